Background: an optimization exercise with open tools, aiming at small area, a short achievable clock period and few clock cycles per item. Do not read the settings as production practice. RTL that was checked went through simulation tests only; none was proved equivalent to the original. Order is by start time. A run may have started before the one above it ended, and the first run may already hold edits. The series may have gaps, and a smaller design here may also do less where the tests do not look. Only the layout flow was run in run 2; the RTL was not checked for function there.

[run.sh]
#!/bin/bash
# synth_recipe.tcl (not shown) runs the flow's synth.tcl, then flattens the netlist and writes it again
# the make line also repeats each setting of config.mk as NAME=value (left out here)
make -C /OpenROAD-flow-scripts/flow DESIGN_CONFIG=/design/flow/config.mk WORK_HOME=/design/flow/orfs CLKGATE_MAP_FILE= SYNTH_SCRIPT=/design/flow/synth_recipe.tcl finish
[constraint.sdc]
create_clock -name core_clock -period 12.0 [get_ports {clk}]
set_input_delay 2.4000 -clock core_clock [delete_from_list [all_inputs] [get_ports {clk}]]
set_output_delay 2.4000 -clock core_clock [all_outputs]
set_load 0.01 [all_outputs]
[config.mk]
export PLATFORM = sky130hd
export DESIGN_NAME = dsha_miner
export DESIGN_NICKNAME = dsha_miner
export VERILOG_FILES = /design/flow/design.v
export SDC_FILE = /design/flow/constraint.sdc
export NUM_CORES = 8
export LEC_CHECK = 0
export CAP_MARGIN = 30
export CORE_MARGIN = 2
export CORE_UTILIZATION = 40
export SLEW_MARGIN = 30
[design.v]
`timescale 1ns / 1ps
module karray(
		input wire [5:0] idx, output reg [31:0] k
	);
	always @(*) begin
		case (idx)
			6'b000000: k = 32'h428a2f98;
			6'b000001: k = 32'h71374491;
			6'b000010: k = 32'hb5c0fbcf;
			6'b000011: k = 32'he9b5dba5;
			6'b000100: k = 32'h3956c25b;
			6'b000101: k = 32'h59f111f1;
			6'b000110: k = 32'h923f82a4;
			6'b000111: k = 32'hab1c5ed5;
			6'b001000: k = 32'hd807aa98;
			6'b001001: k = 32'h12835b01;
			6'b001010: k = 32'h243185be;
			6'b001011: k = 32'h550c7dc3;
			6'b001100: k = 32'h72be5d74;
			6'b001101: k = 32'h80deb1fe;
			6'b001110: k = 32'h9bdc06a7;
			6'b001111: k = 32'hc19bf174;
			6'b010000: k = 32'he49b69c1;
			6'b010001: k = 32'hefbe4786;
			6'b010010: k = 32'h0fc19dc6;
			6'b010011: k = 32'h240ca1cc;
			6'b010100: k = 32'h2de92c6f;
			6'b010101: k = 32'h4a7484aa;
			6'b010110: k = 32'h5cb0a9dc;
			6'b010111: k = 32'h76f988da;
			6'b011000: k = 32'h983e5152;
			6'b011001: k = 32'ha831c66d;
			6'b011010: k = 32'hb00327c8;
			6'b011011: k = 32'hbf597fc7;
			6'b011100: k = 32'hc6e00bf3;
			6'b011101: k = 32'hd5a79147;
			6'b011110: k = 32'h06ca6351;
			6'b011111: k = 32'h14292967;
			6'b100000: k = 32'h27b70a85;
			6'b100001: k = 32'h2e1b2138;
			6'b100010: k = 32'h4d2c6dfc;
			6'b100011: k = 32'h53380d13;
			6'b100100: k = 32'h650a7354;
			6'b100101: k = 32'h766a0abb;
			6'b100110: k = 32'h81c2c92e;
			6'b100111: k = 32'h92722c85;
			6'b101000: k = 32'ha2bfe8a1;
			6'b101001: k = 32'ha81a664b;
			6'b101010: k = 32'hc24b8b70;
			6'b101011: k = 32'hc76c51a3;
			6'b101100: k = 32'hd192e819;
			6'b101101: k = 32'hd6990624;
			6'b101110: k = 32'hf40e3585;
			6'b101111: k = 32'h106aa070;
			6'b110000: k = 32'h19a4c116;
			6'b110001: k = 32'h1e376c08;
			6'b110010: k = 32'h2748774c;
			6'b110011: k = 32'h34b0bcb5;
			6'b110100: k = 32'h391c0cb3;
			6'b110101: k = 32'h4ed8aa4a;
			6'b110110: k = 32'h5b9cca4f;
			6'b110111: k = 32'h682e6ff3;
			6'b111000: k = 32'h748f82ee;
			6'b111001: k = 32'h78a5636f;
			6'b111010: k = 32'h84c87814;
			6'b111011: k = 32'h8cc70208;
			6'b111100: k = 32'h90befffa;
			6'b111101: k = 32'ha4506ceb;
			6'b111110: k = 32'hbef9a3f7;
			6'b111111: k = 32'hc67178f2;
		endcase
	end
endmodule
module dsha_finisher #(parameter START_ROUND=0) (input wire clk, input wire rst, input wire [255:0] X, input wire [95:0] Y, input wire [31:0] in_nonce, output reg [255:0] hash, output reg [31:0] out_nonce, output wire accepted);
	wire [511:0] data1;
	assign data1[95:0] = Y;
	assign data1[127:96] = in_nonce;
	assign data1[135:128] = 8'h80;
	assign data1[495:136] = 0;
	assign data1[511:496] = 16'h8002;
	sha256_chunk #(.START_ROUND(START_ROUND)) chunk1(.clk(clk), .rst(rst), .data(data1), .V_in(X), .hash(hash1), .valid(valid1));
	wire valid1;
	wire [255:0] hash1;
	wire [511:0] data2;
	assign data2[255:0] = hash1;
	assign data2[263:256] = 8'h80;
	assign data2[495:264] = 0;
	assign data2[511:496] = 16'h0001;
	sha256_chunk #(.START_ROUND(START_ROUND)) chunk2(.clk(clk), .rst(rst), .data(data2), .V_in(256'h5be0cd191f83d9ab9b05688c510e527fa54ff53a3c6ef372bb67ae856a09e667), .hash(hash2), .valid(valid2));
	wire [255:0] hash2;
	wire valid2;
	assign accepted = valid2;
	reg [31:0] nonce1, nonce2;
	always @(posedge clk) begin
		if (valid2) begin
			hash <= hash2;
			nonce1 <= in_nonce;
			nonce2 <= nonce1;
			out_nonce <= nonce2;
		end
	end
endmodule
module sha256_chunk #(parameter START_ROUND=0) (
		input wire clk, input wire rst, input wire [511:0] data, input wire [255:0] V_in, output wire [255:0] hash, output wire accepted, output wire valid
	);
	function [31:0] rotate (input [31:0] data, input [4:0] shift);
		reg [63:0] tmp;
		begin
		  tmp = {data, data} >> shift;
		  rotate = tmp[31:0];
		end
	endfunction
	function [31:0] flipbytes (input [31:0] data);
		flipbytes = {data[7:0], data[15:8], data[23:16], data[31:24]};
	endfunction
	reg [5:0] roundnum;
	reg [255:0] V;
	reg [31:0] R[7:0];  
	reg [31:0] w[15:0];
	reg [31:0] nw, nR[7:0], s0, s1, S1, ch, temp1, S0, maj, temp2;
	wire [31:0] k;
	karray karray(.idx(roundnum), .k(k));
	assign hash[31:0] = flipbytes(V[31:0] + nR[0]);
	assign hash[63:32] = flipbytes(V[63:32] + nR[1]);
	assign hash[95:64] = flipbytes(V[95:64] + nR[2]);
	assign hash[127:96] = flipbytes(V[127:96] + nR[3]);
	assign hash[159:128] = flipbytes(V[159:128] + nR[4]);
	assign hash[191:160] = flipbytes(V[191:160] + nR[5]);
	assign hash[223:192] = flipbytes(V[223:192] + nR[6]);
	assign hash[255:224] = flipbytes(V[255:224] + nR[7]);
	assign accepted = (roundnum == 6'b111111);
	assign valid = (roundnum == 6'b111111);
	always @(*) begin
		s0 = rotate(w[1], 7) ^ rotate(w[1], 18) ^ (w[1] >> 3);
		s1 = rotate(w[14], 17) ^ rotate(w[14], 19) ^ (w[14] >> 10);
		nw = w[0] + s0 + w[9] + s1;
		S1 = rotate(R[4], 6) ^ rotate(R[4], 11) ^ rotate(R[4], 25);
		ch = (R[4] & R[5]) ^ ((~R[4]) & R[6]);
		temp1 = R[7] + S1 + ch + k + w[0];
		S0 = rotate(R[0], 2) ^ rotate(R[0], 13) ^ rotate(R[0], 22);
		maj = (R[0] & R[1]) ^ (R[0] & R[2]) ^ (R[1] & R[2]);
		temp2 = S0 + maj;
		nR[7] = R[6];
		nR[6] = R[5];
		nR[5] = R[4];
		nR[4] = R[3] + temp1;
		nR[3] = R[2];
		nR[2] = R[1];
		nR[1] = R[0];
		nR[0] = temp1 + temp2;
	end
	always @(posedge clk) begin
		if (roundnum == 6'b111111) begin
			V <= V_in;
			R[0] <= V_in[31:0];
			R[1] <= V_in[63:32];
			R[2] <= V_in[95:64];
			R[3] <= V_in[127:96];
			R[4] <= V_in[159:128];
			R[5] <= V_in[191:160];
			R[6] <= V_in[223:192];
			R[7] <= V_in[255:224];
			w[0] <= flipbytes(data[31:0]);
			w[1] <= flipbytes(data[63:32]);
			w[2] <= flipbytes(data[95:64]);
			w[3] <= flipbytes(data[127:96]);
			w[4] <= flipbytes(data[159:128]);
			w[5] <= flipbytes(data[191:160]);
			w[6] <= flipbytes(data[223:192]);
			w[7] <= flipbytes(data[255:224]);
			w[8] <= flipbytes(data[287:256]);
			w[9] <= flipbytes(data[319:288]);
			w[10] <= flipbytes(data[351:320]);
			w[11] <= flipbytes(data[383:352]);
			w[12] <= flipbytes(data[415:384]);
			w[13] <= flipbytes(data[447:416]);
			w[14] <= flipbytes(data[479:448]);
			w[15] <= flipbytes(data[511:480]);
		end else begin
			R[0] <= nR[0];
			R[1] <= nR[1];
			R[2] <= nR[2];
			R[3] <= nR[3];
			R[4] <= nR[4];
			R[5] <= nR[5];
			R[6] <= nR[6];
			R[7] <= nR[7];
			w[0] <= w[1];
			w[1] <= w[2];
			w[2] <= w[3];
			w[3] <= w[4];
			w[4] <= w[5];
			w[5] <= w[6];
			w[6] <= w[7];
			w[7] <= w[8];
			w[8] <= w[9];
			w[9] <= w[10];
			w[10] <= w[11];
			w[11] <= w[12];
			w[12] <= w[13];
			w[13] <= w[14];
			w[14] <= w[15];
			w[15] <= nw;
		end
		if (rst)
			roundnum <= START_ROUND;
		else
			roundnum <= roundnum + 1'b1;
	end
endmodule
`timescale 1ns / 1ps
`default_nettype none
module dsha_miner(
		input wire clk,
		input wire rst,
		input wire [255:0] midstate,
		input wire [95:0] tail,
		input wire [31:0] start_nonce,
		output reg out_valid,
		output reg [31:0] out_nonce,
		output reg [255:0] out_hash
	);
	localparam NUM_COPIES = 4;
	reg [31:0] in_nonce;
	wire accepted;
	wire [255:0] _out_hash[NUM_COPIES-1:0];
	wire [31:0] _out_nonce[NUM_COPIES-1:0];
	wire [NUM_COPIES-1:0] _dsha_accepted;
	genvar idx;
	generate
		for (idx = 0; idx < NUM_COPIES; idx = idx + 1) begin: block_dsha
			dsha_finisher #(.START_ROUND(idx)) dsha(.clk(clk), .rst(rst), .X(midstate), .Y(tail), .in_nonce(in_nonce), .hash(_out_hash[idx]), .out_nonce(_out_nonce[idx]), .accepted(_dsha_accepted[idx]));
		end
	endgenerate
	assign accepted = (_dsha_accepted != 0);
	reg [3:0] warm;
	reg [NUM_COPIES-1:0] sel;
	always @(posedge clk) begin
		if (rst) begin
			in_nonce <= start_nonce;
			warm <= 4'd0;
			out_valid <= 1'b0;
			sel <= 0;
		end else begin
			if (accepted) in_nonce <= in_nonce + 1;
			if (accepted && warm != 4'd8) warm <= warm + 1'b1;
			out_valid <= accepted && (warm == 4'd8);
			sel <= _dsha_accepted;
		end
	end
	integer i;
	always @(*) begin
		out_nonce = _out_nonce[0];
		out_hash = _out_hash[0];
		for (i = 1; i < NUM_COPIES; i = i + 1) begin
			if (sel[i]) begin
				out_nonce = _out_nonce[i];
				out_hash = _out_hash[i];
			end
		end
	end
endmodule
==> reports/metrics.cfg, run 1 <==
[status]
status = timing/DRC/antenna clean

[clock_tree]
hold_buffers = 0
ctsResizeCount = 0
post_cts_buffers = 0
clk_pin_slew_worst_paths_ps = 60
clkSinkCount = 8920
cts_root_buf = clkbuf_16
cts.path.max_buffers = 6
cts_buffers = 1107
htreeDepth = 7
cts_tree = built
clk_latency_ps = 1320

[synth]
synth_xor_area_frac = 0.08910
synth_area_leader_cell = dfxtp_1
synth-simple-area-share = 0.1628
syn_area_um2 = 456400
synth-main-ff-cell = dfxtp_1
synthCells = 47210
synthAdderAreaFrac = 0.1281
synth_area_leaders = dfxtp_1 28%, edfxtp_1 16%, fa_1 6.7%
ys_warn_count = 22
synth-seq-cells = 8920
syn-num-nets = 51300
async_flop_share = 0
netlist.area_leader.share = 0.2832
synth_top_family_by_area = simple AND/OR/NAND/NOR gates
syn_area_per_cell_um2 = 9.667
synth_compound_area_frac = 0.1249
synth-edff-count = 2464
synth_cell_types = 127
seq_area_frac_synth = 0.4453
synthMuxAreaShare = 0.01517

[setup_path]
cp.depth = 42
cp.arrival_ps = 11650
cp_top_family = compound AO/OA/AOI/OAI gates
slowest_stage = o31ai_1
critPathRequiredTime_ps = 13130
setup.worst_path.start_class = register
worstRegToRegCells = 42
crit_buf_inv = 6
cpMostUsedCell = a21oi_1
endpoint_kind = register
max_stage_delay_ps = 660
path_class = register to register
cp_max_fo = 6

[global_route]
antenna_found_initial = 353
grt_overflow = 0
grt_usage = 0.3979
grt_pass1_vias = 350100
grt_pass1_wl_um = 3123000
grt_max_degree = 240

[timing]
max_slew_margin = 0.1673
timing.final.crit_share = 0.8761
setup_viol = 0
clock_skew_ps = 104.2
rsz0062_at_grt = no
finalCriticalPeriod_ps = 10510
slew_violations = 0
fin_tns_setup_ps = 0
worst_slew_pin_slew_ps = 1236
max_freq_ghz = 0.09511
hold_violations = 0
fin_ws_ps = 1486

[placement]
gp_congestion = 1.099
numPortBuffers = 674
hpwl_um = 1892000
post-place-ws_ps = 1618
placed_area_um2 = 481700

[floorplan]
die_y_um = 1072
num_io_pins = 675
core-area_um2 = 1138000
initial_core_util = 0.4009
design.die.area_um2 = 1150000
rows = 392
die_width_um = 1072

[final_layout]
final_area_um2 = 519200
finalNetCount = 51770
area_growth_syn_to_layout_pct = 13.77
drive_gt1_frac = 0.07540
final_cell_mix = 7517 x nand2_1, 6445 x dfxtp_1, 3104 x xnor2_1
fill_cells = 108200
mostFrequentLayoutCell = nand2_1

[drt]
first_iter_violations = 40510
via_per_inst = 5.697
postRouteAntennaNets = 0
num_vias = 366300
firstDrtPassIters = 7
drc = 0
wire_per_inst_um = 36.74
drt_wl_total_um = 2362000

[job]
maxCapViolCount = 0

[min_path]
hold_depth = 1
hold_path.class = register to register

[cell type report]
class,instances,area (µm²),area share
well taps,15170,18980,0.03655
diodes,660,1652,0.003181
inverters,1912,7237,0.01394
clock buffers,1526,31560,0.06079
repair buffers,1644,13560,0.02611
multi-input cells,34090,239000,0.4604
flip-flops and latches,8920,203300,0.3915
clock inverters,386,3936,0.007581
[final timing paths]
kind                                 startpoint                                  to  slack, ps
max          block_dsha[3].dsha.chunk1.R[4][27]  block_dsha[3].dsha.chunk2.w[0][31]       1490
min          block_dsha[1].dsha.chunk1.w[15][8]  block_dsha[1].dsha.chunk1.w[14][8]        370
max reg2reg  block_dsha[3].dsha.chunk1.R[4][27]  block_dsha[3].dsha.chunk2.w[0][31]       1490
min reg2reg  block_dsha[1].dsha.chunk1.w[15][8]  block_dsha[1].dsha.chunk1.w[14][8]        370
[logic make-up (layout without fill, tap and decap cells)]
family                     Yosys count  after routing
and+or+nand+nor                  15980          15980
AOI/OAI and AO/OA                 9063           9063
DFF                               8920           8920
xor gates and xnor gates          4628           4628
buffers and inverters             4203           5468
adders and majority gates         3767           3767
muxes                              652            652
other                                0            660
[layer usage]
layer / GRT usage / vias up / wire length (µm)
met5: 0 / - / 665
met4: 0.3633 / 100 / 254900
met3: 0.06949 / 5289 / 156400
met2: 0.6329 / 18000 / 1078000
met1: 0.4588 / 181700 / 872800
li1: - / 161300 / -
[Yosys cell counts, types with 236 or more instances]
cell and number:
nand2_1 7525, dfxtp_1 6456, xnor2_1 3168, and2_1 2823, o21ai_0 2770, edfxtp_1 2464
nor2_1 2328, a21oi_1 2266, ha_1 2179, clkbuf_1 2062, inv_1 1892, fa_1 1528
xor2_1 1450, a21o_1 963, nand2b_1 782, nand3_1 653, nor3_1 594, mux2i_1 372
o21a_1 341, a211oi_1 325, a31oi_1 309, mux2_2 276, o211ai_1 272, nor2b_1 250
o21bai_1 236
[metrics by stage]
stage                     hold slack [ps]  std cells    util
after floorplan                     386.3      47210       -
after global placement              391.9      61710  0.4226
after detailed placement            393.6      61720  0.4232
after CTS                           367.6      63640  0.4544
after global routing                393.5      63940  0.4553
final                               366.8      64310  0.4561
[state kept, by name, summed over array words and instances, names as in the netlist, 3 cells and up]
signal                           count
block_dsha.dsha.chunk2.R          1024
warm                                 4
sel                                  3
block_dsha.dsha.chunk1.k           128
block_dsha.dsha.nonce1             128
block_dsha.dsha.chunk1.R          1024
block_dsha.dsha.out_nonce          128
in_nonce                            32
block_dsha.dsha.nonce2             128
block_dsha.dsha.chunk1.V          1024
block_dsha.dsha.chunk2.w          2048
block_dsha.dsha.hash              1024
block_dsha.dsha.chunk1.w          2048
block_dsha.dsha.chunk2.k           128
block_dsha.dsha.chunk2.roundnum     24
block_dsha.dsha.chunk1.roundnum     24
Testbench counts, summed over its fixed seeds: cycles 133,136, items 8,192.
Power of run 1 is not shown: default switching activity piles up to over one toggle a cycle in this logic, so the estimate is an artifact.
==> run 2: too many edits to list; what changed since run 1 <==
design.v: 262 -> 2413 lines; modules unchanged: 0
  dsha_miner: edited, 50 -> 2411 lines, shown in part
  removed: karray, dsha_finisher, sha256_chunk
  code outside the modules changed too, not shown
==> module dsha_miner, changes in run 2, first 48 of 2438 lines <==
@@ -8,43 +8,2404 @@
 		output reg [31:0] out_nonce,
 		output reg [255:0] out_hash
 	);
-	localparam NUM_COPIES = 4;
-	reg [31:0] in_nonce;
-	wire accepted;
-	wire [255:0] _out_hash[NUM_COPIES-1:0];
-	wire [31:0] _out_nonce[NUM_COPIES-1:0];
-	wire [NUM_COPIES-1:0] _dsha_accepted;
-	genvar idx;
-	generate
-		for (idx = 0; idx < NUM_COPIES; idx = idx + 1) begin: block_dsha
-			dsha_finisher #(.START_ROUND(idx)) dsha(.clk(clk), .rst(rst), .X(midstate), .Y(tail), .in_nonce(in_nonce), .hash(_out_hash[idx]), .out_nonce(_out_nonce[idx]), .accepted(_dsha_accepted[idx]));
-		end
-	endgenerate
-	assign accepted = (_dsha_accepted != 0);
-	reg [3:0] warm;
-	reg [NUM_COPIES-1:0] sel;
+	function [31:0] flip(input [31:0] x);
+		flip = {x[7:0], x[15:8], x[23:16], x[31:24]};
+	endfunction
+	reg [31:0] a0, b0, c0, d0, e0, f0, g0, k0;
+	reg p0;
+	reg [31:0] w0_0, w0_1, w0_2, w0_3, w0_4, w0_5, w0_6, w0_7;
+	reg [31:0] a1, b1, c1, d1, e1, f1, g1, k1;
+	reg p1;
+	reg [31:0] w1_0, w1_1, w1_2, w1_3, w1_4, w1_5, w1_6, w1_7;
+	reg [31:0] a2, b2, c2, d2, e2, f2, g2, k2;
+	reg p2;
+	reg [31:0] w2_0, w2_1, w2_2, w2_3, w2_4, w2_5, w2_6, w2_7;
+	reg [31:0] a3, b3, c3, d3, e3, f3, g3, k3;
+	reg p3;
+	reg [31:0] w3_0, w3_1, w3_2, w3_3, w3_4, w3_5, w3_6, w3_7;
+	reg [31:0] a4, b4, c4, d4, e4, f4, g4, k4;
+	reg p4;
+	reg [31:0] w4_0, w4_1, w4_2, w4_3, w4_4, w4_5, w4_6, w4_7;
+	reg [31:0] a5, b5, c5, d5, e5, f5, g5, k5;
+	reg p5;
+	reg [31:0] w5_0, w5_1, w5_2, w5_3, w5_4, w5_5, w5_6, w5_7;
+	reg [31:0] a6, b6, c6, d6, e6, f6, g6, k6;
+	reg p6;
+	reg [31:0] w6_0, w6_1, w6_2, w6_3, w6_4, w6_5, w6_6, w6_7;
+	reg [31:0] a7, b7, c7, d7, e7, f7, g7, k7;
+	reg p7;
+	reg [31:0] w7_0, w7_1, w7_2, w7_3, w7_4, w7_5, w7_6, w7_7;
+	reg [31:0] a8, b8, c8, d8, e8, f8, g8, k8;
+	reg p8;
--- a/config.mk
+++ b/config.mk
@@ -5,6 +5,7 @@
 export SDC_FILE = /design/flow/constraint.sdc
 export NUM_CORES = 8
 export LEC_CHECK = 0
+export ABC_AREA = 1
 export CAP_MARGIN = 30
 export CORE_MARGIN = 2
 export CORE_UTILIZATION = 40
==> reports/metrics.cfg, run 2 <==
[status]
status = complete, but fails checks  ; was timing/DRC/antenna clean
so_faults = antenna violations

[setup_path]
crit_buf_inv = 1  ; was 6
cp.depth = 1  ; was 42
endpoint = out_hash[51]  ; was block_dsha[3].dsha.chunk2.w[0][31]
crit_chain = clkdlybuf4s50_1
path_class = register to primary output  ; was register to register
critPathRequiredTime_ps = 9600  ; was 13130 ps
critPathLaunch = out_hash[51]  ; was block_dsha[3].dsha.chunk1.R[4][27]
reg2reg_to = g0[7]  ; was block_dsha[3].dsha.chunk2.w[0][31]
cp_max_fo = 6  ; unchanged
setup.worst_path.start_class = register  ; unchanged
worstRegToRegCells = 9  ; was 42
endpoint_kind = primary output  ; was register
cp.arrival_ps = 4050  ; was 11650 ps
cp_top_family = flip-flops  ; was compound AO/OA/AOI/OAI gates
r2r_slack_ps = 5820  ; was 1490 ps
rr_startpoint = p64  ; was block_dsha[3].dsha.chunk1.R[4][27]
max_stage_delay_ps = 1050  ; was 660 ps
slowest_stage = dfxtp_1  ; was o31ai_1

[timing]
fin_tns_setup_ps = 0  ; unchanged
rsz0062_at_grt = no  ; unchanged
clock_skew_ps = 158.2  ; was 104.2 ps
setup_viol = 0  ; unchanged
hold_violations = 0  ; unchanged
finalCriticalPeriod_ps = 6452  ; was 10510 ps
worst_slew_pin_slew_ps = 1408  ; was 1236 ps
slew_violations = 0  ; unchanged
max_slew_margin = 0.06051  ; was 0.1673
timing.final.crit_share = 0.5377  ; was 0.8761
max_freq_ghz = 0.1550  ; was 0.09511 GHz

[global_route]
grt_pass1_vias = 1277000  ; was 350.1k
antenna_found_initial = 2277  ; was 353
grt_max_degree = 88  ; was 240
grt_overflow = 0  ; unchanged
grt_usage = 0.4112  ; was 0.3979
grt_pass1_wl_um = 12200000  ; was 3123000 µm

[job]
maxCapViolCount = 0  ; unchanged

[drt]
first_iter_violations = 188100  ; was 40.51k
wire_per_inst_um = 36.85  ; was 36.74 µm
firstDrtPassIters = 9  ; was 7
num_vias = 1371000  ; was 366.3k
drt_wl_total_um = 9554000  ; was 2362000 µm
via_per_inst = 5.288  ; was 5.697
postRouteAntennaNets = 2  ; was 0
drc = 0  ; unchanged

[synth]
syn_area_um2 = 1782000  ; was 456400 µm²
synthCells = 188900  ; was 47.21k
seq_area_frac_synth = 0.4632  ; was 0.4453
synth_area_leader_cell = dfxtp_1  ; unchanged
synth_xor_area_frac = 0.09456  ; was 0.08910
synthMuxAreaShare = 0.005736  ; was 0.01517
synth-main-ff-cell = dfxtp_1  ; unchanged
synth_common_cells = 41.13k x dfxtp_1, 33.16k x inv_1, 30.72k x nand2_1  ; was 7525 x nand2_1, 6456 x dfxtp_1, 3168 x xnor2_1
synth-simple-area-share = 0.1267  ; was 0.1628
yosysMostFrequentCell = dfxtp_1  ; was nand2_1
synth_top_family_by_area = adder cells  ; was simple AND/OR/NAND/NOR gates
syn_area_per_cell_um2 = 9.431  ; was 9.667 µm²
synth-seq-cells = 41190  ; was 8920
synth_cell_types = 56  ; was 127
synth_compound_area_frac = 0.05579  ; was 0.1249
synth_area_leaders = dfxtp_1 46%, fa_1 11%, inv_1 7.0%  ; was dfxtp_1 28%, edfxtp_1 16%, fa_1 6.7%
synth-edff-count = 64  ; was 2464
ys_warn_count = 1  ; was 22
syn-num-nets = 208100  ; was 51.30k
netlist.area_leader.share = 0.4621  ; was 0.2832
synthAdderAreaFrac = 0.1818  ; was 0.1281
async_flop_share = 0  ; unchanged

[min_path]
hold_path.class = register to register  ; unchanged

[final_layout]
largestRegisters = mid: 256 flops, out_hash: 256 flops, tl: 96 flops  ; was block_dsha.dsha.chunk1.w: 2048 flops, block_dsha.dsha.chunk2.w: 2048 flops
fill_cells = 435600  ; was 108.2k
final_cell_mix = 40.79k x dfxtp_1, 33.14k x inv_1, 30.71k x nand2_1  ; was 7517 x nand2_1, 6445 x dfxtp_1, 3104 x xnor2_1
final_cells = 259300  ; was 64.31k
mostFrequentLayoutCell = dfxtp_1  ; was nand2_1
final_area_um2 = 2023000  ; was 519200 µm²
finalNetCount = 212700  ; was 51.77k
drive_gt1_frac = 0.04699  ; was 0.07540
area_growth_syn_to_layout_pct = 13.54  ; was 13.77%

[placement]
dp.cells = 248100  ; was 61.72k
numPortBuffers = 674  ; unchanged
placed_area_um2 = 1863000  ; was 481700 µm²
gp_congestion = 1.100  ; was 1.099
hpwl_um = 8378000  ; was 1892000 µm

[clock_tree]
cts.path.max_buffers = 8  ; was 6
clk_latency_ps = 1980  ; was 1320 ps
ctsResizeCount = 0  ; unchanged
cts_root_buf = clkbuf_16  ; unchanged
cts_buffers = 4416  ; was 1107
post_cts_buffers = 0  ; unchanged
cts_tree = built  ; unchanged
clkSinkCount = 41190  ; was 8920
hold_buffers = 0  ; unchanged
clk_pin_slew_worst_paths_ps = 60  ; about the same
htreeDepth = 9  ; was 7

[floorplan]
initial_core_util = 0.4006  ; was 0.4009
rows = 775  ; was 392
num_io_pins = 675  ; unchanged
core-area_um2 = 4448000  ; was 1138000 µm²
design.die.area_um2 = 4471000  ; was 1150000 µm²
die_y_um = 2115  ; was 1072 µm
die_width_um = 2115  ; was 1072 µm

## run 2: changes by cell type after synthesis, sizes merged, moves of 2947 or more
cell	change
nand3	+6870
nand2	+23190
fa	+7898
xor2	+9942
inv	+31260
nor2	+9776
dfxtp	+34670
xnor2	+4676
a21oi	+5848
o21ai	+2947
ha	+7228
## run 2: worst min-delay path by stage
stage	start	end	depth (start not counted)
3_3_place_gp	w43_42[27]	w44_42[27]	0
2_1_floorplan	p0	p1	0
3_5_place_dp	w1_3[17]	w2_3[17]	0
5_1_grt	w2_5[7]	w3_5[7]	0
6_report	w51_40[23]	w52_40[23]	0
4_1_cts	w56_52[27]	w57_52[27]	0
## run 2: metal layers
layer	up-vias	share of wire	track usage
met4	740	0.061	0.2116
met1	679400	0.42	0.5644
li1	597000	-	-
met3	15760	0.11	0.1295
met5	-	0.00056	0.0006431
met2	78280	0.40	0.5780
## run 2: through the flow
step	setup WS [ps]	utilization	hold WS [ps]
after floorplan	7548	-	309.6
after global placement	6065	0.4187	309.5
after detailed placement	6308	0.4189	312.0
after CTS	5557	0.4529	211.6
after global routing	5596	0.4540	221.9
final	5548	0.4549	213.9
## run 2: area by class of cell
cell class	instances	area, µm²	area share
well taps	59050	73890	0.03652
inverters	33160	124500	0.06153
clock inverters	1988	26940	0.01332
clock buffers	5866	124300	0.06144
repair buffers	1212	11030	0.005451
diodes	3309	8280	0.004093
flip-flops and latches	41190	825700	0.4081
multi-input cells	113500	828500	0.4095
## run 2: cells by family (layout without fill, tap and decap cells)
group / after synthesis / count (layout)
AO/OA/AOI/OAI: 17930 / 17930
XOR/XNOR: 19240 / 19240
adder cells (fa/ha/maj): 20580 / 20580
buffers and inverters: 34230 / 42230
flip-flops: 41190 / 41190
multiplexers: 946 / 946
other: 0 / 3309
AND/OR/NAND/NOR: 54810 / 54810
Power of run 2 is left out for the same reason.
==> run 3: too many edits to list; what changed since run 2 <==
design.v: 2413 -> 3591 lines; modules unchanged: 0
  dsha_miner: edited, 2411 -> 3589 lines, shown in part
==> module dsha_miner, changes in run 3, first 45 of 4863 lines <==
@@ -11,255 +11,243 @@
 	function [31:0] flip(input [31:0] x);
 		flip = {x[7:0], x[15:8], x[23:16], x[31:24]};
 	endfunction
-	reg [31:0] a0, b0, c0, d0, e0, f0, g0, k0;
-	reg p0;
-	reg [31:0] w0_0, w0_1, w0_2, w0_3, w0_4, w0_5, w0_6, w0_7;
-	reg [31:0] a1, b1, c1, d1, e1, f1, g1, k1;
+	reg [31:0] a1, b1, c1, d1, e1, f1, g1, h1;
 	reg p1;
 	reg [31:0] w1_0, w1_1, w1_2, w1_3, w1_4, w1_5, w1_6, w1_7;
-	reg [31:0] a2, b2, c2, d2, e2, f2, g2, k2;
+	reg [31:0] a2, b2, c2, d2, e2, f2, g2, h2;
 	reg p2;
 	reg [31:0] w2_0, w2_1, w2_2, w2_3, w2_4, w2_5, w2_6, w2_7;
-	reg [31:0] a3, b3, c3, d3, e3, f3, g3, k3;
+	reg [31:0] a3, b3, c3, d3, e3, f3, g3, h3;
 	reg p3;
 	reg [31:0] w3_0, w3_1, w3_2, w3_3, w3_4, w3_5, w3_6, w3_7;
-	reg [31:0] a4, b4, c4, d4, e4, f4, g4, k4;
+	reg [31:0] a4, b4, c4, d4, e4, f4, g4, h4;
 	reg p4;
 	reg [31:0] w4_0, w4_1, w4_2, w4_3, w4_4, w4_5, w4_6, w4_7;
-	reg [31:0] a5, b5, c5, d5, e5, f5, g5, k5;
+	reg [31:0] a5, b5, c5, d5, e5, f5, g5, h5;
 	reg p5;
 	reg [31:0] w5_0, w5_1, w5_2, w5_3, w5_4, w5_5, w5_6, w5_7;
-	reg [31:0] a6, b6, c6, d6, e6, f6, g6, k6;
+	reg [31:0] a6, b6, c6, d6, e6, f6, g6, h6;
 	reg p6;
 	reg [31:0] w6_0, w6_1, w6_2, w6_3, w6_4, w6_5, w6_6, w6_7;
-	reg [31:0] a7, b7, c7, d7, e7, f7, g7, k7;
+	reg [31:0] a7, b7, c7, d7, e7, f7, g7, h7;
 	reg p7;
 	reg [31:0] w7_0, w7_1, w7_2, w7_3, w7_4, w7_5, w7_6, w7_7;
-	reg [31:0] a8, b8, c8, d8, e8, f8, g8, k8;
+	reg [31:0] a8, b8, c8, d8, e8, f8, g8, h8;
 	reg p8;
 	reg [31:0] w8_0, w8_1, w8_2, w8_3, w8_4, w8_5, w8_6, w8_7;
-	reg [31:0] a9, b9, c9, d9, e9, f9, g9, k9;
+	reg [31:0] a9, b9, c9, d9, e9, f9, g9, h9;
 	reg p9;
 	reg [31:0] w9_0, w9_1, w9_2, w9_3, w9_4, w9_5, w9_6, w9_7;
-	reg [31:0] a10, b10, c10, d10, e10, f10, g10, k10;
+	reg [31:0] a10, b10, c10, d10, e10, f10, g10, h10;
removed: run.sh
==> flow/run.sh (new file) <==
#!/bin/bash
# Layout flow: the standard flow (standard.sh), with
#  - synthesis that leaves the adders to ABC (no full/half-adder cells) and
#    maps with ABC's mapper at a 2.5 ns delay target, then its gate sizing,
#  - timing repair aimed below the SDC period (the SDC is unchanged),
#  - larger clock-tree sink clusters and no dummy clock loads,
#  - more rounds of antenna repair after detailed routing.
# Each step's output goes to a log file of its own in this folder.
set -euo pipefail
rm -rf scripts_local
cp -r "$FLOW_HOME/scripts" scripts_local
printf 'strash\ndch\nmap -D 2500\ntopo\nstime -c\nbuffer -c\nupsize -c\ndnsize -c\n' > scripts_local/abc_area.script
export SCRIPTS_DIR=$PWD/scripts_local
export ADDER_MAP_FILE=
bash standard.sh synth > log_synth.txt 2>&1
export SETUP_SLACK_MARGIN=7.1
export CTS_ARGS="-sink_clustering_enable -repair_clock_nets -dont_use_dummy_load -sink_clustering_size 25 -sink_clustering_max_diameter 90"
export MAX_REPAIR_ANTENNAS_ITER_DRT=12
bash standard.sh floorplan > log_floorplan.txt 2>&1
bash standard.sh place > log_place.txt 2>&1
bash standard.sh cts > log_cts.txt 2>&1
bash standard.sh route > log_route.txt 2>&1
bash standard.sh finish > log_finish.txt 2>&1
==> standard.sh (new file) <==
#!/bin/bash
# synth_recipe.tcl (not shown) runs the flow's synth.tcl, then flattens the netlist and writes it again
# the make line also repeats each setting of config.mk as NAME=value (left out here)
make -C /OpenROAD-flow-scripts/flow DESIGN_CONFIG=/design/flow/config.mk WORK_HOME=/design/flow/orfs CLKGATE_MAP_FILE= SYNTH_SCRIPT=/design/flow/synth_recipe.tcl "${@:-finish}"
--- a/config.mk
+++ b/config.mk
@@ -8,5 +8,5 @@
 export ABC_AREA = 1
 export CAP_MARGIN = 30
 export CORE_MARGIN = 2
-export CORE_UTILIZATION = 40
+export CORE_UTILIZATION = 50
 export SLEW_MARGIN = 30
==> reports/metrics.cfg, run 3 <==
[status]
status = did not finish  ; was complete, but fails checks
haltStage = global routing
error = [ERROR GRT-0116] Global routing finished with congestion. Check the congestion regions in the DRC Viewer.

[synth]
yosysMostFrequentCell = nand2_1  ; was dfxtp_1
syn_area_um2 = 1729000  ; was 1782000 µm²
synth_common_cells = 42.50k x nand2_1, 41.23k x dfxtp_1, 23.29k x nor2_1  ; was 41.13k x dfxtp_1, 33.16k x inv_1, 30.72k x nand2_1
syn-num-nets = 206800  ; was 208.1k
synth_cell_types = 116  ; was 56
async_flop_share = 0  ; unchanged
synth_area_leaders = dfxtp_1 48%, nand2_1 9.2%, xor2_1 8.5%  ; was dfxtp_1 46%, fa_1 11%, inv_1 7.0%
synth-edff-count = 64  ; unchanged
synth-main-ff-cell = dfxtp_1  ; unchanged
netlist.area_leader.share = 0.4773  ; was 0.4621
ys_warn_count = 1  ; unchanged
seq_area_frac_synth = 0.4784  ; was 0.4632
synth_area_leader_cell = dfxtp_1  ; unchanged
syn_area_per_cell_um2 = 8.378  ; was 9.431 µm²
synthCells = 206400  ; was 188.9k
synth-seq-cells = 41290  ; was 41.19k

[global_route]
grt_max_degree = 123

[clock_tree]
cts.path.max_buffers = 7  ; was 8
htreeDepth = 8  ; was 9
cts_buffers = 2311  ; was 4416
clkSinkCount = 41290  ; was 41.19k
hold_buffers = 0  ; unchanged
cts_root_buf = clkbuf_16  ; unchanged

[floorplan]
initial_core_util = 0.5007  ; was 0.4006
die_y_um = 1864  ; was 2115 µm
rows = 683  ; was 775
num_io_pins = 675  ; unchanged
die_width_um = 1864  ; was 2115 µm

[placement]
gp_congestion = 1.300  ; was 1.100
hpwl_um = 8412000  ; was 8378000 µm
dp.cells = 253400  ; was 248.1k
numPortBuffers = 674  ; unchanged

## run 3: cells by family after synthesis
kind of cell / count (synthesis) / synth area share
DFF: 41290 / 0.4784
AOI/OAI and AO/OA: 30670 / 0.1035
adders and majority gates: 2061 / 0.01193
muxes: 956 / 0.006085
xor gates and xnor gates: 30750 / 0.1566
buffers and inverters: 15640 / 0.03406
and+or+nand+nor: 85030 / 0.2093
## run 3: repair_timing
item	CTS
endpoints found under the setup margin	3290
gates cloned	2
gates resized for setup	5282
setup buffers	196
pin swaps	146
## run 3: how the worst max path moves through the flow
stage                     startpoint        end  cells past startpoint
after floorplan                  rst  ononce[0]                      4
after global placement           p64   w1_1[29]                     22
after detailed placement         p64   w1_1[29]                     22
after CTS                 w43_43[13]    a44[26]                     21
## run 3: per-stage QoR
step / worst slack (ps) / cell area, µm²
after floorplan: 7745 / 1729000
after detailed placement: 4863 / 1802000
after CTS: 6849 / 1878000
after global placement: 4240 / 1800000
Testbench counts for the RTL of run 3, summed over its fixed seeds: cycles 17,456, items 8,192.
## Run 4: large edit since run 3, in outline
design.v: 3591 -> 2192 lines; modules unchanged: 0
  dsha_miner: edited, 3589 -> 2190 lines, shown in part
==> module dsha_miner, changes in run 4, first 37 of 5696 lines <==
@@ -11,3579 +11,2180 @@
 	function [31:0] flip(input [31:0] x);
 		flip = {x[7:0], x[15:8], x[23:16], x[31:24]};
 	endfunction
+	reg [31:0] a0, b0, c0, d0, e0, f0, g0, h0;
+	reg [31:0] W0_0, W0_1, W0_2, W0_3, W0_4, W0_5, W0_6, W0_7, W0_8, W0_9, W0_10, W0_11, W0_12, W0_13, W0_14, W0_15;
+	reg [1:0] q0;
 	reg [31:0] a1, b1, c1, d1, e1, f1, g1, h1;
-	reg p1;
-	reg [31:0] w1_0, w1_1, w1_2, w1_3, w1_4, w1_5, w1_6, w1_7;
+	reg [31:0] W1_0, W1_1, W1_2, W1_3, W1_4, W1_5, W1_6, W1_7, W1_8, W1_9, W1_10, W1_11, W1_12, W1_13, W1_14, W1_15;
+	reg [1:0] q1;
 	reg [31:0] a2, b2, c2, d2, e2, f2, g2, h2;
-	reg p2;
-	reg [31:0] w2_0, w2_1, w2_2, w2_3, w2_4, w2_5, w2_6, w2_7;
+	reg [31:0] W2_0, W2_1, W2_2, W2_3, W2_4, W2_5, W2_6, W2_7, W2_8, W2_9, W2_10, W2_11, W2_12, W2_13, W2_14, W2_15;
+	reg [1:0] q2;
 	reg [31:0] a3, b3, c3, d3, e3, f3, g3, h3;
-	reg p3;
-	reg [31:0] w3_0, w3_1, w3_2, w3_3, w3_4, w3_5, w3_6, w3_7;
+	reg [31:0] W3_0, W3_1, W3_2, W3_3, W3_4, W3_5, W3_6, W3_7, W3_8, W3_9, W3_10, W3_11, W3_12, W3_13, W3_14, W3_15;
+	reg [1:0] q3;
 	reg [31:0] a4, b4, c4, d4, e4, f4, g4, h4;
-	reg p4;
-	reg [31:0] w4_0, w4_1, w4_2, w4_3, w4_4, w4_5, w4_6, w4_7;
+	reg [31:0] W4_0, W4_1, W4_2, W4_3, W4_4, W4_5, W4_6, W4_7, W4_8, W4_9, W4_10, W4_11, W4_12, W4_13, W4_14, W4_15;
+	reg [1:0] q4;
 	reg [31:0] a5, b5, c5, d5, e5, f5, g5, h5;
-	reg p5;
-	reg [31:0] w5_0, w5_1, w5_2, w5_3, w5_4, w5_5, w5_6, w5_7;
+	reg [31:0] W5_0, W5_1, W5_2, W5_3, W5_4, W5_5, W5_6, W5_7, W5_8, W5_9, W5_10, W5_11, W5_12, W5_13, W5_14, W5_15;
+	reg [1:0] q5;
 	reg [31:0] a6, b6, c6, d6, e6, f6, g6, h6;
-	reg p6;
-	reg [31:0] w6_0, w6_1, w6_2, w6_3, w6_4, w6_5, w6_6, w6_7;
+	reg [31:0] W6_0, W6_1, W6_2, W6_3, W6_4, W6_5, W6_6, W6_7, W6_8, W6_9, W6_10, W6_11, W6_12, W6_13, W6_14, W6_15;
+	reg [1:0] q6;
--- a/flow/run.sh
+++ b/flow/run.sh
@@ -2,7 +2,12 @@
 # Layout flow: the standard flow (standard.sh), with
 #  - synthesis that leaves the adders to ABC (no full/half-adder cells) and
 #    maps with ABC's mapper at a 2.5 ns delay target, then its gate sizing,
-#  - timing repair aimed below the SDC period (the SDC is unchanged),
+#  - timing repair aimed below the SDC period (the SDC is unchanged), on the
+#    worst paths only,
+#  - global-routing capacity reductions set per layer (flow/fastroute.tcl),
+#  - output flip-flops (and buffers between them and the port buffers) moved
+#    next to their port buffers after global
+#    placement (flow/place_outputs.tcl),
 #  - larger clock-tree sink clusters and no dummy clock loads,
 #  - more rounds of antenna repair after detailed routing.
 # Each step's output goes to a log file of its own in this folder.
@@ -13,7 +18,10 @@
 export SCRIPTS_DIR=$PWD/scripts_local
 export ADDER_MAP_FILE=
 bash standard.sh synth > log_synth.txt 2>&1
-export SETUP_SLACK_MARGIN=7.1
+export SETUP_SLACK_MARGIN=7.5
+export TNS_END_PERCENT=0
+export FASTROUTE_TCL=$PWD/flow/fastroute.tcl
+export POST_GLOBAL_PLACE_TCL=$PWD/flow/place_outputs.tcl
 export CTS_ARGS="-sink_clustering_enable -repair_clock_nets -dont_use_dummy_load -sink_clustering_size 25 -sink_clustering_max_diameter 90"
 export MAX_REPAIR_ANTENNAS_ITER_DRT=12
 bash standard.sh floorplan > log_floorplan.txt 2>&1
==> flow/fastroute.tcl (new file) <==
# Global-routing layer setup: the platform's layers, with a larger capacity
# reduction on met1 (kept mostly for pin access) and a smaller one on the
# upper layers, so that global routing of this dense design converges and
# leaves met1 lightly used for detailed routing.
set_global_routing_layer_adjustment met1 0.5
set_global_routing_layer_adjustment met2 0.1
set_global_routing_layer_adjustment met3 0.1
set_global_routing_layer_adjustment met4 0.1
set_global_routing_layer_adjustment met5 0.1

set_routing_layers -clock $::env(MIN_CLK_ROUTING_LAYER)-$::env(MAX_ROUTING_LAYER)
set_routing_layers -signal $::env(MIN_ROUTING_LAYER)-$::env(MAX_ROUTING_LAYER)
==> flow/place_outputs.tcl (new file) <==
# After global placement: move the flip-flop that drives each output port
# (through the port's buffer and any single-fanout buffers in between) next
# to the port's buffer, so the port path has short wires. Detailed placement
# legalizes the moved cells afterwards.
proc po_driver {inst} {
  # the instance driving the (single) signal input of a buffer
  foreach it [$inst getITerms] {
    if {![$it isInputSignal]} { continue }
    set net [$it getNet]
    if {$net == "NULL"} { return "" }
    foreach jt [$net getITerms] {
      if {[$jt isOutputSignal]} { return [list [$jt getInst] [llength [$net getITerms]]] }
    }
  }
  return ""
}
set block [ord::get_db_block]
set moved 0
foreach bterm [$block getBTerms] {
  if {[$bterm getIoType] != "OUTPUT"} { continue }
  set net [$bterm getNet]
  if {$net == "NULL"} { continue }
  set buf ""
  foreach it [$net getITerms] {
    if {[$it isOutputSignal]} { set buf [$it getInst] }
  }
  if {$buf == ""} { continue }
  set loc [$buf getLocation]
  set chain {}
  set cur $buf
  for {set n 0} {$n < 4} {incr n} {
    set d [po_driver $cur]
    if {$d == ""} { break }
    lassign $d src nterms
    if {$nterms != 2} { break }
    if {[[$src getMaster] isSequential]} {
      lappend chain $src
      foreach c $chain { $c setLocation [lindex $loc 0] [lindex $loc 1] }
      incr moved
      break
    }
    if {![string match "*buf*" [[$src getMaster] getName]]} { break }
    lappend chain $src
    set cur $src
  }
}
puts "place_outputs: moved $moved output flip-flops next to their port buffers"
==> reports/metrics.cfg, run 4 <==
[status]
status = did not finish  ; unchanged
haltStage = global routing  ; unchanged
error = [ERROR GRT-0232] Routing congestion too high. Check the congestion heatmap in the GUI.  ; was [ERROR GRT-0116] Global routing finished with congestion. Check the congestion regions in the DRC Viewer.

[synth]
syn_area_um2 = 1083000  ; was 1729000 µm²
synth_common_cells = 28.61k x nand2_1, 26.06k x dfxtp_1, 12.87k x nor2_1  ; was 42.50k x nand2_1, 41.23k x dfxtp_1, 23.29k x nor2_1
seq_area_frac_synth = 0.4836  ; was 0.4784
async_flop_share = 0  ; unchanged
synth_cell_types = 132  ; was 116
syn_area_per_cell_um2 = 8.332  ; was 8.378 µm²
synth-main-ff-cell = dfxtp_1  ; unchanged
synth-edff-count = 64  ; unchanged
synth_area_leaders = dfxtp_1 48%, nand2_1 9.9%, xor2_1 7.3%  ; was dfxtp_1 48%, nand2_1 9.2%, xor2_1 8.5%
synthCells = 129900  ; was 206.4k
syn-num-nets = 130300  ; was 206.8k
netlist.area_leader.share = 0.4819  ; was 0.4773
synth-seq-cells = 26120  ; was 41.29k
yosysMostFrequentCell = nand2_1  ; unchanged
ys_warn_count = 1  ; unchanged
synth_area_leader_cell = dfxtp_1  ; unchanged

[global_route]
grt_max_degree = 120
grt_usage = 0.6571
grt_overflow = 81
antenna_found_initial = 2035

[floorplan]
num_io_pins = 675  ; unchanged
initial_core_util = 0.5010  ; was 0.5007
die_width_um = 1475  ; was 1864 µm
die_y_um = 1475  ; was 1864 µm
rows = 540  ; was 683

[timing]
worst-ep-kind = register data pin
postGrtWorstEndpoint = W0_0[31]$_DFF_P_/D

[clock_tree]
cts.path.max_buffers = 6  ; was 7
clkSinkCount = 26120  ; was 41.29k
cts_root_buf = clkbuf_16  ; unchanged
htreeDepth = 7  ; was 8
cts_buffers = 1356  ; was 2311
hold_buffers = 0  ; unchanged

[placement]
hpwl_um = 5435000  ; was 8412000 µm
numPortBuffers = 674  ; unchanged
post-place-ws_ps = 5809  ; was 4863 ps

==> run 4: kinds of logic after synthesis <==
logic type	count (synthesis)	share of synthesized area
AND/OR/NAND/NOR	56160	0.2235
flip-flops	26120	0.4836
AO/OA/AOI/OAI	17920	0.09876
XOR/XNOR	17220	0.1414
buffers and inverters	11070	0.03938
adder cells (fa/ha/maj)	889	0.008221
multiplexers	545	0.005093
==> run 4: worst min-delay path by stage <==
stage | startpoint | endpoint | depth (start not counted)
floorplan | W9_11[0] | W10_10[0] | 0
CTS | W4_10[25] | W5_9[25] | 0
global placement | W29_11[30] | W30_10[30] | 0
detailed placement | W5_15[27] | W6_14[27] | 0
==> run 4: layer usage <==
metal | overflow | track usage
met5 | 5 | 0.2376
met4 | 26 | 0.5724
met3 | 20 | 0.5465
met2 | 20 | 0.7603
met1 | 10 | 0.7529
==> run 4: timing repair <==
| action | in CTS |
|---|---|
| pin swaps | 80 |
| setup endpoints to repair | 2451 |
| cloned | 10 |
| resized for setup | 2107 |
| setup buffers | 134 |
==> run 4: through the flow <==
stage | instance area, µm² | std cells
after CTS | 1173000 | 160900
after detailed placement | 1131000 | 159400
after global placement | 1130000 | 159400
after floorplan | 1083000 | 129900
Testbench counts for the RTL of run 4, summed over its fixed seeds: cycles 34,096, items 8,192.
==> inputs of run 5 (changes only) <==
==> design.v (replaced) <==
`timescale 1ns / 1ps
`default_nettype none
module dsha_miner(
		input wire clk,
		input wire rst,
		input wire [255:0] midstate,
		input wire [95:0] tail,
		input wire [31:0] start_nonce,
		output reg out_valid,
		output reg [31:0] out_nonce,
		output reg [255:0] out_hash
	);
	function [31:0] flip(input [31:0] x);
		flip = {x[7:0], x[15:8], x[23:16], x[31:24]};
	endfunction
	reg [31:0] a0, b0, c0, d0, e0, f0, g0, h0;
	reg [31:0] W0_0, W0_1, W0_2, W0_3, W0_4, W0_5, W0_6, W0_7, W0_8, W0_9, W0_10, W0_11, W0_12, W0_13, W0_14, W0_15;
	reg [2:0] q0;
	reg [31:0] a1, b1, c1, d1, e1, f1, g1, h1;
	reg [31:0] W1_0, W1_1, W1_2, W1_3, W1_4, W1_5, W1_6, W1_7, W1_8, W1_9, W1_10, W1_11, W1_12, W1_13, W1_14, W1_15;
	reg [2:0] q1;
	reg [31:0] a2, b2, c2, d2, e2, f2, g2, h2;
	reg [31:0] W2_0, W2_1, W2_2, W2_3, W2_4, W2_5, W2_6, W2_7, W2_8, W2_9, W2_10, W2_11, W2_12, W2_13, W2_14, W2_15;
	reg [2:0] q2;
	reg [31:0] a3, b3, c3, d3, e3, f3, g3, h3;
	reg [31:0] W3_0, W3_1, W3_2, W3_3, W3_4, W3_5, W3_6, W3_7, W3_8, W3_9, W3_10, W3_11, W3_12, W3_13, W3_14, W3_15;
	reg [2:0] q3;
	reg [31:0] a4, b4, c4, d4, e4, f4, g4, h4;
	reg [31:0] W4_0, W4_1, W4_2, W4_3, W4_4, W4_5, W4_6, W4_7, W4_8, W4_9, W4_10, W4_11, W4_12, W4_13, W4_14, W4_15;
	reg [2:0] q4;
	reg [31:0] a5, b5, c5, d5, e5, f5, g5, h5;
	reg [31:0] W5_0, W5_1, W5_2, W5_3, W5_4, W5_5, W5_6, W5_7, W5_8, W5_9, W5_10, W5_11, W5_12, W5_13, W5_14, W5_15;
	reg [2:0] q5;
	reg [31:0] a6, b6, c6, d6, e6, f6, g6, h6;
	reg [31:0] W6_0, W6_1, W6_2, W6_3, W6_4, W6_5, W6_6, W6_7, W6_8, W6_9, W6_10, W6_11, W6_12, W6_13, W6_14, W6_15;
	reg [2:0] q6;
	reg [31:0] a7, b7, c7, d7, e7, f7, g7, h7;
	reg [31:0] W7_0, W7_1, W7_2, W7_3, W7_4, W7_5, W7_6, W7_7, W7_8, W7_9, W7_10, W7_11, W7_12, W7_13, W7_14, W7_15;
	reg [2:0] q7;
	reg [31:0] a8, b8, c8, d8, e8, f8, g8, h8;
	reg [31:0] W8_0, W8_1, W8_2, W8_3, W8_4, W8_5, W8_6, W8_7, W8_8, W8_9, W8_10, W8_11, W8_12, W8_13, W8_14, W8_15;
	reg [2:0] q8;
	reg [31:0] a9, b9, c9, d9, e9, f9, g9, h9;
	reg [31:0] W9_0, W9_1, W9_2, W9_3, W9_4, W9_5, W9_6, W9_7, W9_8, W9_9, W9_10, W9_11, W9_12, W9_13, W9_14, W9_15;
	reg [2:0] q9;
	reg [31:0] a10, b10, c10, d10, e10, f10, g10, h10;
	reg [31:0] W10_0, W10_1, W10_2, W10_3, W10_4, W10_5, W10_6, W10_7, W10_8, W10_9, W10_10, W10_11, W10_12, W10_13, W10_14, W10_15;
	reg [2:0] q10;
	reg [31:0] a11, b11, c11, d11, e11, f11, g11, h11;
	reg [31:0] W11_0, W11_1, W11_2, W11_3, W11_4, W11_5, W11_6, W11_7, W11_8, W11_9, W11_10, W11_11, W11_12, W11_13, W11_14, W11_15;
	reg [2:0] q11;
	reg [31:0] a12, b12, c12, d12, e12, f12, g12, h12;
	reg [31:0] W12_0, W12_1, W12_2, W12_3, W12_4, W12_5, W12_6, W12_7, W12_8, W12_9, W12_10, W12_11, W12_12, W12_13, W12_14, W12_15;
	reg [2:0] q12;
	reg [31:0] a13, b13, c13, d13, e13, f13, g13, h13;
	reg [31:0] W13_0, W13_1, W13_2, W13_3, W13_4, W13_5, W13_6, W13_7, W13_8, W13_9, W13_10, W13_11, W13_12, W13_13, W13_14, W13_15;
	reg [2:0] q13;
	reg [31:0] a14, b14, c14, d14, e14, f14, g14, h14;
	reg [31:0] W14_0, W14_1, W14_2, W14_3, W14_4, W14_5, W14_6, W14_7, W14_8, W14_9, W14_10, W14_11, W14_12, W14_13, W14_14, W14_15;
	reg [2:0] q14;
	reg [31:0] a15, b15, c15, d15, e15, f15, g15, h15;
	reg [31:0] W15_0, W15_1, W15_2, W15_3, W15_4, W15_5, W15_6, W15_7, W15_8, W15_9, W15_10, W15_11, W15_12, W15_13, W15_14, W15_15;
	reg [2:0] q15;
	reg [31:0] a16, b16, c16, d16, e16, f16, g16, h16;
	reg [31:0] W16_0, W16_1, W16_2, W16_3, W16_4, W16_5, W16_6, W16_7, W16_8, W16_9, W16_10, W16_11, W16_12, W16_13, W16_14, W16_15;
	reg [2:0] q16;
	reg [255:0] mid;
	reg [95:0] tl;
	reg go;   
	reg [31:0] nonce, ononce;
	reg [4:0] fill;
	always @(posedge clk) begin
		mid <= midstate;
		tl <= tail;
	end
	reg [31:0] s0_kw;
	always @(*) begin
		case (q0[1:0])
			2'd0: s0_kw = 32'h428a2f98;
			2'd1: s0_kw = 32'he49b69c1;
			2'd2: s0_kw = 32'h27b70a85;
			2'd3: s0_kw = 32'h19a4c116;
			default: s0_kw = 32'h0;
		endcase
	end
	wire [31:0] s0_S1 = {e0[5:0], e0[31:6]} ^ {e0[10:0], e0[31:11]} ^ {e0[24:0], e0[31:25]};
	wire [31:0] s0_S0 = {a0[1:0], a0[31:2]} ^ {a0[12:0], a0[31:13]} ^ {a0[21:0], a0[31:22]};
	wire [31:0] s0_ch = (e0 & f0) | (~e0 & g0);
	wire [31:0] s0_mj = (a0 & b0) | (a0 & c0) | (b0 & c0);
	wire [31:0] s0_hw_s = h0 ^ W0_0 ^ s0_kw;
	wire [31:0] s0_hw_c = {(h0[30:0] & W0_0[30:0]) | (h0[30:0] & s0_kw[30:0]) | (W0_0[30:0] & s0_kw[30:0]), 1'b0};
	wire [31:0] s0_l1_p12 = s0_hw_s ^ s0_hw_c;
	wire [31:0] s0_l1_p = s0_l1_p12 ^ s0_ch ^ s0_S1;
	wire [31:0] s0_l1_co = (s0_l1_p12 & s0_ch) | (~s0_l1_p12 & s0_hw_s);
	wire [31:0] s0_l1_ci = {s0_l1_co[30:0], 1'b0};
	wire [31:0] s0_l1_s = s0_l1_p ^ s0_l1_ci;
	wire [31:0] s0_l1_cc = (s0_l1_p & s0_l1_ci) | (~s0_l1_p & s0_S1);
	wire [31:0] s0_l1_c = {s0_l1_cc[30:0], 1'b0};
	wire [31:0] s0_a2_p12 = s0_S0 ^ s0_mj;
	wire [31:0] s0_a2_p = s0_a2_p12 ^ s0_l1_c ^ s0_l1_s;
	wire [31:0] s0_a2_co = (s0_a2_p12 & s0_l1_c) | (~s0_a2_p12 & s0_S0);
	wire [31:0] s0_a2_ci = {s0_a2_co[30:0], 1'b0};
	wire [31:0] s0_a2_s = s0_a2_p ^ s0_a2_ci;
	wire [31:0] s0_a2_cc = (s0_a2_p & s0_a2_ci) | (~s0_a2_p & s0_l1_s);
	wire [31:0] s0_a2_c = {s0_a2_cc[30:0], 1'b0};
	wire [31:0] s0_e2_s = s0_l1_s ^ s0_l1_c ^ d0;
	wire [31:0] s0_e2_c = {(s0_l1_s[30:0] & s0_l1_c[30:0]) | (s0_l1_s[30:0] & d0[30:0]) | (s0_l1_c[30:0] & d0[30:0]), 1'b0};
	wire [31:0] s0_na = s0_a2_s + s0_a2_c;
	wire [31:0] s0_ne = s0_e2_s + s0_e2_c;
	wire [31:0] s0_ws_p12 = W0_9 ^ W0_0;
	wire [31:0] s0_ws_p = s0_ws_p12 ^ ({W0_1[6:0], W0_1[31:7]} ^ {W0_1[17:0], W0_1[31:18]} ^ {3'b0, W0_1[31:3]}) ^ ({W0_14[16:0], W0_14[31:17]} ^ {W0_14[18:0], W0_14[31:19]} ^ {10'b0, W0_14[31:10]});
	wire [31:0] s0_ws_co = (s0_ws_p12 & ({W0_1[6:0], W0_1[31:7]} ^ {W0_1[17:0], W0_1[31:18]} ^ {3'b0, W0_1[31:3]})) | (~s0_ws_p12 & W0_9);
	wire [31:0] s0_ws_ci = {s0_ws_co[30:0], 1'b0};
	wire [31:0] s0_ws_s = s0_ws_p ^ s0_ws_ci;
	wire [31:0] s0_ws_cc = (s0_ws_p & s0_ws_ci) | (~s0_ws_p & ({W0_14[16:0], W0_14[31:17]} ^ {W0_14[18:0], W0_14[31:19]} ^ {10'b0, W0_14[31:10]}));
	wire [31:0] s0_ws_c = {s0_ws_cc[30:0], 1'b0};
	wire [31:0] s0_nw = s0_ws_s + s0_ws_c;
	always @(posedge clk) begin
		a1 <= s0_na; b1 <= a0; c1 <= b0; d1 <= c0;
		e1 <= s0_ne; f1 <= e0; g1 <= f0; h1 <= g0;
		q1 <= q0;
		W1_0 <= W0_1;
		W1_1 <= W0_2;
		W1_2 <= W0_3;
		W1_3 <= W0_4;
		W1_4 <= W0_5;
		W1_5 <= W0_6;
		W1_6 <= W0_7;
		W1_7 <= W0_8;
		W1_8 <= W0_9;
		W1_9 <= W0_10;
		W1_10 <= W0_11;
		W1_11 <= W0_12;
		W1_12 <= W0_13;
		W1_13 <= W0_14;
		W1_14 <= W0_15;
		W1_15 <= s0_nw;
	end
	reg [31:0] s1_kw;
	always @(*) begin
		case (q1[1:0])
			2'd0: s1_kw = 32'h71374491;
			2'd1: s1_kw = 32'hefbe4786;
			2'd2: s1_kw = 32'h2e1b2138;
			2'd3: s1_kw = 32'h1e376c08;
			default: s1_kw = 32'h0;
		endcase
	end
	wire [31:0] s1_S1 = {e1[5:0], e1[31:6]} ^ {e1[10:0], e1[31:11]} ^ {e1[24:0], e1[31:25]};
	wire [31:0] s1_S0 = {a1[1:0], a1[31:2]} ^ {a1[12:0], a1[31:13]} ^ {a1[21:0], a1[31:22]};
	wire [31:0] s1_ch = (e1 & f1) | (~e1 & g1);
	wire [31:0] s1_mj = (a1 & b1) | (a1 & c1) | (b1 & c1);
	wire [31:0] s1_hw_s = h1 ^ W1_0 ^ s1_kw;
	wire [31:0] s1_hw_c = {(h1[30:0] & W1_0[30:0]) | (h1[30:0] & s1_kw[30:0]) | (W1_0[30:0] & s1_kw[30:0]), 1'b0};
	wire [31:0] s1_l1_p12 = s1_hw_s ^ s1_hw_c;
	wire [31:0] s1_l1_p = s1_l1_p12 ^ s1_ch ^ s1_S1;
	wire [31:0] s1_l1_co = (s1_l1_p12 & s1_ch) | (~s1_l1_p12 & s1_hw_s);
	wire [31:0] s1_l1_ci = {s1_l1_co[30:0], 1'b0};
	wire [31:0] s1_l1_s = s1_l1_p ^ s1_l1_ci;
	wire [31:0] s1_l1_cc = (s1_l1_p & s1_l1_ci) | (~s1_l1_p & s1_S1);
	wire [31:0] s1_l1_c = {s1_l1_cc[30:0], 1'b0};
	wire [31:0] s1_a2_p12 = s1_S0 ^ s1_mj;
	wire [31:0] s1_a2_p = s1_a2_p12 ^ s1_l1_c ^ s1_l1_s;
	wire [31:0] s1_a2_co = (s1_a2_p12 & s1_l1_c) | (~s1_a2_p12 & s1_S0);
	wire [31:0] s1_a2_ci = {s1_a2_co[30:0], 1'b0};
	wire [31:0] s1_a2_s = s1_a2_p ^ s1_a2_ci;
	wire [31:0] s1_a2_cc = (s1_a2_p & s1_a2_ci) | (~s1_a2_p & s1_l1_s);
	wire [31:0] s1_a2_c = {s1_a2_cc[30:0], 1'b0};
	wire [31:0] s1_e2_s = s1_l1_s ^ s1_l1_c ^ d1;
	wire [31:0] s1_e2_c = {(s1_l1_s[30:0] & s1_l1_c[30:0]) | (s1_l1_s[30:0] & d1[30:0]) | (s1_l1_c[30:0] & d1[30:0]), 1'b0};
	wire [31:0] s1_na = s1_a2_s + s1_a2_c;
	wire [31:0] s1_ne = s1_e2_s + s1_e2_c;
	wire [31:0] s1_ws_p12 = W1_9 ^ W1_0;
	wire [31:0] s1_ws_p = s1_ws_p12 ^ ({W1_1[6:0], W1_1[31:7]} ^ {W1_1[17:0], W1_1[31:18]} ^ {3'b0, W1_1[31:3]}) ^ ({W1_14[16:0], W1_14[31:17]} ^ {W1_14[18:0], W1_14[31:19]} ^ {10'b0, W1_14[31:10]});
	wire [31:0] s1_ws_co = (s1_ws_p12 & ({W1_1[6:0], W1_1[31:7]} ^ {W1_1[17:0], W1_1[31:18]} ^ {3'b0, W1_1[31:3]})) | (~s1_ws_p12 & W1_9);
	wire [31:0] s1_ws_ci = {s1_ws_co[30:0], 1'b0};
	wire [31:0] s1_ws_s = s1_ws_p ^ s1_ws_ci;
	wire [31:0] s1_ws_cc = (s1_ws_p & s1_ws_ci) | (~s1_ws_p & ({W1_14[16:0], W1_14[31:17]} ^ {W1_14[18:0], W1_14[31:19]} ^ {10'b0, W1_14[31:10]}));
	wire [31:0] s1_ws_c = {s1_ws_cc[30:0], 1'b0};
	wire [31:0] s1_nw = s1_ws_s + s1_ws_c;
	always @(posedge clk) begin
		a2 <= s1_na; b2 <= a1; c2 <= b1; d2 <= c1;
		e2 <= s1_ne; f2 <= e1; g2 <= f1; h2 <= g1;
		q2 <= q1;
		W2_0 <= W1_1;
		W2_1 <= W1_2;
		W2_2 <= W1_3;
		W2_3 <= W1_4;
		W2_4 <= W1_5;
		W2_5 <= W1_6;
		W2_6 <= W1_7;
		W2_7 <= W1_8;
		W2_8 <= W1_9;
		W2_9 <= W1_10;
		W2_10 <= W1_11;
		W2_11 <= W1_12;
		W2_12 <= W1_13;
		W2_13 <= W1_14;
		W2_14 <= W1_15;
		W2_15 <= s1_nw;
	end
	reg [31:0] s2_kw;
	always @(*) begin
		case (q2[1:0])
			2'd0: s2_kw = 32'hb5c0fbcf;
			2'd1: s2_kw = 32'h0fc19dc6;
			2'd2: s2_kw = 32'h4d2c6dfc;
			2'd3: s2_kw = 32'h2748774c;
			default: s2_kw = 32'h0;
		endcase
	end
	wire [31:0] s2_S1 = {e2[5:0], e2[31:6]} ^ {e2[10:0], e2[31:11]} ^ {e2[24:0], e2[31:25]};
	wire [31:0] s2_S0 = {a2[1:0], a2[31:2]} ^ {a2[12:0], a2[31:13]} ^ {a2[21:0], a2[31:22]};
	wire [31:0] s2_ch = (e2 & f2) | (~e2 & g2);
	wire [31:0] s2_mj = (a2 & b2) | (a2 & c2) | (b2 & c2);
	wire [31:0] s2_hw_s = h2 ^ W2_0 ^ s2_kw;
	wire [31:0] s2_hw_c = {(h2[30:0] & W2_0[30:0]) | (h2[30:0] & s2_kw[30:0]) | (W2_0[30:0] & s2_kw[30:0]), 1'b0};
	wire [31:0] s2_l1_p12 = s2_hw_s ^ s2_hw_c;
	wire [31:0] s2_l1_p = s2_l1_p12 ^ s2_ch ^ s2_S1;
	wire [31:0] s2_l1_co = (s2_l1_p12 & s2_ch) | (~s2_l1_p12 & s2_hw_s);
	wire [31:0] s2_l1_ci = {s2_l1_co[30:0], 1'b0};
	wire [31:0] s2_l1_s = s2_l1_p ^ s2_l1_ci;
	wire [31:0] s2_l1_cc = (s2_l1_p & s2_l1_ci) | (~s2_l1_p & s2_S1);
	wire [31:0] s2_l1_c = {s2_l1_cc[30:0], 1'b0};
	wire [31:0] s2_a2_p12 = s2_S0 ^ s2_mj;
	wire [31:0] s2_a2_p = s2_a2_p12 ^ s2_l1_c ^ s2_l1_s;
	wire [31:0] s2_a2_co = (s2_a2_p12 & s2_l1_c) | (~s2_a2_p12 & s2_S0);
	wire [31:0] s2_a2_ci = {s2_a2_co[30:0], 1'b0};
	wire [31:0] s2_a2_s = s2_a2_p ^ s2_a2_ci;
	wire [31:0] s2_a2_cc = (s2_a2_p & s2_a2_ci) | (~s2_a2_p & s2_l1_s);
	wire [31:0] s2_a2_c = {s2_a2_cc[30:0], 1'b0};
	wire [31:0] s2_e2_s = s2_l1_s ^ s2_l1_c ^ d2;
	wire [31:0] s2_e2_c = {(s2_l1_s[30:0] & s2_l1_c[30:0]) | (s2_l1_s[30:0] & d2[30:0]) | (s2_l1_c[30:0] & d2[30:0]), 1'b0};
	wire [31:0] s2_na = s2_a2_s + s2_a2_c;
	wire [31:0] s2_ne = s2_e2_s + s2_e2_c;
	wire [31:0] s2_ws_p12 = W2_9 ^ W2_0;
	wire [31:0] s2_ws_p = s2_ws_p12 ^ ({W2_1[6:0], W2_1[31:7]} ^ {W2_1[17:0], W2_1[31:18]} ^ {3'b0, W2_1[31:3]}) ^ ({W2_14[16:0], W2_14[31:17]} ^ {W2_14[18:0], W2_14[31:19]} ^ {10'b0, W2_14[31:10]});
	wire [31:0] s2_ws_co = (s2_ws_p12 & ({W2_1[6:0], W2_1[31:7]} ^ {W2_1[17:0], W2_1[31:18]} ^ {3'b0, W2_1[31:3]})) | (~s2_ws_p12 & W2_9);
	wire [31:0] s2_ws_ci = {s2_ws_co[30:0], 1'b0};
	wire [31:0] s2_ws_s = s2_ws_p ^ s2_ws_ci;
	wire [31:0] s2_ws_cc = (s2_ws_p & s2_ws_ci) | (~s2_ws_p & ({W2_14[16:0], W2_14[31:17]} ^ {W2_14[18:0], W2_14[31:19]} ^ {10'b0, W2_14[31:10]}));
	wire [31:0] s2_ws_c = {s2_ws_cc[30:0], 1'b0};
	wire [31:0] s2_nw = s2_ws_s + s2_ws_c;
	always @(posedge clk) begin
		a3 <= s2_na; b3 <= a2; c3 <= b2; d3 <= c2;
		e3 <= s2_ne; f3 <= e2; g3 <= f2; h3 <= g2;
		q3 <= q2;
		W3_0 <= W2_1;
		W3_1 <= W2_2;
		W3_2 <= W2_3;
		W3_3 <= W2_4;
		W3_4 <= W2_5;
		W3_5 <= W2_6;
		W3_6 <= W2_7;
		W3_7 <= W2_8;
		W3_8 <= W2_9;
		W3_9 <= W2_10;
		W3_10 <= W2_11;
		W3_11 <= W2_12;
		W3_12 <= W2_13;
		W3_13 <= W2_14;
		W3_14 <= W2_15;
		W3_15 <= s2_nw;
	end
	reg [31:0] s3_kw;
	always @(*) begin
		case (q3[1:0])
			2'd0: s3_kw = 32'he9b5dba5;
			2'd1: s3_kw = 32'h240ca1cc;
			2'd2: s3_kw = 32'h53380d13;
			2'd3: s3_kw = 32'h34b0bcb5;
			default: s3_kw = 32'h0;
		endcase
	end
	wire [31:0] s3_S1 = {e3[5:0], e3[31:6]} ^ {e3[10:0], e3[31:11]} ^ {e3[24:0], e3[31:25]};
	wire [31:0] s3_S0 = {a3[1:0], a3[31:2]} ^ {a3[12:0], a3[31:13]} ^ {a3[21:0], a3[31:22]};
	wire [31:0] s3_ch = (e3 & f3) | (~e3 & g3);
	wire [31:0] s3_mj = (a3 & b3) | (a3 & c3) | (b3 & c3);
	wire [31:0] s3_hw_s = h3 ^ W3_0 ^ s3_kw;
	wire [31:0] s3_hw_c = {(h3[30:0] & W3_0[30:0]) | (h3[30:0] & s3_kw[30:0]) | (W3_0[30:0] & s3_kw[30:0]), 1'b0};
	wire [31:0] s3_l1_p12 = s3_hw_s ^ s3_hw_c;
	wire [31:0] s3_l1_p = s3_l1_p12 ^ s3_ch ^ s3_S1;
	wire [31:0] s3_l1_co = (s3_l1_p12 & s3_ch) | (~s3_l1_p12 & s3_hw_s);
	wire [31:0] s3_l1_ci = {s3_l1_co[30:0], 1'b0};
	wire [31:0] s3_l1_s = s3_l1_p ^ s3_l1_ci;
	wire [31:0] s3_l1_cc = (s3_l1_p & s3_l1_ci) | (~s3_l1_p & s3_S1);
	wire [31:0] s3_l1_c = {s3_l1_cc[30:0], 1'b0};
	wire [31:0] s3_a2_p12 = s3_S0 ^ s3_mj;
	wire [31:0] s3_a2_p = s3_a2_p12 ^ s3_l1_c ^ s3_l1_s;
	wire [31:0] s3_a2_co = (s3_a2_p12 & s3_l1_c) | (~s3_a2_p12 & s3_S0);
	wire [31:0] s3_a2_ci = {s3_a2_co[30:0], 1'b0};
	wire [31:0] s3_a2_s = s3_a2_p ^ s3_a2_ci;
	wire [31:0] s3_a2_cc = (s3_a2_p & s3_a2_ci) | (~s3_a2_p & s3_l1_s);
	wire [31:0] s3_a2_c = {s3_a2_cc[30:0], 1'b0};
	wire [31:0] s3_e2_s = s3_l1_s ^ s3_l1_c ^ d3;
	wire [31:0] s3_e2_c = {(s3_l1_s[30:0] & s3_l1_c[30:0]) | (s3_l1_s[30:0] & d3[30:0]) | (s3_l1_c[30:0] & d3[30:0]), 1'b0};
	wire [31:0] s3_na = s3_a2_s + s3_a2_c;
	wire [31:0] s3_ne = s3_e2_s + s3_e2_c;
	wire [31:0] s3_ws_p12 = W3_9 ^ W3_0;
	wire [31:0] s3_ws_p = s3_ws_p12 ^ ({W3_1[6:0], W3_1[31:7]} ^ {W3_1[17:0], W3_1[31:18]} ^ {3'b0, W3_1[31:3]}) ^ ({W3_14[16:0], W3_14[31:17]} ^ {W3_14[18:0], W3_14[31:19]} ^ {10'b0, W3_14[31:10]});
	wire [31:0] s3_ws_co = (s3_ws_p12 & ({W3_1[6:0], W3_1[31:7]} ^ {W3_1[17:0], W3_1[31:18]} ^ {3'b0, W3_1[31:3]})) | (~s3_ws_p12 & W3_9);
	wire [31:0] s3_ws_ci = {s3_ws_co[30:0], 1'b0};
	wire [31:0] s3_ws_s = s3_ws_p ^ s3_ws_ci;
	wire [31:0] s3_ws_cc = (s3_ws_p & s3_ws_ci) | (~s3_ws_p & ({W3_14[16:0], W3_14[31:17]} ^ {W3_14[18:0], W3_14[31:19]} ^ {10'b0, W3_14[31:10]}));
	wire [31:0] s3_ws_c = {s3_ws_cc[30:0], 1'b0};
	wire [31:0] s3_nw = s3_ws_s + s3_ws_c;
	always @(posedge clk) begin
		a4 <= s3_na; b4 <= a3; c4 <= b3; d4 <= c3;
		e4 <= s3_ne; f4 <= e3; g4 <= f3; h4 <= g3;
		q4 <= q3;
		W4_0 <= W3_1;
		W4_1 <= W3_2;
		W4_2 <= W3_3;
		W4_3 <= W3_4;
		W4_4 <= W3_5;
		W4_5 <= W3_6;
		W4_6 <= W3_7;
		W4_7 <= W3_8;
		W4_8 <= W3_9;
		W4_9 <= W3_10;
		W4_10 <= W3_11;
		W4_11 <= W3_12;
		W4_12 <= W3_13;
		W4_13 <= W3_14;
		W4_14 <= W3_15;
		W4_15 <= s3_nw;
	end
	reg [31:0] s4_kw;
	always @(*) begin
		case (q4[1:0])
			2'd0: s4_kw = 32'h3956c25b;
			2'd1: s4_kw = 32'h2de92c6f;
			2'd2: s4_kw = 32'h650a7354;
			2'd3: s4_kw = 32'h391c0cb3;
			default: s4_kw = 32'h0;
		endcase
	end
	wire [31:0] s4_S1 = {e4[5:0], e4[31:6]} ^ {e4[10:0], e4[31:11]} ^ {e4[24:0], e4[31:25]};
	wire [31:0] s4_S0 = {a4[1:0], a4[31:2]} ^ {a4[12:0], a4[31:13]} ^ {a4[21:0], a4[31:22]};
	wire [31:0] s4_ch = (e4 & f4) | (~e4 & g4);
	wire [31:0] s4_mj = (a4 & b4) | (a4 & c4) | (b4 & c4);
	wire [31:0] s4_hw_s = h4 ^ W4_0 ^ s4_kw;
	wire [31:0] s4_hw_c = {(h4[30:0] & W4_0[30:0]) | (h4[30:0] & s4_kw[30:0]) | (W4_0[30:0] & s4_kw[30:0]), 1'b0};
	wire [31:0] s4_l1_p12 = s4_hw_s ^ s4_hw_c;
	wire [31:0] s4_l1_p = s4_l1_p12 ^ s4_ch ^ s4_S1;
	wire [31:0] s4_l1_co = (s4_l1_p12 & s4_ch) | (~s4_l1_p12 & s4_hw_s);
	wire [31:0] s4_l1_ci = {s4_l1_co[30:0], 1'b0};
	wire [31:0] s4_l1_s = s4_l1_p ^ s4_l1_ci;
	wire [31:0] s4_l1_cc = (s4_l1_p & s4_l1_ci) | (~s4_l1_p & s4_S1);
	wire [31:0] s4_l1_c = {s4_l1_cc[30:0], 1'b0};
	wire [31:0] s4_a2_p12 = s4_S0 ^ s4_mj;
	wire [31:0] s4_a2_p = s4_a2_p12 ^ s4_l1_c ^ s4_l1_s;
	wire [31:0] s4_a2_co = (s4_a2_p12 & s4_l1_c) | (~s4_a2_p12 & s4_S0);
	wire [31:0] s4_a2_ci = {s4_a2_co[30:0], 1'b0};
	wire [31:0] s4_a2_s = s4_a2_p ^ s4_a2_ci;
	wire [31:0] s4_a2_cc = (s4_a2_p & s4_a2_ci) | (~s4_a2_p & s4_l1_s);
	wire [31:0] s4_a2_c = {s4_a2_cc[30:0], 1'b0};
	wire [31:0] s4_e2_s = s4_l1_s ^ s4_l1_c ^ d4;
	wire [31:0] s4_e2_c = {(s4_l1_s[30:0] & s4_l1_c[30:0]) | (s4_l1_s[30:0] & d4[30:0]) | (s4_l1_c[30:0] & d4[30:0]), 1'b0};
	wire [31:0] s4_na = s4_a2_s + s4_a2_c;
	wire [31:0] s4_ne = s4_e2_s + s4_e2_c;
	wire [31:0] s4_ws_p12 = W4_9 ^ W4_0;
	wire [31:0] s4_ws_p = s4_ws_p12 ^ ({W4_1[6:0], W4_1[31:7]} ^ {W4_1[17:0], W4_1[31:18]} ^ {3'b0, W4_1[31:3]}) ^ ({W4_14[16:0], W4_14[31:17]} ^ {W4_14[18:0], W4_14[31:19]} ^ {10'b0, W4_14[31:10]});
	wire [31:0] s4_ws_co = (s4_ws_p12 & ({W4_1[6:0], W4_1[31:7]} ^ {W4_1[17:0], W4_1[31:18]} ^ {3'b0, W4_1[31:3]})) | (~s4_ws_p12 & W4_9);
	wire [31:0] s4_ws_ci = {s4_ws_co[30:0], 1'b0};
	wire [31:0] s4_ws_s = s4_ws_p ^ s4_ws_ci;
	wire [31:0] s4_ws_cc = (s4_ws_p & s4_ws_ci) | (~s4_ws_p & ({W4_14[16:0], W4_14[31:17]} ^ {W4_14[18:0], W4_14[31:19]} ^ {10'b0, W4_14[31:10]}));
	wire [31:0] s4_ws_c = {s4_ws_cc[30:0], 1'b0};
	wire [31:0] s4_nw = s4_ws_s + s4_ws_c;
	always @(posedge clk) begin
		a5 <= s4_na; b5 <= a4; c5 <= b4; d5 <= c4;
		e5 <= s4_ne; f5 <= e4; g5 <= f4; h5 <= g4;
		q5 <= q4;
		W5_0 <= W4_1;
		W5_1 <= W4_2;
		W5_2 <= W4_3;
		W5_3 <= W4_4;
		W5_4 <= W4_5;
		W5_5 <= W4_6;
		W5_6 <= W4_7;
		W5_7 <= W4_8;
		W5_8 <= W4_9;
		W5_9 <= W4_10;
		W5_10 <= W4_11;
		W5_11 <= W4_12;
		W5_12 <= W4_13;
		W5_13 <= W4_14;
		W5_14 <= W4_15;
		W5_15 <= s4_nw;
	end
	reg [31:0] s5_kw;
	always @(*) begin
		case (q5[1:0])
			2'd0: s5_kw = 32'h59f111f1;
			2'd1: s5_kw = 32'h4a7484aa;
			2'd2: s5_kw = 32'h766a0abb;
			2'd3: s5_kw = 32'h4ed8aa4a;
			default: s5_kw = 32'h0;
		endcase
	end
	wire [31:0] s5_S1 = {e5[5:0], e5[31:6]} ^ {e5[10:0], e5[31:11]} ^ {e5[24:0], e5[31:25]};
	wire [31:0] s5_S0 = {a5[1:0], a5[31:2]} ^ {a5[12:0], a5[31:13]} ^ {a5[21:0], a5[31:22]};
	wire [31:0] s5_ch = (e5 & f5) | (~e5 & g5);
	wire [31:0] s5_mj = (a5 & b5) | (a5 & c5) | (b5 & c5);
	wire [31:0] s5_hw_s = h5 ^ W5_0 ^ s5_kw;
	wire [31:0] s5_hw_c = {(h5[30:0] & W5_0[30:0]) | (h5[30:0] & s5_kw[30:0]) | (W5_0[30:0] & s5_kw[30:0]), 1'b0};
	wire [31:0] s5_l1_p12 = s5_hw_s ^ s5_hw_c;
	wire [31:0] s5_l1_p = s5_l1_p12 ^ s5_ch ^ s5_S1;
	wire [31:0] s5_l1_co = (s5_l1_p12 & s5_ch) | (~s5_l1_p12 & s5_hw_s);
	wire [31:0] s5_l1_ci = {s5_l1_co[30:0], 1'b0};
	wire [31:0] s5_l1_s = s5_l1_p ^ s5_l1_ci;
	wire [31:0] s5_l1_cc = (s5_l1_p & s5_l1_ci) | (~s5_l1_p & s5_S1);
	wire [31:0] s5_l1_c = {s5_l1_cc[30:0], 1'b0};
	wire [31:0] s5_a2_p12 = s5_S0 ^ s5_mj;
	wire [31:0] s5_a2_p = s5_a2_p12 ^ s5_l1_c ^ s5_l1_s;
	wire [31:0] s5_a2_co = (s5_a2_p12 & s5_l1_c) | (~s5_a2_p12 & s5_S0);
	wire [31:0] s5_a2_ci = {s5_a2_co[30:0], 1'b0};
	wire [31:0] s5_a2_s = s5_a2_p ^ s5_a2_ci;
	wire [31:0] s5_a2_cc = (s5_a2_p & s5_a2_ci) | (~s5_a2_p & s5_l1_s);
	wire [31:0] s5_a2_c = {s5_a2_cc[30:0], 1'b0};
	wire [31:0] s5_e2_s = s5_l1_s ^ s5_l1_c ^ d5;
	wire [31:0] s5_e2_c = {(s5_l1_s[30:0] & s5_l1_c[30:0]) | (s5_l1_s[30:0] & d5[30:0]) | (s5_l1_c[30:0] & d5[30:0]), 1'b0};
	wire [31:0] s5_na = s5_a2_s + s5_a2_c;
	wire [31:0] s5_ne = s5_e2_s + s5_e2_c;
	wire [31:0] s5_ws_p12 = W5_9 ^ W5_0;
	wire [31:0] s5_ws_p = s5_ws_p12 ^ ({W5_1[6:0], W5_1[31:7]} ^ {W5_1[17:0], W5_1[31:18]} ^ {3'b0, W5_1[31:3]}) ^ ({W5_14[16:0], W5_14[31:17]} ^ {W5_14[18:0], W5_14[31:19]} ^ {10'b0, W5_14[31:10]});
	wire [31:0] s5_ws_co = (s5_ws_p12 & ({W5_1[6:0], W5_1[31:7]} ^ {W5_1[17:0], W5_1[31:18]} ^ {3'b0, W5_1[31:3]})) | (~s5_ws_p12 & W5_9);
	wire [31:0] s5_ws_ci = {s5_ws_co[30:0], 1'b0};
	wire [31:0] s5_ws_s = s5_ws_p ^ s5_ws_ci;
	wire [31:0] s5_ws_cc = (s5_ws_p & s5_ws_ci) | (~s5_ws_p & ({W5_14[16:0], W5_14[31:17]} ^ {W5_14[18:0], W5_14[31:19]} ^ {10'b0, W5_14[31:10]}));
	wire [31:0] s5_ws_c = {s5_ws_cc[30:0], 1'b0};
	wire [31:0] s5_nw = s5_ws_s + s5_ws_c;
	always @(posedge clk) begin
		a6 <= s5_na; b6 <= a5; c6 <= b5; d6 <= c5;
		e6 <= s5_ne; f6 <= e5; g6 <= f5; h6 <= g5;
		q6 <= q5;
		W6_0 <= W5_1;
		W6_1 <= W5_2;
		W6_2 <= W5_3;
		W6_3 <= W5_4;
		W6_4 <= W5_5;
		W6_5 <= W5_6;
		W6_6 <= W5_7;
		W6_7 <= W5_8;
		W6_8 <= W5_9;
		W6_9 <= W5_10;
		W6_10 <= W5_11;
		W6_11 <= W5_12;
		W6_12 <= W5_13;
		W6_13 <= W5_14;
		W6_14 <= W5_15;
		W6_15 <= s5_nw;
	end
	reg [31:0] s6_kw;
	always @(*) begin
		case (q6[1:0])
			2'd0: s6_kw = 32'h923f82a4;
			2'd1: s6_kw = 32'h5cb0a9dc;
			2'd2: s6_kw = 32'h81c2c92e;
			2'd3: s6_kw = 32'h5b9cca4f;
			default: s6_kw = 32'h0;
		endcase
	end
	wire [31:0] s6_S1 = {e6[5:0], e6[31:6]} ^ {e6[10:0], e6[31:11]} ^ {e6[24:0], e6[31:25]};
	wire [31:0] s6_S0 = {a6[1:0], a6[31:2]} ^ {a6[12:0], a6[31:13]} ^ {a6[21:0], a6[31:22]};
	wire [31:0] s6_ch = (e6 & f6) | (~e6 & g6);
	wire [31:0] s6_mj = (a6 & b6) | (a6 & c6) | (b6 & c6);
	wire [31:0] s6_hw_s = h6 ^ W6_0 ^ s6_kw;
	wire [31:0] s6_hw_c = {(h6[30:0] & W6_0[30:0]) | (h6[30:0] & s6_kw[30:0]) | (W6_0[30:0] & s6_kw[30:0]), 1'b0};
	wire [31:0] s6_l1_p12 = s6_hw_s ^ s6_hw_c;
	wire [31:0] s6_l1_p = s6_l1_p12 ^ s6_ch ^ s6_S1;
	wire [31:0] s6_l1_co = (s6_l1_p12 & s6_ch) | (~s6_l1_p12 & s6_hw_s);
	wire [31:0] s6_l1_ci = {s6_l1_co[30:0], 1'b0};
	wire [31:0] s6_l1_s = s6_l1_p ^ s6_l1_ci;
	wire [31:0] s6_l1_cc = (s6_l1_p & s6_l1_ci) | (~s6_l1_p & s6_S1);
	wire [31:0] s6_l1_c = {s6_l1_cc[30:0], 1'b0};
	wire [31:0] s6_a2_p12 = s6_S0 ^ s6_mj;
	wire [31:0] s6_a2_p = s6_a2_p12 ^ s6_l1_c ^ s6_l1_s;
	wire [31:0] s6_a2_co = (s6_a2_p12 & s6_l1_c) | (~s6_a2_p12 & s6_S0);
	wire [31:0] s6_a2_ci = {s6_a2_co[30:0], 1'b0};
	wire [31:0] s6_a2_s = s6_a2_p ^ s6_a2_ci;
	wire [31:0] s6_a2_cc = (s6_a2_p & s6_a2_ci) | (~s6_a2_p & s6_l1_s);
	wire [31:0] s6_a2_c = {s6_a2_cc[30:0], 1'b0};
	wire [31:0] s6_e2_s = s6_l1_s ^ s6_l1_c ^ d6;
	wire [31:0] s6_e2_c = {(s6_l1_s[30:0] & s6_l1_c[30:0]) | (s6_l1_s[30:0] & d6[30:0]) | (s6_l1_c[30:0] & d6[30:0]), 1'b0};
	wire [31:0] s6_na = s6_a2_s + s6_a2_c;
	wire [31:0] s6_ne = s6_e2_s + s6_e2_c;
	wire [31:0] s6_ws_p12 = W6_9 ^ W6_0;
	wire [31:0] s6_ws_p = s6_ws_p12 ^ ({W6_1[6:0], W6_1[31:7]} ^ {W6_1[17:0], W6_1[31:18]} ^ {3'b0, W6_1[31:3]}) ^ ({W6_14[16:0], W6_14[31:17]} ^ {W6_14[18:0], W6_14[31:19]} ^ {10'b0, W6_14[31:10]});
	wire [31:0] s6_ws_co = (s6_ws_p12 & ({W6_1[6:0], W6_1[31:7]} ^ {W6_1[17:0], W6_1[31:18]} ^ {3'b0, W6_1[31:3]})) | (~s6_ws_p12 & W6_9);
	wire [31:0] s6_ws_ci = {s6_ws_co[30:0], 1'b0};
	wire [31:0] s6_ws_s = s6_ws_p ^ s6_ws_ci;
	wire [31:0] s6_ws_cc = (s6_ws_p & s6_ws_ci) | (~s6_ws_p & ({W6_14[16:0], W6_14[31:17]} ^ {W6_14[18:0], W6_14[31:19]} ^ {10'b0, W6_14[31:10]}));
	wire [31:0] s6_ws_c = {s6_ws_cc[30:0], 1'b0};
	wire [31:0] s6_nw = s6_ws_s + s6_ws_c;
	always @(posedge clk) begin
		a7 <= s6_na; b7 <= a6; c7 <= b6; d7 <= c6;
		e7 <= s6_ne; f7 <= e6; g7 <= f6; h7 <= g6;
		q7 <= q6;
		W7_0 <= W6_1;
		W7_1 <= W6_2;
		W7_2 <= W6_3;
		W7_3 <= W6_4;
		W7_4 <= W6_5;
		W7_5 <= W6_6;
		W7_6 <= W6_7;
		W7_7 <= W6_8;
		W7_8 <= W6_9;
		W7_9 <= W6_10;
		W7_10 <= W6_11;
		W7_11 <= W6_12;
		W7_12 <= W6_13;
		W7_13 <= W6_14;
		W7_14 <= W6_15;
		W7_15 <= s6_nw;
	end
	reg [31:0] s7_kw;
	always @(*) begin
		case (q7[1:0])
			2'd0: s7_kw = 32'hab1c5ed5;
			2'd1: s7_kw = 32'h76f988da;
			2'd2: s7_kw = 32'h92722c85;
			2'd3: s7_kw = 32'h682e6ff3;
			default: s7_kw = 32'h0;
		endcase
	end
	wire [31:0] s7_S1 = {e7[5:0], e7[31:6]} ^ {e7[10:0], e7[31:11]} ^ {e7[24:0], e7[31:25]};
	wire [31:0] s7_S0 = {a7[1:0], a7[31:2]} ^ {a7[12:0], a7[31:13]} ^ {a7[21:0], a7[31:22]};
	wire [31:0] s7_ch = (e7 & f7) | (~e7 & g7);
	wire [31:0] s7_mj = (a7 & b7) | (a7 & c7) | (b7 & c7);
	wire [31:0] s7_hw_s = h7 ^ W7_0 ^ s7_kw;
	wire [31:0] s7_hw_c = {(h7[30:0] & W7_0[30:0]) | (h7[30:0] & s7_kw[30:0]) | (W7_0[30:0] & s7_kw[30:0]), 1'b0};
	wire [31:0] s7_l1_p12 = s7_hw_s ^ s7_hw_c;
	wire [31:0] s7_l1_p = s7_l1_p12 ^ s7_ch ^ s7_S1;
	wire [31:0] s7_l1_co = (s7_l1_p12 & s7_ch) | (~s7_l1_p12 & s7_hw_s);
	wire [31:0] s7_l1_ci = {s7_l1_co[30:0], 1'b0};
	wire [31:0] s7_l1_s = s7_l1_p ^ s7_l1_ci;
	wire [31:0] s7_l1_cc = (s7_l1_p & s7_l1_ci) | (~s7_l1_p & s7_S1);
	wire [31:0] s7_l1_c = {s7_l1_cc[30:0], 1'b0};
	wire [31:0] s7_a2_p12 = s7_S0 ^ s7_mj;
	wire [31:0] s7_a2_p = s7_a2_p12 ^ s7_l1_c ^ s7_l1_s;
	wire [31:0] s7_a2_co = (s7_a2_p12 & s7_l1_c) | (~s7_a2_p12 & s7_S0);
	wire [31:0] s7_a2_ci = {s7_a2_co[30:0], 1'b0};
	wire [31:0] s7_a2_s = s7_a2_p ^ s7_a2_ci;
	wire [31:0] s7_a2_cc = (s7_a2_p & s7_a2_ci) | (~s7_a2_p & s7_l1_s);
	wire [31:0] s7_a2_c = {s7_a2_cc[30:0], 1'b0};
	wire [31:0] s7_e2_s = s7_l1_s ^ s7_l1_c ^ d7;
	wire [31:0] s7_e2_c = {(s7_l1_s[30:0] & s7_l1_c[30:0]) | (s7_l1_s[30:0] & d7[30:0]) | (s7_l1_c[30:0] & d7[30:0]), 1'b0};
	wire [31:0] s7_na = s7_a2_s + s7_a2_c;
	wire [31:0] s7_ne = s7_e2_s + s7_e2_c;
	wire [31:0] s7_ws_p12 = W7_9 ^ W7_0;
	wire [31:0] s7_ws_p = s7_ws_p12 ^ ({W7_1[6:0], W7_1[31:7]} ^ {W7_1[17:0], W7_1[31:18]} ^ {3'b0, W7_1[31:3]}) ^ ({W7_14[16:0], W7_14[31:17]} ^ {W7_14[18:0], W7_14[31:19]} ^ {10'b0, W7_14[31:10]});
	wire [31:0] s7_ws_co = (s7_ws_p12 & ({W7_1[6:0], W7_1[31:7]} ^ {W7_1[17:0], W7_1[31:18]} ^ {3'b0, W7_1[31:3]})) | (~s7_ws_p12 & W7_9);
	wire [31:0] s7_ws_ci = {s7_ws_co[30:0], 1'b0};
	wire [31:0] s7_ws_s = s7_ws_p ^ s7_ws_ci;
	wire [31:0] s7_ws_cc = (s7_ws_p & s7_ws_ci) | (~s7_ws_p & ({W7_14[16:0], W7_14[31:17]} ^ {W7_14[18:0], W7_14[31:19]} ^ {10'b0, W7_14[31:10]}));
	wire [31:0] s7_ws_c = {s7_ws_cc[30:0], 1'b0};
	wire [31:0] s7_nw = s7_ws_s + s7_ws_c;
	always @(posedge clk) begin
		a8 <= s7_na; b8 <= a7; c8 <= b7; d8 <= c7;
		e8 <= s7_ne; f8 <= e7; g8 <= f7; h8 <= g7;
		q8 <= q7;
		W8_0 <= W7_1;
		W8_1 <= W7_2;
		W8_2 <= W7_3;
		W8_3 <= W7_4;
		W8_4 <= W7_5;
		W8_5 <= W7_6;
		W8_6 <= W7_7;
		W8_7 <= W7_8;
		W8_8 <= W7_9;
		W8_9 <= W7_10;
		W8_10 <= W7_11;
		W8_11 <= W7_12;
		W8_12 <= W7_13;
		W8_13 <= W7_14;
		W8_14 <= W7_15;
		W8_15 <= s7_nw;
	end
	reg [31:0] s8_kw;
	always @(*) begin
		case (q8[1:0])
			2'd0: s8_kw = 32'hd807aa98;
			2'd1: s8_kw = 32'h983e5152;
			2'd2: s8_kw = 32'ha2bfe8a1;
			2'd3: s8_kw = 32'h748f82ee;
			default: s8_kw = 32'h0;
		endcase
	end
	wire [31:0] s8_S1 = {e8[5:0], e8[31:6]} ^ {e8[10:0], e8[31:11]} ^ {e8[24:0], e8[31:25]};
	wire [31:0] s8_S0 = {a8[1:0], a8[31:2]} ^ {a8[12:0], a8[31:13]} ^ {a8[21:0], a8[31:22]};
	wire [31:0] s8_ch = (e8 & f8) | (~e8 & g8);
	wire [31:0] s8_mj = (a8 & b8) | (a8 & c8) | (b8 & c8);
	wire [31:0] s8_hw_s = h8 ^ W8_0 ^ s8_kw;
	wire [31:0] s8_hw_c = {(h8[30:0] & W8_0[30:0]) | (h8[30:0] & s8_kw[30:0]) | (W8_0[30:0] & s8_kw[30:0]), 1'b0};
	wire [31:0] s8_l1_p12 = s8_hw_s ^ s8_hw_c;
	wire [31:0] s8_l1_p = s8_l1_p12 ^ s8_ch ^ s8_S1;
	wire [31:0] s8_l1_co = (s8_l1_p12 & s8_ch) | (~s8_l1_p12 & s8_hw_s);
	wire [31:0] s8_l1_ci = {s8_l1_co[30:0], 1'b0};
	wire [31:0] s8_l1_s = s8_l1_p ^ s8_l1_ci;
	wire [31:0] s8_l1_cc = (s8_l1_p & s8_l1_ci) | (~s8_l1_p & s8_S1);
	wire [31:0] s8_l1_c = {s8_l1_cc[30:0], 1'b0};
	wire [31:0] s8_a2_p12 = s8_S0 ^ s8_mj;
	wire [31:0] s8_a2_p = s8_a2_p12 ^ s8_l1_c ^ s8_l1_s;
	wire [31:0] s8_a2_co = (s8_a2_p12 & s8_l1_c) | (~s8_a2_p12 & s8_S0);
	wire [31:0] s8_a2_ci = {s8_a2_co[30:0], 1'b0};
	wire [31:0] s8_a2_s = s8_a2_p ^ s8_a2_ci;
	wire [31:0] s8_a2_cc = (s8_a2_p & s8_a2_ci) | (~s8_a2_p & s8_l1_s);
	wire [31:0] s8_a2_c = {s8_a2_cc[30:0], 1'b0};
	wire [31:0] s8_e2_s = s8_l1_s ^ s8_l1_c ^ d8;
	wire [31:0] s8_e2_c = {(s8_l1_s[30:0] & s8_l1_c[30:0]) | (s8_l1_s[30:0] & d8[30:0]) | (s8_l1_c[30:0] & d8[30:0]), 1'b0};
	wire [31:0] s8_na = s8_a2_s + s8_a2_c;
	wire [31:0] s8_ne = s8_e2_s + s8_e2_c;
	wire [31:0] s8_ws_p12 = W8_9 ^ W8_0;
	wire [31:0] s8_ws_p = s8_ws_p12 ^ ({W8_1[6:0], W8_1[31:7]} ^ {W8_1[17:0], W8_1[31:18]} ^ {3'b0, W8_1[31:3]}) ^ ({W8_14[16:0], W8_14[31:17]} ^ {W8_14[18:0], W8_14[31:19]} ^ {10'b0, W8_14[31:10]});
	wire [31:0] s8_ws_co = (s8_ws_p12 & ({W8_1[6:0], W8_1[31:7]} ^ {W8_1[17:0], W8_1[31:18]} ^ {3'b0, W8_1[31:3]})) | (~s8_ws_p12 & W8_9);
	wire [31:0] s8_ws_ci = {s8_ws_co[30:0], 1'b0};
	wire [31:0] s8_ws_s = s8_ws_p ^ s8_ws_ci;
	wire [31:0] s8_ws_cc = (s8_ws_p & s8_ws_ci) | (~s8_ws_p & ({W8_14[16:0], W8_14[31:17]} ^ {W8_14[18:0], W8_14[31:19]} ^ {10'b0, W8_14[31:10]}));
	wire [31:0] s8_ws_c = {s8_ws_cc[30:0], 1'b0};
	wire [31:0] s8_nw = s8_ws_s + s8_ws_c;
	always @(posedge clk) begin
		a9 <= s8_na; b9 <= a8; c9 <= b8; d9 <= c8;
		e9 <= s8_ne; f9 <= e8; g9 <= f8; h9 <= g8;
		q9 <= q8;
		W9_0 <= W8_1;
		W9_1 <= W8_2;
		W9_2 <= W8_3;
		W9_3 <= W8_4;
		W9_4 <= W8_5;
		W9_5 <= W8_6;
		W9_6 <= W8_7;
		W9_7 <= W8_8;
		W9_8 <= W8_9;
		W9_9 <= W8_10;
		W9_10 <= W8_11;
		W9_11 <= W8_12;
		W9_12 <= W8_13;
		W9_13 <= W8_14;
		W9_14 <= W8_15;
		W9_15 <= s8_nw;
	end
	reg [31:0] s9_kw;
	always @(*) begin
		case (q9[1:0])
			2'd0: s9_kw = 32'h12835b01;
			2'd1: s9_kw = 32'ha831c66d;
			2'd2: s9_kw = 32'ha81a664b;
			2'd3: s9_kw = 32'h78a5636f;
			default: s9_kw = 32'h0;
		endcase
	end
	wire [31:0] s9_S1 = {e9[5:0], e9[31:6]} ^ {e9[10:0], e9[31:11]} ^ {e9[24:0], e9[31:25]};
	wire [31:0] s9_S0 = {a9[1:0], a9[31:2]} ^ {a9[12:0], a9[31:13]} ^ {a9[21:0], a9[31:22]};
	wire [31:0] s9_ch = (e9 & f9) | (~e9 & g9);
	wire [31:0] s9_mj = (a9 & b9) | (a9 & c9) | (b9 & c9);
	wire [31:0] s9_hw_s = h9 ^ W9_0 ^ s9_kw;
	wire [31:0] s9_hw_c = {(h9[30:0] & W9_0[30:0]) | (h9[30:0] & s9_kw[30:0]) | (W9_0[30:0] & s9_kw[30:0]), 1'b0};
	wire [31:0] s9_l1_p12 = s9_hw_s ^ s9_hw_c;
	wire [31:0] s9_l1_p = s9_l1_p12 ^ s9_ch ^ s9_S1;
	wire [31:0] s9_l1_co = (s9_l1_p12 & s9_ch) | (~s9_l1_p12 & s9_hw_s);
	wire [31:0] s9_l1_ci = {s9_l1_co[30:0], 1'b0};
	wire [31:0] s9_l1_s = s9_l1_p ^ s9_l1_ci;
	wire [31:0] s9_l1_cc = (s9_l1_p & s9_l1_ci) | (~s9_l1_p & s9_S1);
	wire [31:0] s9_l1_c = {s9_l1_cc[30:0], 1'b0};
	wire [31:0] s9_a2_p12 = s9_S0 ^ s9_mj;
	wire [31:0] s9_a2_p = s9_a2_p12 ^ s9_l1_c ^ s9_l1_s;
	wire [31:0] s9_a2_co = (s9_a2_p12 & s9_l1_c) | (~s9_a2_p12 & s9_S0);
	wire [31:0] s9_a2_ci = {s9_a2_co[30:0], 1'b0};
	wire [31:0] s9_a2_s = s9_a2_p ^ s9_a2_ci;
	wire [31:0] s9_a2_cc = (s9_a2_p & s9_a2_ci) | (~s9_a2_p & s9_l1_s);
	wire [31:0] s9_a2_c = {s9_a2_cc[30:0], 1'b0};
	wire [31:0] s9_e2_s = s9_l1_s ^ s9_l1_c ^ d9;
	wire [31:0] s9_e2_c = {(s9_l1_s[30:0] & s9_l1_c[30:0]) | (s9_l1_s[30:0] & d9[30:0]) | (s9_l1_c[30:0] & d9[30:0]), 1'b0};
	wire [31:0] s9_na = s9_a2_s + s9_a2_c;
	wire [31:0] s9_ne = s9_e2_s + s9_e2_c;
	wire [31:0] s9_ws_p12 = W9_9 ^ W9_0;
	wire [31:0] s9_ws_p = s9_ws_p12 ^ ({W9_1[6:0], W9_1[31:7]} ^ {W9_1[17:0], W9_1[31:18]} ^ {3'b0, W9_1[31:3]}) ^ ({W9_14[16:0], W9_14[31:17]} ^ {W9_14[18:0], W9_14[31:19]} ^ {10'b0, W9_14[31:10]});
	wire [31:0] s9_ws_co = (s9_ws_p12 & ({W9_1[6:0], W9_1[31:7]} ^ {W9_1[17:0], W9_1[31:18]} ^ {3'b0, W9_1[31:3]})) | (~s9_ws_p12 & W9_9);
	wire [31:0] s9_ws_ci = {s9_ws_co[30:0], 1'b0};
	wire [31:0] s9_ws_s = s9_ws_p ^ s9_ws_ci;
	wire [31:0] s9_ws_cc = (s9_ws_p & s9_ws_ci) | (~s9_ws_p & ({W9_14[16:0], W9_14[31:17]} ^ {W9_14[18:0], W9_14[31:19]} ^ {10'b0, W9_14[31:10]}));
	wire [31:0] s9_ws_c = {s9_ws_cc[30:0], 1'b0};
	wire [31:0] s9_nw = s9_ws_s + s9_ws_c;
	always @(posedge clk) begin
		a10 <= s9_na; b10 <= a9; c10 <= b9; d10 <= c9;
		e10 <= s9_ne; f10 <= e9; g10 <= f9; h10 <= g9;
		q10 <= q9;
		W10_0 <= W9_1;
		W10_1 <= W9_2;
		W10_2 <= W9_3;
		W10_3 <= W9_4;
		W10_4 <= W9_5;
		W10_5 <= W9_6;
		W10_6 <= W9_7;
		W10_7 <= W9_8;
		W10_8 <= W9_9;
		W10_9 <= W9_10;
		W10_10 <= W9_11;
		W10_11 <= W9_12;
		W10_12 <= W9_13;
		W10_13 <= W9_14;
		W10_14 <= W9_15;
		W10_15 <= s9_nw;
	end
	reg [31:0] s10_kw;
	always @(*) begin
		case (q10[1:0])
			2'd0: s10_kw = 32'h243185be;
			2'd1: s10_kw = 32'hb00327c8;
			2'd2: s10_kw = 32'hc24b8b70;
			2'd3: s10_kw = 32'h84c87814;
			default: s10_kw = 32'h0;
		endcase
	end
	wire [31:0] s10_S1 = {e10[5:0], e10[31:6]} ^ {e10[10:0], e10[31:11]} ^ {e10[24:0], e10[31:25]};
	wire [31:0] s10_S0 = {a10[1:0], a10[31:2]} ^ {a10[12:0], a10[31:13]} ^ {a10[21:0], a10[31:22]};
	wire [31:0] s10_ch = (e10 & f10) | (~e10 & g10);
	wire [31:0] s10_mj = (a10 & b10) | (a10 & c10) | (b10 & c10);
	wire [31:0] s10_hw_s = h10 ^ W10_0 ^ s10_kw;
	wire [31:0] s10_hw_c = {(h10[30:0] & W10_0[30:0]) | (h10[30:0] & s10_kw[30:0]) | (W10_0[30:0] & s10_kw[30:0]), 1'b0};
	wire [31:0] s10_l1_p12 = s10_hw_s ^ s10_hw_c;
	wire [31:0] s10_l1_p = s10_l1_p12 ^ s10_ch ^ s10_S1;
	wire [31:0] s10_l1_co = (s10_l1_p12 & s10_ch) | (~s10_l1_p12 & s10_hw_s);
	wire [31:0] s10_l1_ci = {s10_l1_co[30:0], 1'b0};
	wire [31:0] s10_l1_s = s10_l1_p ^ s10_l1_ci;
	wire [31:0] s10_l1_cc = (s10_l1_p & s10_l1_ci) | (~s10_l1_p & s10_S1);
	wire [31:0] s10_l1_c = {s10_l1_cc[30:0], 1'b0};
	wire [31:0] s10_a2_p12 = s10_S0 ^ s10_mj;
	wire [31:0] s10_a2_p = s10_a2_p12 ^ s10_l1_c ^ s10_l1_s;
	wire [31:0] s10_a2_co = (s10_a2_p12 & s10_l1_c) | (~s10_a2_p12 & s10_S0);
	wire [31:0] s10_a2_ci = {s10_a2_co[30:0], 1'b0};
	wire [31:0] s10_a2_s = s10_a2_p ^ s10_a2_ci;
	wire [31:0] s10_a2_cc = (s10_a2_p & s10_a2_ci) | (~s10_a2_p & s10_l1_s);
	wire [31:0] s10_a2_c = {s10_a2_cc[30:0], 1'b0};
	wire [31:0] s10_e2_s = s10_l1_s ^ s10_l1_c ^ d10;
	wire [31:0] s10_e2_c = {(s10_l1_s[30:0] & s10_l1_c[30:0]) | (s10_l1_s[30:0] & d10[30:0]) | (s10_l1_c[30:0] & d10[30:0]), 1'b0};
	wire [31:0] s10_na = s10_a2_s + s10_a2_c;
	wire [31:0] s10_ne = s10_e2_s + s10_e2_c;
	wire [31:0] s10_ws_p12 = W10_9 ^ W10_0;
	wire [31:0] s10_ws_p = s10_ws_p12 ^ ({W10_1[6:0], W10_1[31:7]} ^ {W10_1[17:0], W10_1[31:18]} ^ {3'b0, W10_1[31:3]}) ^ ({W10_14[16:0], W10_14[31:17]} ^ {W10_14[18:0], W10_14[31:19]} ^ {10'b0, W10_14[31:10]});
	wire [31:0] s10_ws_co = (s10_ws_p12 & ({W10_1[6:0], W10_1[31:7]} ^ {W10_1[17:0], W10_1[31:18]} ^ {3'b0, W10_1[31:3]})) | (~s10_ws_p12 & W10_9);
	wire [31:0] s10_ws_ci = {s10_ws_co[30:0], 1'b0};
	wire [31:0] s10_ws_s = s10_ws_p ^ s10_ws_ci;
	wire [31:0] s10_ws_cc = (s10_ws_p & s10_ws_ci) | (~s10_ws_p & ({W10_14[16:0], W10_14[31:17]} ^ {W10_14[18:0], W10_14[31:19]} ^ {10'b0, W10_14[31:10]}));
	wire [31:0] s10_ws_c = {s10_ws_cc[30:0], 1'b0};
	wire [31:0] s10_nw = s10_ws_s + s10_ws_c;
	always @(posedge clk) begin
		a11 <= s10_na; b11 <= a10; c11 <= b10; d11 <= c10;
		e11 <= s10_ne; f11 <= e10; g11 <= f10; h11 <= g10;
		q11 <= q10;
		W11_0 <= W10_1;
		W11_1 <= W10_2;
		W11_2 <= W10_3;
		W11_3 <= W10_4;
		W11_4 <= W10_5;
		W11_5 <= W10_6;
		W11_6 <= W10_7;
		W11_7 <= W10_8;
		W11_8 <= W10_9;
		W11_9 <= W10_10;
		W11_10 <= W10_11;
		W11_11 <= W10_12;
		W11_12 <= W10_13;
		W11_13 <= W10_14;
		W11_14 <= W10_15;
		W11_15 <= s10_nw;
	end
	reg [31:0] s11_kw;
	always @(*) begin
		case (q11[1:0])
			2'd0: s11_kw = 32'h550c7dc3;
			2'd1: s11_kw = 32'hbf597fc7;
			2'd2: s11_kw = 32'hc76c51a3;
			2'd3: s11_kw = 32'h8cc70208;
			default: s11_kw = 32'h0;
		endcase
	end
	wire [31:0] s11_S1 = {e11[5:0], e11[31:6]} ^ {e11[10:0], e11[31:11]} ^ {e11[24:0], e11[31:25]};
	wire [31:0] s11_S0 = {a11[1:0], a11[31:2]} ^ {a11[12:0], a11[31:13]} ^ {a11[21:0], a11[31:22]};
	wire [31:0] s11_ch = (e11 & f11) | (~e11 & g11);
	wire [31:0] s11_mj = (a11 & b11) | (a11 & c11) | (b11 & c11);
	wire [31:0] s11_hw_s = h11 ^ W11_0 ^ s11_kw;
	wire [31:0] s11_hw_c = {(h11[30:0] & W11_0[30:0]) | (h11[30:0] & s11_kw[30:0]) | (W11_0[30:0] & s11_kw[30:0]), 1'b0};
	wire [31:0] s11_l1_p12 = s11_hw_s ^ s11_hw_c;
	wire [31:0] s11_l1_p = s11_l1_p12 ^ s11_ch ^ s11_S1;
	wire [31:0] s11_l1_co = (s11_l1_p12 & s11_ch) | (~s11_l1_p12 & s11_hw_s);
	wire [31:0] s11_l1_ci = {s11_l1_co[30:0], 1'b0};
	wire [31:0] s11_l1_s = s11_l1_p ^ s11_l1_ci;
	wire [31:0] s11_l1_cc = (s11_l1_p & s11_l1_ci) | (~s11_l1_p & s11_S1);
	wire [31:0] s11_l1_c = {s11_l1_cc[30:0], 1'b0};
	wire [31:0] s11_a2_p12 = s11_S0 ^ s11_mj;
	wire [31:0] s11_a2_p = s11_a2_p12 ^ s11_l1_c ^ s11_l1_s;
	wire [31:0] s11_a2_co = (s11_a2_p12 & s11_l1_c) | (~s11_a2_p12 & s11_S0);
	wire [31:0] s11_a2_ci = {s11_a2_co[30:0], 1'b0};
	wire [31:0] s11_a2_s = s11_a2_p ^ s11_a2_ci;
	wire [31:0] s11_a2_cc = (s11_a2_p & s11_a2_ci) | (~s11_a2_p & s11_l1_s);
	wire [31:0] s11_a2_c = {s11_a2_cc[30:0], 1'b0};
	wire [31:0] s11_e2_s = s11_l1_s ^ s11_l1_c ^ d11;
	wire [31:0] s11_e2_c = {(s11_l1_s[30:0] & s11_l1_c[30:0]) | (s11_l1_s[30:0] & d11[30:0]) | (s11_l1_c[30:0] & d11[30:0]), 1'b0};
	wire [31:0] s11_na = s11_a2_s + s11_a2_c;
	wire [31:0] s11_ne = s11_e2_s + s11_e2_c;
	wire [31:0] s11_ws_p12 = W11_9 ^ W11_0;
	wire [31:0] s11_ws_p = s11_ws_p12 ^ ({W11_1[6:0], W11_1[31:7]} ^ {W11_1[17:0], W11_1[31:18]} ^ {3'b0, W11_1[31:3]}) ^ ({W11_14[16:0], W11_14[31:17]} ^ {W11_14[18:0], W11_14[31:19]} ^ {10'b0, W11_14[31:10]});
	wire [31:0] s11_ws_co = (s11_ws_p12 & ({W11_1[6:0], W11_1[31:7]} ^ {W11_1[17:0], W11_1[31:18]} ^ {3'b0, W11_1[31:3]})) | (~s11_ws_p12 & W11_9);
	wire [31:0] s11_ws_ci = {s11_ws_co[30:0], 1'b0};
	wire [31:0] s11_ws_s = s11_ws_p ^ s11_ws_ci;
	wire [31:0] s11_ws_cc = (s11_ws_p & s11_ws_ci) | (~s11_ws_p & ({W11_14[16:0], W11_14[31:17]} ^ {W11_14[18:0], W11_14[31:19]} ^ {10'b0, W11_14[31:10]}));
	wire [31:0] s11_ws_c = {s11_ws_cc[30:0], 1'b0};
	wire [31:0] s11_nw = s11_ws_s + s11_ws_c;
	always @(posedge clk) begin
		a12 <= s11_na; b12 <= a11; c12 <= b11; d12 <= c11;
		e12 <= s11_ne; f12 <= e11; g12 <= f11; h12 <= g11;
		q12 <= q11;
		W12_0 <= W11_1;
		W12_1 <= W11_2;
		W12_2 <= W11_3;
		W12_3 <= W11_4;
		W12_4 <= W11_5;
		W12_5 <= W11_6;
		W12_6 <= W11_7;
		W12_7 <= W11_8;
		W12_8 <= W11_9;
		W12_9 <= W11_10;
		W12_10 <= W11_11;
		W12_11 <= W11_12;
		W12_12 <= W11_13;
		W12_13 <= W11_14;
		W12_14 <= W11_15;
		W12_15 <= s11_nw;
	end
	reg [31:0] s12_kw;
	always @(*) begin
		case (q12[1:0])
			2'd0: s12_kw = 32'h72be5d74;
			2'd1: s12_kw = 32'hc6e00bf3;
			2'd2: s12_kw = 32'hd192e819;
			2'd3: s12_kw = 32'h90befffa;
			default: s12_kw = 32'h0;
		endcase
	end
	wire [31:0] s12_S1 = {e12[5:0], e12[31:6]} ^ {e12[10:0], e12[31:11]} ^ {e12[24:0], e12[31:25]};
	wire [31:0] s12_S0 = {a12[1:0], a12[31:2]} ^ {a12[12:0], a12[31:13]} ^ {a12[21:0], a12[31:22]};
	wire [31:0] s12_ch = (e12 & f12) | (~e12 & g12);
	wire [31:0] s12_mj = (a12 & b12) | (a12 & c12) | (b12 & c12);
	wire [31:0] s12_hw_s = h12 ^ W12_0 ^ s12_kw;
	wire [31:0] s12_hw_c = {(h12[30:0] & W12_0[30:0]) | (h12[30:0] & s12_kw[30:0]) | (W12_0[30:0] & s12_kw[30:0]), 1'b0};
	wire [31:0] s12_l1_p12 = s12_hw_s ^ s12_hw_c;
	wire [31:0] s12_l1_p = s12_l1_p12 ^ s12_ch ^ s12_S1;
	wire [31:0] s12_l1_co = (s12_l1_p12 & s12_ch) | (~s12_l1_p12 & s12_hw_s);
	wire [31:0] s12_l1_ci = {s12_l1_co[30:0], 1'b0};
	wire [31:0] s12_l1_s = s12_l1_p ^ s12_l1_ci;
	wire [31:0] s12_l1_cc = (s12_l1_p & s12_l1_ci) | (~s12_l1_p & s12_S1);
	wire [31:0] s12_l1_c = {s12_l1_cc[30:0], 1'b0};
	wire [31:0] s12_a2_p12 = s12_S0 ^ s12_mj;
	wire [31:0] s12_a2_p = s12_a2_p12 ^ s12_l1_c ^ s12_l1_s;
	wire [31:0] s12_a2_co = (s12_a2_p12 & s12_l1_c) | (~s12_a2_p12 & s12_S0);
	wire [31:0] s12_a2_ci = {s12_a2_co[30:0], 1'b0};
	wire [31:0] s12_a2_s = s12_a2_p ^ s12_a2_ci;
	wire [31:0] s12_a2_cc = (s12_a2_p & s12_a2_ci) | (~s12_a2_p & s12_l1_s);
	wire [31:0] s12_a2_c = {s12_a2_cc[30:0], 1'b0};
	wire [31:0] s12_e2_s = s12_l1_s ^ s12_l1_c ^ d12;
	wire [31:0] s12_e2_c = {(s12_l1_s[30:0] & s12_l1_c[30:0]) | (s12_l1_s[30:0] & d12[30:0]) | (s12_l1_c[30:0] & d12[30:0]), 1'b0};
	wire [31:0] s12_na = s12_a2_s + s12_a2_c;
	wire [31:0] s12_ne = s12_e2_s + s12_e2_c;
	wire [31:0] s12_ws_p12 = W12_9 ^ W12_0;
	wire [31:0] s12_ws_p = s12_ws_p12 ^ ({W12_1[6:0], W12_1[31:7]} ^ {W12_1[17:0], W12_1[31:18]} ^ {3'b0, W12_1[31:3]}) ^ ({W12_14[16:0], W12_14[31:17]} ^ {W12_14[18:0], W12_14[31:19]} ^ {10'b0, W12_14[31:10]});
	wire [31:0] s12_ws_co = (s12_ws_p12 & ({W12_1[6:0], W12_1[31:7]} ^ {W12_1[17:0], W12_1[31:18]} ^ {3'b0, W12_1[31:3]})) | (~s12_ws_p12 & W12_9);
	wire [31:0] s12_ws_ci = {s12_ws_co[30:0], 1'b0};
	wire [31:0] s12_ws_s = s12_ws_p ^ s12_ws_ci;
	wire [31:0] s12_ws_cc = (s12_ws_p & s12_ws_ci) | (~s12_ws_p & ({W12_14[16:0], W12_14[31:17]} ^ {W12_14[18:0], W12_14[31:19]} ^ {10'b0, W12_14[31:10]}));
	wire [31:0] s12_ws_c = {s12_ws_cc[30:0], 1'b0};
	wire [31:0] s12_nw = s12_ws_s + s12_ws_c;
	always @(posedge clk) begin
		a13 <= s12_na; b13 <= a12; c13 <= b12; d13 <= c12;
		e13 <= s12_ne; f13 <= e12; g13 <= f12; h13 <= g12;
		q13 <= q12;
		W13_0 <= W12_1;
		W13_1 <= W12_2;
		W13_2 <= W12_3;
		W13_3 <= W12_4;
		W13_4 <= W12_5;
		W13_5 <= W12_6;
		W13_6 <= W12_7;
		W13_7 <= W12_8;
		W13_8 <= W12_9;
		W13_9 <= W12_10;
		W13_10 <= W12_11;
		W13_11 <= W12_12;
		W13_12 <= W12_13;
		W13_13 <= W12_14;
		W13_14 <= W12_15;
		W13_15 <= s12_nw;
	end
	reg [31:0] s13_kw;
	always @(*) begin
		case (q13[1:0])
			2'd0: s13_kw = 32'h80deb1fe;
			2'd1: s13_kw = 32'hd5a79147;
			2'd2: s13_kw = 32'hd6990624;
			2'd3: s13_kw = 32'ha4506ceb;
			default: s13_kw = 32'h0;
		endcase
	end
	wire [31:0] s13_S1 = {e13[5:0], e13[31:6]} ^ {e13[10:0], e13[31:11]} ^ {e13[24:0], e13[31:25]};
	wire [31:0] s13_S0 = {a13[1:0], a13[31:2]} ^ {a13[12:0], a13[31:13]} ^ {a13[21:0], a13[31:22]};
	wire [31:0] s13_ch = (e13 & f13) | (~e13 & g13);
	wire [31:0] s13_mj = (a13 & b13) | (a13 & c13) | (b13 & c13);
	wire [31:0] s13_hw_s = h13 ^ W13_0 ^ s13_kw;
	wire [31:0] s13_hw_c = {(h13[30:0] & W13_0[30:0]) | (h13[30:0] & s13_kw[30:0]) | (W13_0[30:0] & s13_kw[30:0]), 1'b0};
	wire [31:0] s13_l1_p12 = s13_hw_s ^ s13_hw_c;
	wire [31:0] s13_l1_p = s13_l1_p12 ^ s13_ch ^ s13_S1;
	wire [31:0] s13_l1_co = (s13_l1_p12 & s13_ch) | (~s13_l1_p12 & s13_hw_s);
	wire [31:0] s13_l1_ci = {s13_l1_co[30:0], 1'b0};
	wire [31:0] s13_l1_s = s13_l1_p ^ s13_l1_ci;
	wire [31:0] s13_l1_cc = (s13_l1_p & s13_l1_ci) | (~s13_l1_p & s13_S1);
	wire [31:0] s13_l1_c = {s13_l1_cc[30:0], 1'b0};
	wire [31:0] s13_a2_p12 = s13_S0 ^ s13_mj;
	wire [31:0] s13_a2_p = s13_a2_p12 ^ s13_l1_c ^ s13_l1_s;
	wire [31:0] s13_a2_co = (s13_a2_p12 & s13_l1_c) | (~s13_a2_p12 & s13_S0);
	wire [31:0] s13_a2_ci = {s13_a2_co[30:0], 1'b0};
	wire [31:0] s13_a2_s = s13_a2_p ^ s13_a2_ci;
	wire [31:0] s13_a2_cc = (s13_a2_p & s13_a2_ci) | (~s13_a2_p & s13_l1_s);
	wire [31:0] s13_a2_c = {s13_a2_cc[30:0], 1'b0};
	wire [31:0] s13_e2_s = s13_l1_s ^ s13_l1_c ^ d13;
	wire [31:0] s13_e2_c = {(s13_l1_s[30:0] & s13_l1_c[30:0]) | (s13_l1_s[30:0] & d13[30:0]) | (s13_l1_c[30:0] & d13[30:0]), 1'b0};
	wire [31:0] s13_na = s13_a2_s + s13_a2_c;
	wire [31:0] s13_ne = s13_e2_s + s13_e2_c;
	wire [31:0] s13_ws_p12 = W13_9 ^ W13_0;
	wire [31:0] s13_ws_p = s13_ws_p12 ^ ({W13_1[6:0], W13_1[31:7]} ^ {W13_1[17:0], W13_1[31:18]} ^ {3'b0, W13_1[31:3]}) ^ ({W13_14[16:0], W13_14[31:17]} ^ {W13_14[18:0], W13_14[31:19]} ^ {10'b0, W13_14[31:10]});
	wire [31:0] s13_ws_co = (s13_ws_p12 & ({W13_1[6:0], W13_1[31:7]} ^ {W13_1[17:0], W13_1[31:18]} ^ {3'b0, W13_1[31:3]})) | (~s13_ws_p12 & W13_9);
	wire [31:0] s13_ws_ci = {s13_ws_co[30:0], 1'b0};
	wire [31:0] s13_ws_s = s13_ws_p ^ s13_ws_ci;
	wire [31:0] s13_ws_cc = (s13_ws_p & s13_ws_ci) | (~s13_ws_p & ({W13_14[16:0], W13_14[31:17]} ^ {W13_14[18:0], W13_14[31:19]} ^ {10'b0, W13_14[31:10]}));
	wire [31:0] s13_ws_c = {s13_ws_cc[30:0], 1'b0};
	wire [31:0] s13_nw = s13_ws_s + s13_ws_c;
	always @(posedge clk) begin
		a14 <= s13_na; b14 <= a13; c14 <= b13; d14 <= c13;
		e14 <= s13_ne; f14 <= e13; g14 <= f13; h14 <= g13;
		q14 <= q13;
		W14_0 <= W13_1;
		W14_1 <= W13_2;
		W14_2 <= W13_3;
		W14_3 <= W13_4;
		W14_4 <= W13_5;
		W14_5 <= W13_6;
		W14_6 <= W13_7;
		W14_7 <= W13_8;
		W14_8 <= W13_9;
		W14_9 <= W13_10;
		W14_10 <= W13_11;
		W14_11 <= W13_12;
		W14_12 <= W13_13;
		W14_13 <= W13_14;
		W14_14 <= W13_15;
		W14_15 <= s13_nw;
	end
	reg [31:0] s14_kw;
	always @(*) begin
		case (q14[1:0])
			2'd0: s14_kw = 32'h9bdc06a7;
			2'd1: s14_kw = 32'h06ca6351;
			2'd2: s14_kw = 32'hf40e3585;
			2'd3: s14_kw = 32'hbef9a3f7;
			default: s14_kw = 32'h0;
		endcase
	end
	wire [31:0] s14_S1 = {e14[5:0], e14[31:6]} ^ {e14[10:0], e14[31:11]} ^ {e14[24:0], e14[31:25]};
	wire [31:0] s14_S0 = {a14[1:0], a14[31:2]} ^ {a14[12:0], a14[31:13]} ^ {a14[21:0], a14[31:22]};
	wire [31:0] s14_ch = (e14 & f14) | (~e14 & g14);
	wire [31:0] s14_mj = (a14 & b14) | (a14 & c14) | (b14 & c14);
	wire [31:0] s14_hw_s = h14 ^ W14_0 ^ s14_kw;
	wire [31:0] s14_hw_c = {(h14[30:0] & W14_0[30:0]) | (h14[30:0] & s14_kw[30:0]) | (W14_0[30:0] & s14_kw[30:0]), 1'b0};
	wire [31:0] s14_l1_p12 = s14_hw_s ^ s14_hw_c;
	wire [31:0] s14_l1_p = s14_l1_p12 ^ s14_ch ^ s14_S1;
	wire [31:0] s14_l1_co = (s14_l1_p12 & s14_ch) | (~s14_l1_p12 & s14_hw_s);
	wire [31:0] s14_l1_ci = {s14_l1_co[30:0], 1'b0};
	wire [31:0] s14_l1_s = s14_l1_p ^ s14_l1_ci;
	wire [31:0] s14_l1_cc = (s14_l1_p & s14_l1_ci) | (~s14_l1_p & s14_S1);
	wire [31:0] s14_l1_c = {s14_l1_cc[30:0], 1'b0};
	wire [31:0] s14_a2_p12 = s14_S0 ^ s14_mj;
	wire [31:0] s14_a2_p = s14_a2_p12 ^ s14_l1_c ^ s14_l1_s;
	wire [31:0] s14_a2_co = (s14_a2_p12 & s14_l1_c) | (~s14_a2_p12 & s14_S0);
	wire [31:0] s14_a2_ci = {s14_a2_co[30:0], 1'b0};
	wire [31:0] s14_a2_s = s14_a2_p ^ s14_a2_ci;
	wire [31:0] s14_a2_cc = (s14_a2_p & s14_a2_ci) | (~s14_a2_p & s14_l1_s);
	wire [31:0] s14_a2_c = {s14_a2_cc[30:0], 1'b0};
	wire [31:0] s14_e2_s = s14_l1_s ^ s14_l1_c ^ d14;
	wire [31:0] s14_e2_c = {(s14_l1_s[30:0] & s14_l1_c[30:0]) | (s14_l1_s[30:0] & d14[30:0]) | (s14_l1_c[30:0] & d14[30:0]), 1'b0};
	wire [31:0] s14_na = s14_a2_s + s14_a2_c;
	wire [31:0] s14_ne = s14_e2_s + s14_e2_c;
	wire [31:0] s14_ws_p12 = W14_9 ^ W14_0;
	wire [31:0] s14_ws_p = s14_ws_p12 ^ ({W14_1[6:0], W14_1[31:7]} ^ {W14_1[17:0], W14_1[31:18]} ^ {3'b0, W14_1[31:3]}) ^ ({W14_14[16:0], W14_14[31:17]} ^ {W14_14[18:0], W14_14[31:19]} ^ {10'b0, W14_14[31:10]});
	wire [31:0] s14_ws_co = (s14_ws_p12 & ({W14_1[6:0], W14_1[31:7]} ^ {W14_1[17:0], W14_1[31:18]} ^ {3'b0, W14_1[31:3]})) | (~s14_ws_p12 & W14_9);
	wire [31:0] s14_ws_ci = {s14_ws_co[30:0], 1'b0};
	wire [31:0] s14_ws_s = s14_ws_p ^ s14_ws_ci;
	wire [31:0] s14_ws_cc = (s14_ws_p & s14_ws_ci) | (~s14_ws_p & ({W14_14[16:0], W14_14[31:17]} ^ {W14_14[18:0], W14_14[31:19]} ^ {10'b0, W14_14[31:10]}));
	wire [31:0] s14_ws_c = {s14_ws_cc[30:0], 1'b0};
	wire [31:0] s14_nw = s14_ws_s + s14_ws_c;
	always @(posedge clk) begin
		a15 <= s14_na; b15 <= a14; c15 <= b14; d15 <= c14;
		e15 <= s14_ne; f15 <= e14; g15 <= f14; h15 <= g14;
		q15 <= q14;
		W15_0 <= W14_1;
		W15_1 <= W14_2;
		W15_2 <= W14_3;
		W15_3 <= W14_4;
		W15_4 <= W14_5;
		W15_5 <= W14_6;
		W15_6 <= W14_7;
		W15_7 <= W14_8;
		W15_8 <= W14_9;
		W15_9 <= W14_10;
		W15_10 <= W14_11;
		W15_11 <= W14_12;
		W15_12 <= W14_13;
		W15_13 <= W14_14;
		W15_14 <= W14_15;
		W15_15 <= s14_nw;
	end
	reg [31:0] s15_kw;
	always @(*) begin
		case (q15[1:0])
			2'd0: s15_kw = 32'hc19bf174;
			2'd1: s15_kw = 32'h14292967;
			2'd2: s15_kw = 32'h106aa070;
			2'd3: s15_kw = 32'hc67178f2;
			default: s15_kw = 32'h0;
		endcase
	end
	wire [31:0] s15_S1 = {e15[5:0], e15[31:6]} ^ {e15[10:0], e15[31:11]} ^ {e15[24:0], e15[31:25]};
	wire [31:0] s15_S0 = {a15[1:0], a15[31:2]} ^ {a15[12:0], a15[31:13]} ^ {a15[21:0], a15[31:22]};
	wire [31:0] s15_ch = (e15 & f15) | (~e15 & g15);
	wire [31:0] s15_mj = (a15 & b15) | (a15 & c15) | (b15 & c15);
	wire [31:0] s15_hw_s = h15 ^ W15_0 ^ s15_kw;
	wire [31:0] s15_hw_c = {(h15[30:0] & W15_0[30:0]) | (h15[30:0] & s15_kw[30:0]) | (W15_0[30:0] & s15_kw[30:0]), 1'b0};
	wire [31:0] s15_l1_p12 = s15_hw_s ^ s15_hw_c;
	wire [31:0] s15_l1_p = s15_l1_p12 ^ s15_ch ^ s15_S1;
	wire [31:0] s15_l1_co = (s15_l1_p12 & s15_ch) | (~s15_l1_p12 & s15_hw_s);
	wire [31:0] s15_l1_ci = {s15_l1_co[30:0], 1'b0};
	wire [31:0] s15_l1_s = s15_l1_p ^ s15_l1_ci;
	wire [31:0] s15_l1_cc = (s15_l1_p & s15_l1_ci) | (~s15_l1_p & s15_S1);
	wire [31:0] s15_l1_c = {s15_l1_cc[30:0], 1'b0};
	wire [31:0] s15_a2_p12 = s15_S0 ^ s15_mj;
	wire [31:0] s15_a2_p = s15_a2_p12 ^ s15_l1_c ^ s15_l1_s;
	wire [31:0] s15_a2_co = (s15_a2_p12 & s15_l1_c) | (~s15_a2_p12 & s15_S0);
	wire [31:0] s15_a2_ci = {s15_a2_co[30:0], 1'b0};
	wire [31:0] s15_a2_s = s15_a2_p ^ s15_a2_ci;
	wire [31:0] s15_a2_cc = (s15_a2_p & s15_a2_ci) | (~s15_a2_p & s15_l1_s);
	wire [31:0] s15_a2_c = {s15_a2_cc[30:0], 1'b0};
	wire [31:0] s15_e2_s = s15_l1_s ^ s15_l1_c ^ d15;
	wire [31:0] s15_e2_c = {(s15_l1_s[30:0] & s15_l1_c[30:0]) | (s15_l1_s[30:0] & d15[30:0]) | (s15_l1_c[30:0] & d15[30:0]), 1'b0};
	wire [31:0] s15_na = s15_a2_s + s15_a2_c;
	wire [31:0] s15_ne = s15_e2_s + s15_e2_c;
	wire [31:0] s15_ws_p12 = W15_9 ^ W15_0;
	wire [31:0] s15_ws_p = s15_ws_p12 ^ ({W15_1[6:0], W15_1[31:7]} ^ {W15_1[17:0], W15_1[31:18]} ^ {3'b0, W15_1[31:3]}) ^ ({W15_14[16:0], W15_14[31:17]} ^ {W15_14[18:0], W15_14[31:19]} ^ {10'b0, W15_14[31:10]});
	wire [31:0] s15_ws_co = (s15_ws_p12 & ({W15_1[6:0], W15_1[31:7]} ^ {W15_1[17:0], W15_1[31:18]} ^ {3'b0, W15_1[31:3]})) | (~s15_ws_p12 & W15_9);
	wire [31:0] s15_ws_ci = {s15_ws_co[30:0], 1'b0};
	wire [31:0] s15_ws_s = s15_ws_p ^ s15_ws_ci;
	wire [31:0] s15_ws_cc = (s15_ws_p & s15_ws_ci) | (~s15_ws_p & ({W15_14[16:0], W15_14[31:17]} ^ {W15_14[18:0], W15_14[31:19]} ^ {10'b0, W15_14[31:10]}));
	wire [31:0] s15_ws_c = {s15_ws_cc[30:0], 1'b0};
	wire [31:0] s15_nw = s15_ws_s + s15_ws_c;
	always @(posedge clk) begin
		a16 <= s15_na; b16 <= a15; c16 <= b15; d16 <= c15;
		e16 <= s15_ne; f16 <= e15; g16 <= f15; h16 <= g15;
		q16 <= q15;
		W16_0 <= W15_1;
		W16_1 <= W15_2;
		W16_2 <= W15_3;
		W16_3 <= W15_4;
		W16_4 <= W15_5;
		W16_5 <= W15_6;
		W16_6 <= W15_7;
		W16_7 <= W15_8;
		W16_8 <= W15_9;
		W16_9 <= W15_10;
		W16_10 <= W15_11;
		W16_11 <= W15_12;
		W16_12 <= W15_13;
		W16_13 <= W15_14;
		W16_14 <= W15_15;
		W16_15 <= s15_nw;
	end
	wire [31:0] st[0:7];
	assign st[0] = a16;
	assign st[1] = b16;
	assign st[2] = c16;
	assign st[3] = d16;
	assign st[4] = e16;
	assign st[5] = f16;
	assign st[6] = g16;
	assign st[7] = h16;
	wire last = (q16[1:0] == 2'd3);   
	wire second = q16[2];   
	wire [31:0] hs[0:7];
	genvar gi;
	generate for (gi = 0; gi < 8; gi = gi + 1) begin: g_add
		wire [255:0] iv = {32'h5be0cd19, 32'h1f83d9ab, 32'h9b05688c, 32'h510e527f, 32'ha54ff53a, 32'h3c6ef372, 32'hbb67ae85, 32'h6a09e667};
		assign hs[gi] = st[gi] + (second ? iv[32*gi +: 32] : mid[32*gi +: 32]);
	end endgenerate
	wire full = (fill == 5'd17);
	wire done = full & last & second;   
	wire inject = go & (!full | (last & second));
	always @(posedge clk) begin
		if (inject) begin
			a0 <= mid[31:0];
			b0 <= mid[63:32];
			c0 <= mid[95:64];
			d0 <= mid[127:96];
			e0 <= mid[159:128];
			f0 <= mid[191:160];
			g0 <= mid[223:192];
			h0 <= mid[255:224];
			q0 <= 3'd0;
			W0_0 <= flip(tl[31:0]);
			W0_1 <= flip(tl[63:32]);
			W0_2 <= flip(tl[95:64]);
			W0_3 <= flip(nonce);
			W0_4 <= 32'h80000000;
			W0_5 <= 32'h00000000;
			W0_6 <= 32'h00000000;
			W0_7 <= 32'h00000000;
			W0_8 <= 32'h00000000;
			W0_9 <= 32'h00000000;
			W0_10 <= 32'h00000000;
			W0_11 <= 32'h00000000;
			W0_12 <= 32'h00000000;
			W0_13 <= 32'h00000000;
			W0_14 <= 32'h00000000;
			W0_15 <= 32'h00000280;
		end else if (last) begin
			a0 <= 32'h6a09e667;
			b0 <= 32'hbb67ae85;
			c0 <= 32'h3c6ef372;
			d0 <= 32'ha54ff53a;
			e0 <= 32'h510e527f;
			f0 <= 32'h9b05688c;
			g0 <= 32'h1f83d9ab;
			h0 <= 32'h5be0cd19;
			q0 <= 3'd4;
			W0_0 <= hs[0];
			W0_1 <= hs[1];
			W0_2 <= hs[2];
			W0_3 <= hs[3];
			W0_4 <= hs[4];
			W0_5 <= hs[5];
			W0_6 <= hs[6];
			W0_7 <= hs[7];
			W0_8 <= 32'h80000000;
			W0_9 <= 32'h00000000;
			W0_10 <= 32'h00000000;
			W0_11 <= 32'h00000000;
			W0_12 <= 32'h00000000;
			W0_13 <= 32'h00000000;
			W0_14 <= 32'h00000000;
			W0_15 <= 32'h00000100;
		end else begin
			a0 <= a16;
			b0 <= b16;
			c0 <= c16;
			d0 <= d16;
			e0 <= e16;
			f0 <= f16;
			g0 <= g16;
			h0 <= h16;
			q0 <= q16 + 1'b1;
			W0_0 <= W16_0;
			W0_1 <= W16_1;
			W0_2 <= W16_2;
			W0_3 <= W16_3;
			W0_4 <= W16_4;
			W0_5 <= W16_5;
			W0_6 <= W16_6;
			W0_7 <= W16_7;
			W0_8 <= W16_8;
			W0_9 <= W16_9;
			W0_10 <= W16_10;
			W0_11 <= W16_11;
			W0_12 <= W16_12;
			W0_13 <= W16_13;
			W0_14 <= W16_14;
			W0_15 <= W16_15;
		end
		if (rst) begin
			nonce <= start_nonce;
			ononce <= start_nonce;
			fill <= 5'd0;
			go <= 1'b0;
			out_valid <= 1'b0;
		end else begin
			go <= 1'b1;
			if (inject) nonce <= nonce + 1'b1;
			if (go & !full) fill <= fill + 1'b1;
			out_valid <= done;
			if (done) ononce <= ononce + 1'b1;
		end
		out_nonce <= ononce;
		out_hash <= {flip(hs[7]), flip(hs[6]), flip(hs[5]), flip(hs[4]), flip(hs[3]), flip(hs[2]), flip(hs[1]), flip(hs[0])};
	end
endmodule
--- a/flow/run.sh
+++ b/flow/run.sh
@@ -4,7 +4,6 @@
 #    maps with ABC's mapper at a 2.5 ns delay target, then its gate sizing,
 #  - timing repair aimed below the SDC period (the SDC is unchanged), on the
 #    worst paths only,
-#  - global-routing capacity reductions set per layer (flow/fastroute.tcl),
 #  - output flip-flops (and buffers between them and the port buffers) moved
 #    next to their port buffers after global
 #    placement (flow/place_outputs.tcl),
@@ -20,7 +19,6 @@
 bash standard.sh synth > log_synth.txt 2>&1
 export SETUP_SLACK_MARGIN=7.5
 export TNS_END_PERCENT=0
-export FASTROUTE_TCL=$PWD/flow/fastroute.tcl
 export POST_GLOBAL_PLACE_TCL=$PWD/flow/place_outputs.tcl
 export CTS_ARGS="-sink_clustering_enable -repair_clock_nets -dont_use_dummy_load -sink_clustering_size 25 -sink_clustering_max_diameter 90"
 export MAX_REPAIR_ANTENNAS_ITER_DRT=12
--- a/config.mk
+++ b/config.mk
@@ -8,5 +8,5 @@
 export ABC_AREA = 1
 export CAP_MARGIN = 30
 export CORE_MARGIN = 2
-export CORE_UTILIZATION = 50
+export CORE_UTILIZATION = 42
 export SLEW_MARGIN = 30
removed: flow/fastroute.tcl
==> reports/metrics.cfg, run 5 <==
[status]
status = timing/DRC/antenna clean  ; was did not finish

[setup_path]
endpoint_kind = register
cpMostUsedCell = buf_4
rr_startpoint = q16[2]
reg2reg_to = W0_4[18]
max_stage_delay_ps = 680
slowest_stage = buf_4
crit_buf_inv = 7
setup.worst_path.start_class = register
critPathRequiredTime_ps = 13180
r2r_slack_ps = 6940
path_class = register to register
cp_top_family = buffers and inverters
crit_chain = buf_16 > buf_4 > nand2_2 > a21oi_4 > buf_4 > inv_8 > buf_4 > buf_6 > buf_4 > o21ai_0 > a21oi_1
cp.arrival_ps = 6240
worstRegToRegCells = 11
cp_max_fo = 61

[clock_tree]
cts_tree = built
clk_latency_ps = 1320
cts_buffers = 756  ; was 1356
cts.path.max_buffers = 5  ; was 6
htreeDepth = 6  ; was 7
clk_pin_slew_worst_paths_ps = 100
clkSinkCount = 13820  ; was 26.12k
cts_root_buf = clkbuf_16  ; unchanged

[timing]
slew_violations = 0
max_slew_margin = 0.04282
max_freq_ghz = 0.1975
clock_skew_ps = 145.0
rsz0062_at_grt = yes
finalCriticalPeriod_ps = 5064
hold_ws_ps = 238.2
timing.final.crit_share = 0.4220
fin_tns_setup_ps = 0
worst_slew_pin_slew_ps = 1434
hold_violations = 0
setup_viol = 0

[drt]
num_vias = 533000
drc = 0
drt_wl_total_um = 3495000
postRouteAntennaNets = 0
wire_per_inst_um = 37.75
first_iter_violations = 84420
firstDrtPassIters = 10
via_per_inst = 5.756

[global_route]
grt_usage = 0.4816
grt_overflow = 0
grt_pass1_vias = 442500
grt_max_degree = 105
grt_pass1_wl_um = 4341000
antenna_found_initial = 1084

[synth]
synth-main-ff-cell = dfxtp_1  ; unchanged
synthAdderAreaFrac = 0.007160  ; was 0.008221
netlist.area_leader.share = 0.4780  ; was 0.4819
synth_cell_types = 109  ; was 132
synth-edff-count = 64  ; unchanged
seq_area_frac_synth = 0.4814  ; was 0.4836
synth_common_cells = 15.07k x nand2_1, 13.75k x dfxtp_1, 7310 x nor2_1  ; was 28.61k x nand2_1, 26.06k x dfxtp_1, 12.87k x nor2_1
synth_area_leader_cell = dfxtp_1  ; unchanged
syn_area_um2 = 576000  ; was 1083000 µm²
synth_top_family_by_area = simple AND/OR/NAND/NOR gates  ; unchanged
synth_xor_area_frac = 0.1330  ; was 0.1414
yosysMostFrequentCell = nand2_1  ; unchanged
synth_compound_area_frac = 0.1004  ; was 0.09876
async_flop_share = 0  ; unchanged
synth_area_leaders = dfxtp_1 48%, nand2_1 9.8%, xor2_1 6.8%  ; was dfxtp_1 48%, nand2_1 9.9%, xor2_1 7.3%
synth-seq-cells = 13820  ; was 26.12k
ys_warn_count = 1  ; unchanged
synthMuxAreaShare = 0.006189  ; was 0.005093
syn-num-nets = 70450  ; was 130.3k
synthCells = 70070  ; was 129.9k
syn_area_per_cell_um2 = 8.221  ; was 8.332 µm²
synth-simple-area-share = 0.2298  ; was 0.2235

[floorplan]
core-area_um2 = 1369000
num_io_pins = 675  ; unchanged
die_y_um = 1175  ; was 1475 µm
initial_core_util = 0.4207  ; was 0.5010
design.die.area_um2 = 1381000
die_width_um = 1175  ; was 1475 µm
rows = 430  ; was 540

[final_layout]
fill_cells = 134500
mostFrequentLayoutCell = nand2_1
final_cell_mix = 14.96k x nand2_1, 13.38k x dfxtp_1, 7001 x nor2_1
drive_gt1_frac = 0.06905
finalNetCount = 72250
multiInputGateArea_um2 = 283700
seq_area_um2 = 277900
largestRegisters = mid: 256 flops, out_hash: 256 flops, tl: 96 flops
area_growth_syn_to_layout_pct = 12.25

[placement]
numPortBuffers = 674  ; unchanged
hpwl_um = 3028000  ; was 5435000 µm

[min_path]
hold_path.class = register to register
hp-start = W5_13[19]
hold_depth = 0
worst_hold_path.endpoint = W6_12[19]

[job]
maxCapViolCount = 0

[run 5: changes by cell type after synthesis, sizes merged, moves of 638 or more]
cell and change:
o21ai -2926, inv -4382, nand3 -2396, nand4 -638, and2 -779, or2 -1275
a21boi -727, dfxtp -12300, nand2 -13610, xnor2 -3970, nor2 -5703, xor2 -4559
a21oi -2415
[run 5: timing repair]
action,CTS,global route
pin swaps,63,164
resized for setup,1028,1176
hold buffers,0,0
setup endpoints to repair,1983,1460
setup buffers,95,182
gates cloned,7,0
[run 5: layout make-up]
class                           instances  share of cell area
Antenna cell                         2580            0.009986
Clock buffer                          756             0.02926
Inverter                             5793             0.03383
Multi-Input combinational cell      49870              0.4388
Sequential cell                     13820              0.4298
Tap cell                            18140             0.03511
Timing Repair Buffer                 1624             0.02314
Timing Repair inverter                  2          0.00002709
[run 5: worst max path at each step]
| stage | from | endpoint | slack (ps) | cells past startpoint |
|---|---|---|---|---|
| after floorplan | rst | ononce[0] | 7800 | 4 |
| final | q16[2] | W0_4[18] | 6940 | 11 |
| after global routing | W15_0[6] | a16[19] | 6870 | 21 |
| after global placement | q16[2] | W0_1[31] | 5270 | 26 |
| after detailed placement | q16[2] | W0_1[29] | 4740 | 26 |
| after CTS | W3_0[3] | a4[30] | 7240 | 23 |
[run 5: logic make-up after synthesis]
logic type	count (synthesis)
AO/OA/AOI/OAI	9809
XOR/XNOR	8645
adder cells (fa/ha/maj)	412
buffers and inverters	6378
flip-flops	13820
multiplexers	354
AND/OR/NAND/NOR	30650
[run 5: worst register-to-register path: stages (launching register included)]
cell and delay (ps):
dfxtp_4 420, buf_16 240, buf_4 240, nand2_2 410, a21oi_4 110, buf_4 280, inv_8 420, buf_4 870
buf_6 620, buf_4 700, o21ai_0 480, a21oi_1 210
[run 5: per-layer routing]
layer  routed length, µm  GRT usage  vias to the layer above
li1                    -          -                   231700
met1             1290000     0.5816                   253000
met2             1310000     0.6260                    38790
met3              494300     0.2085                     9165
met4              397200     0.4637                      331
met5                3955    0.01156                        -
[run 5: per-stage QoR]
| stage | std cells | util | area [µm²] | setup WS [ps] |
|---|---|---|---|---|
| final | 92590 | 0.4722 | 646600 | 6936 |
| after detailed placement | 88970 | 0.4458 | 610400 | 4736 |
| after global placement | 88940 | 0.4448 | 609000 | 5274 |
| after CTS | 89820 | 0.4632 | 634200 | 7236 |
| after global routing | 91580 | 0.4704 | 644000 | 6873 |
| after floorplan | 70070 | - | 576000 | 7802 |
Testbench counts for the RTL of run 5, summed over its fixed seeds: cycles 67,520, items 8,192.
Power of run 5 is left out for the same reason.
==> inputs of run 6 (changes only) <==
--- a/flow/run.sh
+++ b/flow/run.sh
@@ -4,6 +4,7 @@
 #    maps with ABC's mapper at a 2.5 ns delay target, then its gate sizing,
 #  - timing repair aimed below the SDC period (the SDC is unchanged), on the
 #    worst paths only,
+#  - global-routing capacity reductions set per layer (flow/fastroute.tcl),
 #  - output flip-flops (and buffers between them and the port buffers) moved
 #    next to their port buffers after global
 #    placement (flow/place_outputs.tcl),
@@ -19,6 +20,7 @@
 bash standard.sh synth > log_synth.txt 2>&1
 export SETUP_SLACK_MARGIN=7.5
 export TNS_END_PERCENT=0
+export FASTROUTE_TCL=$PWD/flow/fastroute.tcl
 export POST_GLOBAL_PLACE_TCL=$PWD/flow/place_outputs.tcl
 export CTS_ARGS="-sink_clustering_enable -repair_clock_nets -dont_use_dummy_load -sink_clustering_size 25 -sink_clustering_max_diameter 90"
 export MAX_REPAIR_ANTENNAS_ITER_DRT=12
==> flow/fastroute.tcl (new file) <==
# Global-routing layer setup: the platform's layers, with a larger capacity
# reduction on met1 (kept mostly for pin access) and a smaller one on the
# upper layers, so that global routing of this dense design converges and
# leaves met1 lightly used for detailed routing.
set_global_routing_layer_adjustment met1 0.5
set_global_routing_layer_adjustment met2 0.1
set_global_routing_layer_adjustment met3 0.1
set_global_routing_layer_adjustment met4 0.1
set_global_routing_layer_adjustment met5 0.1

set_routing_layers -clock $::env(MIN_CLK_ROUTING_LAYER)-$::env(MAX_ROUTING_LAYER)
set_routing_layers -signal $::env(MIN_ROUTING_LAYER)-$::env(MAX_ROUTING_LAYER)
--- a/config.mk
+++ b/config.mk
@@ -8,5 +8,5 @@
 export ABC_AREA = 1
 export CAP_MARGIN = 30
 export CORE_MARGIN = 2
-export CORE_UTILIZATION = 42
+export CORE_UTILIZATION = 38
 export SLEW_MARGIN = 30
==> reports/metrics.cfg, run 6 <==
[status]
status = timing/DRC/antenna clean  ; unchanged

[setup_path]
worstRegToRegCells = 11  ; unchanged
setup.worst_path.start_class = register  ; unchanged
reg2reg_to = W0_4[30]  ; was W0_4[18]
cpMostUsedCell = buf_4  ; unchanged
max_stage_delay_ps = 720  ; was 680 ps
critPathRequiredTime_ps = 13230  ; was 13180 ps
path_class = register to register  ; unchanged
slowest_stage = buf_4  ; unchanged
r2r_slack_ps = 6870  ; was 6940 ps
endpoint_kind = register  ; unchanged
crit_buf_inv = 6  ; was 7
cp.arrival_ps = 6370  ; was 6240 ps
rr_startpoint = q16[1]  ; was q16[2]
cp_top_family = buffers and inverters  ; unchanged
cp_max_fo = 66  ; was 61
crit_chain = inv_1 > nor2_4 > nand2_1 > buf_4 > a21oi_4 > buf_12 > inv_8 > buf_4 > buf_6 > o21ai_0 > nor2_1  ; was buf_16 > buf_4 > nand2_2 > a21oi_4 > buf_4 > inv_8 > buf_4 > buf_6 > buf_4 > o21ai_0 > a21oi_1

[min_path]
worst_hold_path.endpoint = W3_14[18]  ; was W6_12[19]
hold_path.class = register to register  ; unchanged
hp-start = W2_15[18]  ; was W5_13[19]
hold_depth = 0  ; unchanged

[synth]
synth_common_cells = 15.07k x nand2_1, 13.75k x dfxtp_1, 7310 x nor2_1  ; unchanged
synthCells = 70070  ; unchanged
synth-edff-count = 64  ; unchanged
async_flop_share = 0  ; unchanged
synth_area_leader_cell = dfxtp_1  ; unchanged
synth_cell_types = 109  ; unchanged
netlist.area_leader.share = 0.4780  ; unchanged
syn-num-nets = 70450  ; unchanged
synth-main-ff-cell = dfxtp_1  ; unchanged
seq_area_frac_synth = 0.4814  ; unchanged
ys_warn_count = 1  ; unchanged
yosysMostFrequentCell = nand2_1  ; unchanged
syn_area_per_cell_um2 = 8.221  ; unchanged
synth_area_leaders = dfxtp_1 48%, nand2_1 9.8%, xor2_1 6.8%  ; unchanged
syn_area_um2 = 576000  ; unchanged
synth-seq-cells = 13820  ; unchanged

[floorplan]
core-area_um2 = 1513000  ; was 1369000 µm²
rows = 452  ; was 430
die_y_um = 1235  ; was 1175 µm
initial_core_util = 0.3807  ; was 0.4207
design.die.area_um2 = 1526000  ; was 1381000 µm²
num_io_pins = 675  ; unchanged
die_width_um = 1235  ; was 1175 µm

[final_layout]
mostFrequentLayoutCell = nand2_1  ; unchanged
final_area_um2 = 652200  ; was 646600 µm²
final_util = 0.4311  ; was 0.4722
area_growth_syn_to_layout_pct = 13.23  ; was 12.25%
drive_gt1_frac = 0.07678  ; was 0.06905
largestRegisters = mid: 256 flops, out_hash: 256 flops, tl: 96 flops  ; unchanged
finalNetCount = 72460  ; was 72.25k
final_cell_mix = 14.93k x nand2_1, 13.15k x dfxtp_1, 6973 x nor2_1  ; was 14.96k x nand2_1, 13.38k x dfxtp_1, 7001 x nor2_1

[global_route]
grt_pass1_vias = 460400  ; was 442.5k
grt_max_degree = 96  ; was 105
grt_usage = 0.4893  ; was 0.4816
antenna_found_initial = 911  ; was 1084
grt_overflow = 0  ; unchanged
grt_pass1_wl_um = 4617000  ; was 4341000 µm

[placement]
placed_area_um2 = 614900  ; was 610400 µm²
hpwl_um = 3265000  ; was 3028000 µm
numPortBuffers = 674  ; unchanged

[timing]
max_freq_ghz = 0.1949  ; was 0.1975 GHz
finalCriticalPeriod_ps = 5132  ; was 5064 ps
fin_tns_setup_ps = 0  ; unchanged
max_slew_margin = 0.1414  ; was 0.04282
setup_viol = 0  ; unchanged
hold_ws_ps = 230.1  ; was 238.2 ps
worst_slew_pin_slew_ps = 1288  ; was 1434 ps
clock_skew_ps = 169.2  ; was 145.0 ps
hold_violations = 0  ; unchanged
slew_violations = 0  ; unchanged
rsz0062_at_grt = yes  ; unchanged
timing.final.crit_share = 0.4277  ; was 0.4220

[drt]
first_iter_violations = 43930  ; was 84.42k
wire_per_inst_um = 39.29  ; was 37.75 µm
firstDrtPassIters = 12  ; was 10
postRouteAntennaNets = 0  ; unchanged
drt_wl_total_um = 3712000  ; was 3495000 µm
num_vias = 506100  ; was 533.0k
drc = 0  ; unchanged
via_per_inst = 5.357  ; was 5.756

[clock_tree]
cts_tree = built  ; unchanged
cts_buffers = 782  ; was 756
htreeDepth = 6  ; unchanged
hold_buffers = 0  ; unchanged
cts.path.max_buffers = 5  ; unchanged
clk_latency_ps = 1380  ; was 1320 ps
clkSinkCount = 13820  ; unchanged
cts_root_buf = clkbuf_16  ; unchanged
clk_pin_slew_worst_paths_ps = 100  ; about the same

[job]
maxCapViolCount = 0  ; unchanged

==> run 6: cell families after synthesis <==
family,after synthesis,synth area share
xor gates and xnor gates,8645,0.1330
buffers and inverters,6378,0.04214
and+or+nand+nor,30650,0.2298
muxes,354,0.006189
AOI/OAI and AO/OA,9809,0.1004
DFF,13820,0.4814
adders and majority gates,412,0.007160
==> run 6: how the worst max path moves through the flow <==
stage / startpoint / to / slack, ps / depth (start not counted)
4_1_cts: q9[1] / a10[29] / 7180 / 26
2_1_floorplan: rst / ononce[0] / 7800 / 4
3_5_place_dp: q16[2] / out_hash[238] / 5180 / 17
6_report: q16[1] / W0_4[30] / 6870 / 11
3_3_place_gp: q16[2] / W0_4[28] / 5690 / 20
5_1_grt: W15_0[3] / a16[6] / 6890 / 22
==> run 6: cell type report <==
class                    count  area, µm²
fillers                 152400     860600
multi-input cells        49870     284900
flip-flops and latches   13820     278200
well taps                20200      25280
inverters                 5793      21880
clock buffers              782      19570
repair buffers            1808      16750
diodes                    2205       5518
repair inverters             2      17.52
==> run 6: timing repair <==
action,4_1_cts,5_1_grt
setup buffers,136,164
pin swaps,92,146
gates resized for setup,1331,1137
gates cloned,3,4
endpoints found under the setup margin,1751,1531
==> run 6: per-layer routing <==
layer / global-route usage / up-vias / wire, µm
li1: - / 231800 / -
met1: 0.6953 / 238000 / 1264000
met2: 0.5846 / 28510 / 1446000
met3: 0.3620 / 7307 / 658700
met4: 0.2968 / 480 / 330400
met5: 0.04436 / - / 12730
==> run 6: through the flow <==
stage / worst slack (ps) / cells
after floorplan: 7802 / 70070
after global placement: 5693 / 91120
after detailed placement: 5177 / 91180
after CTS: 7182 / 92100
after global routing: 6887 / 93320
final: 6868 / 94480
Power of run 6 is left out for the same reason.
==> inputs of run 7 (changes only) <==
--- a/design.v
+++ b/design.v
@@ -69,6 +69,7 @@
 	reg go;   
 	reg [31:0] nonce, ononce;
 	reg [4:0] fill;
+	reg t_last, t_second;   
 	always @(posedge clk) begin
 		mid <= midstate;
 		tl <= tail;
@@ -1064,6 +1065,8 @@
 		a16 <= s15_na; b16 <= a15; c16 <= b15; d16 <= c15;
 		e16 <= s15_ne; f16 <= e15; g16 <= f15; h16 <= g15;
 		q16 <= q15;
+		t_last <= (q15[1:0] == 2'd3);
+		t_second <= q15[2];
 		W16_0 <= W15_1;
 		W16_1 <= W15_2;
 		W16_2 <= W15_3;
@@ -1090,8 +1093,8 @@
 	assign st[5] = f16;
 	assign st[6] = g16;
 	assign st[7] = h16;
-	wire last = (q16[1:0] == 2'd3);   
-	wire second = q16[2];   
+	wire last = t_last;   
+	wire second = t_second;   
 	wire [31:0] hs[0:7];
 	genvar gi;
 	generate for (gi = 0; gi < 8; gi = gi + 1) begin: g_add
--- a/flow/run.sh
+++ b/flow/run.sh
@@ -4,7 +4,6 @@
 #    maps with ABC's mapper at a 2.5 ns delay target, then its gate sizing,
 #  - timing repair aimed below the SDC period (the SDC is unchanged), on the
 #    worst paths only,
-#  - global-routing capacity reductions set per layer (flow/fastroute.tcl),
 #  - output flip-flops (and buffers between them and the port buffers) moved
 #    next to their port buffers after global
 #    placement (flow/place_outputs.tcl),
@@ -20,7 +19,6 @@
 bash standard.sh synth > log_synth.txt 2>&1
 export SETUP_SLACK_MARGIN=7.5
 export TNS_END_PERCENT=0
-export FASTROUTE_TCL=$PWD/flow/fastroute.tcl
 export POST_GLOBAL_PLACE_TCL=$PWD/flow/place_outputs.tcl
 export CTS_ARGS="-sink_clustering_enable -repair_clock_nets -dont_use_dummy_load -sink_clustering_size 25 -sink_clustering_max_diameter 90"
 export MAX_REPAIR_ANTENNAS_ITER_DRT=12
--- a/config.mk
+++ b/config.mk
@@ -8,5 +8,5 @@
 export ABC_AREA = 1
 export CAP_MARGIN = 30
 export CORE_MARGIN = 2
-export CORE_UTILIZATION = 38
+export CORE_UTILIZATION = 42
 export SLEW_MARGIN = 30
removed: flow/fastroute.tcl
==> reports/metrics.cfg, run 7 <==
[drt]
drc = 0  ; unchanged
postRouteAntennaNets = 0  ; unchanged
via_per_inst = 5.723  ; was 5.357
wire_per_inst_um = 38.30  ; was 39.29 µm
num_vias = 526300  ; was 506.1k
drt_wl_total_um = 3522000  ; was 3712000 µm
firstDrtPassIters = 10  ; was 12
first_iter_violations = 81440  ; was 43.93k

[floorplan]
rows = 430  ; was 452
die_y_um = 1176  ; was 1235 µm
core-area_um2 = 1370000  ; was 1513000 µm²
die_width_um = 1176  ; was 1235 µm
design.die.area_um2 = 1383000  ; was 1526000 µm²
initial_core_util = 0.4211  ; was 0.3807
num_io_pins = 675  ; unchanged

[final_layout]
largestRegisters = mid: 256 flops, out_hash: 256 flops, tl: 96 flops  ; unchanged
final_cell_mix = 14.56k x nand2_1, 13.20k x dfxtp_1, 6900 x nor2_1  ; was 14.93k x nand2_1, 13.15k x dfxtp_1, 6973 x nor2_1
fill_cells = 134800  ; was 152.4k
finalNetCount = 72420  ; was 72.46k
mostFrequentLayoutCell = nand2_1  ; unchanged
drive_gt1_frac = 0.09018  ; was 0.07678
area_growth_syn_to_layout_pct = 13.31  ; was 13.23%

[min_path]
hold_depth = 0  ; unchanged
hp-start = W7_6[13]  ; was W2_15[18]
hold_path.class = register to register  ; unchanged
worst_hold_path.endpoint = W8_5[13]  ; was W3_14[18]

[job]
maxCapViolCount = 0  ; unchanged

[timing]
hold_violations = 0  ; unchanged
slew_violations = 0  ; unchanged
clock_skew_ps = 162.7  ; was 169.2 ps
rsz0062_at_grt = yes  ; unchanged
timing.final.crit_share = 0.4115  ; was 0.4277
setup_viol = 0  ; unchanged
finalCriticalPeriod_ps = 4938  ; was 5132 ps
max_slew_margin = 0.1458  ; was 0.1414
fin_tns_setup_ps = 0  ; unchanged
max_freq_ghz = 0.2025  ; was 0.1949 GHz
worst_slew_pin_slew_ps = 1277  ; was 1288 ps

[setup_path]
path_class = register to register  ; unchanged
cp_max_fo = 97  ; was 66
setup.worst_path.start_class = register  ; unchanged
max_stage_delay_ps = 760  ; was 720 ps
rr_startpoint = q16[2]  ; was q16[1]
cp_top_family = buffers and inverters  ; unchanged
reg2reg_to = W0_7[2]  ; was W0_4[30]
endpoint_kind = register  ; unchanged
slowest_stage = nor2_2  ; was buf_4
cp.arrival_ps = 6090  ; was 6370 ps
worstRegToRegCells = 10  ; was 11
crit_chain = buf_12 > buf_16 > buf_16 > nand2_1 > a21oi_4 > inv_8 > buf_4 > buf_12 > o21ai_0 > nor2_2  ; was inv_1 > nor2_4 > nand2_1 > buf_4 > a21oi_4 > buf_12 > inv_8 > buf_4 > buf_6 > o21ai_0 > nor2_1
r2r_slack_ps = 7060  ; was 6870 ps
crit_buf_inv = 6  ; unchanged
critPathRequiredTime_ps = 13150  ; was 13230 ps

[synth]
synthCells = 69990  ; was 70.07k
netlist.area_leader.share = 0.4774  ; was 0.4780
ys_warn_count = 1  ; unchanged
async_flop_share = 0  ; unchanged
synth_area_leaders = dfxtp_1 48%, nand2_1 9.6%, xor2_1 6.8%  ; was dfxtp_1 48%, nand2_1 9.8%, xor2_1 6.8%
syn_area_per_cell_um2 = 8.242  ; was 8.221 µm²
synth_common_cells = 14.81k x nand2_1, 13.76k x dfxtp_1, 7403 x nor2_1  ; was 15.07k x nand2_1, 13.75k x dfxtp_1, 7310 x nor2_1
synth_area_leader_cell = dfxtp_1  ; unchanged
synth_cell_types = 128  ; was 109
syn-num-nets = 70370  ; was 70.45k
yosysMostFrequentCell = nand2_1  ; unchanged
synth-edff-count = 64  ; unchanged
seq_area_frac_synth = 0.4807  ; was 0.4814
synth-seq-cells = 13820  ; about the same
synth-main-ff-cell = dfxtp_1  ; unchanged
syn_area_um2 = 576800  ; was 576000 µm²

[clock_tree]
cts_buffers = 768  ; was 782
cts.path.max_buffers = 5  ; unchanged
cts_tree = built  ; unchanged
clk_latency_ps = 1320  ; was 1380 ps
clkSinkCount = 13820  ; about the same
clk_pin_slew_worst_paths_ps = 90  ; was 100 ps
cts_root_buf = clkbuf_16  ; unchanged
htreeDepth = 6  ; unchanged

[global_route]
grt_pass1_vias = 446000  ; was 460.4k
grt_overflow = 0  ; unchanged
antenna_found_initial = 997  ; was 911
grt_pass1_wl_um = 4378000  ; was 4617000 µm
grt_max_degree = 118  ; was 96
grt_usage = 0.4846  ; was 0.4893

[placement]
hpwl_um = 3063000  ; was 3265000 µm
numPortBuffers = 674  ; unchanged

[status]
status = timing/DRC/antenna clean  ; unchanged

## run 7: cell count changes after synthesis, sizes merged, moves of 19 or more
cell	change
nand3	+29
a21boi	-47
o21bai	-35
o22ai	+22
nand2	-224
and2	-31
xor2	+36
a21o	-20
nand3b	-19
a31oi	-20
a21oi	+29
nor2	+122
inv	+43
## run 7: how the worst max path moves through the flow
stage / start / to / slack, ps / depth (start not counted)
3_5_place_dp: q16[2] / W0_1[31] / 5530 / 21
5_1_grt: q16[2] / out_hash[196] / 7100 / 17
2_1_floorplan: rst / ononce[0] / 7650 / 4
4_1_cts: W11_0[16] / a12[26] / 7200 / 23
3_3_place_gp: W4_9[1] / W5_15[27] / 4280 / 18
6_report: q16[2] / W0_7[2] / 7060 / 10
## run 7: timing repair
| item | CTS | global route |
|---|---|---|
| pin swaps | 64 | 381 |
| hold buffers | 0 | 0 |
| endpoints found under the setup margin | 1932 | 1611 |
| buffers inserted | 105 | 444 |
| gates cloned | 4 | 3 |
| gates resized for setup | 960 | 2762 |
| endpoints found under the hold margin | 0 | 0 |
## run 7: layer usage
layer / routed length, µm / global-route usage
met3: 469600 / 0.1810
met5: 2862 / 0.01105
met4: 354900 / 0.4057
met1: 1369000 / 0.6197
met2: 1325000 / 0.6386
## run 7: cells by family (layout without fill, tap and decap cells)
kind of cell,Yosys count,after routing,synth area share
compound gates,9761,9761,0.1004
buf+inv,6426,8471,0.04255
other cells,0,1779,0
simple gates,30530,30530,0.2292
mux,369,369,0.006438
xor+xnor,8673,8673,0.1335
flops,13820,13820,0.4807
fa+ha+maj,409,409,0.007100
## run 7: cell type report
type                    count  area (µm²)  area share
clock buffers             768       19220     0.02940
inverters                5839       22060     0.03375
well taps               18140       22700     0.03473
diodes                   1779        4452    0.006811
repair inverters            1       8.758  0.00001340
multi-input cells       49740      290200      0.4439
repair buffers           1863       16790     0.02569
flip-flops and latches  13820      278200      0.4257
## run 7: worst reg2reg max path, stage by stage, from the launching register on
cell and delay (ps):
dfxtp_4 360, buf_12 150, buf_16 210, buf_16 230, nand2_1 240, a21oi_4 160, inv_8 480, buf_4 940
buf_12 490, o21ai_0 810, nor2_2 760
## run 7: through the flow
step	utilization	std cells	area [µm²]	hold slack (ps)	setup WS, ps
2_1_floorplan	-	69990	576800	309.6	7653
3_3_place_gp	0.4447	88820	609200	309.5	4284
3_5_place_dp	0.4458	88850	610700	312.0	5532
4_1_cts	0.4633	89720	634600	233.2	7204
5_1_grt	0.4759	91290	651900	235.2	7104
6_report	0.4771	91950	653600	243.1	7063
Testbench counts for the RTL of run 7, summed over its fixed seeds: cycles 67,520, items 8,192.
Power of run 7 is left out for the same reason.
==> inputs of run 8 (changes only) <==
--- a/flow/run.sh
+++ b/flow/run.sh
@@ -4,6 +4,7 @@
 #    maps with ABC's mapper at a 2.5 ns delay target, then its gate sizing,
 #  - timing repair aimed below the SDC period (the SDC is unchanged), on the
 #    worst paths only,
+#  - global-routing capacity reductions set per layer (flow/fastroute.tcl),
 #  - output flip-flops (and buffers between them and the port buffers) moved
 #    next to their port buffers after global
 #    placement (flow/place_outputs.tcl),
@@ -19,6 +20,7 @@
 bash standard.sh synth > log_synth.txt 2>&1
 export SETUP_SLACK_MARGIN=7.5
 export TNS_END_PERCENT=0
+export FASTROUTE_TCL=$PWD/flow/fastroute.tcl
 export POST_GLOBAL_PLACE_TCL=$PWD/flow/place_outputs.tcl
 export CTS_ARGS="-sink_clustering_enable -repair_clock_nets -dont_use_dummy_load -sink_clustering_size 25 -sink_clustering_max_diameter 90"
 export MAX_REPAIR_ANTENNAS_ITER_DRT=12
==> flow/fastroute.tcl (new file) <==
# Global-routing layer setup: the platform's layers, with a larger capacity
# reduction on met1 (kept mostly for pin access) and a smaller one on the
# upper layers, so that global routing of this dense design converges and
# leaves met1 lightly used for detailed routing.
set_global_routing_layer_adjustment met1 0.5
set_global_routing_layer_adjustment met2 0.1
set_global_routing_layer_adjustment met3 0.1
set_global_routing_layer_adjustment met4 0.1
set_global_routing_layer_adjustment met5 0.1

set_routing_layers -clock $::env(MIN_CLK_ROUTING_LAYER)-$::env(MAX_ROUTING_LAYER)
set_routing_layers -signal $::env(MIN_ROUTING_LAYER)-$::env(MAX_ROUTING_LAYER)
--- a/config.mk
+++ b/config.mk
@@ -8,5 +8,5 @@
 export ABC_AREA = 1
 export CAP_MARGIN = 30
 export CORE_MARGIN = 2
-export CORE_UTILIZATION = 42
+export CORE_UTILIZATION = 38
 export SLEW_MARGIN = 30
==> reports/metrics.cfg, run 8 <==
[synth]
async_flop_share = 0  ; unchanged
syn_area_um2 = 576800  ; unchanged
synth_area_leaders = dfxtp_1 48%, nand2_1 9.6%, xor2_1 6.8%  ; unchanged
ys_warn_count = 1  ; unchanged
seq_area_frac_synth = 0.4807  ; unchanged
yosysMostFrequentCell = nand2_1  ; unchanged
synth_common_cells = 14.81k x nand2_1, 13.76k x dfxtp_1, 7403 x nor2_1  ; unchanged
synth_area_leader_cell = dfxtp_1  ; unchanged
synth-main-ff-cell = dfxtp_1  ; unchanged
synth-edff-count = 64  ; unchanged
synth-seq-cells = 13820  ; unchanged
synth_cell_types = 128  ; unchanged
syn_area_per_cell_um2 = 8.242  ; unchanged
syn-num-nets = 70370  ; unchanged
synthCells = 69990  ; unchanged
netlist.area_leader.share = 0.4774  ; unchanged

[status]
status = timing/DRC/antenna clean  ; unchanged

[global_route]
grt_overflow = 0  ; unchanged
antenna_found_initial = 915  ; was 997
grt_usage = 0.4825  ; was 0.4846
grt_max_degree = 84  ; was 118
grt_pass1_wl_um = 4560000  ; was 4378000 µm
grt_pass1_vias = 461100  ; was 446.0k

[timing]
rsz0062_at_grt = yes  ; unchanged
fin_tns_setup_ps = 0  ; unchanged
max_slew_margin = 0.1532  ; was 0.1458
hold_violations = 0  ; unchanged
worst_slew_pin_slew_ps = 1269  ; was 1277 ps
setup_viol = 0  ; unchanged
finalCriticalPeriod_ps = 4869  ; was 4938 ps
slew_violations = 0  ; unchanged
hold_ws_ps = 231.6  ; was 243.1 ps
fin_ws_ps = 7131  ; was 7063 ps
timing.final.crit_share = 0.4058  ; was 0.4115
clock_skew_ps = 163.8  ; was 162.7 ps
max_freq_ghz = 0.2054  ; was 0.2025 GHz

[clock_tree]
cts_buffers = 775  ; was 768
hold_buffers = 0  ; unchanged
clk_latency_ps = 1350  ; was 1320 ps
cts_root_buf = clkbuf_16  ; unchanged
clk_pin_slew_worst_paths_ps = 100  ; was 90 ps
htreeDepth = 6  ; unchanged
clkSinkCount = 13820  ; unchanged
cts_tree = built  ; unchanged
cts.path.max_buffers = 5  ; unchanged

[final_layout]
final_cells = 94390  ; was 91.95k
multiInputGateArea_um2 = 292100  ; was 290200 µm²
drive_gt1_frac = 0.09879  ; was 0.09018
final_cell_mix = 14.50k x nand2_1, 13.15k x dfxtp_1, 6804 x nor2_1  ; was 14.56k x nand2_1, 13.20k x dfxtp_1, 6900 x nor2_1
finalNetCount = 72670  ; was 72.42k
largestRegisters = mid: 256 flops, out_hash: 256 flops, tl: 96 flops  ; unchanged
area_growth_syn_to_layout_pct = 14.67  ; was 13.31%
seq_area_um2 = 278600  ; was 278200 µm²
mostFrequentLayoutCell = nand2_1  ; unchanged
fill_cells = 151900  ; was 134.8k

[drt]
wire_per_inst_um = 38.92  ; was 38.30 µm
firstDrtPassIters = 10  ; unchanged
num_vias = 507700  ; was 526.3k
drc = 0  ; unchanged
postRouteAntennaNets = 0  ; unchanged
first_iter_violations = 44750  ; was 81.44k
drt_wl_total_um = 3674000  ; was 3522000 µm
via_per_inst = 5.379  ; was 5.723

[job]
maxCapViolCount = 0  ; unchanged

[setup_path]
max_stage_delay_ps = 1150  ; was 760 ps
critPathLaunch = g11[19]  ; was q16[2]
critPathRequiredTime_ps = 13110  ; was 13150 ps
endpoint_kind = register  ; unchanged
setup.worst_path.start_class = register  ; unchanged
cpMostUsedCell = nand2_1
cp_max_fo = 6  ; was 97
slowest_stage = dfxtp_1  ; was nor2_2
rr_startpoint = g11[19]  ; was q16[2]
cp.arrival_ps = 5980  ; was 6090 ps
path_class = register to register  ; unchanged
crit_chain = mux2i_1 > xor2_2 > or2_1 > nand2_1 > nand2_1 > nand2_1 > nor2_1 > nor2_2 > nand2_1 > nand2_1 > nand2_1 > nand2_1 > nand3_1 > nand4_1 > buf_4 > o21ai_1 > a21oi_2 > o21ai_0 > o22ai_1 > nand2_1  ; was buf_12 > buf_16 > buf_16 > nand2_1 > a21oi_4 > inv_8 > buf_4 > buf_12 > o21ai_0 > nor2_2

[floorplan]
initial_core_util = 0.3810  ; was 0.4211
design.die.area_um2 = 1528000  ; was 1383000 µm²
core-area_um2 = 1514000  ; was 1370000 µm²
num_io_pins = 675  ; unchanged
die_y_um = 1236  ; was 1176 µm
die_width_um = 1236  ; was 1176 µm
rows = 452  ; was 430

[min_path]
hold_path.class = register to register  ; unchanged
hp-start = W15_5[30]  ; was W7_6[13]

[placement]
hpwl_um = 3231000  ; was 3063000 µm
numPortBuffers = 674  ; unchanged
dp.cells = 91070  ; was 88.85k
post-place-ws_ps = 5024  ; was 5532 ps

## run 8: cell counts after synthesis
Identical to the previous run, type by type.
## run 8: routing by layer
layer  vias up  routed length [µm]  share of wire  GRT usage
li1     231900                   -              -          -
met1    238300             1216000           0.33     0.6767
met2     29460             1428000           0.39     0.5690
met3      7625              675700           0.18     0.3592
met4       447              342700          0.093     0.3165
met5         -               11910         0.0032    0.04300
## run 8: final cells by class
type | instances | share of cell area
multi-input cells | 49740 | 0.4417
clock buffers | 775 | 0.02932
well taps | 20200 | 0.03822
repair buffers | 2102 | 0.02893
flip-flops and latches | 13820 | 0.4212
repair inverters | 2 | 0.00003027
inverters | 5839 | 0.03342
diodes | 1910 | 0.007226
## run 8: critical path, delay by kind of cell, from the launching register on
| family | cells | cell delay [ps] |
|---|---|---|
| buffers and inverters | 1 | 190 |
| flip-flops | 1 | 1150 |
| XOR/XNOR | 1 | 290 |
| AO/OA/AOI/OAI | 4 | 640 |
| AND/OR/NAND/NOR | 13 | 2020 |
| multiplexers | 1 | 330 |
## run 8: kinds of logic after synthesis
kind of cell,synth area share
xor+xnor,0.1335
mux,0.006438
compound gates,0.1004
fa+ha+maj,0.007100
flops,0.4807
buf+inv,0.04255
simple gates,0.2292
## run 8: per-stage QoR
stage               utilization  cell area, µm²
CTS                      0.4206          636700
floorplan                     -          576800
detailed placement       0.4062          614900
global placement         0.4049          613000
finish                   0.4369          661400
global route             0.4357          659600
## run 8: path summary, 6_finish.rpt
check / endpoint / slack [ps] / cells past startpoint
worst min-delay path: W16_4[30] / 230 / 0
worst max register to register: a12[28] / 7130 / 20
worst min register to register: W16_4[30] / 230 / 0
worst max-delay path: a12[28] / 7130 / 20
## run 8: what timing repair did
item	in CTS	in global routing
endpoints found under the setup margin	1831	1557
gates cloned	2	4
pin swaps	20	465
resized for setup	617	3754
buffers inserted	44	578
Power of run 8 is left out for the same reason.
==> inputs of run 9 (changes only) <==
--- a/config.mk
+++ b/config.mk
@@ -8,5 +8,5 @@
 export ABC_AREA = 1
 export CAP_MARGIN = 30
 export CORE_MARGIN = 2
-export CORE_UTILIZATION = 38
+export CORE_UTILIZATION = 34
 export SLEW_MARGIN = 30
==> reports/metrics.cfg, run 9 <==
[status]
status = timing/DRC/antenna clean  ; unchanged

[min_path]
worst_hold_path.endpoint = W15_4[2]  ; was W16_4[30]
hp-start = W14_5[2]  ; was W15_5[30]
hold_depth = 0  ; unchanged
hold_path.class = register to register  ; unchanged

[global_route]
antenna_found_initial = 1135  ; was 915
grt_usage = 0.5015  ; was 0.4825
grt_pass1_wl_um = 5178000  ; was 4560000 µm
grt_pass1_vias = 474000  ; was 461.1k
grt_max_degree = 91  ; was 84
grt_overflow = 0  ; unchanged

[synth]
synth-seq-cells = 13820  ; unchanged
synth-main-ff-cell = dfxtp_1  ; unchanged
synth_area_leaders = dfxtp_1 48%, nand2_1 9.6%, xor2_1 6.8%  ; unchanged
seq_area_frac_synth = 0.4807  ; unchanged
netlist.area_leader.share = 0.4774  ; unchanged
async_flop_share = 0  ; unchanged
synth_common_cells = 14.81k x nand2_1, 13.76k x dfxtp_1, 7403 x nor2_1  ; unchanged
syn_area_per_cell_um2 = 8.242  ; unchanged
synth_cell_types = 128  ; unchanged
syn_area_um2 = 576800  ; unchanged
yosysMostFrequentCell = nand2_1  ; unchanged
synthCells = 69990  ; unchanged
synth-edff-count = 64  ; unchanged
ys_warn_count = 1  ; unchanged
synth_area_leader_cell = dfxtp_1  ; unchanged
syn-num-nets = 70370  ; unchanged

[drt]
num_vias = 521900  ; was 507.7k
drt_wl_total_um = 4258000  ; was 3674000 µm
drc = 0  ; unchanged
wl_met2_um = 1673000  ; was 1428000 µm
drt-met1-wl_um = 1397000  ; was 1216000 µm
wire_per_inst_um = 43.29  ; was 38.92 µm
first_iter_violations = 46120  ; was 44.75k
top_layer = met5  ; unchanged
wl_met3_um = 738500  ; was 675700 µm
via_per_inst = 5.307  ; was 5.379
postRouteAntennaNets = 0  ; unchanged
firstDrtPassIters = 10  ; unchanged

[clock_tree]
cts.path.max_buffers = 5  ; unchanged
cts_tree = built  ; unchanged
htreeDepth = 6  ; unchanged
cts_buffers = 816  ; was 775
clk_pin_slew_worst_paths_ps = 100  ; about the same
clkSinkCount = 13820  ; unchanged
cts_root_buf = clkbuf_16  ; unchanged
hold_buffers = 0  ; unchanged
clk_latency_ps = 1440  ; was 1350 ps

[final_layout]
final_cell_mix = 14.32k x nand2_1, 12.80k x dfxtp_1, 6703 x nor2_1  ; was 14.50k x nand2_1, 13.15k x dfxtp_1, 6804 x nor2_1
largestRegisters = mid: 256 flops, out_hash: 256 flops, tl: 96 flops  ; unchanged
final_area_um2 = 681000  ; was 661400 µm²
area_growth_syn_to_layout_pct = 18.07  ; was 14.67%
finalNetCount = 73410  ; was 72.67k
mostFrequentLayoutCell = nand2_1  ; unchanged
drive_gt1_frac = 0.1256  ; was 0.09879

[floorplan]
die_y_um = 1306  ; was 1236 µm
rows = 478  ; was 452
die_width_um = 1306  ; was 1236 µm
core-area_um2 = 1693000  ; was 1514000 µm²
initial_core_util = 0.3408  ; was 0.3810
design.die.area_um2 = 1707000  ; was 1528000 µm²
num_io_pins = 675  ; unchanged

[setup_path]
critPathRequiredTime_ps = 13260  ; was 13110 ps
endpoint_kind = register  ; unchanged
setup.worst_path.start_class = register  ; unchanged
reg2reg_to = a10[28]  ; was a12[28]
cp.arrival_ps = 6260  ; was 5980 ps
rr_startpoint = W9_0[5]  ; was g11[19]
max_stage_delay_ps = 450  ; was 1150 ps
slowest_stage = dfxtp_4  ; was dfxtp_1
cp_max_fo = 5  ; was 6
r2r_slack_ps = 7000  ; was 7130 ps
worstRegToRegCells = 26  ; was 20
cpMostUsedCell = nand2_1  ; unchanged
path_class = register to register  ; unchanged

[timing]
setup_viol = 0  ; unchanged
clock_skew_ps = 239.1  ; was 163.8 ps
fin_tns_setup_ps = 0  ; unchanged
slew_violations = 0  ; unchanged
timing.final.crit_share = 0.4169  ; was 0.4058
finalCriticalPeriod_ps = 5003  ; was 4869 ps
hold_violations = 0  ; unchanged
rsz0062_at_grt = yes  ; unchanged
max_freq_ghz = 0.1999  ; was 0.2054 GHz
worst_slew_pin_slew_ps = 1283  ; was 1269 ps
max_slew_margin = 0.1438  ; was 0.1532

[placement]
hpwl_um = 3765000  ; was 3231000 µm
placed_area_um2 = 621400  ; was 614900 µm²
numPortBuffers = 674  ; unchanged

[job]
maxCapViolCount = 0  ; unchanged

==> run 9: worst max path at each step <==
stage	startpoint	to
after global placement	q10[1]	a11[31]
after floorplan	rst	ononce[0]
after detailed placement	q16[2]	W0_3[29]
after CTS	q14[1]	a15[25]
final	W9_0[5]	a10[28]
after global routing	W9_0[5]	a10[28]
==> run 9: critical path: cells and delay by family, from the launching register on <==
kind	cells	cell delay [ps]
xor+xnor	1	170
buf+inv	5	700
flops	1	450
compound gates	4	900
simple gates	16	2650
==> run 9: logic make-up after synthesis <==
group	after synthesis	share of synthesized area
multiplexers	369	0.006438
buffers and inverters	6426	0.04255
AO/OA/AOI/OAI	9761	0.1004
XOR/XNOR	8673	0.1335
AND/OR/NAND/NOR	30530	0.2292
flip-flops	13820	0.4807
adder cells (fa/ha/maj)	409	0.007100
==> run 9: final cells by class <==
class	instances	area, µm²
timing repair inverter	3	36.28
antenna	2772	6937
timing repair buffer	2802	25770
sequential	13820	279100
tap	22560	28230
clock buffer	816	20420
inverter	5839	22140
fill	172500	1012000
multi-input combinational	49740	298400
==> run 9: metrics by stage <==
| stage | hold slack (ps) | util | std cells | setup slack (ps) |
|---|---|---|---|---|
| finish | 197.3 | 0.4024 | 98350 | 6997 |
| global route | 203.5 | 0.4008 | 97280 | 6959 |
| CTS | 206.8 | 0.3875 | 95000 | 7234 |
| detailed placement | 311.8 | 0.3671 | 93820 | 5065 |
| global placement | 309.5 | 0.3658 | 93770 | 5622 |
| floorplan | 309.6 | - | 69990 | 7653 |
==> run 9: routing by layer <==
metal  track usage  up-vias
met5       0.04627        -
met4        0.3535      464
met3        0.3663     8650
met2        0.5992    30290
met1        0.6813   248300
li1              -   234200
==> run 9: repair_timing <==
item	in CTS	in global routing
setup buffers	350	574
pin swaps	221	525
endpoints found under the setup margin	2193	1586
resized for setup	2609	3245
gates cloned	8	5
Power of run 9 is left out for the same reason.
==> inputs of run 10 (changes only) <==
--- a/flow/run.sh
+++ b/flow/run.sh
@@ -18,7 +18,7 @@
 export SCRIPTS_DIR=$PWD/scripts_local
 export ADDER_MAP_FILE=
 bash standard.sh synth > log_synth.txt 2>&1
-export SETUP_SLACK_MARGIN=7.5
+export SETUP_SLACK_MARGIN=7.8
 export TNS_END_PERCENT=0
 export FASTROUTE_TCL=$PWD/flow/fastroute.tcl
 export POST_GLOBAL_PLACE_TCL=$PWD/flow/place_outputs.tcl
--- a/config.mk
+++ b/config.mk
@@ -8,5 +8,5 @@
 export ABC_AREA = 1
 export CAP_MARGIN = 30
 export CORE_MARGIN = 2
-export CORE_UTILIZATION = 34
+export CORE_UTILIZATION = 38
 export SLEW_MARGIN = 30
==> reports/metrics.cfg, run 10 <==
[drt]
wire_per_inst_um = 41.20  ; was 43.29 µm
num_vias = 521100  ; was 521.9k
postRouteAntennaNets = 0  ; unchanged
drt-met1-wl_um = 1253000  ; was 1397000 µm
via_per_inst = 5.449  ; was 5.307
top_layer = met5  ; unchanged
wl_met3_um = 705300  ; was 738500 µm
drt_wl_total_um = 3940000  ; was 4258000 µm
first_iter_violations = 46310  ; was 46.12k
wl_met2_um = 1523000  ; was 1673000 µm
firstDrtPassIters = 9  ; was 10
drc = 0  ; unchanged

[final_layout]
final_util = 0.4512  ; was 0.4024
mostFrequentLayoutCell = nand2_1  ; unchanged
finalNetCount = 73420  ; was 73.41k
final_cell_mix = 14.05k x nand2_1, 12.83k x dfxtp_1, 6535 x nor2_1  ; was 14.32k x nand2_1, 12.80k x dfxtp_1, 6703 x nor2_1
drive_gt1_frac = 0.1405  ; was 0.1256
final_area_um2 = 683000  ; was 681000 µm²
area_growth_syn_to_layout_pct = 18.42  ; was 18.07%
largestRegisters = mid: 256 flops, out_hash: 256 flops, tl: 96 flops  ; unchanged

[setup_path]
path_class = register to register  ; unchanged
endpoint_kind = register  ; unchanged
setup.worst_path.start_class = register  ; unchanged
critPathRequiredTime_ps = 13090  ; was 13260 ps
rr_startpoint = W12_14[30]  ; was W9_0[5]
critPathLaunch = W12_14[30]  ; was W9_0[5]
cp_max_fo = 5  ; unchanged
cp.arrival_ps = 5860  ; was 6260 ps

[floorplan]
rows = 452  ; was 478
initial_core_util = 0.3810  ; was 0.3408
num_io_pins = 675  ; unchanged
core-area_um2 = 1514000  ; was 1693000 µm²
design.die.area_um2 = 1528000  ; was 1707000 µm²
die_width_um = 1236  ; was 1306 µm
die_y_um = 1236  ; was 1306 µm

[clock_tree]
cts.path.max_buffers = 5  ; unchanged
cts_buffers = 788  ; was 816
clkSinkCount = 13820  ; unchanged
clk_pin_slew_worst_paths_ps = 100  ; about the same
htreeDepth = 6  ; unchanged
cts_root_buf = clkbuf_16  ; unchanged
cts_tree = built  ; unchanged
hold_buffers = 0  ; unchanged
clk_latency_ps = 1400  ; was 1440 ps

[timing]
fin_tns_setup_ps = 0  ; unchanged
finalCriticalPeriod_ps = 4762  ; was 5003 ps
clock_skew_ps = 188.6  ; was 239.1 ps
hold_ws_ps = 181.3  ; was 197.3 ps
worst_slew_pin_slew_ps = 1331  ; was 1283 ps
timing.final.crit_share = 0.3968  ; was 0.4169
rsz0062_at_grt = yes  ; unchanged
max_slew_margin = 0.1081  ; was 0.1438
setup_viol = 0  ; unchanged
max_freq_ghz = 0.2100  ; was 0.1999 GHz
slew_violations = 0  ; unchanged
hold_violations = 0  ; unchanged

[synth]
synth_cell_types = 128  ; unchanged
synth-edff-count = 64  ; unchanged
ys_warn_count = 1  ; unchanged
seq_area_frac_synth = 0.4807  ; unchanged
syn_area_per_cell_um2 = 8.242  ; unchanged
async_flop_share = 0  ; unchanged
synth_area_leaders = dfxtp_1 48%, nand2_1 9.6%, xor2_1 6.8%  ; unchanged
synthCells = 69990  ; unchanged
syn_area_um2 = 576800  ; unchanged
syn-num-nets = 70370  ; unchanged
synth_common_cells = 14.81k x nand2_1, 13.76k x dfxtp_1, 7403 x nor2_1  ; unchanged
yosysMostFrequentCell = nand2_1  ; unchanged
netlist.area_leader.share = 0.4774  ; unchanged
synth_area_leader_cell = dfxtp_1  ; unchanged
synth-main-ff-cell = dfxtp_1  ; unchanged
synth-seq-cells = 13820  ; unchanged

[min_path]
hold_path.class = register to register  ; unchanged
hp-start = W8_12[11]  ; was W14_5[2]

[global_route]
grt_max_degree = 123  ; was 91
grt_overflow = 0  ; unchanged
antenna_found_initial = 999  ; was 1135
grt_pass1_vias = 467800  ; was 474.0k
grt_pass1_wl_um = 4822000  ; was 5178000 µm
grt_usage = 0.5162  ; was 0.5015

[placement]
hpwl_um = 3439000  ; was 3765000 µm
numPortBuffers = 674  ; unchanged
placed_area_um2 = 616400  ; was 621400 µm²

[status]
status = timing/DRC/antenna clean  ; unchanged

[job]
maxCapViolCount = 0  ; unchanged

==> run 10: repair_timing <==
action,CTS,global route
setup endpoints to repair,2074,1908
gates cloned,10,10
buffers inserted,410,802
pin swaps,276,853
gates resized for setup,3093,4741
==> run 10: critical path, cell delays in order (launching register included) <==
cell and delay [ps]:
dfxtp_1 1050, inv_1 390, xor2_1 610, or2_2 240, nand2_1 60, xor2_1 210, nor2_1 90, nor2_1 220
nand2_1 100, inv_1 80, nand3_1 80, o21ai_2 250, a21oi_1 160, nor3_1 300, a21boi_2 180, xor2_4 430
==> run 10: worst paths after layout <==
check	endpoint	slack, ps	cells after the start
setup reg to reg	W13_15[24]	7240	15
hold reg to reg	W9_11[11]	180	0
hold / removal	W9_11[11]	180	0
setup / recovery	W13_15[24]	7240	15
==> run 10: kinds of logic (layout without fill, tap and decap cells) <==
| logic type | Yosys count | count (layout) | share of synthesized area |
|---|---|---|---|
| compound gates | 9761 | 9761 | 0.1004 |
| xor+xnor | 8673 | 8673 | 0.1335 |
| fa+ha+maj | 409 | 409 | 0.007100 |
| buf+inv | 6426 | 9471 | 0.04255 |
| flops | 13820 | 13820 | 0.4807 |
| mux | 369 | 369 | 0.006438 |
| other cells | 0 | 2382 | 0 |
| simple gates | 30530 | 30530 | 0.2292 |
==> run 10: cell type report <==
cell class	count	area [µm²]
inverters	5839	22190
flip-flops and latches	13820	279200
fillers	150700	830900
well taps	20200	25280
repair inverters	4	40.04
repair buffers	2840	25800
multi-input cells	49740	304900
clock buffers	788	19720
diodes	2382	5961
==> run 10: per-layer routing <==
layer | global-route usage | vias to the layer above
met1 | 0.6849 | 245200
li1 | - | 233800
met4 | 0.3911 | 455
met5 | 0.05241 | -
met3 | 0.3845 | 9327
met2 | 0.6090 | 32360
==> run 10: stage by stage <==
step,setup WS [ps],std cells
after floorplan,7963,69990
after global placement,5903,91160
after detailed placement,4908,91200
after CTS,7402,92410
after global routing,7285,94750
final,7238,95620
Power of run 10 is left out for the same reason.

-- re-timing with driven ports --
The results above use ideal ports. As a check the final layouts listed here were re-extracted and re-timed, cells and wires unchanged.
Step 1: set_driving_cell puts a clkbuf_16 on clk and a buf_2 on each other input, an assumption about the parent block.
Step 2 moves the port delays by t, midway between the first and last clock arrival at a register: inputs arrive t later, outputs are due t later. That takes back most of the time a late clock gives input paths.
Three values: ideal, step 1, step 2; two values: the first two.
| run | t, ns | setup WS [ns] | slew at the worst register clock pin (ns) |
|---|---|---|---|
| run 1 | 1.446 | 1.486 / 1.486 / 1.486 | 0.07 / 0.07 |
| run 2 | 2.151 | 5.548 / 5.290 / 5.815 | 0.08 / 0.08 |
| run 5 | 1.468 | 6.936 / 6.871 / 6.936 | 0.11 / 0.11 |
| run 6 | 1.484 | 6.868 / 6.868 / 6.868 | 0.11 / 0.11 |
| run 7 | 1.442 | 7.062 / 6.995 / 7.062 | 0.12 / 0.12 |
| run 8 | 1.484 | 7.131 / 6.928 / 7.131 | 0.11 / 0.11 |
| run 9 | 1.544 | 6.997 / 6.970 / 6.997 | 0.11 / 0.11 |
| run 10 | 1.516 | 7.238 / 7.142 / 7.238 | 0.11 / 0.11 |
